This design comes from an exercise in tuning for small area and a short achievable clock period on the open sky130 flow, not from production work.
RTL that was checked went through simulation tests only; none was proved equivalent to the original.
Runs are listed by start time; runs that overlapped did not see each other's results, and the first one shown may already differ from the original design.
Some runs may be left out. An edit can pass the tests and still lose a function that they never use.
The RTL of runs 2, 3 and 10 was laid out without a check of its function.
No activity file was given, so power comes from the tool's default toggle rates.

[design/flow/design.v]
module alu(input		    [31:0]	a, 
           input		    [31:0]	b, 
	         input		    [3:0]	 alucontrol,
           output	reg	[31:0]	result,
	         output				        zero,
	         output	reg			     overflow);
	assign zero = (result == 32'b0);
	always @(*)
	begin
		overflow = 1'b0;
		case (alucontrol)
			4'b0000: {overflow,result} = $signed(a) + $signed(b);
			4'b0001: result = a + b;
			4'b0010: {overflow,result} = $signed(a) - $signed(b);
			4'b0011: result = a - b;
			4'b0100: result = a & b;
			4'b0101: result = a | b;
			4'b0110: result = a ^ b;
			4'b0111: result = ~(a | b);
			4'b1100: result = ($signed(a) < $signed(b));
			4'b1101: result = (a < b);
			default: result = 32'd0;
		endcase
	end
endmodule
module EX(input         ALUSrc,
          input  [3:0]  ALUControl,
          input         Branch,
          input         BranchN,
          input  [31:0] RD1,
          input  [31:0] RD2,
          input  [31:0] ExtImm,
          input  [31:0] PCPlus4,
          input  [3:0]  Tag,
          input         Pred,
          output        PCSrc,
          output [31:0] ALUOut,
          output [31:0] WriteData,
          output [31:0] PCBranch,
          output [3:0]  Tago,
          output [4:0]  BTAPTag,
          output [31:0] BTAPAddr);
  wire [31:0] SrcA;
  wire [31:0] SrcB;
  wire Zero;
  wire BranchTaken;
  assign SrcA = RD1; 
  assign SrcB = ALUSrc ? ExtImm : RD2;
  assign WriteData = RD2;
  assign Tago = Tag; 
  alu a1(.a(SrcA), .b(SrcB), .alucontrol(ALUControl), .result(ALUOut), .zero(Zero));
  assign BranchTaken = (Branch & Zero) | (BranchN & (!Zero));
  assign PCSrc = (BranchTaken != Pred);
  assign BTAPTag = PCPlus4[6:2] - 5'd1;
  assign BTAPAddr = (ExtImm << 2) + PCPlus4;
  assign PCBranch = BranchTaken ? (ExtImm << 2) + PCPlus4 : PCPlus4;
endmodule
module ex_cluster(input         CLK,
                  input         reset,
                  input         ALUSrcD1,
                  input  [3:0]  ALUControlD1,
                  input         BranchD1,
                  input         BranchND1,
                  input  [31:0] RDD11,
                  input  [31:0] RDD21,
                  input  [31:0] ExtImmD1,
                  input  [31:0] PCPlus41,
                  input  [3:0]  TagD1,
                  input         PredD1,
                  input         ALUSrcD2,
                  input  [3:0]  ALUControlD2,
                  input         BranchD2,
                  input         BranchND2,
                  input  [31:0] RDD12,
                  input  [31:0] RDD22,
                  input  [31:0] ExtImmD2,
                  input  [31:0] PCPlus42,
                  input  [3:0]  TagD2,
                  input         PredD2,
                  input         ALUSrcD3,
                  input  [3:0]  ALUControlD3,
                  input  [31:0] RDD13,
                  input  [31:0] RDD23,
                  input  [31:0] ExtImmD3,
                  input  [3:0]  TagD3,
                  input         ALUSrcD4,
                  input  [3:0]  ALUControlD4,
                  input  [31:0] RDD14,
                  input  [31:0] RDD24,
                  input  [31:0] ExtImmD4,
                  input  [3:0]  TagD4,
                  output        PCSrc1,
                  output [31:0] ALUOutE1,
                  output [3:0]  TagoE1,
                  output [31:0] PCBranch1,
                  output [4:0]  BTAPTag1,
                  output [31:0] BTAPAddr1,
                  output        PCSrc2,
                  output [31:0] ALUOutE2,
                  output [3:0]  TagoE2,
                  output [31:0] PCBranch2,
                  output [4:0]  BTAPTag2,
                  output [31:0] BTAPAddr2,
                  output [31:0] ALUOutE3,
                  output [31:0] WriteDataE3,
                  output [3:0]  TagoE3,
                  output [31:0] ALUOutE4,
                  output [3:0]  TagoE4);
  reg         ALUSrcE1;
  reg  [3:0]  ALUControlE1;
  reg         BranchE1;
  reg         BranchNE1;
  reg  [31:0] RD1E1;
  reg  [31:0] RD2E1;
  reg  [31:0] ExtImmE1;
  reg  [31:0] PCPlus4E1;
  reg  [3:0]  TagE1;
  reg         PredE1;
  wire [31:0] WriteDataE1;
  reg         ALUSrcE2;
  reg  [3:0]  ALUControlE2;
  reg         BranchE2;
  reg         BranchNE2;
  reg  [31:0] RD1E2;
  reg  [31:0] RD2E2;
  reg  [31:0] ExtImmE2;
  reg  [31:0] PCPlus4E2;
  reg  [3:0]  TagE2;
  reg         PredE2;
  wire [31:0] WriteDataE2;
  reg         ALUSrcE3;
  reg  [3:0]  ALUControlE3;
  reg  [31:0] RD1E3;
  reg  [31:0] RD2E3;
  reg  [31:0] ExtImmE3;
  reg  [3:0]  TagE3;
  reg         ALUSrcE4;
  reg  [3:0]  ALUControlE4;
  reg  [31:0] RD1E4;
  reg  [31:0] RD2E4;
  reg  [31:0] ExtImmE4;
  reg  [3:0]  TagE4;
  wire [31:0] WriteDataE4;
  EX ex1(.ALUSrc(ALUSrcE1), .ALUControl(ALUControlE1), .Branch(BranchE1), .BranchN(BranchNE1),
         .RD1(RD1E1), .RD2(RD2E1), .ExtImm(ExtImmE1), .PCPlus4(PCPlus4E1), .Tag(TagE1), .Pred(PredE1),
         .PCSrc(PCSrc1), .ALUOut(ALUOutE1), .WriteData(WriteDataE1), .PCBranch(PCBranch1), .Tago(TagoE1), .BTAPTag(BTAPTag1), .BTAPAddr(BTAPAddr1));
  EX ex2(.ALUSrc(ALUSrcE2), .ALUControl(ALUControlE2), .Branch(BranchE2), .BranchN(BranchNE2),
         .RD1(RD1E2), .RD2(RD2E2), .ExtImm(ExtImmE2), .PCPlus4(PCPlus4E2), .Tag(TagE2), .Pred(PredE2),
         .PCSrc(PCSrc2), .ALUOut(ALUOutE2), .WriteData(WriteDataE2), .PCBranch(PCBranch2), .Tago(TagoE2), .BTAPTag(BTAPTag2), .BTAPAddr(BTAPAddr2));
  EX ex3(.ALUSrc(ALUSrcE3), .ALUControl(ALUControlE3), .Branch(1'b0), .BranchN(1'b0),
         .RD1(RD1E3), .RD2(RD2E3), .ExtImm(ExtImmE3), .PCPlus4(32'd0), .Tag(TagE3), .Pred(1'b0),
         .PCSrc(), .ALUOut(ALUOutE3), .WriteData(WriteDataE3), .PCBranch(), .Tago(TagoE3), .BTAPTag(), .BTAPAddr());
  EX ex4(.ALUSrc(ALUSrcE4), .ALUControl(ALUControlE4), .Branch(1'b0), .BranchN(1'b0),
         .RD1(RD1E4), .RD2(RD2E4), .ExtImm(ExtImmE4), .PCPlus4(32'd0), .Tag(TagE4), .Pred(1'b0),
         .PCSrc(), .ALUOut(ALUOutE4), .WriteData(WriteDataE4), .PCBranch(), .Tago(TagoE4), .BTAPTag(), .BTAPAddr());
  always @(posedge CLK) begin
    if (reset) begin
      ALUSrcE1 <= 1'd0;
      ALUControlE1 <= 4'd0;
      BranchE1 <= 1'd0;
      BranchNE1 <= 1'd0;
      RD1E1 <= 32'd0;
      RD2E1 <= 32'd0;
      ExtImmE1 <= 32'd0;
      PCPlus4E1 <= 32'd0;
      TagE1 <= 4'd0;
      PredE1 <= 0;
      ALUSrcE2 <= 1'd0;
      ALUControlE2 <= 4'd0;
      BranchE2 <= 1'd0;
      BranchNE2 <= 1'd0;
      RD1E2 <= 32'd0;
      RD2E2 <= 32'd0;
      ExtImmE2 <= 32'd0;
      PCPlus4E2 <= 32'd0;
      TagE2 <= 4'd0;
      PredE2 <= 0;
      ALUSrcE3 <= 1'd0;
      ALUControlE3 <= 4'd0;
      RD1E3 <= 32'd0;
      RD2E3 <= 32'd0;
      ExtImmE3 <= 32'd0;
      TagE3 <= 4'd0;
      ALUSrcE4 <= 1'd0;
      ALUControlE4 <= 4'd0;
      RD1E4 <= 32'd0;
      RD2E4 <= 32'd0;
      ExtImmE4 <= 32'd0;
      TagE4 <= 4'd0;
    end
    else
    begin
      ALUSrcE1 <= ALUSrcD1;
      ALUControlE1 <= ALUControlD1;
      BranchE1 <= BranchD1;
      BranchNE1 <= BranchND1;
      RD1E1 <= RDD11;
      RD2E1 <= RDD21;
      ExtImmE1 <= ExtImmD1;
      PCPlus4E1 <= PCPlus41;
      TagE1 <= TagD1;
      PredE1 <= PredD1;
      ALUSrcE2 <= ALUSrcD2;
      ALUControlE2 <= ALUControlD2;
      BranchE2 <= BranchD2;
      BranchNE2 <= BranchND2;
      RD1E2 <= RDD12;
      RD2E2 <= RDD22;
      ExtImmE2 <= ExtImmD2;
      PCPlus4E2 <= PCPlus42;
      TagE2 <= TagD2;
      PredE2 <= PredD2;
      ALUSrcE3 <= ALUSrcD3;
      ALUControlE3 <= ALUControlD3;
      RD1E3 <= RDD13;
      RD2E3 <= RDD23;
      ExtImmE3 <= ExtImmD3;
      TagE3 <= TagD3;
      ALUSrcE4 <= ALUSrcD4;
      ALUControlE4 <= ALUControlD4;
      RD1E4 <= RDD14;
      RD2E4 <= RDD24;
      ExtImmE4 <= ExtImmD4;
      TagE4 <= TagD4;
    end
  end
endmodule
[design/flow/run.sh]
#!/bin/bash
# synth_recipe.tcl (not shown) runs the flow's synth.tcl, then flattens the netlist and writes it again
# the make line also repeats each setting of config.mk as NAME=value (left out here)
make -C /OpenROAD-flow-scripts/flow DESIGN_CONFIG=/design/flow/config.mk WORK_HOME=/design/flow/orfs CLKGATE_MAP_FILE= SYNTH_SCRIPT=/design/flow/synth_recipe.tcl finish
[design/flow/config.mk]
export PLATFORM = sky130hd
export DESIGN_NAME = ex_cluster
export DESIGN_NICKNAME = ex_cluster
export VERILOG_FILES = /design/flow/design.v
export SDC_FILE = /design/flow/constraint.sdc
export NUM_CORES = 8
export LEC_CHECK = 0
export CAP_MARGIN = 20
export CORE_MARGIN = 2
export CORE_UTILIZATION = 40
export SLEW_MARGIN = 20
[design/flow/constraint.sdc]
create_clock -name core_clock -period 10.0 [get_ports {CLK}]
set_input_delay 2.0000 -clock core_clock [delete_from_list [all_inputs] [get_ports {CLK}]]
set_output_delay 2.0000 -clock core_clock [all_outputs]
set_load 0.01 [all_outputs]
==> results.cfg, run 1 <==
[detailed_routing]
drt_drc_violations_left = 0
drt_first_pass_iters = 9
average_vias_per_placed_instance = 5.89
routed_wirelength_mm = 218
wl_per_cell_um = 24.3
postRouteAntennaNets = 0
drt-initial-drc-count = 5072
routed-via-count = 52900

[critical_path]
required_ns = 8.00
crit_path_max_fanout = 15
path_class = flop to primary output
startpoint_type = flop
worst-endpoint-arrival_ns = 7.73
setup.worst_path.end_class = primary output

[pwr]
total_power_mw = 7.94
power_leakage_nw = 26.3
peakVddDrop_mv = 0.133
power_density_nw_per_um2 = 127

[logic_synthesis]
syn_area_um2 = 50100
synth_area_leaders = sky130_fd_sc_hd__dfxtp_1 (20%), sky130_fd_sc_hd__ha_1 (14%), sky130_fd_sc_hd__nor2b_1 (6.8%), sky130_fd_sc_hd__xnor2_1 (5.2%), sky130_fd_sc_hd__a21oi_1 (5.1%)
syn_area_per_cell_um2 = 7.53
number_of_flops_mapped_to_enable_cells_by_yosys = 0
synth_top_area_cell = sky130_fd_sc_hd__dfxtp_1
synth.ff_latch_count = 490
async_s_r_ff_share_synth_pct = 0
synth_sequential_area_ratio_pct = 19.6
yosys.area.top_type_share_pct = 19.6
synthDistinctLibCells = 93
synthMostInstantiatedCell = sky130_fd_sc_hd__ha_1
synth_top_cells_by_count = sky130_fd_sc_hd__ha_1 (569), sky130_fd_sc_hd__nor2b_1 (542), sky130_fd_sc_hd__nor2_1 (516)
synthFlopType = sky130_fd_sc_hd__dfxtp_1
syn-instance-count = 6645
synth_warnings = 2

[grt]
track_usage_pct = 32.1
grt_antenna_before_repair = 24
globalRoute.totalOverflow = 0
grt_first_pass_wirelength_mm = 314
number_of_global_route_vias_before_repair = 48800
grt_start_max_net_pins = 147

[sta]
min_period_over_period_pct = 97.3
final-max-slew-violation-count = 0
fmaxAchievable_ghz = 0.103
hold_viol_final = 0
timing.setup.tns_ns = 0
final.min_clock_period_ns = 9.73
setup_viol = 0
max_slew.worst_pin.slew_ns = 1.11
maxSlewHeadroom_pct = 25.2

[final_layout]
ff_latch_area_um2 = 9840
fillers = 12200
synthToLayoutAreaGrowth_pct = 24.5
final_layout_size_suffix_gt1_share_pct = 5.64
finish.cell_count_without_fillers = 8969
num-nets-final = 8351
fin_util_pct = 50.3
multi_input_area_um2 = 37500

[clock_network]
cts_inserted_buffers = 57
cts_buffer_depth = 3
clock_sinks = 490
postCtsHoldBufs = 0
cts.reportedPaths.clkPinSlew_ns = 0.06
clockRootBuffer = sky130_fd_sc_hd__clkbuf_16
tritoncts = yes
cts.htree.levels = 2

[die]
dieHeight_um = 358
dieWidth_um = 358
core_region_area_um2 = 124000
fp.dieArea_um2 = 128000
starting_density_pct = 40.4
num_rows = 129
pin_count = 808

[placed_design]
detailed_place_hpwl_mm = 174
port_buffers = 807
gp_congestion = 1.00
placed_cells = 8843

[worst_hold_path]
min_delay_path_depth = 2
worstHoldPathType = primary input to flop

[run]
max_cap_violations = 0

[status]
status = finished clean
[layout make-up]
type / instances / share of cell area, %
clock buffers: 74 / 2.57
clock inverters: 34 / 0.648
diodes: 7 / 0.0281
multi-input cells: 5327 / 60.1
flip-flops and latches: 490 / 15.8
inverters: 458 / 2.76
repair buffers: 942 / 14.8
well taps: 1637 / 3.29
[cell usage in the layout (no fill, tap or decap), types with 59 or more instances in the layout]
cell type	synthesis	layout
sky130_fd_sc_hd__clkdlybuf4s50_1	0	804
sky130_fd_sc_hd__ha_1	569	565
sky130_fd_sc_hd__nor2b_1	542	541
sky130_fd_sc_hd__a21oi_1	514	512
sky130_fd_sc_hd__nor2_1	516	509
sky130_fd_sc_hd__dfxtp_1	490	476
sky130_fd_sc_hd__inv_1	454	454
sky130_fd_sc_hd__nand2_1	437	436
sky130_fd_sc_hd__o21ai_0	415	408
sky130_fd_sc_hd__xnor2_1	297	297
sky130_fd_sc_hd__mux2i_1	222	207
sky130_fd_sc_hd__nor3_1	157	151
sky130_fd_sc_hd__a21o_1	130	129
sky130_fd_sc_hd__buf_4	9	123
sky130_fd_sc_hd__nand3_1	110	110
sky130_fd_sc_hd__o211ai_1	103	103
sky130_fd_sc_hd__a211oi_1	102	100
sky130_fd_sc_hd__a31oi_1	88	88
sky130_fd_sc_hd__xor2_1	70	70
sky130_fd_sc_hd__o21bai_1	69	69
sky130_fd_sc_hd__nand2b_1	63	63
sky130_fd_sc_hd__o21a_1	60	60
sky130_fd_sc_hd__o31ai_1	59	59
sky130_fd_sc_hd__clkbuf_16	0	59
[through the flow]
| step | setup slack [ns] | area (um^2) | hold slack (ns) |
|---|---|---|---|
| after floorplan | 0.0911 | 50100 | 2.13 |
| after global placement | 0.215 | 59800 | 2.47 |
| after detailed placement | 0.109 | 59800 | 2.47 |
| after CTS | 0.00534 | 61900 | 1.72 |
| after global routing | -0.0230 | 62300 | 1.79 |
| final | 0.274 | 62300 | 1.73 |
[path summary, 6_finish.rpt]
kind	startpoint	end	slack, ns
setup / recovery	ExtImmE1[4]	PCBranch1[14]	0.27
hold / removal	reset	RD2E3[16]	1.73
[cell families (layout without fill, tap and decap cells)]
| family | count (synthesis) | after routing | synth area share, % |
|---|---|---|---|
| other | 0 | 7 | 0 |
| buffers and inverters | 828 | 1508 | 6.36 |
| adder cells (fa/ha/maj) | 583 | 583 | 14.8 |
| multiplexers | 267 | 267 | 5.67 |
| AND/OR/NAND/NOR | 2201 | 2201 | 22.6 |
| AO/OA/AOI/OAI | 1909 | 1909 | 24.6 |
| XOR/XNOR | 367 | 367 | 6.42 |
| flip-flops | 490 | 490 | 19.6 |
[routing by layer]
layer | track usage, % | share of wire [%] | wire length (um) | vias up
met2 | 51.9 | 45 | 98100 | 2452
met3 | 6.66 | 9.1 | 19800 | 415
met5 | 0 | 0.081 | 177 | -
li1 | - | - | - | 24900
met1 | 42.1 | 42 | 91200 | 25100
met4 | 11.8 | 4.0 | 8780 | 28
[worst max-delay path, cell delays in order, from the launching register on]
cell and delay (ns):
sky130_fd_sc_hd__dfxtp_1 0.45, sky130_fd_sc_hd__nor4b_2 0.48, sky130_fd_sc_hd__o22ai_2 0.24, sky130_fd_sc_hd__o21ai_0 0.27
sky130_fd_sc_hd__xnor2_1 0.11, sky130_fd_sc_hd__ha_1 0.38, sky130_fd_sc_hd__and4_1 0.22, sky130_fd_sc_hd__and3_1 0.18
sky130_fd_sc_hd__a21bo_2 0.28, sky130_fd_sc_hd__or3_1 0.36, sky130_fd_sc_hd__a32oi_1 0.20, sky130_fd_sc_hd__o211ai_1 0.15
sky130_fd_sc_hd__or4_1 0.58, sky130_fd_sc_hd__or4_1 0.57, sky130_fd_sc_hd__or4_1 0.61, sky130_fd_sc_hd__nor4_1 0.32
sky130_fd_sc_hd__buf_4 0.18, sky130_fd_sc_hd__nand2_1 0.10, sky130_fd_sc_hd__mux2i_4 0.30, sky130_fd_sc_hd__clkbuf_16 0.27
sky130_fd_sc_hd__mux2_4 0.31, sky130_fd_sc_hd__clkdlybuf4s50_1 0.48
[power by group]
part           internal [mW]  switching [mW]
Combinational           1.48            1.97
Sequential              2.06           0.147
Clock                   1.30           0.977
[what timing repair did]
item                                    CTS  global route
cloned                                    0             1
pin swaps                                 0             5
endpoints found under the setup margin   62            62
gates resized for setup                  15            74
setup buffers                             2             8
==> run 2, diff against run 1 <==
==> design/flow/design.v (replaced) <==
module alu(input  [31:0] a,
           input  [31:0] b,
           input  [3:0]  alucontrol,
           input         clr,
           output [31:0] result,
           output        eq);
  wire        sub = alucontrol[3] | (alucontrol[1] & ~alucontrol[2]);
  wire [31:0] bx  = b ^ {32{sub}};
  wire [31:0] p   = a ^ bx;
  wire [31:0] g   = a & bx;
  wire [31:0] G0 = {g[31:1], g[0] | (p[0] & sub)};
  wire [31:0] P0 = p;
  wire [31:0] G1, P1;
  assign G1[0] = G0[0];
  assign P1[0] = P0[0];
  assign G1[1] = G0[1] | (P0[1] & G0[0]);
  assign P1[1] = P0[1] & P0[0];
  assign G1[2] = G0[2];
  assign P1[2] = P0[2];
  assign G1[3] = G0[3] | (P0[3] & G0[2]);
  assign P1[3] = P0[3] & P0[2];
  assign G1[4] = G0[4];
  assign P1[4] = P0[4];
  assign G1[5] = G0[5] | (P0[5] & G0[4]);
  assign P1[5] = P0[5] & P0[4];
  assign G1[6] = G0[6];
  assign P1[6] = P0[6];
  assign G1[7] = G0[7] | (P0[7] & G0[6]);
  assign P1[7] = P0[7] & P0[6];
  assign G1[8] = G0[8];
  assign P1[8] = P0[8];
  assign G1[9] = G0[9] | (P0[9] & G0[8]);
  assign P1[9] = P0[9] & P0[8];
  assign G1[10] = G0[10];
  assign P1[10] = P0[10];
  assign G1[11] = G0[11] | (P0[11] & G0[10]);
  assign P1[11] = P0[11] & P0[10];
  assign G1[12] = G0[12];
  assign P1[12] = P0[12];
  assign G1[13] = G0[13] | (P0[13] & G0[12]);
  assign P1[13] = P0[13] & P0[12];
  assign G1[14] = G0[14];
  assign P1[14] = P0[14];
  assign G1[15] = G0[15] | (P0[15] & G0[14]);
  assign P1[15] = P0[15] & P0[14];
  assign G1[16] = G0[16];
  assign P1[16] = P0[16];
  assign G1[17] = G0[17] | (P0[17] & G0[16]);
  assign P1[17] = P0[17] & P0[16];
  assign G1[18] = G0[18];
  assign P1[18] = P0[18];
  assign G1[19] = G0[19] | (P0[19] & G0[18]);
  assign P1[19] = P0[19] & P0[18];
  assign G1[20] = G0[20];
  assign P1[20] = P0[20];
  assign G1[21] = G0[21] | (P0[21] & G0[20]);
  assign P1[21] = P0[21] & P0[20];
  assign G1[22] = G0[22];
  assign P1[22] = P0[22];
  assign G1[23] = G0[23] | (P0[23] & G0[22]);
  assign P1[23] = P0[23] & P0[22];
  assign G1[24] = G0[24];
  assign P1[24] = P0[24];
  assign G1[25] = G0[25] | (P0[25] & G0[24]);
  assign P1[25] = P0[25] & P0[24];
  assign G1[26] = G0[26];
  assign P1[26] = P0[26];
  assign G1[27] = G0[27] | (P0[27] & G0[26]);
  assign P1[27] = P0[27] & P0[26];
  assign G1[28] = G0[28];
  assign P1[28] = P0[28];
  assign G1[29] = G0[29] | (P0[29] & G0[28]);
  assign P1[29] = P0[29] & P0[28];
  assign G1[30] = G0[30];
  assign P1[30] = P0[30];
  assign G1[31] = G0[31] | (P0[31] & G0[30]);
  assign P1[31] = P0[31] & P0[30];
  wire [31:0] G2, P2;
  assign G2[0] = G1[0];
  assign P2[0] = P1[0];
  assign G2[1] = G1[1];
  assign P2[1] = P1[1];
  assign G2[2] = G1[2] | (P1[2] & G1[1]);
  assign P2[2] = P1[2] & P1[1];
  assign G2[3] = G1[3] | (P1[3] & G1[1]);
  assign P2[3] = P1[3] & P1[1];
  assign G2[4] = G1[4];
  assign P2[4] = P1[4];
  assign G2[5] = G1[5];
  assign P2[5] = P1[5];
  assign G2[6] = G1[6] | (P1[6] & G1[5]);
  assign P2[6] = P1[6] & P1[5];
  assign G2[7] = G1[7] | (P1[7] & G1[5]);
  assign P2[7] = P1[7] & P1[5];
  assign G2[8] = G1[8];
  assign P2[8] = P1[8];
  assign G2[9] = G1[9];
  assign P2[9] = P1[9];
  assign G2[10] = G1[10] | (P1[10] & G1[9]);
  assign P2[10] = P1[10] & P1[9];
  assign G2[11] = G1[11] | (P1[11] & G1[9]);
  assign P2[11] = P1[11] & P1[9];
  assign G2[12] = G1[12];
  assign P2[12] = P1[12];
  assign G2[13] = G1[13];
  assign P2[13] = P1[13];
  assign G2[14] = G1[14] | (P1[14] & G1[13]);
  assign P2[14] = P1[14] & P1[13];
  assign G2[15] = G1[15] | (P1[15] & G1[13]);
  assign P2[15] = P1[15] & P1[13];
  assign G2[16] = G1[16];
  assign P2[16] = P1[16];
  assign G2[17] = G1[17];
  assign P2[17] = P1[17];
  assign G2[18] = G1[18] | (P1[18] & G1[17]);
  assign P2[18] = P1[18] & P1[17];
  assign G2[19] = G1[19] | (P1[19] & G1[17]);
  assign P2[19] = P1[19] & P1[17];
  assign G2[20] = G1[20];
  assign P2[20] = P1[20];
  assign G2[21] = G1[21];
  assign P2[21] = P1[21];
  assign G2[22] = G1[22] | (P1[22] & G1[21]);
  assign P2[22] = P1[22] & P1[21];
  assign G2[23] = G1[23] | (P1[23] & G1[21]);
  assign P2[23] = P1[23] & P1[21];
  assign G2[24] = G1[24];
  assign P2[24] = P1[24];
  assign G2[25] = G1[25];
  assign P2[25] = P1[25];
  assign G2[26] = G1[26] | (P1[26] & G1[25]);
  assign P2[26] = P1[26] & P1[25];
  assign G2[27] = G1[27] | (P1[27] & G1[25]);
  assign P2[27] = P1[27] & P1[25];
  assign G2[28] = G1[28];
  assign P2[28] = P1[28];
  assign G2[29] = G1[29];
  assign P2[29] = P1[29];
  assign G2[30] = G1[30] | (P1[30] & G1[29]);
  assign P2[30] = P1[30] & P1[29];
  assign G2[31] = G1[31] | (P1[31] & G1[29]);
  assign P2[31] = P1[31] & P1[29];
  wire [31:0] G3, P3;
  assign G3[0] = G2[0];
  assign P3[0] = P2[0];
  assign G3[1] = G2[1];
  assign P3[1] = P2[1];
  assign G3[2] = G2[2];
  assign P3[2] = P2[2];
  assign G3[3] = G2[3];
  assign P3[3] = P2[3];
  assign G3[4] = G2[4] | (P2[4] & G2[3]);
  assign P3[4] = P2[4] & P2[3];
  assign G3[5] = G2[5] | (P2[5] & G2[3]);
  assign P3[5] = P2[5] & P2[3];
  assign G3[6] = G2[6] | (P2[6] & G2[3]);
  assign P3[6] = P2[6] & P2[3];
  assign G3[7] = G2[7] | (P2[7] & G2[3]);
  assign P3[7] = P2[7] & P2[3];
  assign G3[8] = G2[8];
  assign P3[8] = P2[8];
  assign G3[9] = G2[9];
  assign P3[9] = P2[9];
  assign G3[10] = G2[10];
  assign P3[10] = P2[10];
  assign G3[11] = G2[11];
  assign P3[11] = P2[11];
  assign G3[12] = G2[12] | (P2[12] & G2[11]);
  assign P3[12] = P2[12] & P2[11];
  assign G3[13] = G2[13] | (P2[13] & G2[11]);
  assign P3[13] = P2[13] & P2[11];
  assign G3[14] = G2[14] | (P2[14] & G2[11]);
  assign P3[14] = P2[14] & P2[11];
  assign G3[15] = G2[15] | (P2[15] & G2[11]);
  assign P3[15] = P2[15] & P2[11];
  assign G3[16] = G2[16];
  assign P3[16] = P2[16];
  assign G3[17] = G2[17];
  assign P3[17] = P2[17];
  assign G3[18] = G2[18];
  assign P3[18] = P2[18];
  assign G3[19] = G2[19];
  assign P3[19] = P2[19];
  assign G3[20] = G2[20] | (P2[20] & G2[19]);
  assign P3[20] = P2[20] & P2[19];
  assign G3[21] = G2[21] | (P2[21] & G2[19]);
  assign P3[21] = P2[21] & P2[19];
  assign G3[22] = G2[22] | (P2[22] & G2[19]);
  assign P3[22] = P2[22] & P2[19];
  assign G3[23] = G2[23] | (P2[23] & G2[19]);
  assign P3[23] = P2[23] & P2[19];
  assign G3[24] = G2[24];
  assign P3[24] = P2[24];
  assign G3[25] = G2[25];
  assign P3[25] = P2[25];
  assign G3[26] = G2[26];
  assign P3[26] = P2[26];
  assign G3[27] = G2[27];
  assign P3[27] = P2[27];
  assign G3[28] = G2[28] | (P2[28] & G2[27]);
  assign P3[28] = P2[28] & P2[27];
  assign G3[29] = G2[29] | (P2[29] & G2[27]);
  assign P3[29] = P2[29] & P2[27];
  assign G3[30] = G2[30] | (P2[30] & G2[27]);
  assign P3[30] = P2[30] & P2[27];
  assign G3[31] = G2[31] | (P2[31] & G2[27]);
  assign P3[31] = P2[31] & P2[27];
  wire [31:0] G4, P4;
  assign G4[0] = G3[0];
  assign P4[0] = P3[0];
  assign G4[1] = G3[1];
  assign P4[1] = P3[1];
  assign G4[2] = G3[2];
  assign P4[2] = P3[2];
  assign G4[3] = G3[3];
  assign P4[3] = P3[3];
  assign G4[4] = G3[4];
  assign P4[4] = P3[4];
  assign G4[5] = G3[5];
  assign P4[5] = P3[5];
  assign G4[6] = G3[6];
  assign P4[6] = P3[6];
  assign G4[7] = G3[7];
  assign P4[7] = P3[7];
  assign G4[8] = G3[8] | (P3[8] & G3[7]);
  assign P4[8] = P3[8] & P3[7];
  assign G4[9] = G3[9] | (P3[9] & G3[7]);
  assign P4[9] = P3[9] & P3[7];
  assign G4[10] = G3[10] | (P3[10] & G3[7]);
  assign P4[10] = P3[10] & P3[7];
  assign G4[11] = G3[11] | (P3[11] & G3[7]);
  assign P4[11] = P3[11] & P3[7];
  assign G4[12] = G3[12] | (P3[12] & G3[7]);
  assign P4[12] = P3[12] & P3[7];
  assign G4[13] = G3[13] | (P3[13] & G3[7]);
  assign P4[13] = P3[13] & P3[7];
  assign G4[14] = G3[14] | (P3[14] & G3[7]);
  assign P4[14] = P3[14] & P3[7];
  assign G4[15] = G3[15] | (P3[15] & G3[7]);
  assign P4[15] = P3[15] & P3[7];
  assign G4[16] = G3[16];
  assign P4[16] = P3[16];
  assign G4[17] = G3[17];
  assign P4[17] = P3[17];
  assign G4[18] = G3[18];
  assign P4[18] = P3[18];
  assign G4[19] = G3[19];
  assign P4[19] = P3[19];
  assign G4[20] = G3[20];
  assign P4[20] = P3[20];
  assign G4[21] = G3[21];
  assign P4[21] = P3[21];
  assign G4[22] = G3[22];
  assign P4[22] = P3[22];
  assign G4[23] = G3[23];
  assign P4[23] = P3[23];
  assign G4[24] = G3[24] | (P3[24] & G3[23]);
  assign P4[24] = P3[24] & P3[23];
  assign G4[25] = G3[25] | (P3[25] & G3[23]);
  assign P4[25] = P3[25] & P3[23];
  assign G4[26] = G3[26] | (P3[26] & G3[23]);
  assign P4[26] = P3[26] & P3[23];
  assign G4[27] = G3[27] | (P3[27] & G3[23]);
  assign P4[27] = P3[27] & P3[23];
  assign G4[28] = G3[28] | (P3[28] & G3[23]);
  assign P4[28] = P3[28] & P3[23];
  assign G4[29] = G3[29] | (P3[29] & G3[23]);
  assign P4[29] = P3[29] & P3[23];
  assign G4[30] = G3[30] | (P3[30] & G3[23]);
  assign P4[30] = P3[30] & P3[23];
  assign G4[31] = G3[31] | (P3[31] & G3[23]);
  assign P4[31] = P3[31] & P3[23];
  wire [31:0] G5, P5;
  assign G5[0] = G4[0];
  assign P5[0] = P4[0];
  assign G5[1] = G4[1];
  assign P5[1] = P4[1];
  assign G5[2] = G4[2];
  assign P5[2] = P4[2];
  assign G5[3] = G4[3];
  assign P5[3] = P4[3];
  assign G5[4] = G4[4];
  assign P5[4] = P4[4];
  assign G5[5] = G4[5];
  assign P5[5] = P4[5];
  assign G5[6] = G4[6];
  assign P5[6] = P4[6];
  assign G5[7] = G4[7];
  assign P5[7] = P4[7];
  assign G5[8] = G4[8];
  assign P5[8] = P4[8];
  assign G5[9] = G4[9];
  assign P5[9] = P4[9];
  assign G5[10] = G4[10];
  assign P5[10] = P4[10];
  assign G5[11] = G4[11];
  assign P5[11] = P4[11];
  assign G5[12] = G4[12];
  assign P5[12] = P4[12];
  assign G5[13] = G4[13];
  assign P5[13] = P4[13];
  assign G5[14] = G4[14];
  assign P5[14] = P4[14];
  assign G5[15] = G4[15];
  assign P5[15] = P4[15];
  assign G5[16] = G4[16] | (P4[16] & G4[15]);
  assign P5[16] = P4[16] & P4[15];
  assign G5[17] = G4[17] | (P4[17] & G4[15]);
  assign P5[17] = P4[17] & P4[15];
  assign G5[18] = G4[18] | (P4[18] & G4[15]);
  assign P5[18] = P4[18] & P4[15];
  assign G5[19] = G4[19] | (P4[19] & G4[15]);
  assign P5[19] = P4[19] & P4[15];
  assign G5[20] = G4[20] | (P4[20] & G4[15]);
  assign P5[20] = P4[20] & P4[15];
  assign G5[21] = G4[21] | (P4[21] & G4[15]);
  assign P5[21] = P4[21] & P4[15];
  assign G5[22] = G4[22] | (P4[22] & G4[15]);
  assign P5[22] = P4[22] & P4[15];
  assign G5[23] = G4[23] | (P4[23] & G4[15]);
  assign P5[23] = P4[23] & P4[15];
  assign G5[24] = G4[24] | (P4[24] & G4[15]);
  assign P5[24] = P4[24] & P4[15];
  assign G5[25] = G4[25] | (P4[25] & G4[15]);
  assign P5[25] = P4[25] & P4[15];
  assign G5[26] = G4[26] | (P4[26] & G4[15]);
  assign P5[26] = P4[26] & P4[15];
  assign G5[27] = G4[27] | (P4[27] & G4[15]);
  assign P5[27] = P4[27] & P4[15];
  assign G5[28] = G4[28] | (P4[28] & G4[15]);
  assign P5[28] = P4[28] & P4[15];
  assign G5[29] = G4[29] | (P4[29] & G4[15]);
  assign P5[29] = P4[29] & P4[15];
  assign G5[30] = G4[30] | (P4[30] & G4[15]);
  assign P5[30] = P4[30] & P4[15];
  assign G5[31] = G4[31] | (P4[31] & G4[15]);
  assign P5[31] = P4[31] & P4[15];
  wire [32:0] c   = {G5, sub};
  wire [31:0] s   = p ^ c[31:0];
  wire        lt  = c[32] ^ (alucontrol[0] | p[31]);
  wire sel_ar  = ~clr & ~alucontrol[3] & ~alucontrol[2];
  wire sel_lt  = ~clr &  alucontrol[3];
  wire lg_ok   = ~clr & ~alucontrol[3] &  alucontrol[2];
  wire k_g     = lg_ok & ~alucontrol[1];                        
  wire k_p     = lg_ok & (alucontrol[1] ^ alucontrol[0]);       
  wire k_n     = lg_ok &  alucontrol[1] & alucontrol[0];        
  assign result = ({32{sel_ar}} & s) | ({32{k_g}} & g) | ({32{k_p}} & p) |
                  ({32{k_n}} & ~(p | g)) | {31'd0, sel_lt & lt};
  assign eq     = &p;
endmodule
module EX #(parameter BR = 0, parameter WD = 0)
         (input         CLK,
          input         reset,
          input         ALUSrc,
          input  [3:0]  ALUControl,
          input         Branch,
          input         BranchN,
          input  [31:0] RD1,
          input  [31:0] RD2,
          input  [31:0] ExtImm,
          input  [31:0] PCPlus4,
          input  [3:0]  Tag,
          input         Pred,
          output        PCSrc,
          output [31:0] ALUOut,
          output [31:0] WriteData,
          output [31:0] PCBranch,
          output [3:0]  Tago,
          output [4:0]  BTAPTag,
          output [31:0] BTAPAddr);
  wire [31:0] SrcB = ALUSrc ? ExtImm : RD2;
  wire [31:0] res;
  alu a1(.a(RD1), .b(SrcB), .alucontrol(ALUControl), .clr(reset), .result(res), .eq(eq));
  wire eq;
  reg [3:0] TagE;
  always @(posedge CLK)
    TagE <= reset ? 4'd0 : Tag;
  assign Tago = TagE;
  generate
    if (WD) begin : g_wd
      reg [31:0] WDE;
      always @(posedge CLK)
        WDE <= reset ? 32'd0 : RD2;
      assign WriteData = WDE;
    end else begin : g_nowd
      assign WriteData = 32'd0;
    end
    if (BR) begin : g_br
      wire        isbr   = Branch | BranchN;
      wire        taken  = (Branch & eq) | (BranchN & ~eq);
      wire [29:0] target = PCPlus4[31:2] + {{14{ExtImm[15]}}, ExtImm[15:0]};
      reg  [31:0] OutE;
      reg  [29:0] PCE;
      reg         TakenE, PCSrcE;
      always @(posedge CLK) begin
        OutE   <= (isbr & ~reset) ? {target, 2'b00} : res;
        PCE    <= PCPlus4[31:2];
        TakenE <= taken;
        PCSrcE <= taken ^ Pred;
      end
      assign ALUOut   = OutE;
      assign BTAPAddr = OutE;
      assign PCBranch = {TakenE ? OutE[31:2] : PCE, 2'b00};
      assign PCSrc    = PCSrcE;
      assign BTAPTag  = PCE[4:0] - 5'd1;
    end else begin : g_nobr
      reg [31:0] OutE;
      always @(posedge CLK)
        OutE <= res;
      assign ALUOut   = OutE;
      assign BTAPAddr = 32'd0;
      assign PCBranch = 32'd0;
      assign PCSrc    = 1'b0;
      assign BTAPTag  = 5'd0;
    end
  endgenerate
endmodule
module ex_cluster(input         CLK,
                  input         reset,
                  input         ALUSrcD1,
                  input  [3:0]  ALUControlD1,
                  input         BranchD1,
                  input         BranchND1,
                  input  [31:0] RDD11,
                  input  [31:0] RDD21,
                  input  [31:0] ExtImmD1,
                  input  [31:0] PCPlus41,
                  input  [3:0]  TagD1,
                  input         PredD1,
                  input         ALUSrcD2,
                  input  [3:0]  ALUControlD2,
                  input         BranchD2,
                  input         BranchND2,
                  input  [31:0] RDD12,
                  input  [31:0] RDD22,
                  input  [31:0] ExtImmD2,
                  input  [31:0] PCPlus42,
                  input  [3:0]  TagD2,
                  input         PredD2,
                  input         ALUSrcD3,
                  input  [3:0]  ALUControlD3,
                  input  [31:0] RDD13,
                  input  [31:0] RDD23,
                  input  [31:0] ExtImmD3,
                  input  [3:0]  TagD3,
                  input         ALUSrcD4,
                  input  [3:0]  ALUControlD4,
                  input  [31:0] RDD14,
                  input  [31:0] RDD24,
                  input  [31:0] ExtImmD4,
                  input  [3:0]  TagD4,
                  output        PCSrc1,
                  output [31:0] ALUOutE1,
                  output [3:0]  TagoE1,
                  output [31:0] PCBranch1,
                  output [4:0]  BTAPTag1,
                  output [31:0] BTAPAddr1,
                  output        PCSrc2,
                  output [31:0] ALUOutE2,
                  output [3:0]  TagoE2,
                  output [31:0] PCBranch2,
                  output [4:0]  BTAPTag2,
                  output [31:0] BTAPAddr2,
                  output [31:0] ALUOutE3,
                  output [31:0] WriteDataE3,
                  output [3:0]  TagoE3,
                  output [31:0] ALUOutE4,
                  output [3:0]  TagoE4);
  wire [31:0] unused_wd1, unused_wd2, unused_wd4;
  wire [31:0] unused_pcb3, unused_pcb4, unused_ba3, unused_ba4;
  wire [4:0]  unused_bt3, unused_bt4;
  wire        unused_ps3, unused_ps4;
  EX #(.BR(1), .WD(0)) ex1(.CLK(CLK), .reset(reset),
         .ALUSrc(ALUSrcD1), .ALUControl(ALUControlD1), .Branch(BranchD1), .BranchN(BranchND1),
         .RD1(RDD11), .RD2(RDD21), .ExtImm(ExtImmD1), .PCPlus4(PCPlus41), .Tag(TagD1), .Pred(PredD1),
         .PCSrc(PCSrc1), .ALUOut(ALUOutE1), .WriteData(unused_wd1), .PCBranch(PCBranch1), .Tago(TagoE1), .BTAPTag(BTAPTag1), .BTAPAddr(BTAPAddr1));
  EX #(.BR(1), .WD(0)) ex2(.CLK(CLK), .reset(reset),
         .ALUSrc(ALUSrcD2), .ALUControl(ALUControlD2), .Branch(BranchD2), .BranchN(BranchND2),
         .RD1(RDD12), .RD2(RDD22), .ExtImm(ExtImmD2), .PCPlus4(PCPlus42), .Tag(TagD2), .Pred(PredD2),
         .PCSrc(PCSrc2), .ALUOut(ALUOutE2), .WriteData(unused_wd2), .PCBranch(PCBranch2), .Tago(TagoE2), .BTAPTag(BTAPTag2), .BTAPAddr(BTAPAddr2));
  EX #(.BR(0), .WD(1)) ex3(.CLK(CLK), .reset(reset),
         .ALUSrc(ALUSrcD3), .ALUControl(ALUControlD3), .Branch(1'b0), .BranchN(1'b0),
         .RD1(RDD13), .RD2(RDD23), .ExtImm(ExtImmD3), .PCPlus4(32'd0), .Tag(TagD3), .Pred(1'b0),
         .PCSrc(unused_ps3), .ALUOut(ALUOutE3), .WriteData(WriteDataE3), .PCBranch(unused_pcb3), .Tago(TagoE3), .BTAPTag(unused_bt3), .BTAPAddr(unused_ba3));
  EX #(.BR(0), .WD(0)) ex4(.CLK(CLK), .reset(reset),
         .ALUSrc(ALUSrcD4), .ALUControl(ALUControlD4), .Branch(1'b0), .BranchN(1'b0),
         .RD1(RDD14), .RD2(RDD24), .ExtImm(ExtImmD4), .PCPlus4(32'd0), .Tag(TagD4), .Pred(1'b0),
         .PCSrc(unused_ps4), .ALUOut(ALUOutE4), .WriteData(unused_wd4), .PCBranch(unused_pcb4), .Tago(TagoE4), .BTAPTag(unused_bt4), .BTAPAddr(unused_ba4));
endmodule
==> run 2 against run 1 <==
  * Still clean on timing, DRC and antenna
  * Power decreased by 44%
  * Combinational power decreased by about 40%
  * Clock power decreased by 46%
  * Non-clock buffer count decreased by 113
  * Count of clock-buffer cells in the layout decreased by 31
  * Design area decreased by 47%
  * Die area decreased by 52%
  * Final cell count decreased by 52%
  * Utilization increased by 6.0 points
  * Hold slack improved by 0.12 ns
  * Critical endpoint is now ex3.g_nobr.OutE[30]
  * Largest power group unchanged
==> results.cfg, run 2 <==
[grt]
grt_antenna_before_repair = 16
number_of_global_route_vias_before_repair = 23000
grt_first_pass_wirelength_mm = 143
globalRoute.totalOverflow = 0
track_usage_pct = 30.3
grt_start_max_net_pins = 63

[sta]
fmaxAchievable_ghz = 0.154
final-max-slew-violation-count = 0
max_slew.worst_pin.slew_ns = 1.09
fin_worst_hold_slack_ns = 1.85
final.setup.worst_slack_ns = 3.52
min_period_over_period_pct = 64.8
timing.setup.tns_ns = 0
rsz_0062_raised_after_global_routing = no
maxSlewHeadroom_pct = 27.2
hold_viol_final = 0
setup_viol = 0
final.min_clock_period_ns = 6.48

[critical_path]
crit_chain = buf_2, mux2i_1, a21oi_1, fa_1, a211oi_1, o21bai_1, o41ai_1, a21oi_1, a311oi_1, or3_1, nand2_1, a21oi_1, xor2_1, o22ai_1
path_class = primary input to flop
setup.worst_path.end_class = flop
required_ns = 10.47
critical_path.most_common_cell = sky130_fd_sc_hd__a21oi_1
slowest_stage = sky130_fd_sc_hd__a311oi_1
crit_path_max_fanout = 32
startpoint_type = primary input
critical-path-max-stage-delay_ns = 0.82
worst-endpoint-arrival_ns = 6.95

[worst_hold_path]
min_delay_path_depth = 2
whs_endpoint = ex2.TagE[2]
worstHoldPathType = primary input to flop
worst_hold_startpoint = reset

[status]
status = finished clean

[clock_network]
cts.htree.levels = 1
cts.repair_timing.setup_buffer_count = 0
cts_inserted_buffers = 31
tritoncts = yes
cts_resized = 0
postCtsHoldBufs = 0
clockRootBuffer = sky130_fd_sc_hd__clkbuf_16
clock_sinks = 240
cts_buffer_depth = 3
cts.reportedPaths.clkPinSlew_ns = 0.06

[placed_design]
place_ws_ns = 3.07
port_buffers = 799
gp_congestion = 0.914
detailed_place_hpwl_mm = 78.6
placed_cells = 4265

[die]
pin_count = 808
num_rows = 89
fp.dieArea_um2 = 61500
core_region_area_um2 = 58900
dieHeight_um = 248
starting_density_pct = 40.5
dieWidth_um = 248

[run]
max_cap_violations = 0

[logic_synthesis]
synthFlopType = sky130_fd_sc_hd__dfxtp_1
syn_area_per_cell_um2 = 8.33
synth_warnings = 3
synthDistinctLibCells = 77
synth.ff_latch_count = 240
synthMostInstantiatedCell = sky130_fd_sc_hd__ha_1
synth_top_area_cell = sky130_fd_sc_hd__dfxtp_1
synth_sequential_area_ratio_pct = 20.2
syn_area_um2 = 23800
async_s_r_ff_share_synth_pct = 0
syn-instance-count = 2861
number_of_flops_mapped_to_enable_cells_by_yosys = 0
synth_top_cells_by_count = sky130_fd_sc_hd__ha_1 (316), sky130_fd_sc_hd__inv_1 (310), sky130_fd_sc_hd__a21oi_1 (258)
yosys.area.top_type_share_pct = 20.2
synth_area_leaders = sky130_fd_sc_hd__dfxtp_1 (20%), sky130_fd_sc_hd__ha_1 (17%), sky130_fd_sc_hd__mux2i_1 (7.2%), sky130_fd_sc_hd__xor2_1 (6.9%), sky130_fd_sc_hd__a21oi_1 (5.4%)

[pwr]
power_leakage_nw = 15.1
power_density_nw_per_um2 = 134
peakVddDrop_mv = 0.135
total_power_mw = 4.46

[detailed_routing]
drt_first_pass_iters = 9
routed-via-count = 23700
wl_per_cell_um = 22.7
drt-initial-drc-count = 1655
postRouteAntennaNets = 0
drt_drc_violations_left = 0
routed_wirelength_mm = 98.5
average_vias_per_placed_instance = 5.46

[final_layout]
final_layout_size_suffix_gt1_share_pct = 5.86
most-common-layout-cells = sky130_fd_sc_hd__clkdlybuf4s50_1 (791), sky130_fd_sc_hd__ha_1 (316), sky130_fd_sc_hd__inv_1 (310), sky130_fd_sc_hd__a21oi_1 (254), sky130_fd_sc_hd__dfxtp_1 (239)
synthToLayoutAreaGrowth_pct = 39.2
fillers = 5410
num-nets-final = 4355
layout_commonest_cell = sky130_fd_sc_hd__clkdlybuf4s50_1
finish.cell_count_without_fillers = 4334
[run 2: how the worst max path moves through the flow]
stage                         start                   to  cells after the start  slack (ns)
finish                     ALUSrcD3  ex3.g_nobr.OutE[30]                     14        3.52
global route               ALUSrcD3  ex3.g_nobr.OutE[30]                     14        3.33
CTS                 ALUControlD2[1]    ex2.g_br.OutE[31]                     17        3.70
detailed placement         ALUSrcD3  ex3.g_nobr.OutE[30]                     15        3.07
global placement    ALUControlD2[1]    ex2.g_br.OutE[31]                     17        3.12
floorplan           ALUControlD2[1]    ex2.g_br.OutE[31]                     16        4.15
[run 2: layer usage]
layer,wire length (um),track usage [%]
met5,57,0
met4,2630,8.82
met2,47700,52.2
met3,6860,5.32
met1,41200,38.6
[run 2: per-stage QoR]
step / instance area [um^2] / util, %
2_1_floorplan: 23800 / -
3_3_place_gp: 32100 / 54.4
3_5_place_dp: 32100 / 54.4
4_1_cts: 33100 / 56.3
5_1_grt: 33200 / 56.3
6_report: 33200 / 56.3
[run 2: final cells by class]
| cell class | count | area, um^2 | area share [%] |
|---|---|---|---|
| Clock buffer | 43 | 881 | 2.65 |
| Tap cell | 773 | 967 | 2.91 |
| Timing Repair Buffer | 829 | 8190 | 24.7 |
| Multi-Input combinational cell | 2112 | 16900 | 51.0 |
| Sequential cell | 240 | 4810 | 14.5 |
| Inverter | 311 | 1170 | 3.52 |
| Clock inverter | 14 | 216 | 0.652 |
| Antenna cell | 12 | 30.0 | 0.0905 |
[run 2: worst max-delay path: cells and delay by family]
kind	cells	cell delay, ns
compound gates	8	2.70
xor+xnor	1	0.17
simple gates	2	0.35
mux	1	0.45
buf+inv	1	0.79
fa+ha+maj	1	0.48
[run 2: power by group]
part           internal, mW  switching [mW]
sequential             1.06          0.0818
clock                 0.743           0.491
combinational          1.02            1.07
total                  2.82            1.64
[run 2: cell families after synthesis]
logic type / share of synthesized area [%]
AOI/OAI and AO/OA: 21.7
xor gates and xnor gates: 9.59
adders and majority gates: 18.4
buffers and inverters: 9.14
DFF: 20.2
muxes: 11.1
other: 0.0157
and+or+nand+nor: 9.87
==> run 3, diff against run 2 <==
--- a/design/flow/config.mk
+++ b/design/flow/config.mk
@@ -8,4 +8,5 @@
 export CAP_MARGIN = 20
 export CORE_MARGIN = 2
 export CORE_UTILIZATION = 40
+export SETUP_SLACK_MARGIN = 5
 export SLEW_MARGIN = 20
==> run 3 against run 2 <==
  * Area after synthesis unchanged
  * Critical endpoint is now ex4.g_nobr.OutE[31]
  * Largest cell class unchanged
  * First-iteration DRC count increased by 4.6%
  * Clock power decreased by 5%
  * Critical path depth unchanged
  * Critical path type unchanged
  * Hold slack improved by 0.0042 ns
  * Design area increased by 7.9%
  * Non-clock buffer count increased by 63
  * Sequential power about the same
  * Still clean
==> results.cfg, run 3 <==
[worst_hold_path]
worstHoldPathType = primary input to flop
min_delay_path_depth = 4

[die]
num_rows = 89
starting_density_pct = 40.5
core_region_area_um2 = 58900
fp.dieArea_um2 = 61500
dieWidth_um = 248
dieHeight_um = 248
pin_count = 808

[grt]
grt_start_max_net_pins = 63
track_usage_pct = 30.9
number_of_global_route_vias_before_repair = 23500
most_crowded_layer_gr = met2
globalRoute.totalOverflow = 0
grt_antenna_before_repair = 16
grt_first_pass_wirelength_mm = 146
met1_global_route_usage_pct = 38.3
grtUsageMet2_pct = 54.6
grt_use_met3_pct = 5.74

[final_layout]
num-nets-final = 4418
final_layout_size_suffix_gt1_share_pct = 13.3
layout_commonest_cell = sky130_fd_sc_hd__clkdlybuf4s50_1
most-common-layout-cells = sky130_fd_sc_hd__clkdlybuf4s50_1 (775), sky130_fd_sc_hd__inv_1 (302), sky130_fd_sc_hd__ha_1 (273), sky130_fd_sc_hd__dfxtp_1 (239), sky130_fd_sc_hd__a21oi_1 (233)
multi_input_area_um2 = 18600
ff_latch_area_um2 = 4810
synthToLayoutAreaGrowth_pct = 50.3
fillers = 5150
fin_util_pct = 60.8
postLayoutCellArea_um2 = 35800

[run]
max_cap_violations = 0

[logic_synthesis]
synthSimpleGateAreaFrac_pct = 9.87
synthDistinctLibCells = 77
synth_sequential_area_ratio_pct = 20.2
synth_warnings = 3
syn-instance-count = 2861
synth_area_leaders = sky130_fd_sc_hd__dfxtp_1 (20%), sky130_fd_sc_hd__ha_1 (17%), sky130_fd_sc_hd__mux2i_1 (7.2%), sky130_fd_sc_hd__xor2_1 (6.9%), sky130_fd_sc_hd__a21oi_1 (5.4%)
synth_compound_area_share_pct = 21.7
synth.ff_latch_count = 240
number_of_flops_mapped_to_enable_cells_by_yosys = 0
synthMostInstantiatedCell = sky130_fd_sc_hd__ha_1
yosys.area.top_type_share_pct = 20.2
syn_area_um2 = 23800
synth_top_cells_by_count = sky130_fd_sc_hd__ha_1 (316), sky130_fd_sc_hd__inv_1 (310), sky130_fd_sc_hd__a21oi_1 (258)
async_s_r_ff_share_synth_pct = 0
syn_area_per_cell_um2 = 8.33
xor_xnor_cell_area_share_of_the_yosys_netlist_pct = 9.59
main_combinational_cell_family_by_area_after_synthesis = compound AO/OA/AOI/OAI gates
synth_top_area_cell = sky130_fd_sc_hd__dfxtp_1
synth_fa_ha_area_share_pct = 18.4
synthFlopType = sky130_fd_sc_hd__dfxtp_1
muxShareOfSynthArea_pct = 11.1

[sta]
maxSlewHeadroom_pct = 24.5
setup_viol = 0
final.setup.worst_slack_ns = 5.04
rsz_0062_raised_after_global_routing = yes
fin_worst_hold_slack_ns = 1.85
timing.setup.tns_ns = 0
max_slew.worst_pin.slew_ns = 1.13
fmaxAchievable_ghz = 0.202
final.min_clock_period_ns = 4.96
final-max-slew-violation-count = 0
min_period_over_period_pct = 49.6
hold_viol_final = 0

[detailed_routing]
average_vias_per_placed_instance = 5.49
drt-initial-drc-count = 1731
drt_first_pass_iters = 7
postRouteAntennaNets = 0
routed_wirelength_mm = 101
routed-via-count = 24100
wl_per_cell_um = 23.1
drt_drc_violations_left = 0

[critical_path]
crit_path_max_fanout = 3
path_class = primary input to flop
setup.worst_path.end_class = flop
startpoint_type = primary input
required_ns = 10.43
slowest_stage = sky130_fd_sc_hd__or4_4
critical-path-max-stage-delay_ns = 0.46
crit_chain = clkdlybuf4s50_1, mux2i_2, xor2_1, fa_2, a211oi_4, o211a_1, nor2_1, a221o_1, a31oi_4, o21ai_4, or4_4, a31oi_4, xor2_1, o22ai_1
worst-endpoint-arrival_ns = 5.39

[pwr]
power.switching_fraction_pct = 37.1
p_seq_share_pct = 24.5
power_density_nw_per_um2 = 129
p_int_mw = 2.92
peakVddDrop_mv = 0.133
switchingPower_mw = 1.72
clock_power_share_pct = 25.2
power_leakage_nw = 15.8
combinationalPowerShare_pct = 50.3

[clock_network]
cts.htree.levels = 1
cts_inserted_buffers = 31
postCtsHoldBufs = 0
cts_buffer_depth = 3
cts.reportedPaths.clkPinSlew_ns = 0.06
clock_sinks = 240
tritoncts = yes
clockRootBuffer = sky130_fd_sc_hd__clkbuf_16

[placed_design]
detailed_place_hpwl_mm = 77.3
port_buffers = 799
placement.cell_area_um2 = 32300
gp_congestion = 0.956
place_ws_ns = 3.18

[status]
status = finished clean
## run 3: changes by cell type in the layout (fill, tap and decap cells not counted), sizes merged, moves of 3 or more
cell           before  now
dlymetal6s2s        0    3
buf                38   92
clkdlybuf4s50     791  775
bufbuf              0   10
clkbuf             43   52
diode              12   16
## run 3: cell families (layout without fill, tap and decap cells)
kind of cell,count (synthesis),count (layout)
muxes,253,253
other,1,20
xor gates and xnor gates,261,261
AOI/OAI and AO/OA,789,789
DFF,240,240
buffers and inverters,512,1257
and+or+nand+nor,467,467
adders and majority gates,338,338
## run 3: power groups by stage
stage | logic, mW | clock network (mW) | registers (mW)
after floorplan | 1.26 | 0 | 1.16
after global placement | 2.04 | 0 | 1.15
after detailed placement | 2.08 | 0 | 1.16
after CTS | 2.23 | 1.20 | 1.14
after global routing | 2.52 | 1.22 | 1.14
final | 2.33 | 1.17 | 1.13
## run 3: what timing repair did
item,in CTS,in global routing
pin swaps,31,39
gates cloned,13,2
endpoints found under the setup margin,107,51
setup buffers,35,16
resized for setup,185,139
## run 3: cell type report
cell class                      count  area share, %
Timing Repair Buffer              892           25.7
Multi-Input combinational cell   2112           51.9
Tap cell                          773           2.70
Antenna cell                       16          0.112
Clock inverter                     13          0.479
Sequential cell                   240           13.4
Clock buffer                       41           2.35
Inverter                          311           3.29
## run 3: routing by layer
metal	part of all wire, %	up-vias	routed length [um]
li1	-	11500	-
met1	40	11600	40900
met2	49	905	50100
met3	7.4	144	7530
met4	2.9	4	2900
met5	0.033	-	33
## run 3: path summary, 6_finish.rpt
| kind | startpoint | end | slack (ns) |
|---|---|---|---|
| min | ALUControlD4[3] | ex4.g_nobr.OutE[0] | 1.85 |
| max | RDD24[1] | ex4.g_nobr.OutE[31] | 5.04 |
## run 3: worst max-delay path, delay by kind of cell
family / cells / cell delay (ns)
compound gates: 7 / 1.41
simple gates: 2 / 0.55
fa+ha+maj: 1 / 0.42
buf+inv: 1 / 0.43
mux: 1 / 0.23
xor+xnor: 2 / 0.33
## run 3: through the flow
stage,cells,power [mW]
final,4398,4.63
after global routing,4394,4.89
after CTS,4363,4.56
after detailed placement,4261,3.24
after global placement,4261,3.19
after floorplan,2864,2.41
==> run 4, diff against run 3 <==
--- a/design/flow/design.v
+++ b/design/flow/design.v
@@ -368,10 +368,11 @@
           output [3:0]  Tago,
           output [4:0]  BTAPTag,
           output [31:0] BTAPAddr);
-  wire [31:0] SrcB = ALUSrc ? ExtImm : RD2;
+  wire [31:0] Imm  = {{16{ExtImm[16]}}, ExtImm[15:0]};
+  wire [31:0] SrcB = ALUSrc ? Imm : RD2;
   wire [31:0] res;
+  wire        eq;
   alu a1(.a(RD1), .b(SrcB), .alucontrol(ALUControl), .clr(reset), .result(res), .eq(eq));
-  wire eq;
   reg [3:0] TagE;
   always @(posedge CLK)
     TagE <= reset ? 4'd0 : Tag;
==> design/flow/flow/run.sh (new file) <==
#!/bin/bash
# The standard layout, with plain buf_1 cells as the port buffers and timing
# repair aiming for extra setup slack. make's output goes to make.log.
set -euo pipefail
bash standard.sh \
  "BUFFER_PORTS_ARGS=-buffer_cell sky130_fd_sc_hd__buf_1" \
  SETUP_SLACK_MARGIN=5 \
  finish > make.log 2>&1
==> design/flow/standard.sh (new file) <==
#!/bin/bash
# synth_recipe.tcl (not shown) runs the flow's synth.tcl, then flattens the netlist and writes it again
# the make line also repeats each setting of config.mk as NAME=value (left out here)
make -C /OpenROAD-flow-scripts/flow DESIGN_CONFIG=/design/flow/config.mk WORK_HOME=/design/flow/orfs CLKGATE_MAP_FILE= SYNTH_SCRIPT=/design/flow/synth_recipe.tcl "${@:-finish}"
--- a/design/flow/config.mk
+++ b/design/flow/config.mk
@@ -8,5 +8,4 @@
 export CAP_MARGIN = 20
 export CORE_MARGIN = 2
 export CORE_UTILIZATION = 40
-export SETUP_SLACK_MARGIN = 5
 export SLEW_MARGIN = 20
removed: design/flow/run.sh
==> run 4 against run 3 <==
  * Non-clock buffer count shrank 76
  * Utilization shrank 11 points
  * Critical path depth rose by 3
  * Sequential share of layout area rose by 3.0 points
  * First-iteration DRC count is 13% lower
  * Sequential cell count unchanged
  * Largest cell class unchanged
==> results.cfg, run 4 <==
[pwr]
switchingPower_mw = 1.67
clock_power_share_pct = 30.7
combinationalPowerShare_pct = 43.0
power.switching_fraction_pct = 39.1
peakVddDrop_mv = 0.125
p_int_mw = 2.61
power_leakage_nw = 13.2
power_density_nw_per_um2 = 146
p_seq_share_pct = 26.3

[logic_synthesis]
synth_top_area_cell = sky130_fd_sc_hd__dfxtp_1
synthDistinctLibCells = 77
syn-instance-count = 2865
synth_warnings = 3
synth_top_cells_by_count = sky130_fd_sc_hd__inv_1 (321), sky130_fd_sc_hd__ha_1 (316), sky130_fd_sc_hd__a21oi_1 (308)
synth_sequential_area_ratio_pct = 20.3
yosys.area.top_type_share_pct = 20.3
synthFlopType = sky130_fd_sc_hd__dfxtp_1
synthMostInstantiatedCell = sky130_fd_sc_hd__inv_1
synth_area_leaders = sky130_fd_sc_hd__dfxtp_1 (20%), sky130_fd_sc_hd__ha_1 (17%), sky130_fd_sc_hd__xor2_1 (7.3%), sky130_fd_sc_hd__a21oi_1 (6.5%), sky130_fd_sc_hd__inv_1 (5.1%)
number_of_flops_mapped_to_enable_cells_by_yosys = 0
syn_area_per_cell_um2 = 8.25
synth.ff_latch_count = 240
syn_area_um2 = 23600
async_s_r_ff_share_synth_pct = 0

[worst_hold_path]
worst_hold_startpoint = PCPlus41[14]
min_delay_path_depth = 1
worstHoldPathType = primary input to flop
whs_endpoint = ex1.g_br.PCE[12]

[die]
dieWidth_um = 247
pin_count = 808
core_region_area_um2 = 58700
fp.dieArea_um2 = 61000
dieHeight_um = 247
num_rows = 89
starting_density_pct = 40.3

[run]
max_cap_violations = 0

[critical_path]
startpoint_type = primary input
required_ns = 10.39
worst-endpoint-arrival_ns = 5.39
crit_path_max_fanout = 49
setup.worst_path.end_class = flop
path_class = primary input to flop

[placed_design]
gp_congestion = 0.969
detailed_place_hpwl_mm = 71.8
port_buffers = 739
placement.cell_area_um2 = 26900

[detailed_routing]
average_vias_per_placed_instance = 5.43
drt_drc_violations_left = 0
routed_wirelength_mm = 91.5
drt_first_pass_iters = 6
postRouteAntennaNets = 0
routed-via-count = 23500
drt-initial-drc-count = 1500
wl_per_cell_um = 21.2

[final_layout]
postLayoutCellArea_um2 = 29400
final_layout_size_suffix_gt1_share_pct = 10.7
fillers = 5838
layout_commonest_cell = sky130_fd_sc_hd__buf_1
num-nets-final = 4347
synthToLayoutAreaGrowth_pct = 24.3
most-common-layout-cells = sky130_fd_sc_hd__buf_1 (727), sky130_fd_sc_hd__inv_1 (314), sky130_fd_sc_hd__ha_1 (299), sky130_fd_sc_hd__a21oi_1 (290), sky130_fd_sc_hd__dfxtp_1 (239)

[grt]
track_usage_pct = 28.1
number_of_global_route_vias_before_repair = 21800
globalRoute.totalOverflow = 0
grt_first_pass_wirelength_mm = 130
grt_start_max_net_pins = 67
grt_antenna_before_repair = 23

[sta]
final-max-slew-violation-count = 0
hold_viol_final = 0
max_slew.worst_pin.slew_ns = 1.16
rsz_0062_raised_after_global_routing = yes
final.min_clock_period_ns = 5.01
min_period_over_period_pct = 50.1
timing.setup.tns_ns = 0
fmaxAchievable_ghz = 0.200
maxSlewHeadroom_pct = 21.9
setup_viol = 0

[clock_network]
postCtsHoldBufs = 0
cts_inserted_buffers = 35
cts_buffer_depth = 3
clockRootBuffer = sky130_fd_sc_hd__clkbuf_16
tritoncts = yes
cts.htree.levels = 2
cts.reportedPaths.clkPinSlew_ns = 0.06
clock_sinks = 240

[status]
status = finished clean
[run 4: cells by family after synthesis]
logic type | after synthesis | synth area share (%)
AOI/OAI and AO/OA | 843 | 23.2
DFF | 240 | 20.3
and+or+nand+nor | 450 | 9.56
buffers and inverters | 526 | 9.44
xor gates and xnor gates | 265 | 9.82
adders and majority gates | 338 | 18.6
muxes | 202 | 9.01
other | 1 | 0.0159
[run 4: how the worst max path moves through the flow]
stage / startpoint / endpoint / slack, ns / cells past startpoint
after detailed placement: ALUControlD2[1] / ex2.g_br.OutE[16] / 3.32 / 16
after CTS: ALUControlD3[1] / ex3.g_nobr.OutE[31] / 5.01 / 16
after floorplan: ALUControlD4[2] / ex4.g_nobr.OutE[9] / 4.97 / 14
after global placement: ALUControlD2[1] / ex2.g_br.OutE[16] / 3.42 / 16
after global routing: ALUControlD2[1] / ex2.g_br.OutE[17] / 4.87 / 17
final: ALUControlD2[1] / ex2.g_br.OutE[17] / 4.99 / 17
[run 4: timing repair]
action	4_1_cts	5_1_grt
gates cloned	1	6
buffers inserted	18	25
resized for setup	63	91
setup endpoints to repair	94	63
pin swaps	7	22
[run 4: routing by layer]
layer  track usage (%)  part of all wire (%)  up-vias
li1                  -                     -    11300
met1              34.1                    40    11000
met3              6.54                   8.6      181
met2              48.2                    48      960
met4              9.82                   3.4       32
met5                 0                  0.24        -
[run 4: critical path, stage by stage]
cell                       delay (ns)
sky130_fd_sc_hd__clkbuf_2        0.10
sky130_fd_sc_hd__buf_12          0.19
sky130_fd_sc_hd__a21oi_4         0.20
sky130_fd_sc_hd__buf_4           0.19
sky130_fd_sc_hd__buf_12          0.18
sky130_fd_sc_hd__xor2_1          0.20
sky130_fd_sc_hd__inv_1           0.06
sky130_fd_sc_hd__ha_1            0.36
sky130_fd_sc_hd__nand4_1         0.19
sky130_fd_sc_hd__nor2b_2         0.20
sky130_fd_sc_hd__nand3_2         0.12
sky130_fd_sc_hd__nand3_4         0.16
sky130_fd_sc_hd__inv_1           0.07
sky130_fd_sc_hd__fa_1            0.40
sky130_fd_sc_hd__a21o_1          0.16
sky130_fd_sc_hd__a222oi_1        0.42
sky130_fd_sc_hd__a22oi_2         0.16
[run 4: cell type report]
class | count | area (um^2) | area share (%)
diodes | 5 | 12.5 | 0.0426
inverters | 321 | 1220 | 4.16
well taps | 773 | 967 | 3.29
multi-input cells | 2103 | 17500 | 59.6
repair buffers | 816 | 3660 | 12.5
clock inverters | 16 | 194 | 0.661
flip-flops and latches | 240 | 4810 | 16.4
clock buffers | 44 | 1000 | 3.41
[run 4: stage by stage]
stage	util [%]	power (mW)	setup slack (ns)	hold WS [ns]	instances
4_1_cts	48.6	4.24	5.01	1.54	4281
3_3_place_gp	45.8	2.86	3.42	2.13	4202
3_5_place_dp	45.8	2.87	3.32	2.13	4202
5_1_grt	50.0	4.55	4.87	1.56	4317
6_report	50.0	4.28	4.99	1.57	4318
2_1_floorplan	-	2.40	4.97	2.03	2868
[run 4: power groups by stage]
| stage | clock (mW) | combinational (mW) | sequential, mW |
|---|---|---|---|
| 6_report | 1.31 | 1.84 | 1.13 |
| 5_1_grt | 1.37 | 2.04 | 1.13 |
| 4_1_cts | 1.35 | 1.77 | 1.13 |
| 3_5_place_dp | 0 | 1.72 | 1.15 |
| 3_3_place_gp | 0 | 1.71 | 1.15 |
| 2_1_floorplan | 0 | 1.25 | 1.15 |
==> run 5, diff against run 4 <==
--- a/design/flow/flow/run.sh
+++ b/design/flow/flow/run.sh
@@ -4,5 +4,5 @@
 set -euo pipefail
 bash standard.sh \
   "BUFFER_PORTS_ARGS=-buffer_cell sky130_fd_sc_hd__buf_1" \
-  SETUP_SLACK_MARGIN=5 \
+  SETUP_SLACK_MARGIN=8 \
   finish > make.log 2>&1
==> run 5 against run 4 <==
  * Still clean on timing, DRC and antenna
  * Combinational power up 52%
  * Global-route usage is 4.7 points higher
  * Routed wire length rose by 21%
  * Maximum frequency up 4.6%
  * First-iteration DRC count up 28%
  * Final cell count increased by 7.2%
  * Power is 23% higher
  * Critical path type unchanged
==> results.cfg, run 5 <==
[status]
status = finished clean

[pwr]
power_density_nw_per_um2 = 135
power.switching_fraction_pct = 38.1
switchingPower_mw = 2.01
power_leakage_nw = 17.5
p_int_mw = 3.26
clock_power_share_pct = 24.6
peakVddDrop_mv = 0.145
p_seq_share_pct = 22.2
combinationalPowerShare_pct = 53.1

[clock_network]
postCtsHoldBufs = 0
clock_sinks = 240
cts.htree.levels = 2
cts_inserted_buffers = 34
tritoncts = yes
cts.reportedPaths.clkPinSlew_ns = 0.06
cts_buffer_depth = 3
clockRootBuffer = sky130_fd_sc_hd__clkbuf_16

[logic_synthesis]
synth.ff_latch_count = 240
synth_sequential_area_ratio_pct = 20.3
synthMostInstantiatedCell = sky130_fd_sc_hd__inv_1
syn_area_um2 = 23600
async_s_r_ff_share_synth_pct = 0
syn_area_per_cell_um2 = 8.25
yosys.area.top_type_share_pct = 20.3
synthFlopType = sky130_fd_sc_hd__dfxtp_1
synthDistinctLibCells = 77
syn-instance-count = 2865
synth_warnings = 3
synth_area_leaders = sky130_fd_sc_hd__dfxtp_1 (20%), sky130_fd_sc_hd__ha_1 (17%), sky130_fd_sc_hd__xor2_1 (7.3%), sky130_fd_sc_hd__a21oi_1 (6.5%), sky130_fd_sc_hd__inv_1 (5.1%)
synth_top_area_cell = sky130_fd_sc_hd__dfxtp_1
synth_top_cells_by_count = sky130_fd_sc_hd__inv_1 (321), sky130_fd_sc_hd__ha_1 (316), sky130_fd_sc_hd__a21oi_1 (308)
number_of_flops_mapped_to_enable_cells_by_yosys = 0

[final_layout]
fillers = 4366
final_layout_size_suffix_gt1_share_pct = 42.6
multi_input_area_um2 = 21200
ff_latch_area_um2 = 5150
synthToLayoutAreaGrowth_pct = 65.6
most-common-layout-cells = sky130_fd_sc_hd__buf_1 (403), sky130_fd_sc_hd__buf_6 (357), sky130_fd_sc_hd__inv_1 (272), sky130_fd_sc_hd__a21oi_1 (234), sky130_fd_sc_hd__ha_1 (234)
num-nets-final = 4645
layout_commonest_cell = sky130_fd_sc_hd__buf_1

[placed_design]
detailed_place_hpwl_mm = 72.7
port_buffers = 739
gp_congestion = 0.939

[die]
dieWidth_um = 247
core_region_area_um2 = 58700
dieHeight_um = 247
starting_density_pct = 40.3
fp.dieArea_um2 = 61000
pin_count = 808
num_rows = 89

[sta]
timing.setup.tns_ns = 0
fin_worst_hold_slack_ns = 1.58
final-max-slew-violation-count = 0
max_slew.worst_pin.slew_ns = 1.11
fmaxAchievable_ghz = 0.209
rsz_0062_raised_after_global_routing = yes
setup_viol = 0
min_period_over_period_pct = 47.9
maxSlewHeadroom_pct = 25.8
final.min_clock_period_ns = 4.79
hold_viol_final = 0

[grt]
globalRoute.totalOverflow = 0
grt_antenna_before_repair = 22
grt_start_max_net_pins = 62
number_of_global_route_vias_before_repair = 24700
grt_first_pass_wirelength_mm = 151
track_usage_pct = 32.7

[critical_path]
crit_path_max_fanout = 6
slowest_stage = sky130_fd_sc_hd__fa_2
timing.critical_path.buf_inv = 6
setup.worst_path.end_class = flop
startpoint_type = primary input
required_ns = 10.44
path_class = primary input to flop
crit_family = compound AO/OA/AOI/OAI gates
crit_chain = buf_8, buf_12, a21oi_4, buf_8, buf_6, xor2_4, fa_2, a21o_1, a21oi_4, o221ai_4, buf_6, a21o_1, a221oi_4, buf_12, o21ai_2, a21oi_2, xnor2_1, a221o_1
critical-path-max-stage-delay_ns = 0.41
worst-endpoint-arrival_ns = 5.22

[detailed_routing]
routed_wirelength_mm = 111
postRouteAntennaNets = 0
drt_drc_violations_left = 0
wl_per_cell_um = 23.9
average_vias_per_placed_instance = 5.62
drt-initial-drc-count = 1927
drt_first_pass_iters = 9
routed-via-count = 26000

[worst_hold_path]
worstHoldPathType = primary input to flop

[run]
max_cap_violations = 0
[run 5: cell counts after synthesis]
Identical to the previous run, type by type.
[run 5: cell type report]
type	count	share of cell area, %
diodes	18	0.115
clock buffers	46	2.53
clock inverters	15	0.467
inverters	321	3.19
multi-input cells	2104	54.2
flip-flops and latches	240	13.2
well taps	773	2.47
repair buffers	1113	23.9
repair inverters	1	0.0192
[run 5: final timing paths]
check / from / cells past startpoint / endpoint / slack, ns
max: ALUControlD1[1] / 18 / ex1.g_br.OutE[29] / 5.21
min: PCPlus41[20] / 1 / ex1.g_br.PCE[18] / 1.58
[run 5: repair_timing]
item	4_1_cts	5_1_grt
gates resized for setup	1100	421
cloned	28	2
endpoints found under the setup margin	489	492
buffers inserted	226	91
pin swaps	216	147
[run 5: cell families (layout without fill, tap and decap cells)]
family	Yosys count	in the layout	share of synthesized area, %
AOI/OAI and AO/OA	843	844	23.2
xor gates and xnor gates	265	265	9.82
adders and majority gates	338	338	18.6
buffers and inverters	526	1496	9.44
DFF	240	240	20.3
muxes	202	202	9.01
other	1	22	0.0159
and+or+nand+nor	450	451	9.56
[run 5: through the flow]
step	setup WS [ns]	util, %	cell area [um^2]	std cells	power, mW
after global placement	3.38	48.0	28200	4205	2.98
after CTS	5.32	62.1	36400	4520	4.91
after global routing	5.09	66.7	39100	4626	5.53
after floorplan	4.99	-	26100	2868	2.57
final	5.21	66.7	39100	4631	5.27
after detailed placement	3.37	48.0	28200	4205	2.99
[run 5: layer usage]
layer / part of all wire, % / GRT usage [%]
met3: 8.0 / 6.44
met2: 47 / 54.2
met5: 0.070 / 0
met1: 37 / 38.6
met4: 7.8 / 20.8
[run 5: power groups by stage]
stage	Combinational [mW]	Sequential (mW)	Clock [mW]
after floorplan	1.39	1.18	0
after global placement	1.82	1.16	0
after detailed placement	1.82	1.16	0
after CTS	2.43	1.16	1.32
after global routing	3.00	1.18	1.36
final	2.80	1.17	1.30
==> run 6, diff against run 5 <==
--- a/design/flow/flow/run.sh
+++ b/design/flow/flow/run.sh
@@ -4,5 +4,5 @@
 set -euo pipefail
 bash standard.sh \
   "BUFFER_PORTS_ARGS=-buffer_cell sky130_fd_sc_hd__buf_1" \
-  SETUP_SLACK_MARGIN=8 \
+  SETUP_SLACK_MARGIN=6.5 \
   finish > make.log 2>&1
==> run 6 against run 5 <==
  * Sequential cell count did not move
  * Critical path type unchanged
  * Sequential power is 4% lower
  * Largest power group unchanged
  * Highest routed layer unchanged
  * Via count is 3.7% lower
  * Sequential share of layout area is 0.32 points higher
  * Still clean
==> results.cfg, run 6 <==
[logic_synthesis]
async_s_r_ff_share_synth_pct = 0
main_combinational_cell_family_by_area_after_synthesis = compound AO/OA/AOI/OAI gates
muxShareOfSynthArea_pct = 9.01
synth_area_leaders = sky130_fd_sc_hd__dfxtp_1 (20%), sky130_fd_sc_hd__ha_1 (17%), sky130_fd_sc_hd__xor2_1 (7.3%), sky130_fd_sc_hd__a21oi_1 (6.5%), sky130_fd_sc_hd__inv_1 (5.1%)
synth_warnings = 3
synth_compound_area_share_pct = 23.2
synth_fa_ha_area_share_pct = 18.6
synth.ff_latch_count = 240
yosys.area.top_type_share_pct = 20.3
syn_area_per_cell_um2 = 8.25
synthSimpleGateAreaFrac_pct = 9.56
synth_sequential_area_ratio_pct = 20.3
synth_top_area_cell = sky130_fd_sc_hd__dfxtp_1
xor_xnor_cell_area_share_of_the_yosys_netlist_pct = 9.82
synth_top_cells_by_count = sky130_fd_sc_hd__inv_1 (321), sky130_fd_sc_hd__ha_1 (316), sky130_fd_sc_hd__a21oi_1 (308)
syn-instance-count = 2865
syn_area_um2 = 23600
synthDistinctLibCells = 77
number_of_flops_mapped_to_enable_cells_by_yosys = 0
synthMostInstantiatedCell = sky130_fd_sc_hd__inv_1
synthFlopType = sky130_fd_sc_hd__dfxtp_1

[critical_path]
critical_path.most_common_cell = sky130_fd_sc_hd__inv_2
crit_chain = buf_8, buf_12, buf_4, mux2i_4, xor2_4, inv_2, ha_4, nand4_1, o221ai_4, a21oi_4, o21bai_4, inv_2, fa_2, nor2_1, a2111oi_1, a21oi_1
worstSetupStartpoint = ALUSrcD1
slowest_stage = sky130_fd_sc_hd__a2111oi_1
path_class = primary input to flop
crit_path_max_fanout = 5
required_ns = 10.47
critical-path-max-stage-delay_ns = 0.61
setup.worst_path.end_class = flop
startpoint_type = primary input
worst-endpoint-arrival_ns = 5.31

[detailed_routing]
routed-via-count = 25100
wl_per_cell_um = 21.9
drt_first_pass_iters = 9
routed_wirelength_mm = 99.7
drt-initial-drc-count = 1806
postRouteAntennaNets = 0
drt_drc_violations_left = 0
average_vias_per_placed_instance = 5.51

[grt]
number_of_global_route_vias_before_repair = 23800
grt_first_pass_wirelength_mm = 141
grt_start_max_net_pins = 62
track_usage_pct = 29.9
globalRoute.totalOverflow = 0
grt_antenna_before_repair = 21

[placed_design]
place_ws_ns = 3.42
detailed_place_hpwl_mm = 68.1
port_buffers = 739
placed_cells = 4205
gp_congestion = 0.942
placement.cell_area_um2 = 27600

[pwr]
power_leakage_nw = 15.5
peakVddDrop_mv = 0.144
power_density_nw_per_um2 = 137

[worst_hold_path]
min_delay_path_depth = 1
worstHoldPathType = primary input to flop
worst_hold_startpoint = PCPlus41[4]

[final_layout]
ff_latch_area_um2 = 4820
final_layout_size_suffix_gt1_share_pct = 29.1
layout_commonest_cell = sky130_fd_sc_hd__buf_1
postLayoutCellArea_um2 = 35800
most-common-layout-cells = sky130_fd_sc_hd__buf_1 (658), sky130_fd_sc_hd__inv_1 (279), sky130_fd_sc_hd__dfxtp_1 (234), sky130_fd_sc_hd__ha_1 (231), sky130_fd_sc_hd__a21oi_1 (223)
synthToLayoutAreaGrowth_pct = 51.4
finish.cell_count_without_fillers = 4551
fillers = 4943
num-nets-final = 4572
multi_input_area_um2 = 20800

[status]
status = finished clean

[die]
pin_count = 808
fp.dieArea_um2 = 61000
starting_density_pct = 40.3
core_region_area_um2 = 58700
num_rows = 89
dieHeight_um = 247
dieWidth_um = 247

[clock_network]
cts.htree.levels = 1
postCtsHoldBufs = 0
cts_buffer_depth = 3
cts.reportedPaths.clkPinSlew_ns = 0.07
tritoncts = yes
clock_sinks = 240
clockRootBuffer = sky130_fd_sc_hd__clkbuf_16
cts_inserted_buffers = 31

[sta]
setup_viol = 0
hold_viol_final = 0
maxSlewHeadroom_pct = 29.5
fmaxAchievable_ghz = 0.206
final.min_clock_period_ns = 4.84
min_period_over_period_pct = 48.4
final.setup.worst_slack_ns = 5.16
final-max-slew-violation-count = 0
max_slew.worst_pin.slew_ns = 1.05
fin_worst_hold_slack_ns = 1.53
timing.setup.tns_ns = 0
rsz_0062_raised_after_global_routing = yes

[run]
max_cap_violations = 0
==> run 6: cell counts after synthesis <==
Identical to the previous run, type by type.
==> run 6: area by class of cell <==
cell class / count / share of cell area (%)
antenna: 13 / 0.0910
clock buffer: 40 / 2.43
clock inverter: 16 / 0.707
inverter: 321 / 3.45
multi-input combinational: 2102 / 58.0
sequential: 240 / 13.5
tap: 773 / 2.70
timing repair buffer: 1045 / 19.1
timing repair inverter: 1 / 0.0210
==> run 6: worst max-delay path: cells and delay by family <==
family	cells	cell delay (ns)
XOR/XNOR	1	0.19
adder cells (fa/ha/maj)	2	0.82
multiplexers	1	0.27
buffers and inverters	5	0.53
AO/OA/AOI/OAI	5	1.27
AND/OR/NAND/NOR	2	0.22
==> run 6: logic make-up after synthesis <==
logic type | after synthesis
other | 1
AOI/OAI and AO/OA | 843
and+or+nand+nor | 450
buffers and inverters | 526
adders and majority gates | 338
muxes | 202
DFF | 240
xor gates and xnor gates | 265
==> run 6: report_power, final <==
part / internal [mW] / switching, mW / total, mW
combinational: 1.20 / 1.34 / 2.53
sequential: 1.05 / 0.0678 / 1.12
clock: 0.766 / 0.496 / 1.26
==> run 6: through the flow <==
stage	utilization [%]	power, mW
floorplan	-	2.48
global placement	47.0	2.91
detailed placement	47.0	2.92
CTS	57.6	4.65
global route	60.9	5.17
finish	60.9	4.91
==> run 6: path summary, 6_finish.rpt <==
| kind | to | slack, ns |
|---|---|---|
| hold / removal | ex1.g_br.PCE[2] | 1.53 |
| setup / recovery | ex1.g_br.OutE[16] | 5.16 |
==> run 6: routing by layer <==
layer	track usage, %	part of all wire (%)	vias up
met1	36.0	39	12000
met4	11.5	4.2	18
met2	52.4	49	1067
met3	5.78	8.0	234
li1	-	-	11700
met5	0	0.12	-
==> run 6: timing repair <==
| action | 4_1_cts | 5_1_grt |
|---|---|---|
| pin swaps | 187 | 162 |
| buffers inserted | 194 | 60 |
| resized for setup | 569 | 365 |
| setup endpoints to repair | 200 | 193 |
| cloned | 22 | 1 |
==> run 7, diff against run 6 <==
==> design/flow/flow/run.sh (replaced) <==
#!/bin/bash
# The standard layout (standard.sh) with these changes:
#  - synthesis maps the logic with a delay-driven ABC script (flow/synth.tcl,
#    flow/abc.script) and without Yosys's full-adder extraction;
#  - port buffers are sky130_fd_sc_hd__buf_1 cells;
#  - timing repair aims for 6 ns of setup slack.
# make's full output goes to make.log in the work folder.
set -euo pipefail
export OWN_WORK="$PWD"
export OWN_ABC_SCRIPT="$PWD/flow/abc.script"
bash standard.sh \
  "SYNTH_SCRIPT=$PWD/flow/synth.tcl" \
  ADDER_MAP_FILE= \
  "BUFFER_PORTS_ARGS=-buffer_cell sky130_fd_sc_hd__buf_1" \
  SETUP_SLACK_MARGIN=6 \
  finish > make.log 2>&1
==> design/flow/flow/abc.script (new file) <==
strash
dch -f
map -D 1600
buffer -p
upsize -D 1600
dnsize -D 1600
stime -p
==> design/flow/flow/synth.tcl (new file) <==
# The standard synthesis (synth_recipe.tcl in the work folder), with one
# change: ABC maps the logic with a delay-driven script (abc.script beside
# this file) instead of ORFS's default script. Registers are mapped before
# ABC runs, exactly as in the standard synthesis.
proc abc {args} {
  set i [lsearch -exact $args -script]
  if {$i >= 0} {
    set args [lreplace $args $i [expr {$i + 1}] -script $::env(OWN_ABC_SCRIPT)]
  }
  set j [lsearch -exact $args -D]
  if {$j >= 0} { set args [lreplace $args $j [expr {$j + 1}]] }
  yosys abc {*}$args
}
source $::env(OWN_WORK)/synth_recipe.tcl
==> run 7 against run 6 <==
  * Sequential cell count unchanged
  * Routed wire length grew 4.1%
  * Clock power is about 10% lower
  * Final cell count rose by 20%
  * Synthesized cell count is 33% higher
  * Power fell by 16%
  * Critical path depth did not move
==> results.cfg, run 7 <==
[detailed_routing]
routed_wirelength_mm = 104
wl_per_cell_um = 19.1
routed-via-count = 29200
drt_first_pass_iters = 6
average_vias_per_placed_instance = 5.36
postRouteAntennaNets = 0
drt_drc_violations_left = 0
drt-initial-drc-count = 2503

[die]
dieWidth_um = 244
dieHeight_um = 244
core_region_area_um2 = 56600
pin_count = 808
starting_density_pct = 40.6
fp.dieArea_um2 = 59500
num_rows = 87

[clock_network]
cts.htree.levels = 1
clockRootBuffer = sky130_fd_sc_hd__clkbuf_16
cts_buffer_depth = 3
tritoncts = yes
clock_sinks = 240
cts_inserted_buffers = 31
cts.reportedPaths.clkPinSlew_ns = 0.06

[grt]
grt_start_max_net_pins = 51
grt_antenna_before_repair = 24
grt_first_pass_wirelength_mm = 144
grt_use_met3_pct = 6.37
met1_global_route_usage_pct = 39.1
most_crowded_layer_gr = met2
track_usage_pct = 30.6
number_of_global_route_vias_before_repair = 25200
globalRoute.totalOverflow = 0
grtUsageMet2_pct = 50.9

[critical_path]
timing.critical_path.buf_inv = 4
critical-path-max-stage-delay_ns = 0.30
worstSetupStartpoint = ALUSrcD1
crit_path_max_fanout = 11
crit_family = compound AO/OA/AOI/OAI gates
setup.worst_path.end_class = flop
path_class = primary input to flop
slowest_stage = sky130_fd_sc_hd__a21boi_4
required_ns = 10.45
startpoint_type = primary input
crit_chain = buf_12, buf_4, clkbuf_16, nand2_2, nand2_4, xnor2_4, nand2_2, a31oi_4, o221ai_4, a21boi_4, nor2_4, buf_12, o21ai_4, a31oi_2, a21oi_2, o21bai_1
setup.worst_path.end = ex1.g_br.OutE[17]
worstSetupPathDepth = 16
worst-endpoint-arrival_ns = 4.52

[logic_synthesis]
syn_area_per_cell_um2 = 6.02
synth_top_area_cell = sky130_fd_sc_hd__dfxtp_1
number_of_flops_mapped_to_enable_cells_by_yosys = 0
synth_top_cells_by_count = sky130_fd_sc_hd__nand2_1 (881), sky130_fd_sc_hd__nor2_1 (581), sky130_fd_sc_hd__inv_1 (466)
synth.ff_latch_count = 240
yosys.area.top_type_share_pct = 20.9
async_s_r_ff_share_synth_pct = 0
synthMostInstantiatedCell = sky130_fd_sc_hd__nand2_1
syn-instance-count = 3819
synth_warnings = 3
synthFlopType = sky130_fd_sc_hd__dfxtp_1
synthDistinctLibCells = 82
synth_sequential_area_ratio_pct = 20.9
synth_area_leaders = sky130_fd_sc_hd__dfxtp_1 (21%), sky130_fd_sc_hd__nand2_1 (14%), sky130_fd_sc_hd__nor2_1 (9.5%), sky130_fd_sc_hd__inv_1 (7.6%), sky130_fd_sc_hd__a21oi_1 (4.9%)
syn_area_um2 = 23000

[final_layout]
num-nets-final = 5138
fillers = 5655
final_layout_size_suffix_gt1_share_pct = 20.0
finish.cell_count_without_fillers = 5443
postLayoutCellArea_um2 = 31900
most-common-layout-cells = sky130_fd_sc_hd__nand2_1 (768), sky130_fd_sc_hd__buf_1 (722), sky130_fd_sc_hd__nor2_1 (486), sky130_fd_sc_hd__inv_1 (436), sky130_fd_sc_hd__dfxtp_1 (239)
layout_commonest_cell = sky130_fd_sc_hd__nand2_1
synthToLayoutAreaGrowth_pct = 38.4

[placed_design]
detailed_place_hpwl_mm = 74.4
gp_congestion = 0.931
placement.cell_area_um2 = 26200
placed_cells = 5155
port_buffers = 739

[worst_hold_path]
worstHoldPathType = primary input to flop

[pwr]
peakVddDrop_mv = 0.149
power_density_nw_per_um2 = 130
power_leakage_nw = 14.2

[sta]
rsz_0062_raised_after_global_routing = yes
final.min_clock_period_ns = 4.06
maxSlewHeadroom_pct = 38.3
min_period_over_period_pct = 40.6
final-max-slew-violation-count = 0
setup_viol = 0
hold_viol_final = 0
max_slew.worst_pin.slew_ns = 0.925
fmaxAchievable_ghz = 0.246
timing.setup.tns_ns = 0

[run]
max_cap_violations = 0

[status]
status = finished clean
run 7: logic make-up (layout without fill, tap and decap cells):
group	count (synthesis)	after routing	share of synthesized area (%)
AO/OA/AOI/OAI	869	872	24.0
buffers and inverters	667	1508	13.0
other	1	23	0.0163
AND/OR/NAND/NOR	1830	1832	33.3
multiplexers	66	66	3.16
XOR/XNOR	146	146	5.59
flip-flops	240	240	20.9
run 7: worst min path at each step:
stage,start,end,cells past startpoint
detailed placement,PCPlus42[5],ex2.g_br.PCE[3],1
CTS,PCPlus42[4],ex2.g_br.PCE[2],1
global route,PCPlus42[5],ex2.g_br.PCE[3],1
finish,PCPlus42[4],ex2.g_br.PCE[2],1
floorplan,PCPlus41[2],ex1.g_br.PCE[0],0
global placement,PCPlus41[2],ex1.g_br.PCE[0],1
run 7: area by class of cell:
type	count	area (um^2)	share of cell area (%)
Antenna cell	19	47.5	0.149
Clock buffer	40	890	2.79
Clock inverter	15	128	0.401
Inverter	481	1930	6.06
Multi-Input combinational cell	2920	17700	55.6
Sequential cell	240	4810	15.1
Tap cell	756	946	2.97
Timing Repair Buffer	964	5320	16.7
Timing Repair inverter	8	78.8	0.247
run 7: power by group:
group          switching, mW  total (mW)  internal (mW)
sequential            0.0609        1.11           1.04
clock                  0.479        1.13          0.650
combinational           1.18        1.90          0.720
total                   1.72        4.13           2.41
run 7: per-stage QoR:
step	worst slack (ns)	hold WS (ns)	util, %	power, mW
finish	5.94	1.54	56.3	4.13
global route	5.90	1.52	56.2	4.36
CTS	5.95	1.49	49.8	3.81
detailed placement	3.86	2.15	46.3	2.59
global placement	3.91	2.15	46.3	2.59
floorplan	5.87	2.03	-	2.21
run 7: repair_timing:
action,4_1_cts,5_1_grt
setup endpoints to repair,158,112
gates resized for setup,128,550
cloned,5,23
buffers inserted,41,145
hold buffers,0,0
hold endpoints to repair,0,0
pin swaps,28,163
run 7: routing by layer:
layer	up-vias	share of wire, %
met5	-	0.077
met4	14	4.4
li1	14300	-
met2	1404	46
met3	244	9.3
met1	13200	40
==> run 8, diff against run 7 <==
==> design/flow/flow/run.sh (replaced) <==
#!/bin/bash
# The standard layout (standard.sh) with these changes:
#  - synthesis maps the logic with a delay-driven ABC script (flow/synth.tcl,
#    flow/abc.script) and without Yosys's full-adder extraction;
#  - port buffers are sky130_fd_sc_hd__buf_1 cells;
#  - timing repair up to clock tree synthesis aims for 6 ns of setup slack,
#    and after global routing only for 4 ns.
# make's full output goes to make_cts.log and make_finish.log in the work folder.
set -euo pipefail
export OWN_WORK="$PWD"
export OWN_ABC_SCRIPT="$PWD/flow/abc.script"
common=("SYNTH_SCRIPT=$PWD/flow/synth.tcl" ADDER_MAP_FILE=
        "BUFFER_PORTS_ARGS=-buffer_cell sky130_fd_sc_hd__buf_1")
bash standard.sh "${common[@]}" SETUP_SLACK_MARGIN=6 cts > make_cts.log 2>&1
bash standard.sh "${common[@]}" SETUP_SLACK_MARGIN=4 finish > make_finish.log 2>&1
==> run 8 against run 7 <==
  * Still clean on timing, DRC and antenna
  * Global-route usage unchanged
  * Routed wire length decreased by 8.0%
  * Highest routed layer unchanged
  * Sequential share of layout area increased by 1.9 points
  * Via count decreased by 5.8%
  * Synthesized cell count unchanged
==> results.cfg, run 8 <==
[placed_design]
detailed_place_hpwl_mm = 74.4
placement.cell_area_um2 = 26200
gp_congestion = 0.931
place_ws_ns = 3.86
port_buffers = 739

[sta]
final.min_clock_period_ns = 4.18
fmaxAchievable_ghz = 0.239
timing.setup.tns_ns = 0
final-max-slew-violation-count = 0
max_slew.worst_pin.slew_ns = 0.979
rsz_0062_raised_after_global_routing = no
setup_viol = 0
maxSlewHeadroom_pct = 34.7
final.setup.worst_slack_ns = 5.82
min_period_over_period_pct = 41.8
hold_viol_final = 0

[final_layout]
layout_commonest_cell = sky130_fd_sc_hd__nand2_1
postLayoutCellArea_um2 = 28200
fin_util_pct = 49.9
num-nets-final = 4970
most-common-layout-cells = sky130_fd_sc_hd__nand2_1 (859), sky130_fd_sc_hd__buf_1 (726), sky130_fd_sc_hd__nor2_1 (550), sky130_fd_sc_hd__inv_1 (460), sky130_fd_sc_hd__dfxtp_1 (239)
synthToLayoutAreaGrowth_pct = 22.8
final_layout_size_suffix_gt1_share_pct = 10.0
fillers = 6047

[grt]
grt_first_pass_wirelength_mm = 144
globalRoute.totalOverflow = 0
grt_start_max_net_pins = 51
track_usage_pct = 30.6
grt_antenna_before_repair = 25
number_of_global_route_vias_before_repair = 25200

[clock_network]
clockRootBuffer = sky130_fd_sc_hd__clkbuf_16
cts_inserted_buffers = 31
cts.reportedPaths.clkPinSlew_ns = 0.06
tritoncts = yes
postCtsHoldBufs = 0
cts_buffer_depth = 3
clock_sinks = 240
cts.htree.levels = 1

[die]
dieWidth_um = 244
pin_count = 808
core_region_area_um2 = 56600
dieHeight_um = 244
fp.dieArea_um2 = 59500
starting_density_pct = 40.6
num_rows = 87

[critical_path]
setup.worst_path.end_class = flop
crit_path_max_fanout = 22
worst-endpoint-arrival_ns = 4.62
path_class = primary input to flop
startpoint_type = primary input
required_ns = 10.44

[run]
max_cap_violations = 0

[detailed_routing]
drt_first_pass_iters = 6
drt-initial-drc-count = 2022
postRouteAntennaNets = 0
drt_drc_violations_left = 0
routed_wirelength_mm = 95.4
wl_per_cell_um = 18.1
average_vias_per_placed_instance = 5.21
routed-via-count = 27500

[logic_synthesis]
synthSimpleGateAreaFrac_pct = 33.3
synth_compound_area_share_pct = 24.0
synthMostInstantiatedCell = sky130_fd_sc_hd__nand2_1
syn_area_um2 = 23000
yosys.area.top_type_share_pct = 20.9
syn-instance-count = 3819
synth_top_cells_by_count = sky130_fd_sc_hd__nand2_1 (881), sky130_fd_sc_hd__nor2_1 (581), sky130_fd_sc_hd__inv_1 (466)
xor_xnor_cell_area_share_of_the_yosys_netlist_pct = 5.59
synth_sequential_area_ratio_pct = 20.9
synthFlopType = sky130_fd_sc_hd__dfxtp_1
synth_warnings = 3
synth_area_leaders = sky130_fd_sc_hd__dfxtp_1 (21%), sky130_fd_sc_hd__nand2_1 (14%), sky130_fd_sc_hd__nor2_1 (9.5%), sky130_fd_sc_hd__inv_1 (7.6%), sky130_fd_sc_hd__a21oi_1 (4.9%)
synth_top_area_cell = sky130_fd_sc_hd__dfxtp_1
async_s_r_ff_share_synth_pct = 0
synth_fa_ha_area_share_pct = 0
synth.ff_latch_count = 240
synthDistinctLibCells = 82
muxShareOfSynthArea_pct = 3.16
main_combinational_cell_family_by_area_after_synthesis = simple AND/OR/NAND/NOR gates
syn_area_per_cell_um2 = 6.02
number_of_flops_mapped_to_enable_cells_by_yosys = 0

[pwr]
peakVddDrop_mv = 0.151
power_leakage_nw = 12.8
power_density_nw_per_um2 = 135

[worst_hold_path]
worstHoldPathType = primary input to flop

[status]
status = finished clean
-- run 8: cell counts after synthesis --
No cell type changed its count.
-- run 8: cell families after synthesis --
logic type | after synthesis
AO/OA/AOI/OAI | 869
XOR/XNOR | 146
buffers and inverters | 667
flip-flops | 240
multiplexers | 66
other | 1
AND/OR/NAND/NOR | 1830
-- run 8: layout make-up --
class                      count  area, um^2  area share (%)
timing repair inverter         3        21.3          0.0753
clock buffer                  40         890            3.15
antenna                       16        40.0           0.142
sequential                   240        4810            17.0
inverter                     481        1860            6.58
multi-input combinational   2916       16000            56.7
tap                          756         946            3.35
clock inverter                15         128           0.452
timing repair buffer         805        3530            12.5
-- run 8: where the power goes --
| group | switching, mW | internal (mW) | leakage, nW |
|---|---|---|---|
| clock network | 0.477 | 0.650 | 0.505 |
| registers | 0.0604 | 1.04 | 2.00 |
| logic | 1.02 | 0.546 | 10.3 |
-- run 8: path summary, 6_finish.rpt --
check	start	end	slack (ns)	cells past startpoint
worst max-delay path	ALUSrcD1	ex1.g_br.OutE[21]	5.82	14
worst min-delay path	PCPlus42[4]	ex2.g_br.PCE[2]	1.54	1
-- run 8: worst max-delay path, stage by stage --
cell	delay [ns]
sky130_fd_sc_hd__buf_1	0.14
sky130_fd_sc_hd__buf_12	0.22
sky130_fd_sc_hd__nor2_1	0.08
sky130_fd_sc_hd__a21oi_1	0.28
sky130_fd_sc_hd__xnor2_1	0.16
sky130_fd_sc_hd__nand2_1	0.15
sky130_fd_sc_hd__a21oi_1	0.24
sky130_fd_sc_hd__nand2_1	0.16
sky130_fd_sc_hd__o211ai_4	0.45
sky130_fd_sc_hd__o21bai_1	0.26
sky130_fd_sc_hd__nand3_1	0.18
sky130_fd_sc_hd__o2bb2ai_1	0.16
sky130_fd_sc_hd__nand3_1	0.07
sky130_fd_sc_hd__a22oi_1	0.06
-- run 8: per-layer routing --
layer / vias to the layer above / track usage (%) / routed length [um]
met3: 143 / 6.37 / 7720
li1: 13900 / - / -
met2: 1066 / 50.9 / 43700
met4: 14 / 10.5 / 3380
met1: 12300 / 39.1 / 40500
met5: - / 0 / 85
-- run 8: timing repair --
action | in CTS | in global routing
resized for setup | 128 | 0
buffers inserted | 41 | 0
endpoints found under the setup margin | 158 | 0
-- run 8: metrics by stage --
step	hold WS, ns	instances	power (mW)
6_report	1.54	5272	3.80
5_1_grt	1.52	5267	4.04
4_1_cts	1.49	5256	3.81
3_5_place_dp	2.15	5155	2.59
3_3_place_gp	2.15	5155	2.59
2_1_floorplan	2.03	3822	2.21
==> run 9, diff against run 8 <==
--- a/design/flow/design.v
+++ b/design/flow/design.v
@@ -348,6 +348,243 @@
                   ({32{k_n}} & ~(p | g)) | {31'd0, sel_lt & lt};
   assign eq     = &p;
 endmodule
+module tgt_add(input  [21:0] pc,
+               input  [21:0] imm,
+               output [21:0] t,
+               output        co);
+  wire [21:0] p = pc[21:0] ^ imm;
+  wire [21:0] g = pc[21:0] & imm;
+  wire [21:0] G0 = g;
+  wire [21:0] P0 = p;
+  wire [21:0] G1, P1;
+  assign G1[0] = G0[0];
+  assign P1[0] = P0[0];
+  assign G1[1] = G0[1] | (P0[1] & G0[0]);
+  assign P1[1] = P0[1] & P0[0];
+  assign G1[2] = G0[2];
+  assign P1[2] = P0[2];
+  assign G1[3] = G0[3] | (P0[3] & G0[2]);
+  assign P1[3] = P0[3] & P0[2];
+  assign G1[4] = G0[4];
+  assign P1[4] = P0[4];
+  assign G1[5] = G0[5] | (P0[5] & G0[4]);
+  assign P1[5] = P0[5] & P0[4];
+  assign G1[6] = G0[6];
+  assign P1[6] = P0[6];
+  assign G1[7] = G0[7] | (P0[7] & G0[6]);
+  assign P1[7] = P0[7] & P0[6];
+  assign G1[8] = G0[8];
+  assign P1[8] = P0[8];
+  assign G1[9] = G0[9] | (P0[9] & G0[8]);
+  assign P1[9] = P0[9] & P0[8];
+  assign G1[10] = G0[10];
+  assign P1[10] = P0[10];
+  assign G1[11] = G0[11] | (P0[11] & G0[10]);
+  assign P1[11] = P0[11] & P0[10];
+  assign G1[12] = G0[12];
+  assign P1[12] = P0[12];
+  assign G1[13] = G0[13] | (P0[13] & G0[12]);
+  assign P1[13] = P0[13] & P0[12];
+  assign G1[14] = G0[14];
+  assign P1[14] = P0[14];
+  assign G1[15] = G0[15] | (P0[15] & G0[14]);
+  assign P1[15] = P0[15] & P0[14];
+  assign G1[16] = G0[16];
+  assign P1[16] = P0[16];
+  assign G1[17] = G0[17] | (P0[17] & G0[16]);
+  assign P1[17] = P0[17] & P0[16];
+  assign G1[18] = G0[18];
+  assign P1[18] = P0[18];
+  assign G1[19] = G0[19] | (P0[19] & G0[18]);
+  assign P1[19] = P0[19] & P0[18];
+  assign G1[20] = G0[20];
+  assign P1[20] = P0[20];
+  assign G1[21] = G0[21] | (P0[21] & G0[20]);
+  assign P1[21] = P0[21] & P0[20];
+  wire [21:0] G2, P2;
+  assign G2[0] = G1[0];
+  assign P2[0] = P1[0];
+  assign G2[1] = G1[1];
+  assign P2[1] = P1[1];
+  assign G2[2] = G1[2] | (P1[2] & G1[1]);
+  assign P2[2] = P1[2] & P1[1];
+  assign G2[3] = G1[3] | (P1[3] & G1[1]);
+  assign P2[3] = P1[3] & P1[1];
+  assign G2[4] = G1[4];
+  assign P2[4] = P1[4];
+  assign G2[5] = G1[5];
+  assign P2[5] = P1[5];
+  assign G2[6] = G1[6] | (P1[6] & G1[5]);
+  assign P2[6] = P1[6] & P1[5];
+  assign G2[7] = G1[7] | (P1[7] & G1[5]);
+  assign P2[7] = P1[7] & P1[5];
+  assign G2[8] = G1[8];
+  assign P2[8] = P1[8];
+  assign G2[9] = G1[9];
+  assign P2[9] = P1[9];
+  assign G2[10] = G1[10] | (P1[10] & G1[9]);
+  assign P2[10] = P1[10] & P1[9];
+  assign G2[11] = G1[11] | (P1[11] & G1[9]);
+  assign P2[11] = P1[11] & P1[9];
+  assign G2[12] = G1[12];
+  assign P2[12] = P1[12];
+  assign G2[13] = G1[13];
+  assign P2[13] = P1[13];
+  assign G2[14] = G1[14] | (P1[14] & G1[13]);
+  assign P2[14] = P1[14] & P1[13];
+  assign G2[15] = G1[15] | (P1[15] & G1[13]);
+  assign P2[15] = P1[15] & P1[13];
+  assign G2[16] = G1[16];
+  assign P2[16] = P1[16];
+  assign G2[17] = G1[17];
+  assign P2[17] = P1[17];
+  assign G2[18] = G1[18] | (P1[18] & G1[17]);
+  assign P2[18] = P1[18] & P1[17];
+  assign G2[19] = G1[19] | (P1[19] & G1[17]);
+  assign P2[19] = P1[19] & P1[17];
+  assign G2[20] = G1[20];
+  assign P2[20] = P1[20];
+  assign G2[21] = G1[21];
+  assign P2[21] = P1[21];
+  wire [21:0] G3, P3;
+  assign G3[0] = G2[0];
+  assign P3[0] = P2[0];
+  assign G3[1] = G2[1];
+  assign P3[1] = P2[1];
+  assign G3[2] = G2[2];
+  assign P3[2] = P2[2];
+  assign G3[3] = G2[3];
+  assign P3[3] = P2[3];
+  assign G3[4] = G2[4] | (P2[4] & G2[3]);
+  assign P3[4] = P2[4] & P2[3];
+  assign G3[5] = G2[5] | (P2[5] & G2[3]);
+  assign P3[5] = P2[5] & P2[3];
+  assign G3[6] = G2[6] | (P2[6] & G2[3]);
+  assign P3[6] = P2[6] & P2[3];
+  assign G3[7] = G2[7] | (P2[7] & G2[3]);
+  assign P3[7] = P2[7] & P2[3];
+  assign G3[8] = G2[8];
+  assign P3[8] = P2[8];
+  assign G3[9] = G2[9];
+  assign P3[9] = P2[9];
+  assign G3[10] = G2[10];
+  assign P3[10] = P2[10];
+  assign G3[11] = G2[11];
+  assign P3[11] = P2[11];
+  assign G3[12] = G2[12] | (P2[12] & G2[11]);
+  assign P3[12] = P2[12] & P2[11];
+  assign G3[13] = G2[13] | (P2[13] & G2[11]);
+  assign P3[13] = P2[13] & P2[11];
+  assign G3[14] = G2[14] | (P2[14] & G2[11]);
+  assign P3[14] = P2[14] & P2[11];
+  assign G3[15] = G2[15] | (P2[15] & G2[11]);
+  assign P3[15] = P2[15] & P2[11];
+  assign G3[16] = G2[16];
+  assign P3[16] = P2[16];
+  assign G3[17] = G2[17];
+  assign P3[17] = P2[17];
+  assign G3[18] = G2[18];
+  assign P3[18] = P2[18];
+  assign G3[19] = G2[19];
+  assign P3[19] = P2[19];
+  assign G3[20] = G2[20] | (P2[20] & G2[19]);
+  assign P3[20] = P2[20] & P2[19];
+  assign G3[21] = G2[21] | (P2[21] & G2[19]);
+  assign P3[21] = P2[21] & P2[19];
+  wire [21:0] G4, P4;
+  assign G4[0] = G3[0];
+  assign P4[0] = P3[0];
+  assign G4[1] = G3[1];
+  assign P4[1] = P3[1];
+  assign G4[2] = G3[2];
+  assign P4[2] = P3[2];
+  assign G4[3] = G3[3];
+  assign P4[3] = P3[3];
+  assign G4[4] = G3[4];
+  assign P4[4] = P3[4];
+  assign G4[5] = G3[5];
+  assign P4[5] = P3[5];
+  assign G4[6] = G3[6];
+  assign P4[6] = P3[6];
+  assign G4[7] = G3[7];
+  assign P4[7] = P3[7];
+  assign G4[8] = G3[8] | (P3[8] & G3[7]);
+  assign P4[8] = P3[8] & P3[7];
+  assign G4[9] = G3[9] | (P3[9] & G3[7]);
+  assign P4[9] = P3[9] & P3[7];
+  assign G4[10] = G3[10] | (P3[10] & G3[7]);
+  assign P4[10] = P3[10] & P3[7];
+  assign G4[11] = G3[11] | (P3[11] & G3[7]);
+  assign P4[11] = P3[11] & P3[7];
+  assign G4[12] = G3[12] | (P3[12] & G3[7]);
+  assign P4[12] = P3[12] & P3[7];
+  assign G4[13] = G3[13] | (P3[13] & G3[7]);
+  assign P4[13] = P3[13] & P3[7];
+  assign G4[14] = G3[14] | (P3[14] & G3[7]);
+  assign P4[14] = P3[14] & P3[7];
+  assign G4[15] = G3[15] | (P3[15] & G3[7]);
+  assign P4[15] = P3[15] & P3[7];
+  assign G4[16] = G3[16];
+  assign P4[16] = P3[16];
+  assign G4[17] = G3[17];
+  assign P4[17] = P3[17];
+  assign G4[18] = G3[18];
+  assign P4[18] = P3[18];
+  assign G4[19] = G3[19];
+  assign P4[19] = P3[19];
+  assign G4[20] = G3[20];
+  assign P4[20] = P3[20];
+  assign G4[21] = G3[21];
+  assign P4[21] = P3[21];
+  wire [21:0] G5, P5;
+  assign G5[0] = G4[0];
+  assign P5[0] = P4[0];
+  assign G5[1] = G4[1];
+  assign P5[1] = P4[1];
+  assign G5[2] = G4[2];
+  assign P5[2] = P4[2];
+  assign G5[3] = G4[3];
+  assign P5[3] = P4[3];
+  assign G5[4] = G4[4];
+  assign P5[4] = P4[4];
+  assign G5[5] = G4[5];
+  assign P5[5] = P4[5];
+  assign G5[6] = G4[6];
+  assign P5[6] = P4[6];
+  assign G5[7] = G4[7];
+  assign P5[7] = P4[7];
+  assign G5[8] = G4[8];
+  assign P5[8] = P4[8];
+  assign G5[9] = G4[9];
+  assign P5[9] = P4[9];
+  assign G5[10] = G4[10];
+  assign P5[10] = P4[10];
+  assign G5[11] = G4[11];
+  assign P5[11] = P4[11];
+  assign G5[12] = G4[12];
+  assign P5[12] = P4[12];
+  assign G5[13] = G4[13];
+  assign P5[13] = P4[13];
+  assign G5[14] = G4[14];
+  assign P5[14] = P4[14];
+  assign G5[15] = G4[15];
+  assign P5[15] = P4[15];
+  assign G5[16] = G4[16] | (P4[16] & G4[15]);
+  assign P5[16] = P4[16] & P4[15];
+  assign G5[17] = G4[17] | (P4[17] & G4[15]);
+  assign P5[17] = P4[17] & P4[15];
+  assign G5[18] = G4[18] | (P4[18] & G4[15]);
+  assign P5[18] = P4[18] & P4[15];
+  assign G5[19] = G4[19] | (P4[19] & G4[15]);
+  assign P5[19] = P4[19] & P4[15];
+  assign G5[20] = G4[20] | (P4[20] & G4[15]);
+  assign P5[20] = P4[20] & P4[15];
+  assign G5[21] = G4[21] | (P4[21] & G4[15]);
+  assign P5[21] = P4[21] & P4[15];
+  wire [22:0] c = {G5, 1'b0};
+  assign t  = p ^ c[21:0];
+  assign co = c[22];
+endmodule
 module EX #(parameter BR = 0, parameter WD = 0)
          (input         CLK,
           input         reset,
@@ -387,23 +624,39 @@
       assign WriteData = 32'd0;
     end
     if (BR) begin : g_br
-      wire        isbr   = Branch | BranchN;
-      wire        taken  = (Branch & eq) | (BranchN & ~eq);
-      wire [29:0] target = PCPlus4[31:2] + {{14{ExtImm[15]}}, ExtImm[15:0]};
-      reg  [31:0] OutE;
-      reg  [29:0] PCE;
-      reg         TakenE, PCSrcE;
+      wire        isbr  = Branch | BranchN;
+      wire        taken = (Branch & eq) | (BranchN & ~eq);
+      localparam LO = 22;
+      localparam HI = 30 - LO;
+      wire [LO-1:0] tlo;
+      wire          co;
+      tgt_add ta(.pc(PCPlus4[LO+1:2]), .imm({{(LO-16){ExtImm[15]}}, ExtImm[15:0]}), .t(tlo), .co(co));
+      wire          up   = co & ~ExtImm[15];
+      wire          down = ~co & ExtImm[15];
+      reg  [31:0]   OutE;
+      reg  [LO-1:0] PCLoE;
+      reg           TakenE, PCSrcE;
       always @(posedge CLK) begin
-        OutE   <= (isbr & ~reset) ? {target, 2'b00} : res;
-        PCE    <= PCPlus4[31:2];
+        OutE   <= (isbr & ~reset) ? {PCPlus4[31:LO+2], tlo, up, down} : res;
+        PCLoE  <= PCPlus4[LO+1:2];
         TakenE <= taken;
         PCSrcE <= taken ^ Pred;
       end
+      wire [HI-1:0] hi = OutE[31:LO+2];
+      wire [HI-1:0] flip;
+      genvar i;
+      for (i = 0; i < HI; i = i + 1) begin : g_flip
+        if (i == 0) begin : g0
+          assign flip[i] = OutE[1] | OutE[0];
+        end else begin : gi
+          assign flip[i] = (OutE[1] & (&hi[i-1:0])) | (OutE[0] & ~(|hi[i-1:0]));
+        end
+      end
       assign ALUOut   = OutE;
-      assign BTAPAddr = OutE;
-      assign PCBranch = {TakenE ? OutE[31:2] : PCE, 2'b00};
+      assign BTAPAddr = {hi ^ flip, OutE[LO+1:2], 2'b00};
+      assign PCBranch = {hi ^ (flip & {HI{TakenE}}), TakenE ? OutE[LO+1:2] : PCLoE, 2'b00};
       assign PCSrc    = PCSrcE;
-      assign BTAPTag  = PCE[4:0] - 5'd1;
+      assign BTAPTag  = PCLoE[4:0] - 5'd1;
     end else begin : g_nobr
       reg [31:0] OutE;
       always @(posedge CLK)
==> design/flow/flow/run.sh (replaced) <==
#!/bin/bash
# The standard layout (standard.sh) with these changes:
#  - synthesis maps the logic with ABC scripts of its own (flow/synth.tcl)
#    and without Yosys's full-adder extraction;
#  - port buffers are sky130_fd_sc_hd__buf_1 cells;
#  - timing repair up to clock tree synthesis aims for 6.3 ns of setup
#    slack, and after global routing for 6 ns.
# make's full output goes to make_cts.log and make_finish.log in the work folder.
set -euo pipefail
export OWN_WORK="$PWD"
export OWN_FLOW="$PWD/flow"
common=("SYNTH_SCRIPT=$PWD/flow/synth.tcl" ADDER_MAP_FILE=
        "BUFFER_PORTS_ARGS=-buffer_cell sky130_fd_sc_hd__buf_1")
bash standard.sh "${common[@]}" SETUP_SLACK_MARGIN=6.3 cts > make_cts.log 2>&1
bash standard.sh "${common[@]}" SETUP_SLACK_MARGIN=6 finish > make_finish.log 2>&1
==> design/flow/flow/abc_in.script (new file) <==
strash
dch
map -B 0.9
topo
stime -c
buffer -c
upsize -c
dnsize -c
==> design/flow/flow/abc_out.script (new file) <==
strash
dch -f
map -D 400
topo
buffer -p
upsize -D 400
dnsize -D 400
stime -p
==> design/flow/flow/synth.tcl (replaced) <==
# The standard synthesis (synth_recipe.tcl in the work folder), with one
# change in the technology mapping of the logic: ABC first maps the logic
# between the registers and the output ports with a tight delay target
# (flow/abc_out.script), then all other logic (flow/abc_in.script).
# Registers are mapped before ABC runs, exactly as in the standard synthesis.
proc abc {args} {
  set i [lsearch -exact $args -script]
  if {$i >= 0} { set args [lreplace $args $i [expr {$i + 1}]] }
  set j [lsearch -exact $args -D]
  if {$j >= 0} { set args [lreplace $args $j [expr {$j + 1}]] }
  yosys select -set outcone o:* %cie*
  yosys abc -script $::env(OWN_FLOW)/abc_out.script {*}$args @outcone
  yosys select -clear
  yosys opt_clean
  yosys abc -script $::env(OWN_FLOW)/abc_in.script {*}$args
}
source $::env(OWN_WORK)/synth_recipe.tcl
removed: design/flow/flow/abc.script
==> run 9 against run 8 <==
  * Synthesized cell count grew 11%
  * Area after synthesis grew 1.0%
  * Utilization grew 0.26 points
  * First-iteration DRC count shrank 3.6%
  * Routed wire length shrank 1.0%
  * Global-route usage shrank 0.90 points
  * Clock power grew 8%
  * Power grew 1.3%
  * Sequential power shrank 5%
  * Hold slack gained 0.0072 ns
  * Die area grew 1.0%
  * Sequential cell count shrank 16
  * Critical endpoint is now PCBranch2[31]
==> results.cfg, run 9 <==
[detailed_routing]
drt_first_pass_iters = 6
wl_per_cell_um = 16.5
average_vias_per_placed_instance = 5.04
routed_wirelength_mm = 94.4
postRouteAntennaNets = 0
routed-via-count = 28900
drt-initial-drc-count = 1950
drt_drc_violations_left = 0

[logic_synthesis]
synth_top_area_cell = sky130_fd_sc_hd__nand2_1
synth_warnings = 3
syn_area_per_cell_um2 = 5.49
synth_area_leaders = sky130_fd_sc_hd__nand2_1 (25%), sky130_fd_sc_hd__dfxtp_1 (19%), sky130_fd_sc_hd__inv_1 (8.6%), sky130_fd_sc_hd__nand3_1 (6.8%), sky130_fd_sc_hd__nor2_1 (6.7%)
synth_top_cells_by_count = sky130_fd_sc_hd__nand2_1 (1,544), sky130_fd_sc_hd__inv_1 (532), sky130_fd_sc_hd__nor2_1 (416)
syn_area_um2 = 23200
synthMostInstantiatedCell = sky130_fd_sc_hd__nand2_1
async_s_r_ff_share_synth_pct = 0
synth.ff_latch_count = 224
synth_sequential_area_ratio_pct = 19.3
synthFlopType = sky130_fd_sc_hd__dfxtp_1
yosys.area.top_type_share_pct = 24.9
synthDistinctLibCells = 68
syn-instance-count = 4231
number_of_flops_mapped_to_enable_cells_by_yosys = 0

[critical_path]
timing.critical_path.buf_inv = 1
critical-path-max-stage-delay_ns = 0.38
crit_path_max_fanout = 7
worst-endpoint-arrival_ns = 1.91
startpoint_type = flop
crit_chain = nor3_1, nand3_1, nand2_1, nand3_1, nand2_1, buf_1
crit_family = simple AND/OR/NAND/NOR gates
setup.worst_path.end_class = primary output
slowest_stage = sky130_fd_sc_hd__dfxtp_1
required_ns = 8.00
path_class = flop to primary output

[grt]
globalRoute.totalOverflow = 0
grt_antenna_before_repair = 23
track_usage_pct = 29.7
grt_start_max_net_pins = 51
grt_first_pass_wirelength_mm = 142
number_of_global_route_vias_before_repair = 25800

[sta]
timing.setup.tns_ns = 0
rsz_0062_raised_after_global_routing = yes
final.min_clock_period_ns = 3.91
final-max-slew-violation-count = 0
fmaxAchievable_ghz = 0.256
setup_viol = 0
hold_viol_final = 0
max_slew.worst_pin.slew_ns = 0.946
min_period_over_period_pct = 39.1
maxSlewHeadroom_pct = 36.9

[pwr]
power_density_nw_per_um2 = 133
peakVddDrop_mv = 0.136
power_leakage_nw = 14.8

[final_layout]
synthToLayoutAreaGrowth_pct = 24.3
most-common-layout-cells = sky130_fd_sc_hd__nand2_1 (1,492), sky130_fd_sc_hd__buf_1 (697), sky130_fd_sc_hd__inv_1 (515), sky130_fd_sc_hd__nor2_1 (389), sky130_fd_sc_hd__nand3_1 (310)
final_layout_size_suffix_gt1_share_pct = 11.9
num-nets-final = 5407
layout_commonest_cell = sky130_fd_sc_hd__nand2_1
finish.cell_count_without_fillers = 5724

[worst_hold_path]
worstHoldPathType = primary input to flop

[clock_network]
cts_inserted_buffers = 30
cts.htree.levels = 1
clockRootBuffer = sky130_fd_sc_hd__clkbuf_16
cts_buffer_depth = 3
tritoncts = yes
cts.reportedPaths.clkPinSlew_ns = 0.06
postCtsHoldBufs = 0
clock_sinks = 224

[die]
pin_count = 808
dieWidth_um = 245
num_rows = 88
starting_density_pct = 40.4
core_region_area_um2 = 57600
fp.dieArea_um2 = 60100
dieHeight_um = 245

[placed_design]
detailed_place_hpwl_mm = 69.8
port_buffers = 735
gp_congestion = 0.944
placed_cells = 5581

[run]
max_cap_violations = 0

[status]
status = finished clean
## run 9: cell count changes in the layout (fill, tap and decap cells not counted), moves of 42 or more
| cell | previous run | this run |
|---|---|---|
| sky130_fd_sc_hd__nand2_1 | 859 | 1492 |
| sky130_fd_sc_hd__nor2_1 | 550 | 389 |
| sky130_fd_sc_hd__nand3_1 | 152 | 310 |
| sky130_fd_sc_hd__nand2_2 | 25 | 115 |
| sky130_fd_sc_hd__a22oi_1 | 70 | 3 |
| sky130_fd_sc_hd__inv_1 | 460 | 515 |
| sky130_fd_sc_hd__o21ai_0 | 180 | 125 |
| sky130_fd_sc_hd__mux2_2 | 54 | 0 |
| sky130_fd_sc_hd__o22ai_1 | 26 | 76 |
| sky130_fd_sc_hd__a31oi_1 | 63 | 21 |
## run 9: area by class of cell
class / count / area [um^2]
fill: 6300 / 28700
multi-input combinational: 3263 / 16300
sequential: 224 / 4530
timing repair buffer: 813 / 3680
inverter: 578 / 2250
tap: 765 / 957
clock buffer: 41 / 862
clock inverter: 13 / 243
antenna: 22 / 55.1
timing repair inverter: 5 / 37.5
## run 9: repair_timing
| action | in CTS | in global routing |
|---|---|---|
| setup buffers | 42 | 9 |
| gates cloned | 15 | 1 |
| endpoints found under the setup margin | 195 | 14 |
| pin swaps | 25 | 3 |
| gates resized for setup | 172 | 8 |
## run 9: cells by family after synthesis
family                 after synthesis  share of synthesized area (%)
AND/OR/NAND/NOR                   2548                           46.8
buffers and inverters              758                           14.6
AO/OA/AOI/OAI                      581                           14.6
flip-flops                         224                           19.3
XOR/XNOR                           117                           4.63
multiplexers                         2                         0.0861
other                                1                         0.0161
## run 9: routing by layer
metal	GRT usage, %	routed length [um]	up-vias
met5	0	74	-
li1	-	-	14700
met3	4.48	7610	165
met4	10.3	3210	10
met2	50.9	44600	1092
met1	37.7	39000	12900
## run 9: final timing paths
path	from	to	slack, ns	depth (start not counted)
worst max-delay path	ex2.g_br.OutE[29]	PCBranch2[31]	6.09	6
worst min-delay path	PCPlus41[7]	ex1.g_br.PCLoE[5]	1.54	1
## run 9: per-stage QoR
step | hold WS (ns) | setup WS, ns | cell area [um^2] | util [%] | power [mW]
2_1_floorplan | 2.03 | 6.19 | 23700 | - | 2.15
3_3_place_gp | 2.16 | 5.05 | 26400 | 45.8 | 2.51
3_5_place_dp | 2.16 | 5.01 | 26400 | 45.8 | 2.52
4_1_cts | 1.50 | 6.09 | 28700 | 49.8 | 3.85
5_1_grt | 1.52 | 5.99 | 28900 | 50.1 | 4.10
6_report | 1.54 | 6.09 | 28900 | 50.2 | 3.85
## run 9: power by group
group          switching, mW  internal [mW]
registers             0.0711          0.977
clock network          0.469          0.755
logic                   1.05          0.534
==> run 10, diff against run 9 <==
--- a/design/flow/design.v
+++ b/design/flow/design.v
@@ -2,6 +2,8 @@
            input  [31:0] b,
            input  [3:0]  alucontrol,
            input         clr,
+           input  [31:0] ext,
+           input         ext_en,
            output [31:0] result,
            output        eq);
   wire        sub = alucontrol[3] | (alucontrol[1] & ~alucontrol[2]);
@@ -338,25 +340,28 @@
   wire [32:0] c   = {G5, sub};
   wire [31:0] s   = p ^ c[31:0];
   wire        lt  = c[32] ^ (alucontrol[0] | p[31]);
-  wire sel_ar  = ~clr & ~alucontrol[3] & ~alucontrol[2];
-  wire sel_lt  = ~clr &  alucontrol[3];
-  wire lg_ok   = ~clr & ~alucontrol[3] &  alucontrol[2];
+  wire use_x   = ~clr & ext_en;
+  wire alu_ok  = ~clr & ~ext_en;
+  wire sel_ar  = alu_ok & ~alucontrol[3] & ~alucontrol[2];
+  wire sel_lt  = alu_ok &  alucontrol[3];
+  wire lg_ok   = alu_ok & ~alucontrol[3] &  alucontrol[2];
   wire k_g     = lg_ok & ~alucontrol[1];                        
   wire k_p     = lg_ok & (alucontrol[1] ^ alucontrol[0]);       
   wire k_n     = lg_ok &  alucontrol[1] & alucontrol[0];        
   assign result = ({32{sel_ar}} & s) | ({32{k_g}} & g) | ({32{k_p}} & p) |
-                  ({32{k_n}} & ~(p | g)) | {31'd0, sel_lt & lt};
+                  ({32{k_n}} & ~(p | g)) | ({32{use_x}} & ext) |
+                  {31'd0, sel_lt & lt};
   assign eq     = &p;
 endmodule
-module tgt_add(input  [21:0] pc,
-               input  [21:0] imm,
-               output [21:0] t,
+module tgt_add(input  [25:0] pc,
+               input  [25:0] imm,
+               output [25:0] t,
                output        co);
-  wire [21:0] p = pc[21:0] ^ imm;
-  wire [21:0] g = pc[21:0] & imm;
-  wire [21:0] G0 = g;
-  wire [21:0] P0 = p;
-  wire [21:0] G1, P1;
+  wire [25:0] p = pc[25:0] ^ imm;
+  wire [25:0] g = pc[25:0] & imm;
+  wire [25:0] G0 = g;
+  wire [25:0] P0 = p;
+  wire [25:0] G1, P1;
   assign G1[0] = G0[0];
   assign P1[0] = P0[0];
   assign G1[1] = G0[1] | (P0[1] & G0[0]);
@@ -401,7 +406,15 @@
   assign P1[20] = P0[20];
   assign G1[21] = G0[21] | (P0[21] & G0[20]);
   assign P1[21] = P0[21] & P0[20];
-  wire [21:0] G2, P2;
+  assign G1[22] = G0[22];
+  assign P1[22] = P0[22];
+  assign G1[23] = G0[23] | (P0[23] & G0[22]);
+  assign P1[23] = P0[23] & P0[22];
+  assign G1[24] = G0[24];
+  assign P1[24] = P0[24];
+  assign G1[25] = G0[25] | (P0[25] & G0[24]);
+  assign P1[25] = P0[25] & P0[24];
+  wire [25:0] G2, P2;
   assign G2[0] = G1[0];
   assign P2[0] = P1[0];
   assign G2[1] = G1[1];
@@ -446,7 +459,15 @@
   assign P2[20] = P1[20];
   assign G2[21] = G1[21];
   assign P2[21] = P1[21];
-  wire [21:0] G3, P3;
+  assign G2[22] = G1[22] | (P1[22] & G1[21]);
+  assign P2[22] = P1[22] & P1[21];
+  assign G2[23] = G1[23] | (P1[23] & G1[21]);
+  assign P2[23] = P1[23] & P1[21];
+  assign G2[24] = G1[24];
+  assign P2[24] = P1[24];
+  assign G2[25] = G1[25];
+  assign P2[25] = P1[25];
+  wire [25:0] G3, P3;
   assign G3[0] = G2[0];
   assign P3[0] = P2[0];
   assign G3[1] = G2[1];
@@ -491,7 +512,15 @@
   assign P3[20] = P2[20] & P2[19];
   assign G3[21] = G2[21] | (P2[21] & G2[19]);
   assign P3[21] = P2[21] & P2[19];
-  wire [21:0] G4, P4;
+  assign G3[22] = G2[22] | (P2[22] & G2[19]);
+  assign P3[22] = P2[22] & P2[19];
+  assign G3[23] = G2[23] | (P2[23] & G2[19]);
+  assign P3[23] = P2[23] & P2[19];
+  assign G3[24] = G2[24];
+  assign P3[24] = P2[24];
+  assign G3[25] = G2[25];
+  assign P3[25] = P2[25];
+  wire [25:0] G4, P4;
   assign G4[0] = G3[0];
   assign P4[0] = P3[0];
   assign G4[1] = G3[1];
@@ -536,7 +565,15 @@
   assign P4[20] = P3[20];
   assign G4[21] = G3[21];
   assign P4[21] = P3[21];
-  wire [21:0] G5, P5;
+  assign G4[22] = G3[22];
+  assign P4[22] = P3[22];
+  assign G4[23] = G3[23];
+  assign P4[23] = P3[23];
+  assign G4[24] = G3[24] | (P3[24] & G3[23]);
+  assign P4[24] = P3[24] & P3[23];
+  assign G4[25] = G3[25] | (P3[25] & G3[23]);
+  assign P4[25] = P3[25] & P3[23];
+  wire [25:0] G5, P5;
   assign G5[0] = G4[0];
   assign P5[0] = P4[0];
   assign G5[1] = G4[1];
@@ -581,9 +618,17 @@
   assign P5[20] = P4[20] & P4[15];
   assign G5[21] = G4[21] | (P4[21] & G4[15]);
   assign P5[21] = P4[21] & P4[15];
-  wire [22:0] c = {G5, 1'b0};
-  assign t  = p ^ c[21:0];
-  assign co = c[22];
+  assign G5[22] = G4[22] | (P4[22] & G4[15]);
+  assign P5[22] = P4[22] & P4[15];
+  assign G5[23] = G4[23] | (P4[23] & G4[15]);
+  assign P5[23] = P4[23] & P4[15];
+  assign G5[24] = G4[24] | (P4[24] & G4[15]);
+  assign P5[24] = P4[24] & P4[15];
+  assign G5[25] = G4[25] | (P4[25] & G4[15]);
+  assign P5[25] = P4[25] & P4[15];
+  wire [26:0] c = {G5, 1'b0};
+  assign t  = p ^ c[25:0];
+  assign co = c[26];
 endmodule
 module EX #(parameter BR = 0, parameter WD = 0)
          (input         CLK,
@@ -609,7 +654,10 @@
   wire [31:0] SrcB = ALUSrc ? Imm : RD2;
   wire [31:0] res;
   wire        eq;
-  alu a1(.a(RD1), .b(SrcB), .alucontrol(ALUControl), .clr(reset), .result(res), .eq(eq));
+  wire [31:0] brv;
+  wire        brsel;
+  alu a1(.a(RD1), .b(SrcB), .alucontrol(ALUControl), .clr(reset), .ext(brv), .ext_en(brsel),
+         .result(res), .eq(eq));
   reg [3:0] TagE;
   always @(posedge CLK)
     TagE <= reset ? 4'd0 : Tag;
@@ -626,18 +674,20 @@
     if (BR) begin : g_br
       wire        isbr  = Branch | BranchN;
       wire        taken = (Branch & eq) | (BranchN & ~eq);
-      localparam LO = 22;
+      localparam LO = 26;
       localparam HI = 30 - LO;
       wire [LO-1:0] tlo;
       wire          co;
       tgt_add ta(.pc(PCPlus4[LO+1:2]), .imm({{(LO-16){ExtImm[15]}}, ExtImm[15:0]}), .t(tlo), .co(co));
       wire          up   = co & ~ExtImm[15];
       wire          down = ~co & ExtImm[15];
+      assign brv   = {PCPlus4[31:LO+2], tlo, up, down};
+      assign brsel = isbr;
       reg  [31:0]   OutE;
       reg  [LO-1:0] PCLoE;
       reg           TakenE, PCSrcE;
       always @(posedge CLK) begin
-        OutE   <= (isbr & ~reset) ? {PCPlus4[31:LO+2], tlo, up, down} : res;
+        OutE   <= res;
         PCLoE  <= PCPlus4[LO+1:2];
         TakenE <= taken;
         PCSrcE <= taken ^ Pred;
@@ -658,6 +708,8 @@
       assign PCSrc    = PCSrcE;
       assign BTAPTag  = PCLoE[4:0] - 5'd1;
     end else begin : g_nobr
+      assign brv   = 32'd0;
+      assign brsel = 1'b0;
       reg [31:0] OutE;
       always @(posedge CLK)
         OutE <= res;
==> run 10 against run 9 <==
  * Combinational power fell by 9%
  * First-iteration DRC count rose by 4.9%
  * Sequential share of layout area increased by 0.52 points
  * Hold slack gained 0.041 ns
  * Area after synthesis up 2.0%
  * Clock power increased by 7%
  * Global-route usage up 0.18 points
==> results.cfg, run 10 <==
[status]
status = finished clean

[pwr]
power_density_nw_per_um2 = 132
total_power_mw = 3.81
power_leakage_nw = 15.1
peakVddDrop_mv = 0.139

[sta]
rsz_0062_raised_after_global_routing = yes
maxSlewHeadroom_pct = 29.0
setup_viol = 0
max_slew.worst_pin.slew_ns = 1.06
fmaxAchievable_ghz = 0.260
timing.setup.tns_ns = 0
fin_worst_hold_slack_ns = 1.59
final.min_clock_period_ns = 3.85
min_period_over_period_pct = 38.5
hold_viol_final = 0
final-max-slew-violation-count = 0

[detailed_routing]
drt_drc_violations_left = 0
wl_per_cell_um = 16.4
routed_wirelength_mm = 95.9
postRouteAntennaNets = 0
drt_first_pass_iters = 9
routed-via-count = 29200
average_vias_per_placed_instance = 5.01
drt-initial-drc-count = 2045

[final_layout]
multi_input_area_um2 = 16000
synthToLayoutAreaGrowth_pct = 21.2
postLayoutCellArea_um2 = 28700
final_layout_size_suffix_gt1_share_pct = 9.52
most-common-layout-cells = sky130_fd_sc_hd__nand2_1 (1,594), sky130_fd_sc_hd__buf_1 (721), sky130_fd_sc_hd__inv_1 (598), sky130_fd_sc_hd__nand3_1 (377), sky130_fd_sc_hd__nor2_1 (353)
num-nets-final = 5510
ff_latch_area_um2 = 4650
layout_commonest_cell = sky130_fd_sc_hd__nand2_1
fillers = 6541

[die]
dieHeight_um = 247
num_rows = 89
core_region_area_um2 = 58800
pin_count = 808
dieWidth_um = 247
starting_density_pct = 40.3
fp.dieArea_um2 = 61200

[logic_synthesis]
xor_xnor_cell_area_share_of_the_yosys_netlist_pct = 2.87
synth_fa_ha_area_share_pct = 0
synth_area_leaders = sky130_fd_sc_hd__nand2_1 (26%), sky130_fd_sc_hd__dfxtp_1 (20%), sky130_fd_sc_hd__inv_1 (9.6%), sky130_fd_sc_hd__nand3_1 (8.3%), sky130_fd_sc_hd__nor2_1 (5.9%)
synth_top_cells_by_count = sky130_fd_sc_hd__nand2_1 (1,649), sky130_fd_sc_hd__inv_1 (608), sky130_fd_sc_hd__nand3_1 (392)
muxShareOfSynthArea_pct = 0
synth_compound_area_share_pct = 13.9
synthMostInstantiatedCell = sky130_fd_sc_hd__nand2_1
yosys.area.top_type_share_pct = 26.1
async_s_r_ff_share_synth_pct = 0
synthSimpleGateAreaFrac_pct = 47.8
syn_area_um2 = 23700
synth_sequential_area_ratio_pct = 19.6
synth_warnings = 3
syn-instance-count = 4369
syn_area_per_cell_um2 = 5.43
main_combinational_cell_family_by_area_after_synthesis = simple AND/OR/NAND/NOR gates
number_of_flops_mapped_to_enable_cells_by_yosys = 0
synth.ff_latch_count = 232
synth_top_area_cell = sky130_fd_sc_hd__nand2_1
synthDistinctLibCells = 64
synthFlopType = sky130_fd_sc_hd__dfxtp_1

[critical_path]
path_class = primary input to flop
worst-endpoint-arrival_ns = 4.32
crit_path_max_fanout = 30
startpoint_type = primary input
crit_chain = buf_2, buf_4, nor3_1, inv_1, nor2_1, clkinvlp_4, o21ai_0, a21oi_1, o21ai_0
crit_family = buffers and inverters
setup.worst_path.end_class = flop
critical-path-max-stage-delay_ns = 0.65
critical_path.most_common_cell = sky130_fd_sc_hd__o21ai_0
timing.critical_path.buf_inv = 4
required_ns = 10.47
slowest_stage = sky130_fd_sc_hd__clkinvlp_4

[placed_design]
port_buffers = 735
placement.cell_area_um2 = 26700
detailed_place_hpwl_mm = 72.0
gp_congestion = 0.956

[grt]
grt_first_pass_wirelength_mm = 143
grt_start_max_net_pins = 43
track_usage_pct = 29.9
number_of_global_route_vias_before_repair = 25700
grt_antenna_before_repair = 21
globalRoute.totalOverflow = 0

[worst_hold_path]
min_delay_path_depth = 1
worstHoldPathType = primary input to flop
worst_hold_startpoint = PCPlus41[8]
whs_endpoint = ex1.g_br.PCLoE[6]

[clock_network]
cts.reportedPaths.clkPinSlew_ns = 0.06
tritoncts = yes
postCtsHoldBufs = 0
clockRootBuffer = sky130_fd_sc_hd__clkbuf_16
cts.htree.levels = 2
cts_buffer_depth = 3
cts_inserted_buffers = 35
clock_sinks = 232

[run]
max_cap_violations = 0
==> run 10: changes by cell type after synthesis, sizes merged, moves of 11 or more <==
cell | before | now
xor2 | 49 | 37
a31oi | 22 | 11
nand3 | 340 | 423
buf | 111 | 142
clkbuf | 69 | 46
nor2 | 449 | 400
nand2 | 1635 | 1729
inv | 574 | 647
xnor2 | 68 | 36
or2 | 31 | 16
==> run 10: layout make-up <==
cell class,count,area share [%]
diodes,19,0.165
clock buffers,45,3.35
clock inverters,17,0.775
inverters,651,8.82
multi-input cells,3315,55.8
flip-flops and latches,232,16.2
well taps,773,3.37
repair buffers,780,11.4
repair inverters,3,0.0740
==> run 10: logic make-up after synthesis <==
logic type	after synthesis
compound gates	571
xor+xnor	73
buf+inv	839
flops	232
other cells	1
simple gates	2653
==> run 10: metal layers <==
layer  GRT usage [%]  vias to the layer above  share of wire (%)
met1            37.9                    13000                 42
li1                -                    15000                  -
met4            12.0                       12                3.5
met2            50.2                     1033                 47
met5               0                        -              0.075
met3            5.05                      174                7.7
==> run 10: repair_timing <==
action | CTS | global route
cloned | 16 | 0
pin swaps | 12 | 0
buffers inserted | 21 | 0
resized for setup | 103 | 1
endpoints found under the setup margin | 175 | 30
==> run 10: report_power, final <==
part / switching, mW / total (mW) / leakage, nW / internal (mW)
clock network: 0.522 / 1.31 / 0.561 / 0.790
registers: 0.0584 / 1.06 / 1.93 / 1.00
logic: 0.978 / 1.44 / 12.6 / 0.459
total: 1.56 / 3.81 / 15.1 / 2.25
==> run 10: metrics by stage <==
stage	utilization (%)	setup WS [ns]	std cells
final	48.9	6.15	5835
after global routing	48.9	5.95	5830
after CTS	48.8	6.23	5816
after detailed placement	45.4	4.69	5717
after global placement	45.4	4.71	5717
after floorplan	-	6.23	4376
==> run 10: worst max-delay path by stage <==
| stage | from | to | depth (start not counted) | slack [ns] |
|---|---|---|---|---|
| 2_1_floorplan | ALUSrcD2 | ex2.g_br.OutE[30] | 20 | 6.23 |
| 3_3_place_gp | reset | ex2.g_br.OutE[1] | 10 | 4.71 |
| 3_5_place_dp | reset | ex2.g_br.OutE[1] | 10 | 4.69 |
| 4_1_cts | reset | ex2.g_br.OutE[1] | 10 | 6.23 |
| 5_1_grt | reset | ex4.g_nobr.OutE[4] | 9 | 5.95 |
| 6_report | reset | ex4.g_nobr.OutE[8] | 9 | 6.15 |
==> run 11, diff against run 10 <==
--- a/design/flow/design.v
+++ b/design/flow/design.v
@@ -353,15 +353,15 @@
                   {31'd0, sel_lt & lt};
   assign eq     = &p;
 endmodule
-module tgt_add(input  [25:0] pc,
-               input  [25:0] imm,
-               output [25:0] t,
+module tgt_add(input  [21:0] pc,
+               input  [21:0] imm,
+               output [21:0] t,
                output        co);
-  wire [25:0] p = pc[25:0] ^ imm;
-  wire [25:0] g = pc[25:0] & imm;
-  wire [25:0] G0 = g;
-  wire [25:0] P0 = p;
-  wire [25:0] G1, P1;
+  wire [21:0] p = pc[21:0] ^ imm;
+  wire [21:0] g = pc[21:0] & imm;
+  wire [21:0] G0 = g;
+  wire [21:0] P0 = p;
+  wire [21:0] G1, P1;
   assign G1[0] = G0[0];
   assign P1[0] = P0[0];
   assign G1[1] = G0[1] | (P0[1] & G0[0]);
@@ -406,15 +406,7 @@
   assign P1[20] = P0[20];
   assign G1[21] = G0[21] | (P0[21] & G0[20]);
   assign P1[21] = P0[21] & P0[20];
-  assign G1[22] = G0[22];
-  assign P1[22] = P0[22];
-  assign G1[23] = G0[23] | (P0[23] & G0[22]);
-  assign P1[23] = P0[23] & P0[22];
-  assign G1[24] = G0[24];
-  assign P1[24] = P0[24];
-  assign G1[25] = G0[25] | (P0[25] & G0[24]);
-  assign P1[25] = P0[25] & P0[24];
-  wire [25:0] G2, P2;
+  wire [21:0] G2, P2;
   assign G2[0] = G1[0];
   assign P2[0] = P1[0];
   assign G2[1] = G1[1];
@@ -459,15 +451,7 @@
   assign P2[20] = P1[20];
   assign G2[21] = G1[21];
   assign P2[21] = P1[21];
-  assign G2[22] = G1[22] | (P1[22] & G1[21]);
-  assign P2[22] = P1[22] & P1[21];
-  assign G2[23] = G1[23] | (P1[23] & G1[21]);
-  assign P2[23] = P1[23] & P1[21];
-  assign G2[24] = G1[24];
-  assign P2[24] = P1[24];
-  assign G2[25] = G1[25];
-  assign P2[25] = P1[25];
-  wire [25:0] G3, P3;
+  wire [21:0] G3, P3;
   assign G3[0] = G2[0];
   assign P3[0] = P2[0];
   assign G3[1] = G2[1];
@@ -512,15 +496,7 @@
   assign P3[20] = P2[20] & P2[19];
   assign G3[21] = G2[21] | (P2[21] & G2[19]);
   assign P3[21] = P2[21] & P2[19];
-  assign G3[22] = G2[22] | (P2[22] & G2[19]);
-  assign P3[22] = P2[22] & P2[19];
-  assign G3[23] = G2[23] | (P2[23] & G2[19]);
-  assign P3[23] = P2[23] & P2[19];
-  assign G3[24] = G2[24];
-  assign P3[24] = P2[24];
-  assign G3[25] = G2[25];
-  assign P3[25] = P2[25];
-  wire [25:0] G4, P4;
+  wire [21:0] G4, P4;
   assign G4[0] = G3[0];
   assign P4[0] = P3[0];
   assign G4[1] = G3[1];
@@ -565,15 +541,7 @@
   assign P4[20] = P3[20];
   assign G4[21] = G3[21];
   assign P4[21] = P3[21];
-  assign G4[22] = G3[22];
-  assign P4[22] = P3[22];
-  assign G4[23] = G3[23];
-  assign P4[23] = P3[23];
-  assign G4[24] = G3[24] | (P3[24] & G3[23]);
-  assign P4[24] = P3[24] & P3[23];
-  assign G4[25] = G3[25] | (P3[25] & G3[23]);
-  assign P4[25] = P3[25] & P3[23];
-  wire [25:0] G5, P5;
+  wire [21:0] G5, P5;
   assign G5[0] = G4[0];
   assign P5[0] = P4[0];
   assign G5[1] = G4[1];
@@ -618,17 +586,9 @@
   assign P5[20] = P4[20] & P4[15];
   assign G5[21] = G4[21] | (P4[21] & G4[15]);
   assign P5[21] = P4[21] & P4[15];
-  assign G5[22] = G4[22] | (P4[22] & G4[15]);
-  assign P5[22] = P4[22] & P4[15];
-  assign G5[23] = G4[23] | (P4[23] & G4[15]);
-  assign P5[23] = P4[23] & P4[15];
-  assign G5[24] = G4[24] | (P4[24] & G4[15]);
-  assign P5[24] = P4[24] & P4[15];
-  assign G5[25] = G4[25] | (P4[25] & G4[15]);
-  assign P5[25] = P4[25] & P4[15];
-  wire [26:0] c = {G5, 1'b0};
-  assign t  = p ^ c[25:0];
-  assign co = c[26];
+  wire [22:0] c = {G5, 1'b0};
+  assign t  = p ^ c[21:0];
+  assign co = c[22];
 endmodule
 module EX #(parameter BR = 0, parameter WD = 0)
          (input         CLK,
@@ -674,7 +634,7 @@
     if (BR) begin : g_br
       wire        isbr  = Branch | BranchN;
       wire        taken = (Branch & eq) | (BranchN & ~eq);
-      localparam LO = 26;
+      localparam LO = 22;
       localparam HI = 30 - LO;
       wire [LO-1:0] tlo;
       wire          co;
==> design/flow/flow/run.sh (replaced) <==
#!/bin/bash
# The standard layout (standard.sh) with these changes:
#  - synthesis maps the logic with ABC scripts of its own (flow/synth.tcl)
#    and without Yosys's full-adder extraction;
#  - port buffers are sky130_fd_sc_hd__buf_1 cells;
#  - timing repair up to clock tree synthesis aims for 6.2 ns of setup
#    slack, and after global routing for 6 ns.
# make's full output goes to make_cts.log and make_finish.log in the work folder.
set -euo pipefail
export OWN_WORK="$PWD"
export OWN_FLOW="$PWD/flow"
common=("SYNTH_SCRIPT=$PWD/flow/synth.tcl" ADDER_MAP_FILE=
        "BUFFER_PORTS_ARGS=-buffer_cell sky130_fd_sc_hd__buf_1")
bash standard.sh "${common[@]}" SETUP_SLACK_MARGIN=6.2 cts > make_cts.log 2>&1
bash standard.sh "${common[@]}" SETUP_SLACK_MARGIN=6 finish > make_finish.log 2>&1
==> run 11 against run 10 <==
  * Die area down 2.4%
  * Global-route usage shrank 0.20 points
  * Largest cell class unchanged
  * Still clean
  * Sequential cell count down 8
  * Critical path depth is 4 lower
  * Setup slack got worse by 0.10 ns
  * Combinational power about the same
==> results.cfg, run 11 <==
[detailed_routing]
routed-via-count = 29000
routed_wirelength_mm = 94.4
postRouteAntennaNets = 0
drt_first_pass_iters = 8
wl_per_cell_um = 16.4
average_vias_per_placed_instance = 5.05
drt_drc_violations_left = 0
drt-initial-drc-count = 2149

[final_layout]
final_layout_size_suffix_gt1_share_pct = 7.62
most-common-layout-cells = sky130_fd_sc_hd__nand2_1 (1,636), sky130_fd_sc_hd__buf_1 (705), sky130_fd_sc_hd__inv_1 (565), sky130_fd_sc_hd__nand3_1 (402), sky130_fd_sc_hd__nor2_1 (335)
layout_commonest_cell = sky130_fd_sc_hd__nand2_1
synthToLayoutAreaGrowth_pct = 20.8
num-nets-final = 5434

[logic_synthesis]
synthFlopType = sky130_fd_sc_hd__dfxtp_1
syn-instance-count = 4285
synth_sequential_area_ratio_pct = 19.4
synth_top_cells_by_count = sky130_fd_sc_hd__nand2_1 (1,654), sky130_fd_sc_hd__inv_1 (573), sky130_fd_sc_hd__nand3_1 (406)
synthDistinctLibCells = 67
async_s_r_ff_share_synth_pct = 0
synth_top_area_cell = sky130_fd_sc_hd__nand2_1
synth.ff_latch_count = 224
syn_area_um2 = 23100
synth_warnings = 3
yosys.area.top_type_share_pct = 26.8
syn_area_per_cell_um2 = 5.40
number_of_flops_mapped_to_enable_cells_by_yosys = 0
synthMostInstantiatedCell = sky130_fd_sc_hd__nand2_1
synth_area_leaders = sky130_fd_sc_hd__nand2_1 (27%), sky130_fd_sc_hd__dfxtp_1 (19%), sky130_fd_sc_hd__inv_1 (9.3%), sky130_fd_sc_hd__nand3_1 (8.8%), sky130_fd_sc_hd__nor2_1 (5.6%)

[die]
dieHeight_um = 244
fp.dieArea_um2 = 59800
pin_count = 808
dieWidth_um = 244
core_region_area_um2 = 57500
num_rows = 88
starting_density_pct = 40.3

[clock_network]
clockRootBuffer = sky130_fd_sc_hd__clkbuf_16
cts.htree.levels = 1
cts.reportedPaths.clkPinSlew_ns = 0.06
cts_buffer_depth = 3
postCtsHoldBufs = 0
tritoncts = yes
clock_sinks = 224
cts_inserted_buffers = 30

[pwr]
p_seq_share_pct = 28.3
switchingPower_mw = 1.46
power_density_nw_per_um2 = 129
clock_power_share_pct = 32.6
power.switching_fraction_pct = 40.5
p_int_mw = 2.14
power_leakage_nw = 14.7
peakVddDrop_mv = 0.133
total_power_mw = 3.60
combinationalPowerShare_pct = 39.1

[grt]
grt_first_pass_wirelength_mm = 141
number_of_global_route_vias_before_repair = 25500
track_usage_pct = 29.7
grt_start_max_net_pins = 51
globalRoute.totalOverflow = 0
grt_antenna_before_repair = 28

[sta]
maxSlewHeadroom_pct = 24.8
timing.setup.tns_ns = 0
min_period_over_period_pct = 39.5
setup_viol = 0
max_slew.worst_pin.slew_ns = 1.13
rsz_0062_raised_after_global_routing = yes
fmaxAchievable_ghz = 0.253
hold_viol_final = 0
final-max-slew-violation-count = 0
final.min_clock_period_ns = 3.95

[critical_path]
setup.worst_path.end_class = primary output
required_ns = 8.00
crit_path_max_fanout = 7
critical-path-max-stage-delay_ns = 0.36
slowest_stage = sky130_fd_sc_hd__dfxtp_4
startpoint_type = flop
worst-endpoint-arrival_ns = 1.95
crit_chain = nor3b_4, nand2_2, o21ai_4, xor2_2, buf_2
path_class = flop to primary output

[run]
max_cap_violations = 0

[placed_design]
gp_congestion = 0.967
detailed_place_hpwl_mm = 71.5
port_buffers = 735

[worst_hold_path]
worstHoldPathType = primary input to flop

[status]
status = finished clean
-- run 11: repair_timing --
| item | 4_1_cts | 5_1_grt |
|---|---|---|
| setup endpoints to repair | 190 | 69 |
| resized for setup | 153 | 26 |
| gates cloned | 11 | 3 |
| pin swaps | 18 | 9 |
| endpoints found under the hold margin | 0 | 0 |
| buffers inserted | 21 | 6 |
-- run 11: cells by family (layout without fill, tap and decap cells) --
logic type	Yosys count	in the layout	share of synthesized area (%)
buffers and inverters	783	1446	15.1
AOI/OAI and AO/OA	572	574	14.2
and+or+nand+nor	2623	2629	48.0
other	1	28	0.0162
DFF	224	224	19.4
xor gates and xnor gates	82	82	3.25
-- run 11: routing by layer --
metal  vias up  part of all wire (%)  GRT usage [%]
met5         -                  0.12              0
li1      14900                     -              -
met4        16                   3.7           12.4
met3       185                   8.4           5.65
met1     12900                    43           38.1
met2      1110                    45           48.6
-- run 11: worst paths after layout --
kind	start	endpoint	slack, ns	cells past startpoint
max	ex1.g_br.OutE[25]	BTAPAddr1[28]	6.05	5
min	PCPlus42[16]	ex2.g_br.PCLoE[14]	1.55	1
-- run 11: worst max-delay path: cells and delay by family, from the launching register on --
kind | cells | cell delay (ns)
simple gates | 2 | 0.47
xor+xnor | 1 | 0.25
buf+inv | 1 | 0.18
flops | 1 | 0.36
compound gates | 1 | 0.10
-- run 11: final cells by class --
class	count	area, um^2
well taps	765	957
repair buffers	783	3400
flip-flops and latches	224	4530
multi-input cells	3293	15600
diodes	20	50.0
inverters	607	2340
fillers	6378	29500
clock buffers	41	862
clock inverters	12	199
repair inverters	3	22.5
-- run 11: power groups by stage --
| stage | clock (mW) | combinational (mW) | sequential [mW] |
|---|---|---|---|
| finish | 1.17 | 1.41 | 1.02 |
| global route | 1.23 | 1.58 | 1.02 |
| CTS | 1.19 | 1.38 | 1.02 |
| detailed placement | 0 | 1.32 | 1.04 |
| global placement | 0 | 1.32 | 1.04 |
| floorplan | 0 | 0.955 | 1.05 |
-- run 11: stage by stage --
stage / hold WS, ns / cells / utilization (%) / area (um^2) / setup slack, ns
after floorplan: 2.03 / 4292 / - / 23200 / 6.20
after global placement: 2.16 / 5634 / 45.0 / 25900 / 4.60
after detailed placement: 2.16 / 5634 / 45.0 / 25900 / 4.66
after CTS: 1.52 / 5719 / 48.2 / 27700 / 6.03
after global routing: 1.53 / 5747 / 48.6 / 27900 / 5.97
final: 1.55 / 5748 / 48.6 / 28000 / 6.05
==> run 12, diff against run 11 <==
==> design/flow/flow/run.sh (replaced) <==
#!/bin/bash
# The standard layout (standard.sh) with these changes:
#  - synthesis maps the logic with ABC scripts of its own (flow/synth.tcl)
#    and without Yosys's full-adder extraction;
#  - port buffers are sky130_fd_sc_hd__buf_1 cells;
#  - clock tree sinks are clustered by 20 within 100 um;
#  - timing repair up to clock tree synthesis aims for 6.2 ns of setup
#    slack, and after global routing for 6 ns.
# make's full output goes to make_cts.log and make_finish.log in the work folder.
set -euo pipefail
export OWN_WORK="$PWD"
export OWN_FLOW="$PWD/flow"
common=("SYNTH_SCRIPT=$PWD/flow/synth.tcl" ADDER_MAP_FILE=
        "BUFFER_PORTS_ARGS=-buffer_cell sky130_fd_sc_hd__buf_1")
bash standard.sh "${common[@]}" SETUP_SLACK_MARGIN=6.2 CTS_CLUSTER_SIZE=20 CTS_CLUSTER_DIAMETER=100 cts > make_cts.log 2>&1
bash standard.sh "${common[@]}" SETUP_SLACK_MARGIN=6 CTS_CLUSTER_SIZE=20 CTS_CLUSTER_DIAMETER=100 finish > make_finish.log 2>&1
==> run 12 against run 11 <==
  * Final cell count fell by 0.45%
  * Non-clock buffer count did not move
  * Critical path depth did not move
  * Sequential cell count did not move
  * Maximum frequency fell by 0.11%
  * Die area did not move
  * Critical endpoint unchanged
  * Highest routed layer unchanged
==> results.cfg, run 12 <==
[status]
status = finished clean

[critical_path]
path_class = flop to primary output
worst-endpoint-arrival_ns = 1.96
required_ns = 8.00
setup.worst_path.end_class = primary output
startpoint_type = flop
crit_path_max_fanout = 7

[logic_synthesis]
yosys.area.top_type_share_pct = 26.8
number_of_flops_mapped_to_enable_cells_by_yosys = 0
synthMostInstantiatedCell = sky130_fd_sc_hd__nand2_1
syn-instance-count = 4285
synth_warnings = 3
synth_top_cells_by_count = sky130_fd_sc_hd__nand2_1 (1,654), sky130_fd_sc_hd__inv_1 (573), sky130_fd_sc_hd__nand3_1 (406)
async_s_r_ff_share_synth_pct = 0
synth_top_area_cell = sky130_fd_sc_hd__nand2_1
synthDistinctLibCells = 67
synth.ff_latch_count = 224
synth_area_leaders = sky130_fd_sc_hd__nand2_1 (27%), sky130_fd_sc_hd__dfxtp_1 (19%), sky130_fd_sc_hd__inv_1 (9.3%), sky130_fd_sc_hd__nand3_1 (8.8%), sky130_fd_sc_hd__nor2_1 (5.6%)
syn_area_um2 = 23100
synth_sequential_area_ratio_pct = 19.4
syn_area_per_cell_um2 = 5.40
synthFlopType = sky130_fd_sc_hd__dfxtp_1

[detailed_routing]
wl_per_cell_um = 16.6
drt_drc_violations_left = 0
routed-via-count = 29000
detailroute.wirelength.met3_mm = 8.06
average_vias_per_placed_instance = 5.07
highest_routed_layer = met5
postRouteAntennaNets = 0
wl_met1_mm = 40.0
drt-initial-drc-count = 2020
routed_wirelength_mm = 94.8
drt_first_pass_iters = 7
detailroute.wirelength.met2_mm = 43.5

[die]
dieHeight_um = 244
core_region_area_um2 = 57500
starting_density_pct = 40.3
fp.dieArea_um2 = 59800
dieWidth_um = 244
pin_count = 808
num_rows = 88

[clock_network]
cts.reportedPaths.clkPinSlew_ns = 0.09
cts.htree.levels = 1
tritoncts = yes
cts_inserted_buffers = 17
clock_sinks = 224
cts_buffer_depth = 3
clockRootBuffer = sky130_fd_sc_hd__clkbuf_16

[sta]
maxSlewHeadroom_pct = 28.7
rsz_0062_raised_after_global_routing = yes
setup_viol = 0
max_slew.worst_pin.slew_ns = 1.07
fmaxAchievable_ghz = 0.253
timing.setup.tns_ns = 0
min_period_over_period_pct = 39.6
final.min_clock_period_ns = 3.96
final.setup.worst_slack_ns = 6.04
hold_viol_final = 0
final-max-slew-violation-count = 0

[final_layout]
most-common-layout-cells = sky130_fd_sc_hd__nand2_1 (1,638), sky130_fd_sc_hd__buf_1 (706), sky130_fd_sc_hd__inv_1 (565), sky130_fd_sc_hd__nand3_1 (402), sky130_fd_sc_hd__nor2_1 (335)
fillers = 6415
ff_latch_area_um2 = 4520
multi_input_area_um2 = 15600
layout_commonest_cell = sky130_fd_sc_hd__nand2_1
synthToLayoutAreaGrowth_pct = 18.7
num-nets-final = 5423
final_layout_size_suffix_gt1_share_pct = 7.15

[grt]
grt_antenna_before_repair = 24
globalRoute.totalOverflow = 0
number_of_global_route_vias_before_repair = 25200
grt_start_max_net_pins = 51
grt_first_pass_wirelength_mm = 140
track_usage_pct = 29.6

[placed_design]
detailed_place_hpwl_mm = 71.5
place_ws_ns = 4.66
gp_congestion = 0.967
port_buffers = 735

[pwr]
power_leakage_nw = 14.5
power_density_nw_per_um2 = 115
peakVddDrop_mv = 0.122

[worst_hold_path]
worstHoldPathType = primary input to flop

[run]
max_cap_violations = 0
run 12: cell count changes in the layout (fill, tap and decap cells not counted), sizes merged:
cell	previous run	this run
inv	597	602
buf	779	775
diode	20	17
clkinv	11	9
nand2	1721	1722
bufinv	5	0
clkbuf	42	24
run 12: final timing paths:
path                     startpoint                end  slack [ns]  cells after the start
setup / recovery  ex1.g_br.OutE[25]      BTAPAddr1[28]        6.04                      5
hold / removal          PCPlus41[2]  ex1.g_br.PCLoE[0]        1.59                      1
run 12: layer usage:
| layer | vias up | track usage (%) |
|---|---|---|
| met1 | 12900 | 38.3 |
| met3 | 154 | 5.17 |
| met5 | - | 0 |
| li1 | 14800 | - |
| met2 | 1091 | 49.2 |
| met4 | 16 | 10.6 |
run 12: stage by stage:
step	total power, mW	hold WS (ns)	util (%)	area (um^2)	std cells
floorplan	2.00	2.03	-	23200	4292
global placement	2.35	2.16	45.0	25900	5634
detailed placement	2.36	2.16	45.0	25900	5634
CTS	3.14	1.56	47.2	27100	5691
global route	3.39	1.57	47.8	27500	5720
finish	3.16	1.59	47.8	27500	5722
run 12: cell families after synthesis:
| group | Yosys count | share of synthesized area [%] |
|---|---|---|
| buffers and inverters | 783 | 15.1 |
| XOR/XNOR | 82 | 3.25 |
| flip-flops | 224 | 19.4 |
| AND/OR/NAND/NOR | 2623 | 48.0 |
| other | 1 | 0.0162 |
| AO/OA/AOI/OAI | 572 | 14.2 |
run 12: final cells by class:
class / count / area share (%)
Clock buffer: 19 / 1.61
Antenna cell: 17 / 0.155
Clock inverter: 9 / 0.282
Sequential cell: 224 / 16.5
Inverter: 607 / 8.57
Multi-Input combinational cell: 3294 / 56.8
Timing Repair inverter: 4 / 0.114
Timing Repair Buffer: 783 / 12.5
Tap cell: 765 / 3.49
run 12: power by group:
group	internal (mW)	switching [mW]
Sequential	0.964	0.0531
Combinational	0.453	0.960
Clock	0.331	0.401
Total	1.75	1.41
run 12: repair_timing:
item / in CTS / in global routing
buffers inserted: 18 / 6
gates cloned: 11 / 7
pin swaps: 11 / 8
endpoints found under the setup margin: 188 / 81
hold buffers: 0 / 0
gates resized for setup: 142 / 30
run 12: worst max-delay path, cell delays in order, from the launching register on:
cell and delay [ns]:
sky130_fd_sc_hd__dfxtp_4 0.37, sky130_fd_sc_hd__nor3b_4 0.34, sky130_fd_sc_hd__nand2_2 0.14, sky130_fd_sc_hd__o21ai_4 0.10, sky130_fd_sc_hd__xor2_2 0.27, sky130_fd_sc_hd__buf_2 0.19
==> run 13, diff against run 12 <==
--- a/design/flow/design.v
+++ b/design/flow/design.v
@@ -1,5 +1,7 @@
 module alu(input  [31:0] a,
-           input  [31:0] b,
+           input  [31:0] r2,
+           input  [31:0] imm,
+           input         alusrc,
            input  [3:0]  alucontrol,
            input         clr,
            input  [31:0] ext,
@@ -7,7 +9,10 @@
            output [31:0] result,
            output        eq);
   wire        sub = alucontrol[3] | (alucontrol[1] & ~alucontrol[2]);
-  wire [31:0] bx  = b ^ {32{sub}};
+  wire        s_im = alusrc;
+  wire        s_r2 = ~alusrc & ~sub;
+  wire        s_nr = ~alusrc & sub;
+  wire [31:0] bx  = ({32{s_im}} & imm) | ({32{s_r2}} & r2) | ({32{s_nr}} & ~r2);
   wire [31:0] p   = a ^ bx;
   wire [31:0] g   = a & bx;
   wire [31:0] G0 = {g[31:1], g[0] | (p[0] & sub)};
@@ -611,12 +616,11 @@
           output [4:0]  BTAPTag,
           output [31:0] BTAPAddr);
   wire [31:0] Imm  = {{16{ExtImm[16]}}, ExtImm[15:0]};
-  wire [31:0] SrcB = ALUSrc ? Imm : RD2;
   wire [31:0] res;
   wire        eq;
   wire [31:0] brv;
   wire        brsel;
-  alu a1(.a(RD1), .b(SrcB), .alucontrol(ALUControl), .clr(reset), .ext(brv), .ext_en(brsel),
+  alu a1(.a(RD1), .r2(RD2), .imm(Imm), .alusrc(ALUSrc), .alucontrol(ALUControl), .clr(reset), .ext(brv), .ext_en(brsel),
          .result(res), .eq(eq));
   reg [3:0] TagE;
   always @(posedge CLK)
==> run 13 against run 12 <==
  * Synthesized cell count is 10% lower
  * Maximum frequency up 0.84%
  * Critical path type is now primary input to flop
  * Sequential share of layout area is essentially flat
  * Sequential cell count stayed put
  * Die area is 6.1% lower
  * Largest cell class unchanged
  * Critical endpoint is now ex2.g_br.OutE[16]
  * Utilization rose by 3.3 points
  * Design area down 0.12%
  * Largest power group unchanged
==> results.cfg, run 13 <==
[status]
status = finished clean

[final_layout]
final_layout_size_suffix_gt1_share_pct = 14.4
synthToLayoutAreaGrowth_pct = 26.4
most-common-layout-cells = sky130_fd_sc_hd__nand2_1 (1,222), sky130_fd_sc_hd__buf_1 (703), sky130_fd_sc_hd__inv_1 (440), sky130_fd_sc_hd__nor2_1 (349), sky130_fd_sc_hd__nand3_1 (324)
layout_commonest_cell = sky130_fd_sc_hd__nand2_1
fillers = 5815
num-nets-final = 5077

[clock_network]
cts.reportedPaths.clkPinSlew_ns = 0.08
postCtsHoldBufs = 0
cts.htree.levels = 1
clock_sinks = 224
cts_buffer_depth = 3
clockRootBuffer = sky130_fd_sc_hd__clkbuf_16
cts_inserted_buffers = 17
tritoncts = yes

[pwr]
switchingPower_mw = 1.33
clock_power_share_pct = 23.5
power.switching_fraction_pct = 43.2
power_leakage_nw = 13.3
power_density_nw_per_um2 = 112
combinationalPowerShare_pct = 43.4
p_seq_share_pct = 33.1
peakVddDrop_mv = 0.140
p_int_mw = 1.75

[grt]
grt_first_pass_wirelength_mm = 138
globalRoute.totalOverflow = 0
number_of_global_route_vias_before_repair = 24000
grt_start_max_net_pins = 45
track_usage_pct = 31.4
grt_antenna_before_repair = 35

[logic_synthesis]
synth_sequential_area_ratio_pct = 20.7
async_s_r_ff_share_synth_pct = 0
synth.ff_latch_count = 224
syn_area_um2 = 21700
synth_top_cells_by_count = sky130_fd_sc_hd__nand2_1 (1,278), sky130_fd_sc_hd__inv_1 (463), sky130_fd_sc_hd__nor2_1 (394)
syn-instance-count = 3839
syn_area_per_cell_um2 = 5.65
synth_area_leaders = sky130_fd_sc_hd__nand2_1 (22%), sky130_fd_sc_hd__dfxtp_1 (21%), sky130_fd_sc_hd__inv_1 (8.0%), sky130_fd_sc_hd__nand3_1 (7.6%), sky130_fd_sc_hd__nor2_1 (6.8%)
number_of_flops_mapped_to_enable_cells_by_yosys = 0
synthDistinctLibCells = 67
synth_top_area_cell = sky130_fd_sc_hd__nand2_1
synth_warnings = 3
synthFlopType = sky130_fd_sc_hd__dfxtp_1
synthMostInstantiatedCell = sky130_fd_sc_hd__nand2_1
yosys.area.top_type_share_pct = 22.1

[critical_path]
crit_chain = buf_2, buf_12, inv_1, nand3_1, nor2_1, inv_1, nor2_1, clkinvlp_4, o22ai_1, a21oi_1, o211ai_1
critical-path-max-stage-delay_ns = 0.52
slowest_stage = sky130_fd_sc_hd__clkinvlp_4
required_ns = 10.42
timing.critical_path.buf_inv = 5
worst-endpoint-arrival_ns = 4.34
startpoint_type = primary input
crit_path_max_fanout = 44
setup.worst_path.end_class = flop
crit_family = buffers and inverters
path_class = primary input to flop

[die]
fp.dieArea_um2 = 56100
dieWidth_um = 237
core_region_area_um2 = 53700
pin_count = 808
num_rows = 85
dieHeight_um = 237
starting_density_pct = 40.4

[sta]
max_slew.worst_pin.slew_ns = 1.02
final.min_clock_period_ns = 3.92
final-max-slew-violation-count = 0
final.setup.worst_slack_ns = 6.08
min_period_over_period_pct = 39.2
setup_viol = 0
timing.setup.tns_ns = 0
hold_viol_final = 0
rsz_0062_raised_after_global_routing = yes
fin_worst_hold_slack_ns = 1.61
maxSlewHeadroom_pct = 31.8
fmaxAchievable_ghz = 0.255

[placed_design]
gp_congestion = 0.961
detailed_place_hpwl_mm = 69.9
place_ws_ns = 4.65
port_buffers = 735

[detailed_routing]
routed-via-count = 27300
drt_first_pass_iters = 6
routed_wirelength_mm = 93.8
average_vias_per_placed_instance = 5.15
wl_per_cell_um = 17.7
drt_drc_violations_left = 0
drt-initial-drc-count = 1976
postRouteAntennaNets = 0

[worst_hold_path]
worstHoldPathType = primary input to flop

[run]
max_cap_violations = 0
-- run 13: cell types whose count changed in the layout (fill, tap and decap cells not counted), sizes merged, moves of 65 or more --
cell,change
or2,+86
buf,+74
inv,-114
nand3,-72
o211ai,+86
nand2,-361
nor2,+65
-- run 13: timing repair --
action                                 CTS  global route
pin swaps                               38            24
setup endpoints to repair              197            72
cloned                                  23             2
buffers inserted                        75            21
endpoints found under the hold margin    0             0
gates resized for setup                200            66
-- run 13: routing by layer --
metal  part of all wire [%]  global-route usage [%]  up-vias
met3                    9.8                    7.37      176
met2                     45                    50.7     1128
met5                   0.19                       0        -
met4                    3.4                    11.0       26
li1                       -                       -    13900
met1                     42                    40.9    12100
-- run 13: stage by stage --
| step | instances | cell area [um^2] | total power [mW] | util (%) |
|---|---|---|---|---|
| 6_report | 5311 | 27400 | 3.07 | 51.1 |
| 5_1_grt | 5299 | 27400 | 3.27 | 51.0 |
| 3_3_place_gp | 5141 | 24800 | 2.20 | 46.2 |
| 4_1_cts | 5265 | 26900 | 3.04 | 50.1 |
| 3_5_place_dp | 5141 | 24800 | 2.21 | 46.2 |
| 2_1_floorplan | 3846 | 22100 | 1.88 | - |
-- run 13: layout make-up --
| type | instances | area, um^2 | area share [%] |
|---|---|---|---|
| multi-input cells | 2976 | 15400 | 56.0 |
| flip-flops and latches | 224 | 4530 | 16.5 |
| repair buffers | 855 | 4060 | 14.8 |
| inverters | 503 | 1980 | 7.23 |
| well taps | 696 | 871 | 3.18 |
| clock buffers | 18 | 429 | 1.56 |
| clock inverters | 8 | 75.1 | 0.274 |
| repair inverters | 8 | 60.1 | 0.219 |
| diodes | 23 | 57.6 | 0.210 |
-- run 13: path summary, 6_finish.rpt --
kind	from	end	cells after the start
max	reset	ex2.g_br.OutE[16]	11
min	PCPlus42[14]	ex2.g_br.PCLoE[12]	1
-- run 13: cell families (layout without fill, tap and decap cells) --
logic type | after synthesis | count (layout) | share of synthesized area (%)
AOI/OAI and AO/OA | 606 | 606 | 18.0
buffers and inverters | 660 | 1392 | 13.5
and+or+nand+nor | 2317 | 2331 | 46.5
other | 1 | 31 | 0.0173
xor gates and xnor gates | 31 | 31 | 1.29
DFF | 224 | 224 | 20.7
-- run 13: power groups by stage --
stage | Sequential [mW] | Clock [mW] | Combinational (mW)
6_report | 1.02 | 0.721 | 1.34
5_1_grt | 1.02 | 0.764 | 1.48
3_5_place_dp | 1.04 | 0 | 1.17
3_3_place_gp | 1.04 | 0 | 1.17
4_1_cts | 1.02 | 0.740 | 1.28
2_1_floorplan | 1.05 | 0 | 0.834
==> run 14, diff against run 13 <==
==> design/flow/flow/run.sh (replaced) <==
#!/bin/bash
# The standard layout (standard.sh) with these changes:
#  - synthesis maps the logic with ABC scripts of its own (flow/synth.tcl)
#    and without Yosys's full-adder extraction;
#  - port buffers are sky130_fd_sc_hd__buf_1 cells;
#  - timing repair up to clock tree synthesis aims for 6.2 ns of setup
#    slack, and after global routing for 6 ns.
# make's full output goes to make_cts.log and make_finish.log in the work folder.
set -euo pipefail
export OWN_WORK="$PWD"
export OWN_FLOW="$PWD/flow"
common=("SYNTH_SCRIPT=$PWD/flow/synth.tcl" ADDER_MAP_FILE=
        "BUFFER_PORTS_ARGS=-buffer_cell sky130_fd_sc_hd__buf_1")
bash standard.sh "${common[@]}" SETUP_SLACK_MARGIN=6.2  cts > make_cts.log 2>&1
bash standard.sh "${common[@]}" SETUP_SLACK_MARGIN=6  finish > make_finish.log 2>&1
==> run 14 against run 13 <==
  * Count of clock-buffer cells in the layout rose by 18
  * Design area hardly changed
  * Utilization barely moved
  * Critical endpoint is now PCBranch1[31]
  * Critical path type is now flop to primary output
  * Sequential power barely moved
  * Via count fell by 0.41%
==> results.cfg, run 14 <==
[clock_network]
cts_inserted_buffers = 29
cts_buffer_depth = 3
tritoncts = yes
clock_sinks = 224
cts.reportedPaths.clkPinSlew_ns = 0.07
cts.htree.levels = 1
clockRootBuffer = sky130_fd_sc_hd__clkbuf_16

[logic_synthesis]
synthMostInstantiatedCell = sky130_fd_sc_hd__nand2_1
synth_top_area_cell = sky130_fd_sc_hd__nand2_1
yosys.area.top_type_share_pct = 22.1
synthDistinctLibCells = 67
synthFlopType = sky130_fd_sc_hd__dfxtp_1
synth_sequential_area_ratio_pct = 20.7
syn-instance-count = 3839
syn_area_per_cell_um2 = 5.65
async_s_r_ff_share_synth_pct = 0
synth_area_leaders = sky130_fd_sc_hd__nand2_1 (22%), sky130_fd_sc_hd__dfxtp_1 (21%), sky130_fd_sc_hd__inv_1 (8.0%), sky130_fd_sc_hd__nand3_1 (7.6%), sky130_fd_sc_hd__nor2_1 (6.8%)
synth.ff_latch_count = 224
number_of_flops_mapped_to_enable_cells_by_yosys = 0
synth_warnings = 3
syn_area_um2 = 21700
synth_top_cells_by_count = sky130_fd_sc_hd__nand2_1 (1,278), sky130_fd_sc_hd__inv_1 (463), sky130_fd_sc_hd__nor2_1 (394)

[placed_design]
detailed_place_hpwl_mm = 69.9
port_buffers = 735
place_ws_ns = 4.65
gp_congestion = 0.961

[sta]
fmaxAchievable_ghz = 0.257
min_period_over_period_pct = 38.9
final.setup.worst_slack_ns = 6.11
timing.setup.tns_ns = 0
final.min_clock_period_ns = 3.89
final-max-slew-violation-count = 0
setup_viol = 0
maxSlewHeadroom_pct = 30.0
hold_viol_final = 0
max_slew.worst_pin.slew_ns = 1.04
rsz_0062_raised_after_global_routing = yes

[critical_path]
crit_family = flip-flops
slowest_stage = sky130_fd_sc_hd__dfxtp_4
timing.critical_path.buf_inv = 2
crit_path_max_fanout = 3
worst-endpoint-arrival_ns = 1.89
path_class = flop to primary output
setup.worst_path.end_class = primary output
required_ns = 8.00
crit_chain = nor3b_4, buf_4, a32oi_2, o21bai_1, nand2_1, buf_6
startpoint_type = flop
critical-path-max-stage-delay_ns = 0.38

[final_layout]
layout_commonest_cell = sky130_fd_sc_hd__nand2_1
num-nets-final = 5061
most-common-layout-cells = sky130_fd_sc_hd__nand2_1 (1,238), sky130_fd_sc_hd__buf_1 (703), sky130_fd_sc_hd__inv_1 (442), sky130_fd_sc_hd__nor2_1 (360), sky130_fd_sc_hd__nand3_1 (323)
synthToLayoutAreaGrowth_pct = 26.3
final_layout_size_suffix_gt1_share_pct = 13.5

[die]
num_rows = 85
dieHeight_um = 237
dieWidth_um = 237
core_region_area_um2 = 53700
pin_count = 808
starting_density_pct = 40.4
fp.dieArea_um2 = 56100

[grt]
globalRoute.totalOverflow = 0
number_of_global_route_vias_before_repair = 23900
grt_antenna_before_repair = 31
track_usage_pct = 31.2
grt_first_pass_wirelength_mm = 137
grt_start_max_net_pins = 45

[pwr]
p_seq_share_pct = 30.1
p_int_mw = 2.02
peakVddDrop_mv = 0.127
switchingPower_mw = 1.37
power_leakage_nw = 13.3
clock_power_share_pct = 31.7
total_power_mw = 3.39
combinationalPowerShare_pct = 38.2
power_density_nw_per_um2 = 124
power.switching_fraction_pct = 40.4

[detailed_routing]
drt-initial-drc-count = 2088
drt_drc_violations_left = 0
average_vias_per_placed_instance = 5.13
drt_first_pass_iters = 6
routed_wirelength_mm = 92.9
postRouteAntennaNets = 0
wl_per_cell_um = 17.5
routed-via-count = 27200

[run]
max_cap_violations = 0

[status]
status = finished clean

[worst_hold_path]
worstHoldPathType = primary input to flop
## run 14: repair_timing
action | in CTS | in global routing
setup buffers | 58 | 14
pin swaps | 31 | 14
endpoints found under the setup margin | 201 | 74
resized for setup | 171 | 51
cloned | 19 | 2
hold buffers | 0 | 0
## run 14: final timing paths
kind	from	to	slack [ns]	depth (start not counted)
max	ex1.g_br.OutE[25]	PCBranch1[31]	6.11	6
min	PCPlus41[9]	ex1.g_br.PCLoE[7]	1.55	1
## run 14: power by group through the flow
stage	logic, mW	clock network (mW)	registers (mW)
finish	1.29	1.07	1.02
global placement	1.17	0	1.04
floorplan	0.834	0	1.05
global route	1.44	1.13	1.02
CTS	1.25	1.09	1.02
detailed placement	1.17	0	1.04
## run 14: logic make-up after synthesis
kind of cell,after synthesis,synth area share [%]
flops,224,20.7
simple gates,2317,46.5
compound gates,606,18.0
other cells,1,0.0173
xor+xnor,31,1.29
buf+inv,660,13.5
## run 14: final cells by class
| cell class | instances | area [um^2] |
|---|---|---|
| Fill cell | 5800 | 26300 |
| Multi-Input combinational cell | 2973 | 15200 |
| Sequential cell | 224 | 4530 |
| Timing Repair Buffer | 830 | 3770 |
| Inverter | 503 | 1980 |
| Tap cell | 696 | 871 |
| Clock buffer | 36 | 792 |
| Clock inverter | 15 | 153 |
| Timing Repair inverter | 8 | 60.1 |
| Antenna cell | 19 | 47.5 |
## run 14: per-stage QoR
stage	hold slack [ns]	instance area [um^2]	cells	util, %
4_1_cts	1.52	27000	5269	50.3
3_5_place_dp	2.15	24800	5141	46.2
3_3_place_gp	2.15	24800	5141	46.2
5_1_grt	1.54	27400	5295	51.0
2_1_floorplan	2.03	22100	3846	-
6_report	1.55	27400	5304	51.0
## run 14: routing by layer
layer | wire length (um) | vias to the layer above | GRT usage [%]
li1 | - | 13800 | -
met1 | 39100 | 12100 | 40.6
met2 | 41000 | 1125 | 49.9
met3 | 9200 | 185 | 7.40
met4 | 3420 | 20 | 11.7
met5 | 137 | - | 0
==> run 15, diff against run 14 <==
--- a/design/flow/design.v
+++ b/design/flow/design.v
@@ -87,64 +87,64 @@
   assign P2[0] = P1[0];
   assign G2[1] = G1[1];
   assign P2[1] = P1[1];
-  assign G2[2] = G1[2] | (P1[2] & G1[1]);
-  assign P2[2] = P1[2] & P1[1];
+  assign G2[2] = G1[2];
+  assign P2[2] = P1[2];
   assign G2[3] = G1[3] | (P1[3] & G1[1]);
   assign P2[3] = P1[3] & P1[1];
   assign G2[4] = G1[4];
   assign P2[4] = P1[4];
   assign G2[5] = G1[5];
   assign P2[5] = P1[5];
-  assign G2[6] = G1[6] | (P1[6] & G1[5]);
-  assign P2[6] = P1[6] & P1[5];
+  assign G2[6] = G1[6];
+  assign P2[6] = P1[6];
   assign G2[7] = G1[7] | (P1[7] & G1[5]);
   assign P2[7] = P1[7] & P1[5];
   assign G2[8] = G1[8];
   assign P2[8] = P1[8];
   assign G2[9] = G1[9];
   assign P2[9] = P1[9];
-  assign G2[10] = G1[10] | (P1[10] & G1[9]);
-  assign P2[10] = P1[10] & P1[9];
+  assign G2[10] = G1[10];
+  assign P2[10] = P1[10];
   assign G2[11] = G1[11] | (P1[11] & G1[9]);
   assign P2[11] = P1[11] & P1[9];
   assign G2[12] = G1[12];
   assign P2[12] = P1[12];
   assign G2[13] = G1[13];
   assign P2[13] = P1[13];
-  assign G2[14] = G1[14] | (P1[14] & G1[13]);
-  assign P2[14] = P1[14] & P1[13];
+  assign G2[14] = G1[14];
+  assign P2[14] = P1[14];
   assign G2[15] = G1[15] | (P1[15] & G1[13]);
   assign P2[15] = P1[15] & P1[13];
   assign G2[16] = G1[16];
   assign P2[16] = P1[16];
   assign G2[17] = G1[17];
   assign P2[17] = P1[17];
-  assign G2[18] = G1[18] | (P1[18] & G1[17]);
-  assign P2[18] = P1[18] & P1[17];
+  assign G2[18] = G1[18];
+  assign P2[18] = P1[18];
   assign G2[19] = G1[19] | (P1[19] & G1[17]);
   assign P2[19] = P1[19] & P1[17];
   assign G2[20] = G1[20];
   assign P2[20] = P1[20];
   assign G2[21] = G1[21];
   assign P2[21] = P1[21];
-  assign G2[22] = G1[22] | (P1[22] & G1[21]);
-  assign P2[22] = P1[22] & P1[21];
+  assign G2[22] = G1[22];
+  assign P2[22] = P1[22];
   assign G2[23] = G1[23] | (P1[23] & G1[21]);
   assign P2[23] = P1[23] & P1[21];
   assign G2[24] = G1[24];
   assign P2[24] = P1[24];
   assign G2[25] = G1[25];
   assign P2[25] = P1[25];
-  assign G2[26] = G1[26] | (P1[26] & G1[25]);
-  assign P2[26] = P1[26] & P1[25];
+  assign G2[26] = G1[26];
+  assign P2[26] = P1[26];
   assign G2[27] = G1[27] | (P1[27] & G1[25]);
   assign P2[27] = P1[27] & P1[25];
   assign G2[28] = G1[28];
   assign P2[28] = P1[28];
   assign G2[29] = G1[29];
   assign P2[29] = P1[29];
-  assign G2[30] = G1[30] | (P1[30] & G1[29]);
-  assign P2[30] = P1[30] & P1[29];
+  assign G2[30] = G1[30];
+  assign P2[30] = P1[30];
   assign G2[31] = G1[31] | (P1[31] & G1[29]);
   assign P2[31] = P1[31] & P1[29];
   wire [31:0] G3, P3;
@@ -156,12 +156,12 @@
   assign P3[2] = P2[2];
   assign G3[3] = G2[3];
   assign P3[3] = P2[3];
-  assign G3[4] = G2[4] | (P2[4] & G2[3]);
-  assign P3[4] = P2[4] & P2[3];
+  assign G3[4] = G2[4];
+  assign P3[4] = P2[4];
   assign G3[5] = G2[5] | (P2[5] & G2[3]);
   assign P3[5] = P2[5] & P2[3];
-  assign G3[6] = G2[6] | (P2[6] & G2[3]);
-  assign P3[6] = P2[6] & P2[3];
+  assign G3[6] = G2[6];
+  assign P3[6] = P2[6];
   assign G3[7] = G2[7] | (P2[7] & G2[3]);
   assign P3[7] = P2[7] & P2[3];
   assign G3[8] = G2[8];
@@ -172,12 +172,12 @@
   assign P3[10] = P2[10];
   assign G3[11] = G2[11];
   assign P3[11] = P2[11];
-  assign G3[12] = G2[12] | (P2[12] & G2[11]);
-  assign P3[12] = P2[12] & P2[11];
+  assign G3[12] = G2[12];
+  assign P3[12] = P2[12];
   assign G3[13] = G2[13] | (P2[13] & G2[11]);
   assign P3[13] = P2[13] & P2[11];
-  assign G3[14] = G2[14] | (P2[14] & G2[11]);
-  assign P3[14] = P2[14] & P2[11];
+  assign G3[14] = G2[14];
+  assign P3[14] = P2[14];
   assign G3[15] = G2[15] | (P2[15] & G2[11]);
   assign P3[15] = P2[15] & P2[11];
   assign G3[16] = G2[16];
@@ -188,12 +188,12 @@
   assign P3[18] = P2[18];
   assign G3[19] = G2[19];
   assign P3[19] = P2[19];
-  assign G3[20] = G2[20] | (P2[20] & G2[19]);
-  assign P3[20] = P2[20] & P2[19];
+  assign G3[20] = G2[20];
+  assign P3[20] = P2[20];
   assign G3[21] = G2[21] | (P2[21] & G2[19]);
   assign P3[21] = P2[21] & P2[19];
-  assign G3[22] = G2[22] | (P2[22] & G2[19]);
-  assign P3[22] = P2[22] & P2[19];
+  assign G3[22] = G2[22];
+  assign P3[22] = P2[22];
   assign G3[23] = G2[23] | (P2[23] & G2[19]);
   assign P3[23] = P2[23] & P2[19];
   assign G3[24] = G2[24];
@@ -204,12 +204,12 @@
   assign P3[26] = P2[26];
   assign G3[27] = G2[27];
   assign P3[27] = P2[27];
-  assign G3[28] = G2[28] | (P2[28] & G2[27]);
-  assign P3[28] = P2[28] & P2[27];
+  assign G3[28] = G2[28];
+  assign P3[28] = P2[28];
   assign G3[29] = G2[29] | (P2[29] & G2[27]);
   assign P3[29] = P2[29] & P2[27];
-  assign G3[30] = G2[30] | (P2[30] & G2[27]);
-  assign P3[30] = P2[30] & P2[27];
+  assign G3[30] = G2[30];
+  assign P3[30] = P2[30];
   assign G3[31] = G2[31] | (P2[31] & G2[27]);
   assign P3[31] = P2[31] & P2[27];
   wire [31:0] G4, P4;
@@ -229,20 +229,20 @@
   assign P4[6] = P3[6];
   assign G4[7] = G3[7];
   assign P4[7] = P3[7];
-  assign G4[8] = G3[8] | (P3[8] & G3[7]);
-  assign P4[8] = P3[8] & P3[7];
+  assign G4[8] = G3[8];
+  assign P4[8] = P3[8];
   assign G4[9] = G3[9] | (P3[9] & G3[7]);
   assign P4[9] = P3[9] & P3[7];
-  assign G4[10] = G3[10] | (P3[10] & G3[7]);
-  assign P4[10] = P3[10] & P3[7];
+  assign G4[10] = G3[10];
+  assign P4[10] = P3[10];
   assign G4[11] = G3[11] | (P3[11] & G3[7]);
   assign P4[11] = P3[11] & P3[7];
-  assign G4[12] = G3[12] | (P3[12] & G3[7]);
-  assign P4[12] = P3[12] & P3[7];
+  assign G4[12] = G3[12];
+  assign P4[12] = P3[12];
   assign G4[13] = G3[13] | (P3[13] & G3[7]);
   assign P4[13] = P3[13] & P3[7];
-  assign G4[14] = G3[14] | (P3[14] & G3[7]);
-  assign P4[14] = P3[14] & P3[7];
+  assign G4[14] = G3[14];
+  assign P4[14] = P3[14];
   assign G4[15] = G3[15] | (P3[15] & G3[7]);
   assign P4[15] = P3[15] & P3[7];
   assign G4[16] = G3[16];
@@ -261,20 +261,20 @@
   assign P4[22] = P3[22];
   assign G4[23] = G3[23];
   assign P4[23] = P3[23];
-  assign G4[24] = G3[24] | (P3[24] & G3[23]);
-  assign P4[24] = P3[24] & P3[23];
+  assign G4[24] = G3[24];
+  assign P4[24] = P3[24];
   assign G4[25] = G3[25] | (P3[25] & G3[23]);
   assign P4[25] = P3[25] & P3[23];
-  assign G4[26] = G3[26] | (P3[26] & G3[23]);
-  assign P4[26] = P3[26] & P3[23];
+  assign G4[26] = G3[26];
+  assign P4[26] = P3[26];
   assign G4[27] = G3[27] | (P3[27] & G3[23]);
   assign P4[27] = P3[27] & P3[23];
-  assign G4[28] = G3[28] | (P3[28] & G3[23]);
-  assign P4[28] = P3[28] & P3[23];
+  assign G4[28] = G3[28];
+  assign P4[28] = P3[28];
   assign G4[29] = G3[29] | (P3[29] & G3[23]);
   assign P4[29] = P3[29] & P3[23];
-  assign G4[30] = G3[30] | (P3[30] & G3[23]);
-  assign P4[30] = P3[30] & P3[23];
+  assign G4[30] = G3[30];
+  assign P4[30] = P3[30];
   assign G4[31] = G3[31] | (P3[31] & G3[23]);
   assign P4[31] = P3[31] & P3[23];
   wire [31:0] G5, P5;
@@ -310,39 +310,104 @@
   assign P5[14] = P4[14];
   assign G5[15] = G4[15];
   assign P5[15] = P4[15];
-  assign G5[16] = G4[16] | (P4[16] & G4[15]);
-  assign P5[16] = P4[16] & P4[15];
+  assign G5[16] = G4[16];
+  assign P5[16] = P4[16];
   assign G5[17] = G4[17] | (P4[17] & G4[15]);
   assign P5[17] = P4[17] & P4[15];
-  assign G5[18] = G4[18] | (P4[18] & G4[15]);
-  assign P5[18] = P4[18] & P4[15];
+  assign G5[18] = G4[18];
+  assign P5[18] = P4[18];
   assign G5[19] = G4[19] | (P4[19] & G4[15]);
   assign P5[19] = P4[19] & P4[15];
-  assign G5[20] = G4[20] | (P4[20] & G4[15]);
-  assign P5[20] = P4[20] & P4[15];
+  assign G5[20] = G4[20];
+  assign P5[20] = P4[20];
   assign G5[21] = G4[21] | (P4[21] & G4[15]);
   assign P5[21] = P4[21] & P4[15];
-  assign G5[22] = G4[22] | (P4[22] & G4[15]);
-  assign P5[22] = P4[22] & P4[15];
+  assign G5[22] = G4[22];
+  assign P5[22] = P4[22];
   assign G5[23] = G4[23] | (P4[23] & G4[15]);
   assign P5[23] = P4[23] & P4[15];
-  assign G5[24] = G4[24] | (P4[24] & G4[15]);
-  assign P5[24] = P4[24] & P4[15];
+  assign G5[24] = G4[24];
+  assign P5[24] = P4[24];
   assign G5[25] = G4[25] | (P4[25] & G4[15]);
   assign P5[25] = P4[25] & P4[15];
-  assign G5[26] = G4[26] | (P4[26] & G4[15]);
-  assign P5[26] = P4[26] & P4[15];
+  assign G5[26] = G4[26];
+  assign P5[26] = P4[26];
   assign G5[27] = G4[27] | (P4[27] & G4[15]);
   assign P5[27] = P4[27] & P4[15];
-  assign G5[28] = G4[28] | (P4[28] & G4[15]);
-  assign P5[28] = P4[28] & P4[15];
+  assign G5[28] = G4[28];
+  assign P5[28] = P4[28];
   assign G5[29] = G4[29] | (P4[29] & G4[15]);
   assign P5[29] = P4[29] & P4[15];
-  assign G5[30] = G4[30] | (P4[30] & G4[15]);
-  assign P5[30] = P4[30] & P4[15];
+  assign G5[30] = G4[30];
+  assign P5[30] = P4[30];
   assign G5[31] = G4[31] | (P4[31] & G4[15]);
   assign P5[31] = P4[31] & P4[15];
-  wire [32:0] c   = {G5, sub};
+  wire [31:0] G6, P6;
+  assign G6[0] = G5[0];
+  assign P6[0] = P5[0];
+  assign G6[1] = G5[1];
+  assign P6[1] = P5[1];
+  assign G6[2] = G5[2] | (P5[2] & G5[1]);
+  assign P6[2] = P5[2] & P5[1];
+  assign G6[3] = G5[3];
+  assign P6[3] = P5[3];
+  assign G6[4] = G5[4] | (P5[4] & G5[3]);
+  assign P6[4] = P5[4] & P5[3];
+  assign G6[5] = G5[5];
+  assign P6[5] = P5[5];
+  assign G6[6] = G5[6] | (P5[6] & G5[5]);
+  assign P6[6] = P5[6] & P5[5];
+  assign G6[7] = G5[7];
+  assign P6[7] = P5[7];
+  assign G6[8] = G5[8] | (P5[8] & G5[7]);
+  assign P6[8] = P5[8] & P5[7];
+  assign G6[9] = G5[9];
+  assign P6[9] = P5[9];
+  assign G6[10] = G5[10] | (P5[10] & G5[9]);
+  assign P6[10] = P5[10] & P5[9];
+  assign G6[11] = G5[11];
+  assign P6[11] = P5[11];
+  assign G6[12] = G5[12] | (P5[12] & G5[11]);
+  assign P6[12] = P5[12] & P5[11];
+  assign G6[13] = G5[13];
+  assign P6[13] = P5[13];
+  assign G6[14] = G5[14] | (P5[14] & G5[13]);
+  assign P6[14] = P5[14] & P5[13];
+  assign G6[15] = G5[15];
+  assign P6[15] = P5[15];
+  assign G6[16] = G5[16] | (P5[16] & G5[15]);
+  assign P6[16] = P5[16] & P5[15];
+  assign G6[17] = G5[17];
+  assign P6[17] = P5[17];
+  assign G6[18] = G5[18] | (P5[18] & G5[17]);
+  assign P6[18] = P5[18] & P5[17];
+  assign G6[19] = G5[19];
+  assign P6[19] = P5[19];
+  assign G6[20] = G5[20] | (P5[20] & G5[19]);
+  assign P6[20] = P5[20] & P5[19];
+  assign G6[21] = G5[21];
+  assign P6[21] = P5[21];
+  assign G6[22] = G5[22] | (P5[22] & G5[21]);
+  assign P6[22] = P5[22] & P5[21];
+  assign G6[23] = G5[23];
+  assign P6[23] = P5[23];
+  assign G6[24] = G5[24] | (P5[24] & G5[23]);
+  assign P6[24] = P5[24] & P5[23];
+  assign G6[25] = G5[25];
+  assign P6[25] = P5[25];
+  assign G6[26] = G5[26] | (P5[26] & G5[25]);
+  assign P6[26] = P5[26] & P5[25];
+  assign G6[27] = G5[27];
+  assign P6[27] = P5[27];
+  assign G6[28] = G5[28] | (P5[28] & G5[27]);
+  assign P6[28] = P5[28] & P5[27];
+  assign G6[29] = G5[29];
+  assign P6[29] = P5[29];
+  assign G6[30] = G5[30] | (P5[30] & G5[29]);
+  assign P6[30] = P5[30] & P5[29];
+  assign G6[31] = G5[31];
+  assign P6[31] = P5[31];
+  wire [32:0] c   = {G6, sub};
   wire [31:0] s   = p ^ c[31:0];
   wire        lt  = c[32] ^ (alucontrol[0] | p[31]);
   wire use_x   = ~clr & ext_en;
@@ -373,40 +438,40 @@
   assign P1[1] = P0[1] & P0[0];
   assign G1[2] = G0[2];
   assign P1[2] = P0[2];
-  assign G1[3] = G0[3] | (P0[3] & G0[2]);
-  assign P1[3] = P0[3] & P0[2];
+  assign G1[3] = G0[3];
+  assign P1[3] = P0[3];
   assign G1[4] = G0[4];
   assign P1[4] = P0[4];
   assign G1[5] = G0[5] | (P0[5] & G0[4]);
   assign P1[5] = P0[5] & P0[4];
   assign G1[6] = G0[6];
   assign P1[6] = P0[6];
-  assign G1[7] = G0[7] | (P0[7] & G0[6]);
-  assign P1[7] = P0[7] & P0[6];
+  assign G1[7] = G0[7];
+  assign P1[7] = P0[7];
   assign G1[8] = G0[8];
   assign P1[8] = P0[8];
   assign G1[9] = G0[9] | (P0[9] & G0[8]);
   assign P1[9] = P0[9] & P0[8];
   assign G1[10] = G0[10];
   assign P1[10] = P0[10];
-  assign G1[11] = G0[11] | (P0[11] & G0[10]);
-  assign P1[11] = P0[11] & P0[10];
+  assign G1[11] = G0[11];
+  assign P1[11] = P0[11];
   assign G1[12] = G0[12];
   assign P1[12] = P0[12];
   assign G1[13] = G0[13] | (P0[13] & G0[12]);
   assign P1[13] = P0[13] & P0[12];
   assign G1[14] = G0[14];
   assign P1[14] = P0[14];
-  assign G1[15] = G0[15] | (P0[15] & G0[14]);
-  assign P1[15] = P0[15] & P0[14];
+  assign G1[15] = G0[15];
+  assign P1[15] = P0[15];
   assign G1[16] = G0[16];
   assign P1[16] = P0[16];
   assign G1[17] = G0[17] | (P0[17] & G0[16]);
   assign P1[17] = P0[17] & P0[16];
   assign G1[18] = G0[18];
   assign P1[18] = P0[18];
-  assign G1[19] = G0[19] | (P0[19] & G0[18]);
-  assign P1[19] = P0[19] & P0[18];
+  assign G1[19] = G0[19];
+  assign P1[19] = P0[19];
   assign G1[20] = G0[20];
   assign P1[20] = P0[20];
   assign G1[21] = G0[21] | (P0[21] & G0[20]);
@@ -418,40 +483,40 @@
   assign P2[1] = P1[1];
   assign G2[2] = G1[2] | (P1[2] & G1[1]);
   assign P2[2] = P1[2] & P1[1];
-  assign G2[3] = G1[3] | (P1[3] & G1[1]);
-  assign P2[3] = P1[3] & P1[1];
+  assign G2[3] = G1[3];
+  assign P2[3] = P1[3];
   assign G2[4] = G1[4];
   assign P2[4] = P1[4];
   assign G2[5] = G1[5];
   assign P2[5] = P1[5];
   assign G2[6] = G1[6] | (P1[6] & G1[5]);
   assign P2[6] = P1[6] & P1[5];
-  assign G2[7] = G1[7] | (P1[7] & G1[5]);
-  assign P2[7] = P1[7] & P1[5];
+  assign G2[7] = G1[7];
+  assign P2[7] = P1[7];
   assign G2[8] = G1[8];
   assign P2[8] = P1[8];
   assign G2[9] = G1[9];
   assign P2[9] = P1[9];
   assign G2[10] = G1[10] | (P1[10] & G1[9]);
   assign P2[10] = P1[10] & P1[9];
-  assign G2[11] = G1[11] | (P1[11] & G1[9]);
-  assign P2[11] = P1[11] & P1[9];
+  assign G2[11] = G1[11];
+  assign P2[11] = P1[11];
   assign G2[12] = G1[12];
   assign P2[12] = P1[12];
   assign G2[13] = G1[13];
   assign P2[13] = P1[13];
   assign G2[14] = G1[14] | (P1[14] & G1[13]);
   assign P2[14] = P1[14] & P1[13];
-  assign G2[15] = G1[15] | (P1[15] & G1[13]);
-  assign P2[15] = P1[15] & P1[13];
+  assign G2[15] = G1[15];
+  assign P2[15] = P1[15];
   assign G2[16] = G1[16];
   assign P2[16] = P1[16];
   assign G2[17] = G1[17];
   assign P2[17] = P1[17];
   assign G2[18] = G1[18] | (P1[18] & G1[17]);
   assign P2[18] = P1[18] & P1[17];
-  assign G2[19] = G1[19] | (P1[19] & G1[17]);
-  assign P2[19] = P1[19] & P1[17];
+  assign G2[19] = G1[19];
+  assign P2[19] = P1[19];
   assign G2[20] = G1[20];
   assign P2[20] = P1[20];
   assign G2[21] = G1[21];
@@ -463,44 +528,44 @@
   assign P3[1] = P2[1];
   assign G3[2] = G2[2];
   assign P3[2] = P2[2];
-  assign G3[3] = G2[3];
-  assign P3[3] = P2[3];
-  assign G3[4] = G2[4] | (P2[4] & G2[3]);
-  assign P3[4] = P2[4] & P2[3];
-  assign G3[5] = G2[5] | (P2[5] & G2[3]);
-  assign P3[5] = P2[5] & P2[3];
-  assign G3[6] = G2[6] | (P2[6] & G2[3]);
-  assign P3[6] = P2[6] & P2[3];
-  assign G3[7] = G2[7] | (P2[7] & G2[3]);
-  assign P3[7] = P2[7] & P2[3];
+  assign G3[3] = G2[3] | (P2[3] & G2[2]);
+  assign P3[3] = P2[3] & P2[2];
+  assign G3[4] = G2[4];
+  assign P3[4] = P2[4];
+  assign G3[5] = G2[5];
+  assign P3[5] = P2[5];
+  assign G3[6] = G2[6];
+  assign P3[6] = P2[6];
+  assign G3[7] = G2[7] | (P2[7] & G2[6]);
+  assign P3[7] = P2[7] & P2[6];
   assign G3[8] = G2[8];
   assign P3[8] = P2[8];
   assign G3[9] = G2[9];
   assign P3[9] = P2[9];
   assign G3[10] = G2[10];
   assign P3[10] = P2[10];
-  assign G3[11] = G2[11];
-  assign P3[11] = P2[11];
-  assign G3[12] = G2[12] | (P2[12] & G2[11]);
-  assign P3[12] = P2[12] & P2[11];
-  assign G3[13] = G2[13] | (P2[13] & G2[11]);
-  assign P3[13] = P2[13] & P2[11];
-  assign G3[14] = G2[14] | (P2[14] & G2[11]);
-  assign P3[14] = P2[14] & P2[11];
-  assign G3[15] = G2[15] | (P2[15] & G2[11]);
-  assign P3[15] = P2[15] & P2[11];
+  assign G3[11] = G2[11] | (P2[11] & G2[10]);
+  assign P3[11] = P2[11] & P2[10];
+  assign G3[12] = G2[12];
+  assign P3[12] = P2[12];
+  assign G3[13] = G2[13];
+  assign P3[13] = P2[13];
+  assign G3[14] = G2[14];
+  assign P3[14] = P2[14];
+  assign G3[15] = G2[15] | (P2[15] & G2[14]);
+  assign P3[15] = P2[15] & P2[14];
   assign G3[16] = G2[16];
   assign P3[16] = P2[16];
   assign G3[17] = G2[17];
   assign P3[17] = P2[17];
   assign G3[18] = G2[18];
   assign P3[18] = P2[18];
-  assign G3[19] = G2[19];
-  assign P3[19] = P2[19];
-  assign G3[20] = G2[20] | (P2[20] & G2[19]);
-  assign P3[20] = P2[20] & P2[19];
-  assign G3[21] = G2[21] | (P2[21] & G2[19]);
-  assign P3[21] = P2[21] & P2[19];
+  assign G3[19] = G2[19] | (P2[19] & G2[18]);
+  assign P3[19] = P2[19] & P2[18];
+  assign G3[20] = G2[20];
+  assign P3[20] = P2[20];
+  assign G3[21] = G2[21];
+  assign P3[21] = P2[21];
   wire [21:0] G4, P4;
   assign G4[0] = G3[0];
   assign P4[0] = P3[0];
@@ -516,24 +581,24 @@
   assign P4[5] = P3[5];
   assign G4[6] = G3[6];
   assign P4[6] = P3[6];
-  assign G4[7] = G3[7];
-  assign P4[7] = P3[7];
-  assign G4[8] = G3[8] | (P3[8] & G3[7]);
-  assign P4[8] = P3[8] & P3[7];
-  assign G4[9] = G3[9] | (P3[9] & G3[7]);
-  assign P4[9] = P3[9] & P3[7];
-  assign G4[10] = G3[10] | (P3[10] & G3[7]);
-  assign P4[10] = P3[10] & P3[7];
-  assign G4[11] = G3[11] | (P3[11] & G3[7]);
-  assign P4[11] = P3[11] & P3[7];
-  assign G4[12] = G3[12] | (P3[12] & G3[7]);
-  assign P4[12] = P3[12] & P3[7];
-  assign G4[13] = G3[13] | (P3[13] & G3[7]);
-  assign P4[13] = P3[13] & P3[7];
-  assign G4[14] = G3[14] | (P3[14] & G3[7]);
-  assign P4[14] = P3[14] & P3[7];
-  assign G4[15] = G3[15] | (P3[15] & G3[7]);
-  assign P4[15] = P3[15] & P3[7];
+  assign G4[7] = G3[7] | (P3[7] & G3[3]);
+  assign P4[7] = P3[7] & P3[3];
+  assign G4[8] = G3[8];
+  assign P4[8] = P3[8];
+  assign G4[9] = G3[9];
+  assign P4[9] = P3[9];
+  assign G4[10] = G3[10];
+  assign P4[10] = P3[10];
+  assign G4[11] = G3[11];
+  assign P4[11] = P3[11];
+  assign G4[12] = G3[12];
+  assign P4[12] = P3[12];
+  assign G4[13] = G3[13];
+  assign P4[13] = P3[13];
+  assign G4[14] = G3[14];
+  assign P4[14] = P3[14];
+  assign G4[15] = G3[15] | (P3[15] & G3[11]);
+  assign P4[15] = P3[15] & P3[11];
   assign G4[16] = G3[16];
   assign P4[16] = P3[16];
   assign G4[17] = G3[17];
@@ -544,8 +609,8 @@
   assign P4[19] = P3[19];
   assign G4[20] = G3[20];
   assign P4[20] = P3[20];
-  assign G4[21] = G3[21];
-  assign P4[21] = P3[21];
+  assign G4[21] = G3[21] | (P3[21] & G3[19]);
+  assign P4[21] = P3[21] & P3[19];
   wire [21:0] G5, P5;
   assign G5[0] = G4[0];
   assign P5[0] = P4[0];
@@ -569,29 +634,119 @@
   assign P5[9] = P4[9];
   assign G5[10] = G4[10];
   assign P5[10] = P4[10];
-  assign G5[11] = G4[11];
-  assign P5[11] = P4[11];
+  assign G5[11] = G4[11] | (P4[11] & G4[7]);
+  assign P5[11] = P4[11] & P4[7];
   assign G5[12] = G4[12];
   assign P5[12] = P4[12];
   assign G5[13] = G4[13];
   assign P5[13] = P4[13];
   assign G5[14] = G4[14];
   assign P5[14] = P4[14];
-  assign G5[15] = G4[15];
-  assign P5[15] = P4[15];
-  assign G5[16] = G4[16] | (P4[16] & G4[15]);
-  assign P5[16] = P4[16] & P4[15];
-  assign G5[17] = G4[17] | (P4[17] & G4[15]);
-  assign P5[17] = P4[17] & P4[15];
-  assign G5[18] = G4[18] | (P4[18] & G4[15]);
-  assign P5[18] = P4[18] & P4[15];
-  assign G5[19] = G4[19] | (P4[19] & G4[15]);
-  assign P5[19] = P4[19] & P4[15];
-  assign G5[20] = G4[20] | (P4[20] & G4[15]);
-  assign P5[20] = P4[20] & P4[15];
-  assign G5[21] = G4[21] | (P4[21] & G4[15]);
-  assign P5[21] = P4[21] & P4[15];
-  wire [22:0] c = {G5, 1'b0};
+  assign G5[15] = G4[15] | (P4[15] & G4[7]);
+  assign P5[15] = P4[15] & P4[7];
+  assign G5[16] = G4[16];
+  assign P5[16] = P4[16];
+  assign G5[17] = G4[17];
+  assign P5[17] = P4[17];
+  assign G5[18] = G4[18];
+  assign P5[18] = P4[18];
+  assign G5[19] = G4[19];
+  assign P5[19] = P4[19];
+  assign G5[20] = G4[20];
+  assign P5[20] = P4[20];
+  assign G5[21] = G4[21];
+  assign P5[21] = P4[21];
+  wire [21:0] G6, P6;
+  assign G6[0] = G5[0];
+  assign P6[0] = P5[0];
+  assign G6[1] = G5[1];
+  assign P6[1] = P5[1];
+  assign G6[2] = G5[2];
+  assign P6[2] = P5[2];
+  assign G6[3] = G5[3];
+  assign P6[3] = P5[3];
+  assign G6[4] = G5[4];
+  assign P6[4] = P5[4];
+  assign G6[5] = G5[5];
+  assign P6[5] = P5[5];
+  assign G6[6] = G5[6];
+  assign P6[6] = P5[6];
+  assign G6[7] = G5[7];
+  assign P6[7] = P5[7];
+  assign G6[8] = G5[8];
+  assign P6[8] = P5[8];
+  assign G6[9] = G5[9];
+  assign P6[9] = P5[9];
+  assign G6[10] = G5[10];
+  assign P6[10] = P5[10];
+  assign G6[11] = G5[11];
+  assign P6[11] = P5[11];
+  assign G6[12] = G5[12];
+  assign P6[12] = P5[12];
+  assign G6[13] = G5[13];
+  assign P6[13] = P5[13];
+  assign G6[14] = G5[14];
+  assign P6[14] = P5[14];
+  assign G6[15] = G5[15];
+  assign P6[15] = P5[15];
+  assign G6[16] = G5[16];
+  assign P6[16] = P5[16];
+  assign G6[17] = G5[17];
+  assign P6[17] = P5[17];
+  assign G6[18] = G5[18];
+  assign P6[18] = P5[18];
+  assign G6[19] = G5[19] | (P5[19] & G5[15]);
+  assign P6[19] = P5[19] & P5[15];
+  assign G6[20] = G5[20];
+  assign P6[20] = P5[20];
+  assign G6[21] = G5[21] | (P5[21] & G5[15]);
+  assign P6[21] = P5[21] & P5[15];
+  wire [21:0] G7, P7;
+  assign G7[0] = G6[0];
+  assign P7[0] = P6[0];
+  assign G7[1] = G6[1];
+  assign P7[1] = P6[1];
+  assign G7[2] = G6[2];
+  assign P7[2] = P6[2];
+  assign G7[3] = G6[3];
+  assign P7[3] = P6[3];
+  assign G7[4] = G6[4] | (P6[4] & G6[3]);
+  assign P7[4] = P6[4] & P6[3];
+  assign G7[5] = G6[5] | (P6[5] & G6[3]);
+  assign P7[5] = P6[5] & P6[3];
+  assign G7[6] = G6[6] | (P6[6] & G6[3]);
+  assign P7[6] = P6[6] & P6[3];
+  assign G7[7] = G6[7];
+  assign P7[7] = P6[7];
+  assign G7[8] = G6[8] | (P6[8] & G6[7]);
+  assign P7[8] = P6[8] & P6[7];
+  assign G7[9] = G6[9] | (P6[9] & G6[7]);
+  assign P7[9] = P6[9] & P6[7];
+  assign G7[10] = G6[10] | (P6[10] & G6[7]);
+  assign P7[10] = P6[10] & P6[7];
+  assign G7[11] = G6[11];
+  assign P7[11] = P6[11];
+  assign G7[12] = G6[12] | (P6[12] & G6[11]);
+  assign P7[12] = P6[12] & P6[11];
+  assign G7[13] = G6[13] | (P6[13] & G6[11]);
+  assign P7[13] = P6[13] & P6[11];
+  assign G7[14] = G6[14] | (P6[14] & G6[11]);
+  assign P7[14] = P6[14] & P6[11];
+  assign G7[15] = G6[15];
+  assign P7[15] = P6[15];
+  assign G7[16] = G6[16] | (P6[16] & G6[15]);
+  assign P7[16] = P6[16] & P6[15];
+  assign G7[17] = G6[17] | (P6[17] & G6[15]);
+  assign P7[17] = P6[17] & P6[15];
+  assign G7[18] = G6[18] | (P6[18] & G6[15]);
+  assign P7[18] = P6[18] & P6[15];
+  assign G7[19] = G6[19];
+  assign P7[19] = P6[19];
+  assign G7[20] = G6[20] | (P6[20] & G6[19]);
+  assign P7[20] = P6[20] & P6[19];
+  assign G7[21] = G6[21];
+  assign P7[21] = P6[21];
+  wire [22:0] c = {G7, 1'b0};
   assign t  = p ^ c[21:0];
   assign co = c[22];
 endmodule
==> run 15 against run 14 <==
  * Still clean
  * Design area down 2.5%
  * Largest cell class unchanged
  * Hold slack got worse by 0.017 ns
  * Routed wire length shrank 2.4%
  * Area after synthesis is 5.3% lower
  * First-iteration DRC count grew 4.3%
  * Clock power rose by about 10%
  * Utilization is 1.3 points higher
  * Setup slack got worse by 0.030 ns
==> results.cfg, run 15 <==
[status]
status = finished clean

[grt]
grt_antenna_before_repair = 33
track_usage_pct = 32.3
grt_start_max_net_pins = 58
globalRoute.totalOverflow = 0
grt_first_pass_wirelength_mm = 134
number_of_global_route_vias_before_repair = 23400

[logic_synthesis]
synthDistinctLibCells = 65
synthFlopType = sky130_fd_sc_hd__dfxtp_1
syn_area_per_cell_um2 = 5.70
syn-instance-count = 3608
synth_area_leaders = sky130_fd_sc_hd__dfxtp_1 (22%), sky130_fd_sc_hd__nand2_1 (22%), sky130_fd_sc_hd__inv_1 (7.7%), sky130_fd_sc_hd__nand3_1 (7.2%), sky130_fd_sc_hd__nor2_1 (6.7%)
synthMostInstantiatedCell = sky130_fd_sc_hd__nand2_1
async_s_r_ff_share_synth_pct = 0
synth_sequential_area_ratio_pct = 21.8
yosys.area.top_type_share_pct = 21.8
synth_warnings = 3
synth.ff_latch_count = 224
syn_area_um2 = 20600
synth_top_cells_by_count = sky130_fd_sc_hd__nand2_1 (1,192), sky130_fd_sc_hd__inv_1 (422), sky130_fd_sc_hd__nor2_1 (367)
number_of_flops_mapped_to_enable_cells_by_yosys = 0
synth_top_area_cell = sky130_fd_sc_hd__dfxtp_1

[sta]
maxSlewHeadroom_pct = 33.8
final.setup.worst_slack_ns = 6.08
setup_viol = 0
rsz_0062_raised_after_global_routing = yes
timing.setup.tns_ns = 0
max_slew.worst_pin.slew_ns = 0.987
final.min_clock_period_ns = 3.92
min_period_over_period_pct = 39.2
final-max-slew-violation-count = 0
hold_viol_final = 0
fin_worst_hold_slack_ns = 1.54
fmaxAchievable_ghz = 0.255

[placed_design]
placement.cell_area_um2 = 23700
detailed_place_hpwl_mm = 67.0
placed_cells = 4900
port_buffers = 735
gp_congestion = 0.940
place_ws_ns = 4.30

[run]
max_cap_violations = 0

[detailed_routing]
routed-via-count = 26200
average_vias_per_placed_instance = 5.16
drt_first_pass_iters = 6
wl_per_cell_um = 17.8
drt_drc_violations_left = 0
routed_wirelength_mm = 90.6
postRouteAntennaNets = 0
drt-initial-drc-count = 2178

[clock_network]
cts_buffer_depth = 3
postCtsHoldBufs = 0
cts.reportedPaths.clkPinSlew_ns = 0.06
cts.htree.levels = 1
clock_sinks = 224
clockRootBuffer = sky130_fd_sc_hd__clkbuf_16
cts_inserted_buffers = 30
tritoncts = yes

[die]
pin_count = 808
num_rows = 83
dieWidth_um = 231
core_region_area_um2 = 51100
starting_density_pct = 40.2
fp.dieArea_um2 = 53200
dieHeight_um = 231

[critical_path]
worst-endpoint-arrival_ns = 1.92
required_ns = 8.00
path_class = flop to primary output
setup.worst_path.end = PCBranch2[31]
worstSetupStartpoint = ex2.g_br.OutE[25]
setup.worst_path.end_class = primary output
crit_path_max_fanout = 3
startpoint_type = flop

[final_layout]
final_layout_size_suffix_gt1_share_pct = 13.5
num-nets-final = 4851
most-common-layout-cells = sky130_fd_sc_hd__nand2_1 (1,133), sky130_fd_sc_hd__buf_1 (695), sky130_fd_sc_hd__inv_1 (404), sky130_fd_sc_hd__nor2_1 (336), sky130_fd_sc_hd__nand3_1 (290)
fillers = 5499
postLayoutCellArea_um2 = 26700
layout_commonest_cell = sky130_fd_sc_hd__nand2_1
finish.cell_count_without_fillers = 5085
synthToLayoutAreaGrowth_pct = 30.0

[pwr]
power_density_nw_per_um2 = 128
power_leakage_nw = 12.7
peakVddDrop_mv = 0.131

[worst_hold_path]
worstHoldPathType = primary input to flop
## run 15: critical path, stage by stage, from the launching register on
cell	delay, ns
sky130_fd_sc_hd__dfxtp_4	0.37
sky130_fd_sc_hd__nor3b_4	0.26
sky130_fd_sc_hd__buf_6	0.14
sky130_fd_sc_hd__buf_4	0.10
sky130_fd_sc_hd__a32oi_1	0.10
sky130_fd_sc_hd__o21bai_1	0.14
sky130_fd_sc_hd__nand2_1	0.06
sky130_fd_sc_hd__buf_2	0.14
## run 15: how the worst min path moves through the flow
| stage | start | end | slack (ns) | cells after the start |
|---|---|---|---|---|
| CTS | PCPlus42[5] | ex2.g_br.PCLoE[3] | 1.51 | 1 |
| finish | PCPlus42[6] | ex2.g_br.PCLoE[4] | 1.54 | 1 |
| global route | PCPlus42[5] | ex2.g_br.PCLoE[3] | 1.52 | 1 |
| global placement | PCPlus42[11] | ex2.g_br.PCLoE[9] | 2.15 | 1 |
| floorplan | PCPlus41[2] | ex1.g_br.PCLoE[0] | 2.03 | 0 |
| detailed placement | PCPlus42[7] | ex2.g_br.PCLoE[5] | 2.16 | 1 |
## run 15: kinds of logic after synthesis
logic type / share of synthesized area (%)
compound gates: 18.0
buf+inv: 12.9
flops: 21.8
other cells: 0.0182
xor+xnor: 1.61
simple gates: 45.5
fa+ha+maj: 0.0974
## run 15: what timing repair did
item	4_1_cts	5_1_grt
hold endpoints to repair	0	0
pin swaps	49	21
gates resized for setup	195	54
setup endpoints to repair	192	57
setup buffers	65	17
gates cloned	23	2
## run 15: layout make-up
type	instances	area, um^2	share of cell area, %
tap	680	851	3.18
inverter	449	1790	6.69
clock buffer	37	837	3.13
antenna	22	55.1	0.206
timing repair buffer	845	4100	15.4
multi-input combinational	2806	14300	53.5
clock inverter	19	239	0.894
sequential	224	4540	17.0
timing repair inverter	3	22.5	0.0843
## run 15: through the flow
step	util, %	total power, mW
4_1_cts	51.4	3.41
6_report	52.3	3.43
5_1_grt	52.3	3.62
3_3_place_gp	46.3	2.12
3_5_place_dp	46.3	2.13
2_1_floorplan	-	1.79
## run 15: routing by layer
layer | wire length [um] | vias up | GRT usage, %
met5 | 171 | - | 0
met4 | 3600 | 24 | 13.6
met3 | 8340 | 188 | 7.00
met2 | 40000 | 1120 | 50.7
met1 | 38500 | 11700 | 42.6
li1 | - | 13200 | -
## run 15: power by group
| group | internal (mW) | leakage, nW | switching, mW |
|---|---|---|---|
| clock | 0.682 | 0.527 | 0.499 |
| combinational | 0.425 | 10.3 | 0.802 |
| sequential | 0.963 | 1.87 | 0.0551 |
==> run 16, diff against run 15 <==
--- a/design/flow/design.v
+++ b/design/flow/design.v
@@ -418,9 +418,9 @@
   wire k_g     = lg_ok & ~alucontrol[1];                        
   wire k_p     = lg_ok & (alucontrol[1] ^ alucontrol[0]);       
   wire k_n     = lg_ok &  alucontrol[1] & alucontrol[0];        
-  assign result = ({32{sel_ar}} & s) | ({32{k_g}} & g) | ({32{k_p}} & p) |
-                  ({32{k_n}} & ~(p | g)) | ({32{use_x}} & ext) |
-                  {31'd0, sel_lt & lt};
+  wire [31:0] pl  = ({32{sel_ar | k_p}} & p) | ({32{k_g}} & g) | ({32{k_n}} & ~(p | g));
+  wire [31:0] cc  = c[31:0] & {32{sel_ar}};
+  assign result = (pl ^ cc) | ({32{use_x}} & ext) | {31'd0, sel_lt & lt};
   assign eq     = &p;
 endmodule
 module tgt_add(input  [21:0] pc,
==> run 16 against run 15 <==
  * Still clean on timing, DRC and antenna
  * Design area fell by 3.6%
  * Global-route usage grew 0.11 points
  * Routed wire length up 0.21%
  * Final cell count decreased by 2.5%
  * Via count fell by 2.4%
  * Area after synthesis shrank 0.70%
  * Non-clock buffer count decreased by 26
  * Sequential power hardly changed
==> results.cfg, run 16 <==
[clock_network]
postCtsHoldBufs = 0
tritoncts = yes
clockRootBuffer = sky130_fd_sc_hd__clkbuf_16
cts_buffer_depth = 3
cts.reportedPaths.clkPinSlew_ns = 0.06
cts.htree.levels = 1
clock_sinks = 224
cts_inserted_buffers = 31

[sta]
fmaxAchievable_ghz = 0.256
fin_worst_hold_slack_ns = 1.54
min_period_over_period_pct = 39.0
maxSlewHeadroom_pct = 32.2
final-max-slew-violation-count = 0
hold_viol_final = 0
final.setup.worst_slack_ns = 6.10
final.min_clock_period_ns = 3.90
setup_viol = 0
timing.setup.tns_ns = 0
max_slew.worst_pin.slew_ns = 1.02
rsz_0062_raised_after_global_routing = no

[grt]
grtUsageMet2_pct = 52.6
grt_use_met3_pct = 8.62
grt_first_pass_wirelength_mm = 133
grt_start_max_net_pins = 49
grt_antenna_before_repair = 20
most_crowded_layer_gr = met2
track_usage_pct = 32.4
globalRoute.totalOverflow = 0
number_of_global_route_vias_before_repair = 22500
met1_global_route_usage_pct = 40.4

[detailed_routing]
average_vias_per_placed_instance = 5.16
postRouteAntennaNets = 0
wl_per_cell_um = 18.3
drt_first_pass_iters = 7
routed-via-count = 25600
routed_wirelength_mm = 90.8
drt_drc_violations_left = 0
drt-initial-drc-count = 1786

[die]
fp.dieArea_um2 = 52800
num_rows = 82
dieHeight_um = 230
core_region_area_um2 = 50300
starting_density_pct = 40.6
pin_count = 808
dieWidth_um = 230

[placed_design]
place_ws_ns = 4.70
port_buffers = 735
placement.cell_area_um2 = 23300
placed_cells = 4798
detailed_place_hpwl_mm = 69.4
gp_congestion = 0.977

[logic_synthesis]
syn_area_per_cell_um2 = 5.79
synth_top_area_cell = sky130_fd_sc_hd__dfxtp_1
synth.ff_latch_count = 224
number_of_flops_mapped_to_enable_cells_by_yosys = 0
synthFlopType = sky130_fd_sc_hd__dfxtp_1
synth_area_leaders = sky130_fd_sc_hd__dfxtp_1 (22%), sky130_fd_sc_hd__nand2_1 (21%), sky130_fd_sc_hd__inv_1 (7.5%), sky130_fd_sc_hd__nor2_1 (7.0%), sky130_fd_sc_hd__nand3_1 (6.8%)
syn_area_um2 = 20400
synth_sequential_area_ratio_pct = 22.0
synthMostInstantiatedCell = sky130_fd_sc_hd__nand2_1
async_s_r_ff_share_synth_pct = 0
synth_warnings = 3
synth_top_cells_by_count = sky130_fd_sc_hd__nand2_1 (1,156), sky130_fd_sc_hd__inv_1 (409), sky130_fd_sc_hd__nor2_1 (382)
synthDistinctLibCells = 63
syn-instance-count = 3525
yosys.area.top_type_share_pct = 22.0

[final_layout]
final_layout_size_suffix_gt1_share_pct = 10.6
most-common-layout-cells = sky130_fd_sc_hd__nand2_1 (1,139), sky130_fd_sc_hd__buf_1 (710), sky130_fd_sc_hd__inv_1 (398), sky130_fd_sc_hd__nor2_1 (364), sky130_fd_sc_hd__nand3_1 (278)
fin_util_pct = 51.3
postLayoutCellArea_um2 = 25800
layout_commonest_cell = sky130_fd_sc_hd__nand2_1
synthToLayoutAreaGrowth_pct = 26.3
num-nets-final = 4733
finish.cell_count_without_fillers = 4956
fillers = 5388

[pwr]
peakVddDrop_mv = 0.128
power_leakage_nw = 12.5
power_density_nw_per_um2 = 132
total_power_mw = 3.39

[worst_hold_path]
worstHoldPathType = primary input to flop

[critical_path]
required_ns = 10.50
worst-endpoint-arrival_ns = 4.40
crit_path_max_fanout = 17
setup.worst_path.end_class = flop
path_class = primary input to flop
startpoint_type = primary input

[status]
status = finished clean

[run]
max_cap_violations = 0
[run 16: cell types whose count changed in the layout (fill, tap and decap cells not counted), moves of 19 or more]
cell,delta
sky130_fd_sc_hd__nor3_1,+25
sky130_fd_sc_hd__a31oi_1,+19
sky130_fd_sc_hd__nand2_2,-50
sky130_fd_sc_hd__a21oi_1,-68
sky130_fd_sc_hd__nor2_1,+28
sky130_fd_sc_hd__o21ai_0,-87
sky130_fd_sc_hd__xor2_1,+44
sky130_fd_sc_hd__o221ai_1,+19
sky130_fd_sc_hd__or2_2,+21
sky130_fd_sc_hd__nand4_1,+25
[run 16: cell type report]
cell class	count	area [um^2]	area share (%)
Antenna cell	18	45.0	0.175
Clock buffer	37	838	3.25
Clock inverter	21	302	1.17
Inverter	435	1710	6.62
Multi-Input combinational cell	2725	13800	53.5
Sequential cell	224	4520	17.6
Tap cell	672	841	3.26
Timing Repair Buffer	819	3690	14.3
Timing Repair inverter	5	37.5	0.146
[run 16: logic make-up (layout without fill, tap and decap cells)]
kind of cell	Yosys count	after routing	share of synthesized area [%]
AND/OR/NAND/NOR	2136	2146	45.8
buffers and inverters	593	1317	12.7
AO/OA/AOI/OAI	479	479	15.5
flip-flops	224	224	22.0
XOR/XNOR	92	92	3.95
other	1	26	0.0184
[run 16: where the power goes]
part | switching [mW] | total [mW] | internal, mW
sequential | 0.0630 | 1.03 | 0.971
clock | 0.491 | 1.25 | 0.758
combinational | 0.736 | 1.11 | 0.374
[run 16: repair_timing]
action                                  4_1_cts  5_1_grt
endpoints found under the setup margin      196       42
resized for setup                           157       19
buffers inserted                             55       10
pin swaps                                    28        8
gates cloned                                 16        1
[run 16: layer usage]
layer  up-vias  wire length, um  part of all wire [%]
li1      12900                -                     -
met1     11500            37100                    41
met2      1053            40800                    45
met3       155             8870                   9.8
met4         6             3990                   4.4
met5         -               44                 0.048
[run 16: path summary, 6_finish.rpt]
| kind | depth (start not counted) | startpoint | slack [ns] | end |
|---|---|---|---|---|
| setup / recovery | 9 | reset | 6.10 | ex2.g_br.OutE[7] |
| hold / removal | 1 | PCPlus41[3] | 1.54 | ex1.g_br.PCLoE[1] |
[run 16: worst max-delay path, cell delays in order]
cell and delay [ns]:
sky130_fd_sc_hd__buf_4 0.27, sky130_fd_sc_hd__nor3_1 0.14, sky130_fd_sc_hd__nand2_1 0.13, sky130_fd_sc_hd__nor2_1 0.08, sky130_fd_sc_hd__a21oi_1 0.17, sky130_fd_sc_hd__clkinv_1 0.61, sky130_fd_sc_hd__a221oi_1 0.71, sky130_fd_sc_hd__or2_2 0.20
sky130_fd_sc_hd__nand3_1 0.06
==> run 17, diff against run 16 <==
--- a/design/flow/design.v
+++ b/design/flow/design.v
@@ -16,7 +16,7 @@
   wire [31:0] p   = a ^ bx;
   wire [31:0] g   = a & bx;
   wire [31:0] G0 = {g[31:1], g[0] | (p[0] & sub)};
-  wire [31:0] P0 = p;
+  wire [31:0] P0 = a | bx;
   wire [31:0] G1, P1;
   assign G1[0] = G0[0];
   assign P1[0] = P0[0];
==> run 17 against run 16 <==
  * Highest routed layer unchanged
  * Count of clock-buffer cells in the layout up 2
  * Area after synthesis up 1.3%
  * Design area is 0.33% lower
  * Largest power group is now combinational cells
  * Critical path depth decreased by 4
  * Sequential cell count unchanged
  * Power shrank 2.9%
  * Non-clock buffer count down 13
  * Routed wire length up 1.4%
  * Synthesized cell count grew 3.7%
  * First-iteration DRC count up 19%
  * Combinational power rose by 5%
==> results.cfg, run 17 <==
[detailed_routing]
drt_drc_violations_left = 0
drt-initial-drc-count = 2117
wl_per_cell_um = 18.2
average_vias_per_placed_instance = 5.13
routed-via-count = 25900
postRouteAntennaNets = 0
routed_wirelength_mm = 92.1
drt_first_pass_iters = 6

[pwr]
power_leakage_nw = 12.8
clock_power_share_pct = 33.5
peakVddDrop_mv = 0.132
total_power_mw = 3.30
p_seq_share_pct = 31.4
combinationalPowerShare_pct = 35.2
power.switching_fraction_pct = 39.6
switchingPower_mw = 1.31
power_density_nw_per_um2 = 128
p_int_mw = 1.99

[clock_network]
postCtsHoldBufs = 0
cts.htree.levels = 1
clock_sinks = 224
cts_buffer_depth = 3
clockRootBuffer = sky130_fd_sc_hd__clkbuf_16
cts.reportedPaths.clkPinSlew_ns = 0.06
cts_inserted_buffers = 30
tritoncts = yes

[logic_synthesis]
synthDistinctLibCells = 59
synthFlopType = sky130_fd_sc_hd__dfxtp_1
syn_area_um2 = 20700
syn_area_per_cell_um2 = 5.66
synth_top_cells_by_count = sky130_fd_sc_hd__nand2_1 (1,174), sky130_fd_sc_hd__inv_1 (500), sky130_fd_sc_hd__nor2_1 (426)
synth_warnings = 3
async_s_r_ff_share_synth_pct = 0
synthMostInstantiatedCell = sky130_fd_sc_hd__nand2_1
number_of_flops_mapped_to_enable_cells_by_yosys = 0
syn-instance-count = 3655
synth_top_area_cell = sky130_fd_sc_hd__dfxtp_1
synth_area_leaders = sky130_fd_sc_hd__dfxtp_1 (22%), sky130_fd_sc_hd__nand2_1 (21%), sky130_fd_sc_hd__inv_1 (9.1%), sky130_fd_sc_hd__nand3_1 (8.6%), sky130_fd_sc_hd__nor2_1 (7.7%)
synth_sequential_area_ratio_pct = 21.7
synth.ff_latch_count = 224
yosys.area.top_type_share_pct = 21.7

[die]
dieHeight_um = 231
dieWidth_um = 231
core_region_area_um2 = 51200
pin_count = 808
fp.dieArea_um2 = 53500
num_rows = 83
starting_density_pct = 40.4

[final_layout]
synthToLayoutAreaGrowth_pct = 24.2
most-common-layout-cells = sky130_fd_sc_hd__nand2_1 (1,160), sky130_fd_sc_hd__buf_1 (709), sky130_fd_sc_hd__inv_1 (490), sky130_fd_sc_hd__nor2_1 (414), sky130_fd_sc_hd__nand3_1 (351)
fillers = 5563
num-nets-final = 4843
multi_input_area_um2 = 13700
ff_latch_area_um2 = 4530
layout_commonest_cell = sky130_fd_sc_hd__nand2_1
final_layout_size_suffix_gt1_share_pct = 8.85
postLayoutCellArea_um2 = 25700

[critical_path]
slowest_stage = sky130_fd_sc_hd__dfxtp_4
timing.critical_path.buf_inv = 2
setup.worst_path.end_class = primary output
required_ns = 8.00
crit_family = flip-flops
path_class = flop to primary output
critical-path-max-stage-delay_ns = 0.39
crit_chain = inv_1, nand2_1, o21ai_2, xor2_1, buf_1
worst-endpoint-arrival_ns = 1.93
startpoint_type = flop
crit_path_max_fanout = 4

[status]
status = finished clean

[placed_design]
detailed_place_hpwl_mm = 71.3
placement.cell_area_um2 = 23500
port_buffers = 735
place_ws_ns = 4.14
gp_congestion = 0.976

[sta]
hold_viol_final = 0
final.setup.worst_slack_ns = 6.07
fmaxAchievable_ghz = 0.254
max_slew.worst_pin.slew_ns = 0.941
final.min_clock_period_ns = 3.93
setup_viol = 0
rsz_0062_raised_after_global_routing = no
final-max-slew-violation-count = 0
min_period_over_period_pct = 39.3
maxSlewHeadroom_pct = 37.2
timing.setup.tns_ns = 0

[grt]
number_of_global_route_vias_before_repair = 22300
grt_antenna_before_repair = 17
grt_start_max_net_pins = 38
grt_first_pass_wirelength_mm = 133
track_usage_pct = 32.3
globalRoute.totalOverflow = 0

[worst_hold_path]
whs_endpoint = ex2.g_br.PCLoE[12]
worst_hold_startpoint = PCPlus42[14]
worstHoldPathType = primary input to flop
min_delay_path_depth = 1

[run]
max_cap_violations = 0
## run 17: logic make-up (layout without fill, tap and decap cells)
group,count (synthesis),in the layout,synth area share [%]
xor+xnor,87,87,3.69
buf+inv,673,1378,13.9
simple gates,2265,2270,47.7
compound gates,405,405,13.0
other cells,1,18,0.0181
flops,224,224,21.7
## run 17: worst max path at each step
stage	start	to	slack, ns	depth (start not counted)
floorplan	ALUControlD3[2]	ex3.g_nobr.OutE[30]	6.24	17
global placement	reset	ex4.g_nobr.OutE[0]	4.05	12
detailed placement	reset	ex4.g_nobr.OutE[0]	4.14	12
CTS	ex2.g_br.OutE[24]	PCBranch2[30]	6.09	6
global route	ALUControlD2[2]	ex2.g_br.OutE[20]	6.00	21
finish	ex2.g_br.OutE[24]	BTAPAddr2[26]	6.07	5
## run 17: power groups by stage
stage / clock network, mW / logic [mW] / registers (mW)
final: 1.10 / 1.16 / 1.03
after global placement: 0 / 1.07 / 1.05
after detailed placement: 0 / 1.07 / 1.05
after global routing: 1.16 / 1.28 / 1.04
after CTS: 1.12 / 1.13 / 1.03
after floorplan: 0 / 0.701 / 1.06
## run 17: routing by layer
metal	GRT usage [%]	part of all wire, %	vias up
met4	11.7	3.5	16
met3	7.33	10	159
met2	50.5	44	1146
met1	43.2	42	11500
met5	0	0.11	-
li1	-	-	13100
## run 17: what timing repair did
item	4_1_cts	5_1_grt
endpoints found under the setup margin	198	48
pin swaps	21	7
buffers inserted	44	6
hold endpoints to repair	0	0
cloned	11	1
resized for setup	169	16
## run 17: area by class of cell
type	instances	area share [%]
clock inverter	14	0.624
inverter	515	7.76
tap	680	3.31
sequential	224	17.6
antenna	10	0.0974
timing repair inverter	4	0.117
timing repair buffer	806	13.9
multi-input combinational	2770	53.3
clock buffer	39	3.21
## run 17: per-stage QoR
step / util (%) / hold WS [ns] / std cells
4_1_cts: 49.8 / 1.52 / 5045
2_1_floorplan: - / 2.03 / 3662
3_5_place_dp: 45.9 / 2.16 / 4937
3_3_place_gp: 45.9 / 2.15 / 4937
6_report: 50.2 / 1.55 / 5062
5_1_grt: 50.1 / 1.53 / 5057
==> run 18, diff against run 17 <==
--- a/design/flow/flow/run.sh
+++ b/design/flow/flow/run.sh
@@ -11,5 +11,5 @@
 export OWN_FLOW="$PWD/flow"
 common=("SYNTH_SCRIPT=$PWD/flow/synth.tcl" ADDER_MAP_FILE=
         "BUFFER_PORTS_ARGS=-buffer_cell sky130_fd_sc_hd__buf_1")
-bash standard.sh "${common[@]}" SETUP_SLACK_MARGIN=6.2  cts > make_cts.log 2>&1
-bash standard.sh "${common[@]}" SETUP_SLACK_MARGIN=6  finish > make_finish.log 2>&1
+bash standard.sh "${common[@]}" SETUP_SLACK_MARGIN=6.2 cts > make_cts.log 2>&1
+bash standard.sh "${common[@]}" SETUP_SLACK_MARGIN=6 finish > make_finish.log 2>&1
==> run 18 against run 17 <==
  * Count of clock-buffer cells in the layout is the same
  * Die area unchanged
  * Hold slack unchanged
  * Largest cell class unchanged
  * Maximum frequency stayed put
  * Still clean on timing, DRC and antenna
  * Area after synthesis unchanged
==> results.cfg, run 18 <==
[status]
status = finished clean

[detailed_routing]
average_vias_per_placed_instance = 5.13
drt_drc_violations_left = 0
routed_wirelength_mm = 92.1
drt_first_pass_iters = 6
drt-initial-drc-count = 2117
postRouteAntennaNets = 0
wl_per_cell_um = 18.2
routed-via-count = 25900

[sta]
setup_viol = 0
final-max-slew-violation-count = 0
fmaxAchievable_ghz = 0.254
max_slew.worst_pin.slew_ns = 0.941
final.setup.worst_slack_ns = 6.07
rsz_0062_raised_after_global_routing = no
min_period_over_period_pct = 39.3
timing.setup.tns_ns = 0
final.min_clock_period_ns = 3.93
hold_viol_final = 0
maxSlewHeadroom_pct = 37.2

[die]
dieHeight_um = 231
fp.dieArea_um2 = 53500
num_rows = 83
dieWidth_um = 231
core_region_area_um2 = 51200
pin_count = 808
starting_density_pct = 40.4

[grt]
grt_first_pass_wirelength_mm = 133
track_usage_pct = 32.3
globalRoute.totalOverflow = 0
number_of_global_route_vias_before_repair = 22300
grt_start_max_net_pins = 38
grt_antenna_before_repair = 17

[critical_path]
worstSetupPathDepth = 5
timing.critical_path.buf_inv = 2
crit_chain = inv_1, nand2_1, o21ai_2, xor2_1, buf_1
startpoint_type = flop
slowest_stage = sky130_fd_sc_hd__dfxtp_4
crit_family = flip-flops
critical-path-max-stage-delay_ns = 0.39
worst-endpoint-arrival_ns = 1.93
setup.worst_path.end_class = primary output
path_class = flop to primary output
worstSetupStartpoint = ex2.g_br.OutE[24]
required_ns = 8.00
crit_path_max_fanout = 4

[logic_synthesis]
synth_top_area_cell = sky130_fd_sc_hd__dfxtp_1
syn_area_um2 = 20700
synth_top_cells_by_count = sky130_fd_sc_hd__nand2_1 (1,174), sky130_fd_sc_hd__inv_1 (500), sky130_fd_sc_hd__nor2_1 (426)
synthFlopType = sky130_fd_sc_hd__dfxtp_1
synth_area_leaders = sky130_fd_sc_hd__dfxtp_1 (22%), sky130_fd_sc_hd__nand2_1 (21%), sky130_fd_sc_hd__inv_1 (9.1%), sky130_fd_sc_hd__nand3_1 (8.6%), sky130_fd_sc_hd__nor2_1 (7.7%)
number_of_flops_mapped_to_enable_cells_by_yosys = 0
synth_sequential_area_ratio_pct = 21.7
synth_warnings = 3
async_s_r_ff_share_synth_pct = 0
yosys.area.top_type_share_pct = 21.7
synthDistinctLibCells = 59
synthMostInstantiatedCell = sky130_fd_sc_hd__nand2_1
syn-instance-count = 3655
synth.ff_latch_count = 224
syn_area_per_cell_um2 = 5.66

[worst_hold_path]
worst_hold_startpoint = PCPlus42[14]
whs_endpoint = ex2.g_br.PCLoE[12]
worstHoldPathType = primary input to flop
min_delay_path_depth = 1

[run]
max_cap_violations = 0

[placed_design]
place_ws_ns = 4.14
gp_congestion = 0.976
placement.cell_area_um2 = 23500
detailed_place_hpwl_mm = 71.3
port_buffers = 735

[clock_network]
cts_buffer_depth = 3
clock_sinks = 224
cts.reportedPaths.clkPinSlew_ns = 0.06
clockRootBuffer = sky130_fd_sc_hd__clkbuf_16
tritoncts = yes
cts.htree.levels = 1
postCtsHoldBufs = 0
cts_inserted_buffers = 30

[final_layout]
postLayoutCellArea_um2 = 25700
most-common-layout-cells = sky130_fd_sc_hd__nand2_1 (1,160), sky130_fd_sc_hd__buf_1 (709), sky130_fd_sc_hd__inv_1 (490), sky130_fd_sc_hd__nor2_1 (414), sky130_fd_sc_hd__nand3_1 (351)
layout_commonest_cell = sky130_fd_sc_hd__nand2_1
final_layout_size_suffix_gt1_share_pct = 8.85
num-nets-final = 4843
synthToLayoutAreaGrowth_pct = 24.2

[pwr]
power_density_nw_per_um2 = 128
power_leakage_nw = 12.8
peakVddDrop_mv = 0.132
[run 18: cell counts after synthesis]
Identical to the previous run, type by type.
[run 18: kinds of logic (layout without fill, tap and decap cells)]
logic type | Yosys count | after routing | share of synthesized area [%]
compound gates | 405 | 405 | 13.0
xor+xnor | 87 | 87 | 3.69
buf+inv | 673 | 1378 | 13.9
flops | 224 | 224 | 21.7
other cells | 1 | 18 | 0.0181
simple gates | 2265 | 2270 | 47.7
[run 18: worst max-delay path by stage]
stage / to / slack [ns]
floorplan: ex3.g_nobr.OutE[30] / 6.24
global placement: ex4.g_nobr.OutE[0] / 4.05
detailed placement: ex4.g_nobr.OutE[0] / 4.14
CTS: PCBranch2[30] / 6.09
global route: ex2.g_br.OutE[20] / 6.00
finish: BTAPAddr2[26] / 6.07
[run 18: cell type report]
type,instances,area (um^2)
diodes,10,25.0
clock buffers,39,825
clock inverters,14,160
fillers,5563,25500
inverters,515,1990
multi-input cells,2770,13700
flip-flops and latches,224,4530
well taps,680,851
repair buffers,806,3570
repair inverters,4,30.0
[run 18: timing repair]
| item | CTS | global route |
|---|---|---|
| setup buffers | 44 | 6 |
| cloned | 11 | 1 |
| gates resized for setup | 169 | 16 |
| pin swaps | 21 | 7 |
| endpoints found under the setup margin | 198 | 48 |
[run 18: where the power goes]
part	leakage (nW)	total, mW	internal, mW	switching (mW)
clock network	0.475	1.10	0.634	0.470
registers	1.87	1.03	0.972	0.0616
logic	10.4	1.16	0.385	0.774
total	12.8	3.30	1.99	1.31
[run 18: per-layer routing]
metal  GRT usage [%]  wire length (um)  share of wire (%)
met5               0               100               0.11
met4            11.7              3250                3.5
met1            43.2             39000                 42
met3            7.33              9360                 10
met2            50.5             40300                 44
[run 18: metrics by stage]
stage                     cells  hold slack [ns]  total power [mW]  util (%)
after floorplan            3662             2.03              1.76         -
after global placement     4937             2.15              2.12      45.9
after detailed placement   4937             2.16              2.12      45.9
after CTS                  5045             1.52              3.29      49.8
after global routing       5057             1.53              3.48      50.1
final                      5062             1.55              3.30      50.2
==> run 19, diff against run 18 <==
==> design/flow/run.sh (new file) <==
#!/bin/bash
# synth_recipe.tcl (not shown) runs the flow's synth.tcl, then flattens the netlist and writes it again
# the make line also repeats each setting of config.mk as NAME=value (left out here)
make -C /OpenROAD-flow-scripts/flow DESIGN_CONFIG=/design/flow/config.mk WORK_HOME=/design/flow/orfs CLKGATE_MAP_FILE= SYNTH_SCRIPT=/design/flow/synth_recipe.tcl finish
--- a/design/flow/config.mk
+++ b/design/flow/config.mk
@@ -8,4 +8,5 @@
 export CAP_MARGIN = 20
 export CORE_MARGIN = 2
 export CORE_UTILIZATION = 40
+export SETUP_SLACK_MARGIN = 5
 export SLEW_MARGIN = 20
removed: design/flow/flow/run.sh
removed: design/flow/flow/abc_in.script
removed: design/flow/flow/abc_out.script
removed: design/flow/flow/synth.tcl
removed: design/flow/standard.sh
==> run 19 against run 18 <==
  * First-iteration DRC count decreased by 15%
  * Area after synthesis rose by 5.2%
  * Still clean on timing, DRC and antenna
  * Critical endpoint is now ex2.g_br.OutE[31]
  * Synthesized cell count is 28% lower
  * Sequential power hardly changed
  * Global-route usage shrank 1.2 points
==> results.cfg, run 19 <==
[status]
status = finished clean

[final_layout]
num-nets-final = 4232
finish.cell_count_without_fillers = 4114
synthToLayoutAreaGrowth_pct = 48.6
layout_commonest_cell = sky130_fd_sc_hd__clkdlybuf4s50_1
most-common-layout-cells = sky130_fd_sc_hd__clkdlybuf4s50_1 (701), sky130_fd_sc_hd__inv_1 (348), sky130_fd_sc_hd__ha_1 (344), sky130_fd_sc_hd__dfxtp_1 (217), sky130_fd_sc_hd__xor2_1 (201)
final_layout_size_suffix_gt1_share_pct = 12.2
ff_latch_area_um2 = 4500
fillers = 4755
multi_input_area_um2 = 16100

[sta]
hold_viol_final = 0
min_period_over_period_pct = 49.8
maxSlewHeadroom_pct = 28.0
fmaxAchievable_ghz = 0.201
final.min_clock_period_ns = 4.98
rsz_0062_raised_after_global_routing = yes
setup_viol = 0
timing.setup.tns_ns = 0
fin_worst_hold_slack_ns = 1.52
max_slew.worst_pin.slew_ns = 1.08
final-max-slew-violation-count = 0

[pwr]
power_density_nw_per_um2 = 116
power_leakage_nw = 14.3
power.switching_fraction_pct = 35.0
total_power_mw = 3.76
p_seq_share_pct = 27.7
switchingPower_mw = 1.32
combinationalPowerShare_pct = 42.6
clock_power_share_pct = 29.7
p_int_mw = 2.44
peakVddDrop_mv = 0.166

[placed_design]
port_buffers = 735
detailed_place_hpwl_mm = 72.0
placed_cells = 3949
gp_congestion = 0.938

[critical_path]
path_class = primary input to flop
worst-endpoint-arrival_ns = 5.46
worstSetupStartpoint = ALUControlD2[2]
crit_path_max_fanout = 6
required_ns = 10.48
setup.worst_path.end_class = flop
startpoint_type = primary input

[grt]
track_usage_pct = 31.1
grt_antenna_before_repair = 37
grt_start_max_net_pins = 54
number_of_global_route_vias_before_repair = 22000
grt_first_pass_wirelength_mm = 134
globalRoute.totalOverflow = 0

[detailed_routing]
drt-initial-drc-count = 1791
routed-via-count = 22100
drt_drc_violations_left = 0
average_vias_per_placed_instance = 5.37
drt_first_pass_iters = 9
routed_wirelength_mm = 91.8
wl_per_cell_um = 22.3
postRouteAntennaNets = 0

[logic_synthesis]
synthFlopType = sky130_fd_sc_hd__dfxtp_1
synth_fa_ha_area_share_pct = 22.2
main_combinational_cell_family_by_area_after_synthesis = adder cells
synth_sequential_area_ratio_pct = 20.6
synth_warnings = 3
synthDistinctLibCells = 76
synth.ff_latch_count = 224
synth_area_leaders = sky130_fd_sc_hd__ha_1 (21%), sky130_fd_sc_hd__dfxtp_1 (21%), sky130_fd_sc_hd__xor2_1 (8.1%), sky130_fd_sc_hd__inv_1 (6.1%), sky130_fd_sc_hd__a222oi_1 (5.8%)
number_of_flops_mapped_to_enable_cells_by_yosys = 0
synth_compound_area_share_pct = 19.7
syn_area_um2 = 21700
syn_area_per_cell_um2 = 8.22
syn-instance-count = 2647
async_s_r_ff_share_synth_pct = 0
xor_xnor_cell_area_share_of_the_yosys_netlist_pct = 12.5
muxShareOfSynthArea_pct = 2.46
synth_top_area_cell = sky130_fd_sc_hd__ha_1
synthMostInstantiatedCell = sky130_fd_sc_hd__ha_1
synth_top_cells_by_count = sky130_fd_sc_hd__ha_1 (360), sky130_fd_sc_hd__inv_1 (352), sky130_fd_sc_hd__dfxtp_1 (224)
yosys.area.top_type_share_pct = 20.7
synthSimpleGateAreaFrac_pct = 12.7

[clock_network]
cts.reportedPaths.clkPinSlew_ns = 0.06
cts.htree.levels = 1
cts_inserted_buffers = 29
clockRootBuffer = sky130_fd_sc_hd__clkbuf_16
clock_sinks = 224
tritoncts = yes
cts_buffer_depth = 3

[die]
num_rows = 85
pin_count = 808
dieHeight_um = 237
dieWidth_um = 237
starting_density_pct = 40.4
core_region_area_um2 = 53800
fp.dieArea_um2 = 56300

[worst_hold_path]
worstHoldPathType = primary input to flop
whs_endpoint = ex1.g_br.PCLoE[0]
worst_hold_startpoint = PCPlus41[2]
min_delay_path_depth = 1

[run]
max_cap_violations = 0
## run 19: changes by cell type after synthesis, moves of 73 or more
| cell | previous run | this run |
|---|---|---|
| sky130_fd_sc_hd__nand2_1 | 1174 | 128 |
| sky130_fd_sc_hd__ha_1 | 0 | 360 |
| sky130_fd_sc_hd__nand3_1 | 355 | 15 |
| sky130_fd_sc_hd__nor2_1 | 426 | 204 |
| sky130_fd_sc_hd__inv_1 | 500 | 352 |
| sky130_fd_sc_hd__xor2_1 | 59 | 202 |
| sky130_fd_sc_hd__a222oi_1 | 0 | 127 |
| sky130_fd_sc_hd__xnor2_1 | 28 | 108 |
| sky130_fd_sc_hd__nor2b_1 | 0 | 73 |
## run 19: area by class of cell
type	instances	share of cell area, %
Antenna cell	31	0.240
Clock buffer	35	2.44
Clock inverter	19	0.681
Inverter	352	4.09
Multi-Input combinational cell	1914	49.8
Sequential cell	224	13.9
Tap cell	696	2.69
Timing Repair Buffer	843	26.1
## run 19: how the worst max path moves through the flow
| stage | endpoint | slack, ns | depth (start not counted) |
|---|---|---|---|
| floorplan | ex1.g_br.OutE[30] | 4.85 | 15 |
| global placement | ex2.g_br.OutE[23] | 3.16 | 17 |
| detailed placement | ex2.g_br.OutE[23] | 3.10 | 17 |
| CTS | PCBranch2[31] | 4.91 | 8 |
| global route | ex2.g_br.OutE[31] | 4.92 | 19 |
| finish | ex2.g_br.OutE[31] | 5.02 | 19 |
## run 19: power by group through the flow
| stage | clock network (mW) | logic (mW) | registers, mW |
|---|---|---|---|
| 3_3_place_gp | 0 | 1.43 | 1.06 |
| 3_5_place_dp | 0 | 1.46 | 1.06 |
| 2_1_floorplan | 0 | 0.756 | 1.07 |
| 4_1_cts | 1.14 | 1.55 | 1.04 |
| 6_report | 1.12 | 1.60 | 1.04 |
| 5_1_grt | 1.17 | 1.73 | 1.05 |
## run 19: stage by stage
| step | setup slack (ns) | util, % | cell area, um^2 |
|---|---|---|---|
| final | 5.02 | 60.0 | 32300 |
| after global routing | 4.92 | 60.0 | 32300 |
| after CTS | 4.91 | 58.9 | 31700 |
| after detailed placement | 3.10 | 55.1 | 29600 |
| after global placement | 3.16 | 55.1 | 29600 |
| after floorplan | 4.85 | - | 22000 |
## run 19: timing repair
action | in CTS | in global routing
gates resized for setup | 174 | 102
cloned | 3 | 2
setup endpoints to repair | 112 | 78
buffers inserted | 50 | 25
pin swaps | 51 | 59
hold buffers | 0 | 0
## run 19: cells by family (layout without fill, tap and decap cells)
group	Yosys count	after routing
AOI/OAI and AO/OA	600	600
muxes	48	48
DFF	224	224
other	1	39
xor gates and xnor gates	310	310
and+or+nand+nor	572	572
adders and majority gates	376	376
buffers and inverters	516	1249
## run 19: worst max-delay path: stages
cell and delay [ns]:
sky130_fd_sc_hd__buf_6 0.10, sky130_fd_sc_hd__nand2b_4 0.12, sky130_fd_sc_hd__nor2b_4 0.18, sky130_fd_sc_hd__buf_6 0.15, sky130_fd_sc_hd__buf_6 0.11, sky130_fd_sc_hd__xor2_1 0.14
sky130_fd_sc_hd__nor2_1 0.06, sky130_fd_sc_hd__a21oi_2 0.17, sky130_fd_sc_hd__inv_1 0.10, sky130_fd_sc_hd__ha_4 0.18, sky130_fd_sc_hd__or3_4 0.41, sky130_fd_sc_hd__o211ai_1 0.32
sky130_fd_sc_hd__nand4_2 0.23, sky130_fd_sc_hd__a311oi_4 0.37, sky130_fd_sc_hd__buf_4 0.17, sky130_fd_sc_hd__o211ai_4 0.12, sky130_fd_sc_hd__nand2b_1 0.12, sky130_fd_sc_hd__a21oi_2 0.07
sky130_fd_sc_hd__mux2_4 0.33
## run 19: layer usage
| metal | part of all wire [%] | GRT usage [%] | vias to the layer above |
|---|---|---|---|
| met5 | 0.081 | 0 | - |
| met4 | 3.6 | 12.6 | 12 |
| met3 | 7.2 | 6.79 | 157 |
| met2 | 51 | 57.0 | 841 |
| met1 | 38 | 34.9 | 10600 |
| li1 | - | - | 10500 |
==> run 20, diff against run 19 <==
--- a/design/flow/config.mk
+++ b/design/flow/config.mk
@@ -5,6 +5,7 @@
 export SDC_FILE = /design/flow/constraint.sdc
 export NUM_CORES = 8
 export LEC_CHECK = 0
+export ABC_AREA = 1
 export CAP_MARGIN = 20
 export CORE_MARGIN = 2
 export CORE_UTILIZATION = 40
==> run 20 against run 19 <==
  * Sequential cell count did not move
  * Clock power rose by 5%
  * Count of clock-buffer cells in the layout rose by 10
  * Design area fell by 0.89%
  * Largest power group unchanged
  * Utilization fell by 3.3 points
  * Non-clock buffer count fell by 73
  * Critical path depth fell by 6
  * Hold slack improved by 0.077 ns
  * Via count rose by 7.9%
  * Still clean
==> results.cfg, run 20 <==
[status]
status = finished clean

[critical_path]
critical-path-max-stage-delay_ns = 0.52
crit_path_max_fanout = 3
slowest_stage = sky130_fd_sc_hd__clkdlybuf4s50_1
path_class = flop to primary output
critical_path.most_common_cell = sky130_fd_sc_hd__inv_1
worst-endpoint-arrival_ns = 2.85
required_ns = 8.00
crit_chain = nand2_1, nor2_1, inv_1, nor2_2, inv_1, nor2_1, inv_1, nor2_2, nand3_1, o31ai_1, xor2_1, mux2_2, clkdlybuf4s50_1
setup.worst_path.end_class = primary output
startpoint_type = flop

[logic_synthesis]
synth.ff_latch_count = 224
async_s_r_ff_share_synth_pct = 0
synth_sequential_area_ratio_pct = 19.6
syn_area_per_cell_um2 = 6.64
synth_area_leaders = sky130_fd_sc_hd__ha_1 (20%), sky130_fd_sc_hd__dfxtp_1 (20%), sky130_fd_sc_hd__nand2_1 (11%), sky130_fd_sc_hd__inv_1 (11%), sky130_fd_sc_hd__nor2_1 (5.5%)
synthDistinctLibCells = 51
synthMostInstantiatedCell = sky130_fd_sc_hd__nand2_1
syn_area_um2 = 22800
synth_compound_area_share_pct = 13.3
muxShareOfSynthArea_pct = 2.02
synth_top_area_cell = sky130_fd_sc_hd__ha_1
synthFlopType = sky130_fd_sc_hd__dfxtp_1
syn-instance-count = 3439
main_combinational_cell_family_by_area_after_synthesis = simple AND/OR/NAND/NOR gates
xor_xnor_cell_area_share_of_the_yosys_netlist_pct = 3.34
synth_warnings = 3
synth_fa_ha_area_share_pct = 21.1
yosys.area.top_type_share_pct = 19.7
number_of_flops_mapped_to_enable_cells_by_yosys = 0
synthSimpleGateAreaFrac_pct = 25.9
synth_top_cells_by_count = sky130_fd_sc_hd__nand2_1 (680), sky130_fd_sc_hd__inv_1 (665), sky130_fd_sc_hd__ha_1 (360)

[sta]
fmaxAchievable_ghz = 0.206
min_period_over_period_pct = 48.5
rsz_0062_raised_after_global_routing = no
max_slew.worst_pin.slew_ns = 1.01
maxSlewHeadroom_pct = 32.2
final.min_clock_period_ns = 4.85
hold_viol_final = 0
timing.setup.tns_ns = 0
setup_viol = 0
fin_worst_hold_slack_ns = 1.59
final-max-slew-violation-count = 0

[worst_hold_path]
worst_hold_startpoint = PCPlus41[2]
worstHoldPathType = primary input to flop
whs_endpoint = ex1.g_br.PCLoE[0]
min_delay_path_depth = 1

[final_layout]
fillers = 5601
ff_latch_area_um2 = 4490
final_layout_size_suffix_gt1_share_pct = 5.65
synthToLayoutAreaGrowth_pct = 40.2
num-nets-final = 4970
layout_commonest_cell = sky130_fd_sc_hd__clkdlybuf4s50_1
most-common-layout-cells = sky130_fd_sc_hd__clkdlybuf4s50_1 (725), sky130_fd_sc_hd__nand2_1 (670), sky130_fd_sc_hd__inv_1 (659), sky130_fd_sc_hd__ha_1 (358), sky130_fd_sc_hd__nor2_1 (327)
multi_input_area_um2 = 15300

[clock_network]
cts.htree.levels = 1
clock_sinks = 224
clockRootBuffer = sky130_fd_sc_hd__clkbuf_16
cts_inserted_buffers = 30
cts.reportedPaths.clkPinSlew_ns = 0.06
tritoncts = yes
postCtsHoldBufs = 0
cts_buffer_depth = 3

[die]
starting_density_pct = 40.5
dieHeight_um = 243
num_rows = 87
fp.dieArea_um2 = 59000
dieWidth_um = 243
pin_count = 808
core_region_area_um2 = 56400

[grt]
track_usage_pct = 28.9
grt_antenna_before_repair = 33
grt_first_pass_wirelength_mm = 132
number_of_global_route_vias_before_repair = 22700
grt_start_max_net_pins = 44
globalRoute.totalOverflow = 0

[detailed_routing]
average_vias_per_placed_instance = 4.86
wl_per_cell_um = 18.2
routed_wirelength_mm = 89.0
drt_drc_violations_left = 0
drt-initial-drc-count = 1222
drt_first_pass_iters = 7
postRouteAntennaNets = 0
routed-via-count = 23800

[pwr]
peakVddDrop_mv = 0.127
power_density_nw_per_um2 = 113
power_leakage_nw = 15.9

[run]
max_cap_violations = 0

[placed_design]
port_buffers = 735
gp_congestion = 0.923
detailed_place_hpwl_mm = 72.4
run 20: cell types whose count changed in the layout (fill, tap and decap cells not counted), moves of 45 or more:
cell	change
sky130_fd_sc_hd__nand3_1	+157
sky130_fd_sc_hd__nor2_1	+132
sky130_fd_sc_hd__xnor2_1	-85
sky130_fd_sc_hd__inv_1	+311
sky130_fd_sc_hd__xor2_1	-135
sky130_fd_sc_hd__a221oi_1	+45
sky130_fd_sc_hd__nor3_1	+66
sky130_fd_sc_hd__nor2b_1	-67
sky130_fd_sc_hd__nand2_1	+548
sky130_fd_sc_hd__buf_4	-55
sky130_fd_sc_hd__a222oi_1	-127
run 20: logic make-up after synthesis:
logic type,count (synthesis)
simple gates,1390
buf+inv,823
compound gates,497
fa+ha+maj,376
flops,224
xor+xnor,87
mux,41
other cells,1
run 20: final cells by class:
type	instances	share of cell area, %
diodes	21	0.164
clock buffers	45	2.77
inverters	675	7.95
well taps	756	2.95
flip-flops and latches	224	14.0
multi-input cells	2401	47.6
repair buffers	770	23.9
clock inverters	10	0.566
run 20: worst max-delay path by stage:
stage	from	end	slack, ns	depth (start not counted)
floorplan	ExtImmD1[0]	ex1.g_br.OutE[22]	5.09	20
finish	ex2.g_br.OutE[24]	PCBranch2[31]	5.15	13
CTS	ALUControlD4[2]	ex4.g_nobr.OutE[27]	5.00	22
global placement	ALUSrcD4	ex4.g_nobr.OutE[30]	3.74	19
global route	ex2.g_br.OutE[1]	PCBranch2[31]	4.98	13
detailed placement	ALUSrcD4	ex4.g_nobr.OutE[27]	3.66	20
run 20: critical path: cells and delay by family (launching register included):
family	cells	cell delay, ns
DFF	1	0.36
buffers and inverters	4	0.74
xor gates and xnor gates	1	0.21
and+or+nand+nor	6	0.68
muxes	1	0.18
AOI/OAI and AO/OA	1	0.10
run 20: routing by layer:
layer	part of all wire (%)	wire, um	global-route usage (%)	up-vias
li1	-	-	-	12200
met1	41	36400	33.8	10700
met2	47	42200	49.9	722
met3	7.3	6510	7.33	150
met4	4.2	3720	12.6	20
met5	0.14	126	0	-
run 20: timing repair:
| item | in CTS | in global routing |
|---|---|---|
| cloned | 0 | 2 |
| hold endpoints to repair | 0 | 0 |
| setup endpoints to repair | 77 | 89 |
| buffers inserted | 4 | 10 |
| pin swaps | 7 | 17 |
| resized for setup | 31 | 63 |
run 20: per-stage QoR:
step                instances  area, um^2  setup WS (ns)  power, mW  util, %
global route             4898       32000           4.98       3.82     56.8
CTS                      4869       31700           5.00       3.62     56.2
global placement         4810       30500           3.74       2.41     54.1
finish                   4902       32000           5.15       3.61     56.8
detailed placement       4810       30500           3.66       2.42     54.1
floorplan                3446       22900           5.09       1.75        -
run 20: power breakdown:
| group | switching, mW | leakage (nW) | total, mW | internal (mW) |
|---|---|---|---|---|
| Clock | 0.440 | 0.521 | 1.18 | 0.737 |
| Combinational | 0.721 | 13.6 | 1.39 | 0.672 |
| Sequential | 0.0657 | 1.87 | 1.04 | 0.978 |
| Total | 1.23 | 15.9 | 3.61 | 2.39 |

==> separate check: timing with driven ports <==
In the flow no input, the clock included, has a driving cell. The finished layouts below were timed again as built, in two steps.
Step 1: set_driving_cell puts a clkbuf_16 on CLK and a buf_2 on each other input, an assumption about the parent block.
Step 2 adds t to the input delays and takes it off the output delays; t is the mean of the earliest and latest rising clock arrival at the registers after step 1. Input paths then give back, and output paths get back, about the clock's delay inside the block.
Three values: ideal, step 1, step 2; two values: the first two.
run | t, ns | setup WS [ns] | worst setup path after step 2 | slew at the worst register clock pin (ns) | pins driven straight from the clock port
run 1 | 0.766 | 0.274 / 0.194 / 0.960 | register to output | 0.08 / 0.08 | 1
run 2 | 0.669 | 3.521 / 3.554 / 2.885 | input to register | 0.07 / 0.07 | 1
run 3 | 0.654 | 5.044 / 5.071 / 4.417 | input to register | 0.07 / 0.07 | 1
run 4 | 0.609 | 4.994 / 5.015 / 4.406 | input to register | 0.06 / 0.06 | 1
run 5 | 0.615 | 5.214 / 5.229 / 4.614 | input to register | 0.07 / 0.07 | 1
run 6 | 0.659 | 5.157 / 5.126 / 4.467 | input to register | 0.07 / 0.07 | 1
run 7 | 0.659 | 5.938 / 5.888 / 5.228 | input to register | 0.07 / 0.07 | 1
run 8 | 0.659 | 5.823 / 5.823 / 5.164 | input to register | 0.07 / 0.07 | 1
run 9 | 0.667 | 6.094 / 6.031 / 5.484 | input to register | 0.06 / 0.06 | 1
run 10 | 0.608 | 6.153 / 6.194 / 5.586 | input to register | 0.06 / 0.06 | 1
run 11 | 0.657 | 6.049 / 5.985 / 5.540 | input to register | 0.06 / 0.06 | 1
run 12 | 0.605 | 6.044 / 5.984 / 5.571 | input to register | 0.09 / 0.09 | 1
run 13 | 0.589 | 6.078 / 6.079 / 5.490 | input to register | 0.10 / 0.10 | 1
run 14 | 0.641 | 6.112 / 6.053 / 5.466 | input to register | 0.07 / 0.07 | 1
run 15 | 0.667 | 6.082 / 6.020 / 5.459 | input to register | 0.07 / 0.07 | 1
run 16 | 0.658 | 6.099 / 6.109 / 5.478 | input to register | 0.07 / 0.07 | 1
run 17 | 0.647 | 6.069 / 6.013 / 5.504 | input to register | 0.07 / 0.07 | 1
run 18 | 0.647 | 6.069 / 6.013 / 5.504 | input to register | 0.07 / 0.07 | 1
run 19 | 0.659 | 5.018 / 4.990 / 4.331 | input to register | 0.07 / 0.07 | 1
run 20 | 0.629 | 5.148 / 5.088 / 4.586 | input to register | 0.06 / 0.06 | 1
After both steps every run listed still meets setup and hold. For run 7, which loses most, drivers alone change the setup slack by -0.050 ns; drivers and shift together by -0.710 ns.
